This design comes from an exercise in tuning for small area on the open sky130 flow, not from production work. RTL that was checked went through simulation tests only; none was proved equivalent to the original. Runs are listed by start time; runs that overlapped did not see each other's results, and the first one shown may already differ from the original design. Some runs may be left out. An edit can pass the tests and still lose a function that they never use. No functional check of the RTL was part of runs 5 to 7. No driver is modelled on the clock port, so clock power and skew are understated where the tree is cut down; a real chip needs a root buffer or a tree. No activity file was given, so power comes from the tool's default toggle rates.

### flow/run.sh
#!/bin/bash
# synth_recipe.tcl (not shown) runs the flow's synth.tcl, then flattens the netlist and writes it again
# the make line also repeats each setting of config.mk as NAME=value (left out here)
make -C /OpenROAD-flow-scripts/flow DESIGN_CONFIG=/design/flow/config.mk WORK_HOME=/design/flow/orfs CLKGATE_MAP_FILE= SYNTH_SCRIPT=/design/flow/synth_recipe.tcl finish
### flow/config.mk
export PLATFORM = sky130hd
export DESIGN_NAME = home_automation
export DESIGN_NICKNAME = home_automation
export VERILOG_FILES = /design/flow/design.v
export SDC_FILE = /design/flow/constraint.sdc
export NUM_CORES = 4
export LEC_CHECK = 0
export CAP_MARGIN = 20
export CORE_MARGIN = 2
export CORE_UTILIZATION = 40
export PLACE_DENSITY = 0.6
export SLEW_MARGIN = 20
### flow/constraint.sdc
create_clock -name core_clock -period 10.0 [get_ports {clk}]
set_input_delay 2.0000 -clock core_clock [delete_from_list [all_inputs] [get_ports {clk}]]
set_output_delay 2.0000 -clock core_clock [all_outputs]
set_load 0.01 [all_outputs]
### flow/design.v
`timescale 1ns / 1ps
module uart_controller_rx #(parameter CLOCK_RATE=100_000_000, BAUDE_RATE=9600)(clk, reset, rx, data_ready, data_out);
    input clk, reset, rx;
    output reg data_ready;
    output [7:0] data_out;
    localparam COUNTER_LIMIT = (CLOCK_RATE / BAUDE_RATE);
    localparam COUNTER_WIDTH = $clog2(COUNTER_LIMIT)+1;
    localparam COUNTER_TICK_VALUE = (COUNTER_LIMIT/2)-1;
    localparam STARTBIT=0, DATAPART=1, STOPBIT=2;
    reg counter_enable;
    reg [COUNTER_WIDTH-1:0] counter;
    reg [2:0] status, status_next;
    reg [3:0] dataCounter, dataCounter_next;
    reg [7:0] data, data_next;
    wire tick;
    assign data_out = data;
    assign tick = (counter == COUNTER_TICK_VALUE);
    always @(posedge clk, posedge reset) begin
        if (reset) begin
            counter <= 0;
        end else if ((counter > COUNTER_LIMIT) | ~counter_enable) begin
            counter <= 0;
        end else if (counter_enable) begin
            counter <= (counter + 1);
        end
    end
    always @(posedge clk, posedge reset) begin
        if (reset) begin
            status <= 0;
            dataCounter <= 0;
        end else begin
            status <= status_next;
            dataCounter <= dataCounter_next;
        end
    end
    always @(posedge clk) begin
        data <= data_next;
    end
    always @* begin
        counter_enable = 0;
        status_next = status;
        dataCounter_next = dataCounter;
        data_next = data;
        data_ready = 1'b0;
        case (status)
            STARTBIT: begin
                if (~rx) begin
                    dataCounter_next = 0;
                    counter_enable = 1;
                    status_next = DATAPART;
                end
            end
            DATAPART: begin
                counter_enable = 1;
                if (tick) begin
                    data_next = {rx, data[7:1]};
                    dataCounter_next = dataCounter + 1;
                    if (dataCounter == 8) begin
                        status_next = STOPBIT;
                    end
                end
            end
            STOPBIT: begin
                counter_enable = 1;
                if (tick) begin
                    data_ready = 1'b1;
                    status_next = STARTBIT;
                end
            end
        endcase
    end
endmodule
`timescale 1ns / 1ps
module uart_controller_tx #(parameter CLOCK_RATE=100_000_000, BAUDE_RATE=9600)(clk, reset, tx, data_valid, data_in, done);
    input clk, reset, data_valid;
    input [7:0] data_in;
    output reg tx, done;
    localparam COUNTER_LIMIT = (CLOCK_RATE / BAUDE_RATE);
    localparam COUNTER_WIDTH = $clog2(COUNTER_LIMIT)+1;
    localparam COUNTER_TICK_VALUE = COUNTER_LIMIT-1;
    localparam IDLE=0, STARTBIT=1, DATAPART=2, STOPBIT=3;
    reg counter_enable;
    reg [COUNTER_WIDTH-1:0] counter;
    reg [2:0] status, status_next;
    reg [3:0] dataCounter, dataCounter_next;
    reg [7:0] data, data_next;
    wire tick;
    assign tick = (counter == COUNTER_TICK_VALUE);
    always @(posedge clk, posedge reset) begin
        if (reset) begin
            counter <= 0;
        end else if ((counter == COUNTER_LIMIT) | ~counter_enable) begin
            counter <= 0;
        end else if (counter_enable) begin
            counter <= (counter + 1);
        end
    end
    always @(posedge clk, posedge reset) begin
        if (reset) begin
            status <= 0;
            dataCounter <= 0;
        end else begin
            status <= status_next;
            dataCounter <= dataCounter_next;
        end
    end
    always @(posedge clk) begin
        data <= data_next;
    end
    always @* begin
        counter_enable = 0;
        status_next = status;
        dataCounter_next = dataCounter;
        data_next = data;
        tx = 1'b1;
        done = 1'b0;
        case (status)
            IDLE: begin
                if (data_valid) begin
                    dataCounter_next = 0;
                    counter_enable = 1;
                    data_next = data_in;
                    status_next = STARTBIT;
                end
            end
            STARTBIT: begin
                counter_enable = 1;
                tx = 1'b0;
                if (tick) begin
                    status_next = DATAPART;
                end
            end
            DATAPART: begin
                counter_enable = 1;
                tx = data[0];
                if (tick) begin
                    data_next = {1'b0, data[7:1]};
                    dataCounter_next = dataCounter + 1;
                    if (dataCounter == 7) begin
                        status_next = STOPBIT;
                    end
                end
            end
            STOPBIT: begin
                counter_enable = 1;
                tx = 1'b1;
                if (tick) begin
                    done = 1'b1;
                    status_next = IDLE;
                end
            end
        endcase
    end
endmodule
`timescale 1ns / 1ps
module panel_controller (clk, reset, uart_rx_done, uart_rx_data,
    emergency_control_valid, ECO_mod_valid_r, ac_working_mode_r, person_count_r, security_control_valid_r
);
    input clk, reset, uart_rx_done;
    input [7:0] uart_rx_data;
    output reg emergency_control_valid;
    output reg ECO_mod_valid_r;
    output reg [1:0] ac_working_mode_r;
    output reg [16-1:0] person_count_r;
    output reg security_control_valid_r;
    always @(posedge clk, posedge reset) begin
        if (reset) begin
            emergency_control_valid <= 1'b0;
            ECO_mod_valid_r <= 1'b0;
            security_control_valid_r <= 1'b0;
            ac_working_mode_r <= 2'b0;
            person_count_r <= 'd0;
        end else if (uart_rx_done) begin
            case (uart_rx_data[7:4])
                4'h1: emergency_control_valid <= uart_rx_data[0];
                4'h0: ECO_mod_valid_r <= uart_rx_data[0];
                4'h7: security_control_valid_r <= uart_rx_data[0];
                4'ha: ac_working_mode_r <= uart_rx_data[3:0];
                4'hc: person_count_r <= (person_count_r + {{(16-4){uart_rx_data[3]}}, uart_rx_data[3:0]});
            endcase
        end
    end
endmodule
module ac_control_unit(btn,status,clk,reset);
    input wire clk;
    input wire reset;
    input wire btn;
    reg btn_prev;
    output reg status;
    always @(posedge clk, posedge reset) begin
        if (reset) begin
            status <= 1'b0;
            btn_prev <= 1'b0;
        end else begin
            if(btn && ~btn_prev)begin
                status <= ~status;
            end
            btn_prev <= btn;
        end
    end
endmodule
`timescale 1ns / 1ps
module ac_economy_mode
  (  
input eco_mode_valid_i,
input [8-1:0] WINDOW_STATUS_i,
input [4-1:0] DOOR_STATUS_i,
output close_ac_o 
  );
  wire close_ac_w = (|WINDOW_STATUS_i) | (|DOOR_STATUS_i);
  assign  close_ac_o = close_ac_w & eco_mode_valid_i;
endmodule
module ac_economy_mode_bhv
#(
  parameter HOME_WINDOW_COUNT = 8,   
  parameter HOME_DOOR_COUNT = 4     
)
(
  input eco_mode_valid_i,
  input [HOME_WINDOW_COUNT-1:0] WINDOW_STATUS_i,
  input [HOME_DOOR_COUNT-1:0] DOOR_STATUS_i,
  output reg close_ac_o
);
  always @(*) begin
    if ((|WINDOW_STATUS_i) || (|DOOR_STATUS_i)) begin
      if (eco_mode_valid_i) 
        close_ac_o = 1'b1;
      else 
        close_ac_o = 1'b0;  
    end else begin
      close_ac_o = 1'b0;
    end
  end
endmodule
`timescale 1ns / 1ps
module ac_temp_controller(
    input[1:0] ac_working_mode_i ,
    input[8-1:0] temparature_i,
    output[0:0] heater_mode_active_o,
    output[0:0] cooler_mode_active_o
    );
    wire need_to_cool_w = (temparature_i > 20);
    assign cooler_mode_active_o = (need_to_cool_w & ac_working_mode_i[0]);
    wire need_to_heat_w = (temparature_i < 7);
    assign heater_mode_active_o =(need_to_heat_w & ac_working_mode_i[1]);
endmodule
module ac_temp_controller_bhv(
    input [1:0] ac_working_mode_i,
    input [8-1:0] temparature_i,
    output reg heater_mode_active_o,
    output reg cooler_mode_active_o
);
    always @(*) begin
        if (temparature_i > 20 && ac_working_mode_i[0]) begin
            cooler_mode_active_o = 1'b1;
        end else begin
            cooler_mode_active_o = 1'b0;
        end
        if (temparature_i < 7 && ac_working_mode_i[1]) begin
            heater_mode_active_o = 1'b1;
        end else begin
            heater_mode_active_o = 1'b0;
        end
    end
endmodule
`timescale 1ns / 1ps
module blinds_controller
    (
        input blinds_controller_valid_i,
        input [11:0] time_i,         
        input [7:0] sunlight_level_i,
        output reg blinds_status_o
    );
    always @(*) begin
        if ((6'd8 < time_i[11:6]) & (time_i[11:6] < 6'd17)) begin
            blinds_status_o = 1'b1;      
        end else if (sunlight_level_i > 8'd128) begin  
            blinds_status_o = 1'b1;      
        end else begin
            blinds_status_o = 1'b0;      
        end
    end
endmodule
module blinds_controller_df
    (
        input blinds_controller_valid_i,
        input [11:0] time_i,         
        input [7:0] sunlight_level_i,
        output blinds_status_o
    );
    wire time_condition = (6'd8 < time_i[11:6]) & (time_i[11:6] < 6'd17);   
    wire sunlight_condition = sunlight_level_i > 8'd128;   
    assign blinds_status_o = blinds_controller_valid_i & (time_condition | sunlight_condition);
endmodule
`timescale 1ns / 1ps
module emergency_control
    (
        input emergency_control_valid_i,
        output warning_o, alert_o,
        input water_meter_status_i,
        input [7:0] home_tap_status_i,
        input gas_meter_i,
        input gas_detector_i,
        input [1:0] stove_status_i,
        input [0:0] ac_system_status_i
    );
    assign warning_o = emergency_control_valid_i & water_meter_status_i & ~(|home_tap_status_i);
    assign alert_o = emergency_control_valid_i & (
            ((gas_meter_i & ~((|stove_status_i) | (|ac_system_status_i))) | gas_detector_i)
        );
endmodule
module emergency_control_bhv
    (
        input emergency_control_valid_i,    
        output reg warning_o,               
        output reg alert_o,                 
        input water_meter_status_i,         
        input [7:0] home_tap_status_i,      
        input gas_meter_i,                  
        input gas_detector_i,               
        input [1:0] stove_status_i,         
        input [0:0] ac_system_status_i      
    );
    always @(*) begin
        if (emergency_control_valid_i && water_meter_status_i && ~(|home_tap_status_i)) begin
            warning_o = 1'b1;
        end else begin
            warning_o = 1'b0;
        end
        if (emergency_control_valid_i && 
           ((gas_meter_i && ~((|stove_status_i) || (|ac_system_status_i))) || gas_detector_i)) begin
            alert_o = 1'b1;
        end else begin
            alert_o = 1'b0;
        end
    end
endmodule
`timescale 1ns / 1ps
module fsm_lights(a,b,clk,rst,led_status
);
    input wire a;   
    input wire b;      
    input wire clk;    
    input wire rst;    
    output reg [2:0] led_status;
    localparam
        OFF = 3'b000,
        RED_LIGHT = 3'b001,
        GREEN_LIGHT = 3'b010,
        BLUE_LIGHT = 3'b011,
        WHITE_LIGHT = 3'b100;
    reg [7:0] current_state, next_state;
    always @(*) begin
        case (current_state)
            OFF: begin
                if (a && ~b) next_state = RED_LIGHT;
                else if (~a && b) next_state = GREEN_LIGHT;
                else next_state = OFF;
            end
            RED_LIGHT: begin
                if (a && ~b) next_state = GREEN_LIGHT;              
                else next_state = RED_LIGHT;
            end
            GREEN_LIGHT: begin
                if (a && ~b) next_state = BLUE_LIGHT;
                else if (~a && b) next_state = WHITE_LIGHT;
                else next_state = GREEN_LIGHT;
            end
            BLUE_LIGHT: begin
                if (a && ~b) next_state = WHITE_LIGHT;
                else next_state = BLUE_LIGHT;
            end
            WHITE_LIGHT: begin
                if (a && ~b) next_state = OFF;
                else next_state = WHITE_LIGHT;
            end
            default: next_state = OFF;
        endcase
    end
    always @(posedge clk or posedge rst) begin
        if (rst)
            current_state <= OFF;
        else
            current_state <= next_state;
    end
    always @(*) begin
        led_status = current_state;
    end
endmodule
module secuirty_hazard_controller #(parameter CLOCK_RATE = 100_000_000, parameter COUNTER_LIMIT_IN_SEC = 1) (
        input clk,
        input reset,
        input threat,
        output reg [1:0] security_level
    );
    localparam COUNTER_LIMIT = CLOCK_RATE * COUNTER_LIMIT_IN_SEC;
    localparam COUNTER_WIDTH = $clog2(COUNTER_LIMIT)+1;
    wire tick;
    reg counter_enable;
    reg [COUNTER_WIDTH-1:0] tick_counter;
    reg [3:0] status, status_next;
    reg [7:0] hazard_counter, hazard_counter_next;
    reg [1:0] security_level_next;
    always @(posedge clk, posedge reset) begin
        if (reset) begin
            tick_counter <= 0;
        end else begin
            if (counter_enable | (tick_counter != 0))
                tick_counter <= tick_counter + 1;
            if (tick_counter >= COUNTER_LIMIT)
                tick_counter <= 0;
        end
    end
    assign tick = (tick_counter >= COUNTER_LIMIT);
    always @(posedge clk, posedge reset) begin
        if (reset) begin
            status <= 0;
            hazard_counter <= 0;
            security_level <= 0;
        end else begin
            status <= status_next;
            hazard_counter <= hazard_counter_next;
            security_level <= security_level_next;
        end
    end
    always @(*) begin
        status_next = status;
        counter_enable = 1'b0;
        hazard_counter_next = hazard_counter;
        security_level_next = security_level;
        case (status)
            0: begin
                if (threat) begin
                    status_next = 1;
                    counter_enable = 1;
                end
            end
            1: begin
                if (threat)
                    hazard_counter_next = hazard_counter + 1;
                if (tick) begin
                    status_next = 0;
                    if (hazard_counter < 3)
                        security_level_next = 0;
                    else if (hazard_counter < 7)
                        security_level_next = 1;
                    else if (hazard_counter < 11)
                        security_level_next = 2;
                    else
                        security_level_next = 3;
                end
            end
        endcase
    end
endmodule
`timescale 1ns / 1ps
module security_controller
    (
        input security_control_valid_i,                          
        input [16-1:0] person_count_i,   
        output lock_doors_o, lock_windows_o                      
    );
    wire security_mode_on = security_control_valid_i & (person_count_i == 0);  
    assign lock_doors_o = security_mode_on;
    assign lock_windows_o = security_mode_on;
endmodule
module security_controller_bhv
    (
        input security_control_valid_i,                          
        input [16-1:0] person_count_i,   
        output reg lock_doors_o,                                 
        output reg lock_windows_o                                
    );
    always @(*) begin
        if (security_control_valid_i && (person_count_i == 0)) begin
            lock_doors_o = 1'b1;      
            lock_windows_o = 1'b1;   
        end else begin
            lock_doors_o = 1'b0;      
            lock_windows_o = 1'b0;   
        end
    end
endmodule
`timescale 1ns / 1ps
module home_automation
    (
        input clk, reset,
        input rx,
        output tx,
        output warning_o, alert_o,
        input AC_push_button,
        input threat,
        input[8-1:0] temparature_i,
        input [8-1:0] WINDOW_STATUS_i,
        input [4-1:0] DOOR_STATUS_i,
        input [11:0] time_i,         
        input [7:0] sunlight_level_i,
        output blinds_status_o,
        input wire a,
        input wire b,    
        output wire [2:0] led_status,
        input water_meter_status_i,
        input [7:0] home_tap_status_i,
        input gas_meter_i,
        input gas_detector_i,
        input [1:0] stove_status_i,
        output AC_heat_o, AC_cool_o,
        output lock_doors_o, lock_windows_o
    );
    wire uart_rx_done;
    wire [7:0] uart_rx_data;
    wire done;
    wire uart_send;
    wire [7:0] security_level_uart_data;
    uart_controller_rx
    #(.CLOCK_RATE(1_000_000), .BAUDE_RATE(9600))
    UART_RX
    (clk, reset, rx, uart_rx_done, uart_rx_data);
    uart_controller_tx
    #(.CLOCK_RATE(1_000_000), .BAUDE_RATE(9600))
    UART_TX
    (clk, reset, tx, uart_send, security_level_uart_data, done);
    wire ECO_mod_valid_r;
    wire emergency_control_valid;
    wire [1:0] ac_working_mode_r;
    wire [16-1:0] person_count_r;
    wire security_control_valid_r;
    panel_controller CONTROL_PANEL (clk, reset, uart_rx_done, uart_rx_data,
        emergency_control_valid, ECO_mod_valid_r, ac_working_mode_r, person_count_r, security_control_valid_r
    );
    wire AC_ECO_STATUS;
    wire TEMPCONTROLLER_ac_heat_w;
    wire TEMPCONTROLLER_ac_cool_w;
    wire NOWASTE_ac_energy_w;
    assign AC_heat_o = ~NOWASTE_ac_energy_w & TEMPCONTROLLER_ac_heat_w;
    assign AC_cool_o = ~NOWASTE_ac_energy_w & TEMPCONTROLLER_ac_cool_w;
    ac_control_unit AC_UNIT_CONTROLlER (AC_push_button,AC_ECO_STATUS,clk,reset);
    blinds_controller BLINDS_CONTROLLER
    (
        .blinds_controller_valid_i(AC_ECO_STATUS),
        .time_i(time_i),
        .sunlight_level_i(sunlight_level_i),
        .blinds_status_o(blinds_status_o)
    );
    fsm_lights LIGHTS (a,b,clk,reset,led_status);
    secuirty_hazard_controller
    #(.CLOCK_RATE(10_000), .COUNTER_LIMIT_IN_SEC(1))
    SECURTY_CONTROL
    (
        clk,
        reset,
        threat,
        security_level_uart_data
    );
    assign uart_send = (|security_level_uart_data);
    emergency_control EMERGENCY
    (
        emergency_control_valid,
        warning_o, alert_o,
        water_meter_status_i,
        home_tap_status_i,
        gas_meter_i,
        gas_detector_i,
        stove_status_i,
        (ac_working_mode_r & AC_ECO_STATUS)
    );
    ac_temp_controller AC_TEMP_CONTROLLER
    (
        .ac_working_mode_i(ac_working_mode_r & {2{AC_ECO_STATUS}}),
        .temparature_i(temparature_i),
        .heater_mode_active_o(TEMPCONTROLLER_ac_heat_w),
        .cooler_mode_active_o(TEMPCONTROLLER_ac_cool_w)
    );
    ac_economy_mode AC_ECO_CONTROLLER
    (  
        .eco_mode_valid_i(ECO_mod_valid_r),
        .WINDOW_STATUS_i(WINDOW_STATUS_i),
        .DOOR_STATUS_i(DOOR_STATUS_i),
        .close_ac_o(NOWASTE_ac_energy_w)
    );
    security_controller SECURTY_CONTOLLER
    (
        .security_control_valid_i(security_control_valid_r),
        .person_count_i(person_count_r),
        .lock_doors_o(lock_doors_o),
        .lock_windows_o(lock_windows_o)
    );
endmodule
==> results of run 1 <==
[per-layer routing]
metal  wire [µm]  vias up  part of all wire, %  GRT usage [%]
li1            -     2102                    -              -
met1        5210     2017                   47           22.4
met2        5250       71                   48           27.0
met3         440        8                  4.0           3.81
met4         123        0                  1.1           5.95
met5           0        -                    0              0
[stage by stage]
| step | power, W | cells | setup slack, ps | cell area (µm²) |
|---|---|---|---|---|
| 2_1_floorplan | 0.000654 | 549 | 5070 | 5240 |
| 3_3_place_gp | 0.000732 | 771 | 4130 | 6050 |
| 3_5_place_dp | 0.000744 | 771 | 4160 | 6050 |
| 4_1_cts | 0.00106 | 787 | 4140 | 6310 |
| 5_1_grt | 0.00112 | 787 | 4060 | 6310 |
| 6_report | 0.00104 | 787 | 4150 | 6310 |
[where the power goes]
part | switching (W) | internal [W]
combinational | 0.000128 | 0.000126
sequential | 0.0000572 | 0.000426
clock | 0.000138 | 0.000168
total | 0.000323 | 0.000721
[sequential cells by signal, indices dropped and copies added, names as in the netlist, 4 cells and up]
signal,cells
CONTROL_PANEL.person_count_r,16
SECURTY_CONTROL.hazard_counter,8
SECURTY_CONTROL.tick_counter,15
UART_RX.counter,8
UART_RX.data,8
UART_RX.dataCounter,4
UART_TX.counter,8
UART_TX.dataCounter,4
[cell type report]
cell class                      instances  area (µm²)  share of cell area [%]
Timing Repair Buffer                   67         667                    10.6
Clock inverter                          5        30.0                   0.476
Inverter                               24        91.3                    1.45
Multi-Input combinational cell        418        2780                    44.0
Tap cell                              172         215                    3.41
Clock buffer                           11         233                    3.69
Sequential cell                        90        2300                    36.5
[worst min-delay path by stage]
| stage | slack (ps) | start | end | depth (start not counted) |
|---|---|---|---|---|
| after floorplan | 430 | UART_RX.data[2]$_DFFE_PP_ | UART_RX.data[1]$_DFFE_PP_ | 0 |
| after global placement | 460 | UART_RX.data[2]$_DFFE_PP_ | UART_RX.data[1]$_DFFE_PP_ | 0 |
| after detailed placement | 450 | UART_RX.data[2]$_DFFE_PP_ | UART_RX.data[1]$_DFFE_PP_ | 0 |
| after CTS | 470 | UART_RX.data[2]$_DFFE_PP_ | UART_RX.data[1]$_DFFE_PP_ | 0 |
| after global routing | 500 | UART_RX.data[2]$_DFFE_PP_ | UART_RX.data[1]$_DFFE_PP_ | 0 |
| final | 470 | UART_RX.data[2]$_DFFE_PP_ | UART_RX.data[1]$_DFFE_PP_ | 0 |
[layout by cell type, fill, tap and decap left out, types with 6 or more instances in the layout]
cell type	count
nand3_1	26
clkbuf_16	9
nand2b_1	9
inv_1	23
nor2_1	54
o21ai_0	29
mux2_2	9
a21oi_1	25
a31oi_1	7
and3_1	9
nand2_1	47
a211oi_1	7
dfrtp_1	80
a21o_1	6
nor4_1	14
nand4_1	7
xnor2_1	16
nor2b_1	6
edfxtp_1	10
nor3_1	7
clkdlybuf4s50_1	64
ha_1	33
xor2_1	22
[cell families (layout without fill, tap and decap cells)]
| logic type | Yosys count | in the layout | synth area share [%] |
|---|---|---|---|
| muxes | 12 | 12 | 2.51 |
| adders and majority gates | 34 | 34 | 8.27 |
| and+or+nand+nor | 217 | 217 | 21.4 |
| xor gates and xnor gates | 38 | 38 | 6.36 |
| DFF | 90 | 90 | 44.0 |
| other | 1 | 2 | 0.0717 |
| AOI/OAI and AO/OA | 115 | 115 | 14.3 |
| buffers and inverters | 41 | 107 | 3.04 |
[worst register-to-register path: cells and delay by family, from the launching register on]
kind | cells | cell delay [ps]
adders and majority gates | 1 | 440
DFF | 1 | 840
AOI/OAI and AO/OA | 2 | 790
and+or+nand+nor | 3 | 830
==> impl_results.md, run 1 <==
- Final ANT Viol Nets: 0
- Row count: between 40 and 50
- DR WL/cell: ~14 µm
- Library cells used by synthesis: between 60 and 70
- Setup crit end: warning_o
- CP max FO: 1
- Post-synth top cells: 80 x dfrtp_1, 54 x nor2_1, 47 x nand2_1
- Relative slew slack: between 30 and 40%
- CP required: 8000 ps
- Yosys warns: 9
- Startpoint Class: input port
- GRT Overall Usage: roughly 17%
- CTS Buf Count: 9
- R2R depth: 6
- DRT iter0 DRCs: 230
- Pwr/cell area: roughly 170 nW/µm²
- Vias per std cell: ~5.3
- Layout cell share with drive strength beyond 1: roughly 5.5%
- Clk_skew: between 5 and 6 ps
- CTS root buf: clkbuf_16
- Clk slew on worst S/H paths: 60 ps
- R2R setup slack: between 7000 and 8000 ps
- First-pass GRT wire length: slightly below 20 mm
- Gpl congestion: 0.836
- Port Buf Inserts: 64
- Sequential share of the synthesized area: a little over two fifths
- Minimum clock period: approximately 5800 ps
- Post-synth EDFFs: 10
- Leak: between 2 and 3 nW
- RSZ-0062 raised after global routing: false
- Initial core utilization: roughly two fifths
- Largest net degree at the start of global routing: 81
- CP Depth: 4
- CTS tree: yes
- Sink Count: 90
- # diodes: 0
- Max Cap Viol: 0
- CP Cell Sequence: clkdlybuf4s50_1 > or4_1 > nor4_1 > clkdlybuf4s50_1
- Most common cell on crit path: clkdlybuf4s50_1
- Fmax: roughly 170 MHz
- Fin crit share: approximately three fifths
- Number of global-route vias before repair: between 4000 and 5000
- Post-cts sizing count: 0
- Post-Route WL: 11.0 mm
- Final hold viol count: 0
- Die H: approximately 120 µm
- FILL cells: ~1200
- CORE AREA: around 13000 µm²
- Most common cell in the netlist: dfrtp_1
- Hold Slack: around 470 ps
- Async SR Flop Fraction: around nine tenths
- Yosys top cell area share: around two fifths
- Skew-Pair Late Insertion Delay: 340 ps
- WP data arrival: between 3000 and 4000 ps
- Buf+Inv Stages, Crit Path: 2
- Post-detail-place hpwl: approximately 7.8 mm
- Slew @ Worst Pin: a little under 900 ps
- Nets: ~700
- Postcts setup bufs: 0
- Die Span X: 118 µm
- Worst path slowest cell: clkdlybuf4s50_1
- Full die area: around 14000 µm²
- HP Class: register to register
- Post-route DRC: 0
- IO Count: 71
- Vias: 4198
- Mapped Cells: between 500 and 600
- Synth area leader: dfrtp_1
- Synth Area per Inst: 9.55 µm²
- Synth area leaders: dfrtp_1 38%, ha_1 7.9%, edfxtp_1 5.7%
- Final setup TNS: 0 ps
- Post-Syn Area: 5230 µm²
- Primary FF master, synth: dfrtp_1
- Initial antenna violation count: 0
- Gate family responsible for the most delay along the worst path: buffers and inverters
- Reg2reg start: UART_RX.data[3]$_DFFE_PP_
- CP peak stage delay: 610 ps
- FF-to-FF End: CONTROL_PANEL.person_count_r[13]$_DFFE_PP0P_
- Number of synthesized register bits: 90
- Grt total ovfl: 0
- Setup violations, final: 0
- CP endpoint kind: output pin
- CP Class: input port to output pin
- CP Launch Point: home_tap_status_i[3]
- Max-slew violation count: 0
- # H-tree levels: 3
- DRT Pass-1 Iters: 4
- Area Overhead vs Synth: 20.7%
- CTS Buffer Depth: 2
- CTS Hold Bufs: 0
- Worst vdd ir: 0.000104 V
- End-of-flow core utilization: between 40% and 50%
- Status: complete, no violations
==> run 2: changes to the inputs <==
==> flow/design.v (replaced) <==
module uart_controller_rx (clk, reset, rx, data_ready, data_out);
    input clk, reset, rx;
    output data_ready;
    output [7:0] data_out;
    reg  [6:0] rc;
    reg        busy;
    reg  [8:0] rs;
    wire rtick = (rc == 7'd51);
    wire rwrap = rc[6] & rc[5] & rc[3] & rc[0];            
    wire rzero = ~|rs;
    wire rstop = rs[0];
    assign data_ready = busy & rstop & rtick;
    assign data_out   = rs[8:1];
    wire [7:0] rcy;
    wire [6:0] rinc;
    assign rcy[0] = 1'b1;
    genvar i;
    generate for (i = 0; i < 7; i = i + 1) begin : g_rinc
        assign rinc[i]  = rc[i] ^ rcy[i];
        assign rcy[i+1] = rc[i] & rcy[i];
    end endgenerate
    always @(posedge clk, posedge reset) begin
        if (reset) begin
            rc   <= 7'd0;
            busy <= 1'b0;
        end else begin
            rc <= (rwrap | ~(busy | ~rx)) ? 7'd0 : rinc;
            if (~busy)
                busy <= ~rx;
            else if (data_ready)
                busy <= 1'b0;
        end
    end
    always @(posedge clk) begin
        if (~busy)
            rs <= 9'd0;
        else if (rtick & ~rstop)
            rs <= {rx | rzero, rs[8:1]};
    end
endmodule
module uart_controller_tx (clk, reset, tx, level);
    input clk, reset;
    input [1:0] level;
    output tx;
    reg  [6:0] tc;
    reg  [3:0] ts;
    reg  [1:0] td;
    wire tsend = |level;
    wire ttick = tc[6] & tc[5] & tc[2] & tc[1] & tc[0];     
    wire twrap = tc[6] & tc[5] & tc[3];                     
    wire tidle = (ts == 4'd0);
    wire [7:0] tcy;
    wire [6:0] tinc;
    wire [4:0] scy;
    wire [3:0] sinc;
    assign tcy[0] = 1'b1;
    assign scy[0] = 1'b1;
    genvar i;
    generate for (i = 0; i < 7; i = i + 1) begin : g_tinc
        assign tinc[i]  = tc[i] ^ tcy[i];
        assign tcy[i+1] = tc[i] & tcy[i];
    end
    for (i = 0; i < 4; i = i + 1) begin : g_sinc
        assign sinc[i]  = ts[i] ^ scy[i];
        assign scy[i+1] = ts[i] & scy[i];
    end endgenerate
    always @(posedge clk, posedge reset) begin
        if (reset) begin
            tc <= 7'd0;
            ts <= 4'd0;
        end else begin
            tc <= (twrap | (tidle & ~tsend)) ? 7'd0 : tinc;
            if (tidle) begin
                if (tsend) ts <= 4'd1;
            end else if (ttick)
                ts <= (ts == 4'd10) ? 4'd0 : sinc;
        end
    end
    always @(posedge clk)
        if (tidle & tsend) td <= level;
    assign tx = ~((ts == 4'd1) | (ts == 4'd2 & ~td[0]) | (ts == 4'd3 & ~td[1]) |
                  ((ts >= 4'd4) & (ts <= 4'd9)));
endmodule
module panel_controller (clk, reset, uart_rx_done, uart_rx_data,
    emergency_control_valid, ECO_mod_valid_r, ac_working_mode_r, person_count_r, security_control_valid_r);
    input clk, reset, uart_rx_done;
    input [7:0] uart_rx_data;
    output reg emergency_control_valid;
    output reg ECO_mod_valid_r;
    output reg [1:0] ac_working_mode_r;
    output reg [15:0] person_count_r;
    output reg security_control_valid_r;
    wire [16:0] pcy;
    wire [15:0] psum;
    wire [15:0] padd = {{12{uart_rx_data[3]}}, uart_rx_data[3:0]};
    assign pcy[0] = 1'b0;
    genvar i;
    generate for (i = 0; i < 16; i = i + 1) begin : g_padd
        assign psum[i]  = person_count_r[i] ^ padd[i] ^ pcy[i];
        assign pcy[i+1] = (person_count_r[i] & padd[i]) | (pcy[i] & (person_count_r[i] ^ padd[i]));
    end endgenerate
    always @(posedge clk, posedge reset) begin
        if (reset) begin
            emergency_control_valid  <= 1'b0;
            ECO_mod_valid_r          <= 1'b0;
            security_control_valid_r <= 1'b0;
            ac_working_mode_r        <= 2'b0;
            person_count_r           <= 16'd0;
        end else if (uart_rx_done) begin
            case (uart_rx_data[7:4])
                4'h1: emergency_control_valid  <= uart_rx_data[0];
                4'h0: ECO_mod_valid_r          <= uart_rx_data[0];
                4'h7: security_control_valid_r <= uart_rx_data[0];
                4'ha: ac_working_mode_r        <= uart_rx_data[1:0];
                4'hc: person_count_r <= psum;
                default: ;
            endcase
        end
    end
endmodule
module ac_control_unit(btn, status, clk, reset);
    input wire clk;
    input wire reset;
    input wire btn;
    output reg status;
    reg btn_prev;
    always @(posedge clk, posedge reset) begin
        if (reset) begin
            status   <= 1'b0;
            btn_prev <= 1'b0;
        end else begin
            status   <= status ^ (btn & ~btn_prev);
            btn_prev <= btn;
        end
    end
endmodule
module ac_economy_mode (input eco_mode_valid_i, input [8-1:0] WINDOW_STATUS_i,
    input [4-1:0] DOOR_STATUS_i, output close_ac_o);
    assign close_ac_o = eco_mode_valid_i & ((|WINDOW_STATUS_i) | (|DOOR_STATUS_i));
endmodule
module ac_temp_controller (input [1:0] ac_working_mode_i, input [8-1:0] temparature_i,
    output heater_mode_active_o, output cooler_mode_active_o);
    assign cooler_mode_active_o = (temparature_i > 20) & ac_working_mode_i[0];
    assign heater_mode_active_o = (temparature_i < 7) & ac_working_mode_i[1];
endmodule
module blinds_controller (input [11:0] time_i, input [7:0] sunlight_level_i, output blinds_status_o);
    assign blinds_status_o = ((6'd8 < time_i[11:6]) & (time_i[11:6] < 6'd17)) | (sunlight_level_i > 8'd128);
endmodule
module emergency_control (emergency_control_valid_i, warning_o, alert_o,
    water_meter_status_i, home_tap_status_i, gas_meter_i, gas_detector_i, stove_status_i, ac_system_status_i);
    input emergency_control_valid_i;
    output warning_o, alert_o;
    input water_meter_status_i;
    input [7:0] home_tap_status_i;
    input gas_meter_i, gas_detector_i;
    input [1:0] stove_status_i;
    input ac_system_status_i;
    assign warning_o = emergency_control_valid_i & water_meter_status_i & ~(|home_tap_status_i);
    assign alert_o   = emergency_control_valid_i &
        ((gas_meter_i & ~((|stove_status_i) | ac_system_status_i)) | gas_detector_i);
endmodule
module fsm_lights(a, b, clk, rst, led_status);
    input wire a;
    input wire b;
    input wire clk;
    input wire rst;
    output reg [2:0] led_status;
    wire pa = a & ~b;
    wire pb = ~a & b;
    always @(posedge clk, posedge rst) begin
        if (rst)
            led_status <= 3'd0;
        else begin
            case (led_status)
                3'd0: led_status <= pa ? 3'd1 : (pb ? 3'd2 : 3'd0);
                3'd1: led_status <= pa ? 3'd2 : 3'd1;
                3'd2: led_status <= pa ? 3'd3 : (pb ? 3'd4 : 3'd2);
                3'd3: led_status <= pa ? 3'd4 : 3'd3;
                default: led_status <= pa ? 3'd0 : 3'd4;
            endcase
        end
    end
endmodule
module secuirty_hazard_controller (clk, reset, threat, security_level);
    input clk, reset, threat;
    output reg [1:0] security_level;
    reg [13:0] hc;
    reg  [7:0] hz;
    wire hact = |hc;
    wire hend = hc[13] & hc[10] & hc[9] & hc[8] & hc[4];    
    wire [14:0] hcy;
    wire [13:0] hinc;
    wire [8:0] zcy;
    wire [7:0] zinc;
    assign hcy[0] = 1'b1;
    assign zcy[0] = 1'b1;
    genvar i;
    generate for (i = 0; i < 14; i = i + 1) begin : g_hinc
        assign hinc[i]  = hc[i] ^ hcy[i];
        assign hcy[i+1] = hc[i] & hcy[i];
    end
    for (i = 0; i < 8; i = i + 1) begin : g_zinc
        assign zinc[i]  = hz[i] ^ zcy[i];
        assign zcy[i+1] = hz[i] & zcy[i];
    end endgenerate
    always @(posedge clk, posedge reset) begin
        if (reset) begin
            hc             <= 14'd0;
            hz             <= 8'd0;
            security_level <= 2'd0;
        end else begin
            if (hend)
                hc <= 14'd0;
            else if (hact | threat)
                hc <= hinc;
            if (hact & threat)
                hz <= zinc;
            if (hend)
                security_level <= (hz < 8'd3) ? 2'd0 : (hz < 8'd7) ? 2'd1 : (hz < 8'd11) ? 2'd2 : 2'd3;
        end
    end
endmodule
module security_controller (input security_control_valid_i, input [15:0] person_count_i,
    output lock_doors_o, output lock_windows_o);
    wire on = security_control_valid_i & (person_count_i == 16'd0);
    assign lock_doors_o   = on;
    assign lock_windows_o = on;
endmodule
module home_automation
    (
        input clk, reset,
        input rx,
        output tx,
        output warning_o, alert_o,
        input AC_push_button,
        input threat,
        input [8-1:0] temparature_i,
        input [8-1:0] WINDOW_STATUS_i,
        input [4-1:0] DOOR_STATUS_i,
        input [11:0] time_i,
        input [7:0] sunlight_level_i,
        output blinds_status_o,
        input wire a,
        input wire b,
        output wire [2:0] led_status,
        input water_meter_status_i,
        input [7:0] home_tap_status_i,
        input gas_meter_i,
        input gas_detector_i,
        input [1:0] stove_status_i,
        output AC_heat_o, AC_cool_o,
        output lock_doors_o, lock_windows_o
    );
    wire uart_rx_done;
    wire [7:0] uart_rx_data;
    wire [1:0] security_level;
    uart_controller_rx UART_RX (clk, reset, rx, uart_rx_done, uart_rx_data);
    uart_controller_tx UART_TX (clk, reset, tx, security_level);
    wire ECO_mod_valid_r;
    wire emergency_control_valid;
    wire [1:0] ac_working_mode_r;
    wire [16-1:0] person_count_r;
    wire security_control_valid_r;
    panel_controller CONTROL_PANEL (clk, reset, uart_rx_done, uart_rx_data,
        emergency_control_valid, ECO_mod_valid_r, ac_working_mode_r, person_count_r, security_control_valid_r);
    wire AC_ECO_STATUS;
    ac_control_unit AC_UNIT_CONTROLlER (AC_push_button, AC_ECO_STATUS, clk, reset);
    fsm_lights LIGHTS (a, b, clk, reset, led_status);
    secuirty_hazard_controller SECURTY_CONTROL (clk, reset, threat, security_level);
    wire TEMPCONTROLLER_ac_heat_w, TEMPCONTROLLER_ac_cool_w, NOWASTE_ac_energy_w;
    wire [1:0] ac_mode_w = ac_working_mode_r & {2{AC_ECO_STATUS}};
    assign AC_heat_o = ~NOWASTE_ac_energy_w & TEMPCONTROLLER_ac_heat_w;
    assign AC_cool_o = ~NOWASTE_ac_energy_w & TEMPCONTROLLER_ac_cool_w;
    blinds_controller BLINDS_CONTROLLER (.time_i(time_i), .sunlight_level_i(sunlight_level_i),
        .blinds_status_o(blinds_status_o));
    emergency_control EMERGENCY (emergency_control_valid, warning_o, alert_o,
        water_meter_status_i, home_tap_status_i,
        gas_meter_i, gas_detector_i, stove_status_i, ac_mode_w[0]);
    ac_temp_controller AC_TEMP_CONTROLLER (.ac_working_mode_i(ac_mode_w), .temparature_i(temparature_i),
        .heater_mode_active_o(TEMPCONTROLLER_ac_heat_w), .cooler_mode_active_o(TEMPCONTROLLER_ac_cool_w));
    ac_economy_mode AC_ECO_CONTROLLER (.eco_mode_valid_i(ECO_mod_valid_r), .WINDOW_STATUS_i(WINDOW_STATUS_i),
        .DOOR_STATUS_i(DOOR_STATUS_i), .close_ac_o(NOWASTE_ac_energy_w));
    security_controller SECURTY_CONTOLLER (.security_control_valid_i(security_control_valid_r),
        .person_count_i(person_count_r), .lock_doors_o(lock_doors_o), .lock_windows_o(lock_windows_o));
endmodule
==> run 2 against run 1 <==
  * Sequential power decreased by 16%
  * Flip-flop and latch count decreased by 10
  * Cell count is 28% lower
  * Cell area fell by 16%
  * Hold slack improved by 7.6 ps
==> impl_results.md, run 2 <==
- Status: complete, no violations (unchanged)
- Hold path start: CONTROL_PANEL.person_count_r[15]$_DFFE_PP0P_ (was UART_RX.data[2]$_DFFE_PP_)
- Grt total ovfl: 0 (unchanged)
- Relative slew slack: 36.8% (was 40.0%)
- Library cells used by synthesis: 62 (was 61)
- Die Span X: 108 µm (was 118 µm)
- Final setup TNS: 0 ps (unchanged)
- Top Registers: CONTROL_PANEL.person_count_r: 16 flops, SECURTY_CONTROL.hc: 14 flops, UART_RX.rs: 9 flops (was CONTROL_PANEL.person_count_r: 16 flops, SECURTY_CONTROL.tick_counter: 15 flops)
- Pwr/cell area: 148 nW/µm² (was 165 nW/µm²)
- CTS Buf Count: 9 (unchanged)
- Most common cell in the netlist: dfrtp_1 (unchanged)
- CP required: 10280 ps (was 8000 ps)
- Post-synth top cells: 69 x dfrtp_1, 31 x ha_1, 24 x mux2_2 (was 80 x dfrtp_1, 54 x nor2_1, 47 x nand2_1)
- Vias: 3058 (was 4198)
- FF-to-FF End: CONTROL_PANEL.person_count_r[15]$_DFFE_PP0P_ (was CONTROL_PANEL.person_count_r[13]$_DFFE_PP0P_)
- Post-DP Area: 5090 µm² (was 6050 µm²)
- R2R depth: 18 (was 6)
- Leak: 2.36 nW (was 2.66 nW)
- Die H: 108 µm (was 118 µm)
- Gpl congestion: 0.777 (was 0.836)
- Largest net degree at the start of global routing: 70 (was 81)
- Port Buf Inserts: 64 (unchanged)
- CTS Hold Bufs: 0 (unchanged)
- Sink Count: 80 (was 90)
- Post-synth EDFFs: 2 (was 10)
- Layout cell share with drive strength beyond 1: 12.3% (was 5.53%)
- Full die area: 11600 µm² (was 14000 µm²)
- Hold EP: CONTROL_PANEL.person_count_r[15]$_DFFE_PP0P_ (was UART_RX.data[1]$_DFFE_PP_)
- CORE AREA: 10400 µm² (was 12700 µm²)
- Final ANT Viol Nets: 0 (unchanged)
- Design area: 5280 µm² (was 6310 µm²)
- Register bank with the most flops: CONTROL_PANEL.person_count_r (unchanged)
- RSZ-0062 raised after global routing: false (unchanged)
- Synth area leaders: dfrtp_1 40%, ha_1 9.0%, fa_1 6.5% (was dfrtp_1 38%, ha_1 7.9%, edfxtp_1 5.7%)
- Yosys top cell area share: 40.0% (was 38.3%)
- CTS tree: yes (unchanged)
- Synth area leader: dfrtp_1 (unchanged)
- Fmax: 149 MHz (was 171 MHz)
- Clk slew on worst S/H paths: 80 ps (was 60 ps)
- Post-Syn Area: 4320 µm² (was 5230 µm²)
- CTS Buffer Depth: 2 (unchanged)
- # diodes: 0 (unchanged)
- Clk_skew: 11.7 ps (was 5.69 ps)
- CP max FO: 8 (was 1)
- Skew-Pair Late Insertion Delay: 350 ps (was 340 ps)
- Post-route DRC: 0 (unchanged)
- Slew @ Worst Pin: 945 ps (was 893 ps)
- R2R setup slack: 3300 ps (was 7040 ps)
- Sequential share of the synthesized area: 45.6% (was 44.0%)
- Worst vdd ir: 0.000105 V (was 0.000104 V)
- Max Cap Viol: 0 (unchanged)
- FILL cells: 946 (was 1193)
- Minimum clock period: 6700 ps (was 5850 ps)
- # H-tree levels: 3 (unchanged)
- Commonest non-fill, non-tap cells in the layout: 69 x dfrtp_1, 64 x clkdlybuf4s50_1, 31 x ha_1, 24 x mux2_2 (was 80 x dfrtp_1, 64 x clkdlybuf4s50_1, 54 x nor2_1, 47 x nand2_1, 33 x ha_1)
- Post-Route WL: 8.09 mm (was 11.0 mm)
- Number of global-route vias before repair: 3152 (was 4150)
- CTS root buf: clkbuf_8 (was clkbuf_16)
- Row count: 37 (was 41)
- First-pass GRT wire length: 14.6 mm (was 19.8 mm)
- Primary FF master, synth: dfrtp_1 (unchanged)
- Yosys warns: 6 (was 9)
- DRT Pass-1 Iters: 4 (unchanged)
- Initial core utilization: 41.4% (was 41.3%)
- Fin crit share: 67.0% (was 58.5%)
- Startpoint Class: register (was input port)
- Hold path cells: 1 (was 0)
- Synth Area per Inst: 12.0 µm² (was 9.55 µm²)
- Post-cts sizing count: 0 (unchanged)
- Setup violations, final: 0 (unchanged)
- Initial antenna violation count: 0 (unchanged)
- GRT Overall Usage: 15.6% (was 16.8%)
- DR WL/cell: 14.3 µm (was 14.0 µm)
- Nets: 532 (was 704)
- HP Class: register to register (unchanged)
- Final hold viol count: 0 (unchanged)
- CP endpoint kind: register (was output pin)
- Reg2reg start: UART_RX.rs[1]$_SDFFE_PN0P_ (was UART_RX.data[3]$_DFFE_PP_)
- Commonest non-fill, non-tap cell in the layout: dfrtp_1 (unchanged)
- Async SR Flop Fraction: 86.3% (was 88.9%)
- CP Class: register to register (was input port to output pin)
- Post-detail-place hpwl: 5.83 mm (was 7.79 mm)
- Vias per std cell: 5.38 (was 5.33)
- IO Count: 71 (unchanged)
- WP data arrival: 6980 ps (was 3850 ps)
- Area Overhead vs Synth: 22.2% (was 20.7%)
- Mapped Cells: 361 (was 548)
- Postcts setup bufs: 0 (unchanged)
- Number of flip-flops in the largest register: 16 (unchanged)
- DRT iter0 DRCs: 158 (was 230)
- Max-slew violation count: 0 (unchanged)
- Number of synthesized register bits: 80 (was 90)
==> run 2: cell count changes in the layout (fill, tap and decap cells not counted), sizes merged, moves of 9 or more <==
cell and change:
nand3 -18, nand2 -42, nor3b +9, nor2 -42, xor2 -19, fa +13
and2 +11, dfrtp -11, inv -16, o21ai -22, dfxtp +9, mux2 +16
a21oi -14, xnor2 -11
==> run 2: through the flow <==
| step | power (W) | hold slack [ps] | setup slack [ps] | instances | util, % |
|---|---|---|---|---|---|
| 5_1_grt | 0.000836 | 497 | 2940 | 568 | 50.6 |
| 6_report | 0.000780 | 476 | 3300 | 568 | 50.6 |
| 3_5_place_dp | 0.000570 | 461 | 3260 | 552 | 48.9 |
| 4_1_cts | 0.000790 | 480 | 3260 | 568 | 50.6 |
| 2_1_floorplan | 0.000506 | 433 | 3550 | 361 | - |
| 3_3_place_gp | 0.000566 | 464 | 3320 | 552 | 48.9 |
==> run 2: worst max path at each step <==
stage                     slack [ps]                        from                                            to  cells past startpoint
after floorplan                 3550  UART_RX.rs[1]$_SDFFE_PN0P_  CONTROL_PANEL.person_count_r[15]$_DFFE_PP0P_                     18
after global placement          3320  UART_RX.rs[1]$_SDFFE_PN0P_  CONTROL_PANEL.person_count_r[15]$_DFFE_PP0P_                     18
after detailed placement        3260  UART_RX.rs[1]$_SDFFE_PN0P_  CONTROL_PANEL.person_count_r[15]$_DFFE_PP0P_                     18
after CTS                       3260  UART_RX.rs[1]$_SDFFE_PN0P_  CONTROL_PANEL.person_count_r[15]$_DFFE_PP0P_                     18
after global routing            2940  UART_RX.rs[1]$_SDFFE_PN0P_  CONTROL_PANEL.person_count_r[15]$_DFFE_PP0P_                     18
final                           3300  UART_RX.rs[1]$_SDFFE_PN0P_  CONTROL_PANEL.person_count_r[15]$_DFFE_PP0P_                     18
==> run 2: cells by family (layout without fill, tap and decap cells) <==
kind of cell / Yosys count / after routing / share of synthesized area, %
AO/OA/AOI/OAI: 52 / 52 / 8.73
XOR/XNOR: 8 / 8 / 1.62
adder cells (fa/ha/maj): 45 / 45 / 15.5
buffers and inverters: 21 / 92 / 2.03
flip-flops: 80 / 80 / 45.6
multiplexers: 29 / 29 / 7.45
AND/OR/NAND/NOR: 126 / 126 / 19.1
==> run 2: where the power goes <==
| group | leakage [nW] | internal, W | switching [W] |
|---|---|---|---|
| Clock | 0.0845 | 0.0000972 | 0.000120 |
| Combinational | 1.28 | 0.0000860 | 0.0000705 |
| Sequential | 0.996 | 0.000364 | 0.0000427 |
==> run 2: layout make-up <==
cell class                 instances  area (µm²)  area share [%]
inverter                          10        37.5           0.712
multi-input combinational        260        2260            42.9
tap                              136         170            3.23
timing repair buffer              66         656            12.4
sequential                        80        1970            37.3
clock inverter                     6        45.0           0.854
clock buffer                      10         138            2.61
==> run 2: metal layers <==
layer  vias to the layer above  GRT usage, %  wire length [µm]
met1                      1521          19.8              3770
li1                       1493             -                 -
met4                         0          5.77               155
met2                        30          26.0              4000
met3                        14          3.57               171
met5                         -             0                 0
==> run 2: critical path: stages (launching register included) <==
cell,delay (ps)
dfxtp_1,400
ha_1,250
fa_1,380
fa_1,390
fa_1,390
fa_1,390
fa_1,380
fa_1,380
fa_1,380
fa_1,380
fa_1,400
fa_1,400
fa_1,400
fa_1,390
fa_1,400
fa_1,400
xnor2_1,130
nor4_1,240
xor2_1,170
==> run 3: changes to the inputs <==
--- a/flow/design.v
+++ b/flow/design.v
@@ -5,26 +5,19 @@
     reg  [6:0] rc;
     reg        busy;
     reg  [8:0] rs;
-    wire rtick = (rc == 7'd51);
-    wire rwrap = rc[6] & rc[5] & rc[3] & rc[0];            
+    wire rtick = (rc == 7'b1000100);                       
+    wire rfb   = rc[6] ^ rc[5] ^ rc[1] ^ rc[0] ^ ~|rc[5:0];
+    wire ren   = busy | ~rx;
     wire rzero = ~|rs;
     wire rstop = rs[0];
     assign data_ready = busy & rstop & rtick;
     assign data_out   = rs[8:1];
-    wire [7:0] rcy;
-    wire [6:0] rinc;
-    assign rcy[0] = 1'b1;
-    genvar i;
-    generate for (i = 0; i < 7; i = i + 1) begin : g_rinc
-        assign rinc[i]  = rc[i] ^ rcy[i];
-        assign rcy[i+1] = rc[i] & rcy[i];
-    end endgenerate
     always @(posedge clk, posedge reset) begin
         if (reset) begin
             rc   <= 7'd0;
             busy <= 1'b0;
         end else begin
-            rc <= (rwrap | ~(busy | ~rx)) ? 7'd0 : rinc;
+            rc <= ren ? {rc[5:0], rfb} : 7'd0;
             if (~busy)
                 busy <= ~rx;
             else if (data_ready)
@@ -46,30 +39,24 @@
     reg  [3:0] ts;
     reg  [1:0] td;
     wire tsend = |level;
-    wire ttick = tc[6] & tc[5] & tc[2] & tc[1] & tc[0];     
-    wire twrap = tc[6] & tc[5] & tc[3];                     
     wire tidle = (ts == 4'd0);
-    wire [7:0] tcy;
-    wire [6:0] tinc;
+    wire ten   = ~tidle | tsend;
+    wire ttick = (tc == 7'b1100000);                       
+    wire tfb   = tc[6] ^ tc[5] ^ tc[1] ^ tc[0];
     wire [4:0] scy;
     wire [3:0] sinc;
-    assign tcy[0] = 1'b1;
     assign scy[0] = 1'b1;
     genvar i;
-    generate for (i = 0; i < 7; i = i + 1) begin : g_tinc
-        assign tinc[i]  = tc[i] ^ tcy[i];
-        assign tcy[i+1] = tc[i] & tcy[i];
-    end
-    for (i = 0; i < 4; i = i + 1) begin : g_sinc
+    generate for (i = 0; i < 4; i = i + 1) begin : g_sinc
         assign sinc[i]  = ts[i] ^ scy[i];
         assign scy[i+1] = ts[i] & scy[i];
     end endgenerate
     always @(posedge clk, posedge reset) begin
         if (reset) begin
-            tc <= 7'd0;
+            tc <= 7'b0000001;
             ts <= 4'd0;
         end else begin
-            tc <= (twrap | (tidle & ~tsend)) ? 7'd0 : tinc;
+            tc <= ten ? {tc[5:0], tfb} : 7'b0000001;
             if (tidle) begin
                 if (tsend) ts <= 4'd1;
             end else if (ttick)
@@ -92,7 +79,9 @@
     output reg security_control_valid_r;
     wire [16:0] pcy;
     wire [15:0] psum;
-    wire [15:0] padd = {{12{uart_rx_data[3]}}, uart_rx_data[3:0]};
+    wire       padd_en = uart_rx_done & (uart_rx_data[7:4] == 4'hc);
+    wire [3:0] pn      = uart_rx_data[3:0] & {4{padd_en}};
+    wire [15:0] padd   = {{12{pn[3]}}, pn};
     assign pcy[0] = 1'b0;
     genvar i;
     generate for (i = 0; i < 16; i = i + 1) begin : g_padd
@@ -100,19 +89,23 @@
         assign pcy[i+1] = (person_count_r[i] & padd[i]) | (pcy[i] & (person_count_r[i] ^ padd[i]));
     end endgenerate
     always @(posedge clk, posedge reset) begin
+        if (reset)
+            person_count_r <= 16'd0;
+        else
+            person_count_r <= psum;
+    end
+    always @(posedge clk, posedge reset) begin
         if (reset) begin
             emergency_control_valid  <= 1'b0;
             ECO_mod_valid_r          <= 1'b0;
             security_control_valid_r <= 1'b0;
             ac_working_mode_r        <= 2'b0;
-            person_count_r           <= 16'd0;
         end else if (uart_rx_done) begin
             case (uart_rx_data[7:4])
                 4'h1: emergency_control_valid  <= uart_rx_data[0];
                 4'h0: ECO_mod_valid_r          <= uart_rx_data[0];
                 4'h7: security_control_valid_r <= uart_rx_data[0];
                 4'ha: ac_working_mode_r        <= uart_rx_data[1:0];
-                4'hc: person_count_r <= psum;
                 default: ;
             endcase
         end
@@ -186,20 +179,16 @@
     output reg [1:0] security_level;
     reg [13:0] hc;
     reg  [7:0] hz;
-    wire hact = |hc;
-    wire hend = hc[13] & hc[10] & hc[9] & hc[8] & hc[4];    
-    wire [14:0] hcy;
-    wire [13:0] hinc;
+    wire hlow  = |hc[12:0];
+    wire hact  = hc[13] | hlow;                  
+    wire hend  = hc[13] & ~hlow;                 
+    wire hfb   = (hc[13] ^ hc[8] ^ hc[2] ^ hc[1]) & ~hend;
+    wire hst   = threat & ~hact;                 
     wire [8:0] zcy;
     wire [7:0] zinc;
-    assign hcy[0] = 1'b1;
-    assign zcy[0] = 1'b1;
+    assign zcy[0] = hact & threat;
     genvar i;
-    generate for (i = 0; i < 14; i = i + 1) begin : g_hinc
-        assign hinc[i]  = hc[i] ^ hcy[i];
-        assign hcy[i+1] = hc[i] & hcy[i];
-    end
-    for (i = 0; i < 8; i = i + 1) begin : g_zinc
+    generate for (i = 0; i < 8; i = i + 1) begin : g_zinc
         assign zinc[i]  = hz[i] ^ zcy[i];
         assign zcy[i+1] = hz[i] & zcy[i];
     end endgenerate
@@ -209,12 +198,8 @@
             hz             <= 8'd0;
             security_level <= 2'd0;
         end else begin
-            if (hend)
-                hc <= 14'd0;
-            else if (hact | threat)
-                hc <= hinc;
-            if (hact & threat)
-                hz <= zinc;
+            hc <= {hc[12:2], hc[1] | hst, hc[0], hfb};
+            hz <= zinc;
             if (hend)
                 security_level <= (hz < 8'd3) ? 2'd0 : (hz < 8'd7) ? 2'd1 : (hz < 8'd11) ? 2'd2 : 2'd3;
         end
==> flow/flow/run.sh (new file) <==
#!/bin/bash
# The standard layout (standard.sh) with three changes:
#  - after synthesis (POST_SYNTH hook) every combinational cell is given its
#    smallest drive strength; the standard repair steps resize where needed;
#  - input/output port buffers are sky130_fd_sc_hd__buf_1;
#  - the clock tree uses small clock buffers and no dummy loads.
# All ORFS logs stay under orfs/logs; make's own output goes to standard_flow.log.
set -euo pipefail
HERE=$(pwd)
CTS="-sink_clustering_enable -repair_clock_nets -buf_list {sky130_fd_sc_hd__clkbuf_4 sky130_fd_sc_hd__clkbuf_8} -root_buf sky130_fd_sc_hd__clkbuf_8 -dont_use_dummy_load"
bash standard.sh \
  "POST_SYNTH_TCL=$HERE/flow/downsize.tcl" \
  "BUFFER_PORTS_ARGS=-buffer_cell sky130_fd_sc_hd__buf_1" \
  "CTS_ARGS=$CTS" \
  finish > standard_flow.log 2>&1
==> flow/flow/downsize.tcl (new file) <==
# POST_SYNTH hook: give every combinational cell the smallest-area drive
# strength of its own type (same function and pins).  Registers keep the
# cell type synthesis gave them.  Later repair_design / repair_timing steps
# of the standard flow upsize or buffer again wherever slew, capacitance or
# timing need it.
set db [ord::get_db]
set block [ord::get_db_block]
set dont_use {}
if { [info exists ::env(DONT_USE_CELLS)] } { set dont_use $::env(DONT_USE_CELLS) }
array set best {}
foreach lib [$db getLibs] {
  foreach m [$lib getMasters] {
    set n [$m getName]
    if { [lsearch -exact $dont_use $n] >= 0 } { continue }
    if { ![regexp {^(sky130_fd_sc_hd__[a-z0-9]+)_([0-9]+)$} $n -> base drv] } { continue }
    set a [expr { [$m getWidth] * [$m getHeight] }]
    if { ![info exists best($base)] || $a < [lindex $best($base) 1] } {
      set best($base) [list $n $a]
    }
  }
}
set swapped 0
foreach inst [$block getInsts] {
  set m [$inst getMaster]
  set n [$m getName]
  if { ![regexp {^(sky130_fd_sc_hd__[a-z0-9]+)_([0-9]+)$} $n -> base drv] } { continue }
  if { [regexp {__(df|dl|sdf|edf|sedf|conb|clk)} $n] } { continue }
  if { ![info exists best($base)] } { continue }
  set target [lindex $best($base) 0]
  if { $target ne $n && [lindex $best($base) 1] < [expr { [$m getWidth] * [$m getHeight] }] } {
    replace_cell [$inst getName] $target
    incr swapped
  }
}
puts "downsize: swapped $swapped instances to their smallest drive strength"
==> flow/standard.sh (new file) <==
#!/bin/bash
# synth_recipe.tcl (not shown) runs the flow's synth.tcl, then flattens the netlist and writes it again
# the make line also repeats each setting of config.mk as NAME=value (left out here)
make -C /OpenROAD-flow-scripts/flow DESIGN_CONFIG=/design/flow/config.mk WORK_HOME=/design/flow/orfs CLKGATE_MAP_FILE= SYNTH_SCRIPT=/design/flow/synth_recipe.tcl "${@:-finish}"
removed: flow/run.sh
==> run 3 against run 2 <==
  * Still clean
  * Synthesized area shrank 18%
  * Routed wire length shrank 31%
  * Register-to-register slack lost 210 ps
  * Utilization shrank 3.9 points
  * Via count shrank 24%
==> impl_results.md, run 3 <==
- Synth area leaders: dfrtp_1 48%, fa_1 7.9%, dfxtp_1 5.1% (was dfrtp_1 40%, ha_1 9.0%, fa_1 6.5%)
- CP endpoint kind: register (unchanged)
- Final ANT Viol Nets: 0 (unchanged)
- Setup violations, final: 0 (unchanged)
- Commonest non-fill, non-tap cell in the layout: dfrtp_1 (unchanged)
- Top layer in use: met4 (unchanged)
- Post-Syn Area: 3530 µm² (was 4320 µm²)
- DRT Pass-1 Iters: 4 (unchanged)
- Initial core utilization: 40.9% (was 41.4%)
- Layout cell share with drive strength beyond 1: 5.87% (was 12.3%)
- Clk_skew: 21.1 ps (was 11.7 ps)
- Most common cell on crit path: fa_1 (unchanged)
- Number of synthesized register bits: 80 (unchanged)
- Grt total ovfl: 0 (unchanged)
- Max Cap Viol: 0 (unchanged)
- Vias per std cell: 5.01 (was 5.38)
- Top Registers: CONTROL_PANEL.person_count_r: 16 flops, SECURTY_CONTROL.hc: 14 flops, UART_RX.rs: 9 flops (unchanged)
- Detail Route met3 WL: 209 µm (was 171 µm)
- Hold path cells: 0 (was 1)
- End-of-flow core utilization: 46.8% (was 50.6%)
- Power Total: 0.000783 W (was 0.000780 W)
- Non-Filler Instances: 466 (was 568)
- # H-tree levels: 3 (unchanged)
- Yosys Chip Area: around 3600 µm²
- Gpl congestion: 0.738 (was 0.777)
- CTS Buffer Depth: 2 (unchanged)
- Nets: 443 (was 532)
- R2R depth: 22 (was 18)
- Post-synth top cells: 68 x dfrtp_1, 20 x nor2_1, 16 x and2_1 (was 69 x dfrtp_1, 31 x ha_1, 24 x mux2_2)
- Library cells used by synthesis: 47 (was 62)
- Primary FF master, synth: dfrtp_1 (unchanged)
- WL met2: 2.79 mm (was 4.00 mm)
- Metal-1 WL: 2.57 mm (was 3.77 mm)
- # diodes: 0 (unchanged)
- Worst path slowest cell: fa_1 (was dfxtp_1)
- CTS root buf: clkbuf_8 (unchanged)
- CP required: 10170 ps (was 10280 ps)
- CTS tree: yes (unchanged)
- Largest net degree at the start of global routing: 70 (unchanged)
- IO Count: 71 (unchanged)
- Fmax: 145 MHz (was 149 MHz)
- CP Cell Sequence: or4_1 > nor4_1 > and2_1 > ha_1 > inv_1 > fa_1 > inv_1 > fa_1 > fa_1 > fa_1 > fa_1 > fa_1 > fa_1 > fa_1 > fa_1 > fa_1 > fa_1 > fa_1 > fa_1 > fa_1 > xnor2_1 > xnor2_1 (was ha_1 > fa_1 > fa_1 > fa_1 > fa_1 > fa_1 > fa_1 > fa_1 > fa_1 > fa_1 > fa_1 > fa_1 > fa_1 > fa_1 > fa_1 > xnor2_1 > nor4_1 > xor2_1)
- Max-slew violation count: 0 (unchanged)
- Vias: 2333 (was 3058)
- WP data arrival: 7090 ps (was 6980 ps)
- Full die area: 9600 µm² (was 11600 µm²)
- CTS Hold Bufs: 0 (unchanged)
- Relative slew slack: 43.9% (was 36.8%)
- R2R setup slack: 3090 ps (was 3300 ps)
- Worst vdd ir: 0.0000831 V (was 0.000105 V)
- DRT iter0 DRCs: 74 (was 158)
- Slew @ Worst Pin: 841 ps (was 945 ps)
- Die H: 98.0 µm (was 108 µm)
- Initial antenna violation count: 0 (unchanged)
- CP Class: register to register (unchanged)
- Reg2reg start: UART_RX.rc[1]$_DFF_PP0_ (was UART_RX.rs[1]$_SDFFE_PN0P_)
- Post-detail-place hpwl: 4.05 mm (was 5.83 mm)
- Hold path start: SECURTY_CONTROL.hc[3]$_DFF_PP0_ (was CONTROL_PANEL.person_count_r[15]$_DFFE_PP0P_)
- Fin crit share: 69.1% (was 67.0%)
- Synth Area per Inst: 12.3 µm² (was 12.0 µm²)
- Commonest non-fill, non-tap cells in the layout: 68 x dfrtp_1, 64 x buf_1, 20 x nor2_1, 16 x and2_1 (was 69 x dfrtp_1, 64 x clkdlybuf4s50_1, 31 x ha_1, 24 x mux2_2)
- Clk slew on worst S/H paths: 90 ps (was 80 ps)
- FF-to-FF End: CONTROL_PANEL.person_count_r[15]$_DFF_PP0_ (was CONTROL_PANEL.person_count_r[15]$_DFFE_PP0P_)
- First-pass GRT wire length: 10.6 mm (was 14.6 mm)
- Yosys warns: 6 (unchanged)
- Status: complete, no violations (unchanged)
- CTS Buf Count: 9 (unchanged)
- Hold EP: SECURTY_CONTROL.hc[4]$_DFF_PP0_ (was CONTROL_PANEL.person_count_r[15]$_DFFE_PP0P_)
- Synth area leader: dfrtp_1 (unchanged)
- CP max FO: 5 (was 8)
- Mapped Cells: 288 (was 361)
- DR WL/cell: 12.1 µm (was 14.3 µm)
- FILL cells: 818 (was 946)
- Minimum clock period: 6910 ps (was 6700 ps)
- Most common cell in the netlist: dfrtp_1 (unchanged)
- CP peak stage delay: 410 ps (was 400 ps)
- Area Overhead vs Synth: 14.4% (was 22.2%)
- Placed Instances: 457 (was 552)
- Postcts setup bufs: 0 (unchanged)
- Yosys top cell area share: 47.8% (was 40.0%)
- Post-cts sizing count: 0 (unchanged)
- Port Buf Inserts: 64 (unchanged)
- Post-route DRC: 0 (unchanged)
- Final hold viol count: 0 (unchanged)
- Sequential share of the synthesized area: 55.3% (was 45.6%)
- Register bank with the most flops: CONTROL_PANEL.person_count_r (unchanged)
- RSZ-0062 raised after global routing: false (unchanged)
- CORE AREA: 8640 µm² (was 10400 µm²)
- Hold Slack: 365 ps (was 476 ps)
- Final setup TNS: 0 ps (unchanged)
- HP Class: register to register (unchanged)
- Skew-Pair Late Insertion Delay: 350 ps (about the same)
- Pwr/cell area: 194 nW/µm² (was 148 nW/µm²)
- Row count: 34 (was 37)
- Number of global-route vias before repair: 2414 (was 3152)
- Die Span X: 98.0 µm (was 108 µm)
- Async SR Flop Fraction: 86.3% (unchanged)
- Sink Count: 80 (unchanged)
- Leak: 1.76 nW (was 2.36 nW)
- GRT Overall Usage: 13.6% (was 15.6%)
- Post-Route WL: 5.63 mm (was 8.09 mm)
- Number of flip-flops in the largest register: 16 (unchanged)
- Startpoint Class: register (unchanged)
- Post-synth EDFFs: 2 (unchanged)
-- run 3: cell types whose count changed after synthesis, sizes merged, moves of 5 or more --
| cell | before | now |
|---|---|---|
| xnor2 | 5 | 10 |
| o31ai | 8 | 0 |
| nor3b | 14 | 2 |
| nor2 | 12 | 20 |
| mux2 | 25 | 6 |
| ha | 31 | 9 |
| clkbuf | 7 | 2 |
| nand4 | 13 | 6 |
-- run 3: per-stage QoR --
stage	area [µm²]	setup WS, ps
3_3_place_gp	3910	3190
5_1_grt	4040	2680
3_5_place_dp	3910	3110
6_report	4040	3090
4_1_cts	4030	3080
2_1_floorplan	3530	3400
-- run 3: power breakdown --
part,switching (W),internal [W],total (W)
clock,0.0000961,0.0000804,0.000176
sequential,0.0000637,0.000397,0.000460
combinational,0.0000684,0.0000776,0.000146
-- run 3: area by class of cell --
| class | instances | area [µm²] | share of cell area [%] |
|---|---|---|---|
| tap | 108 | 135 | 3.35 |
| timing repair buffer | 65 | 248 | 6.14 |
| inverter | 8 | 30.0 | 0.744 |
| multi-input combinational | 196 | 1530 | 38.0 |
| sequential | 80 | 1970 | 48.7 |
| clock buffer | 9 | 124 | 3.07 |
-- run 3: worst max path at each step --
| stage | start | to | slack, ps | cells past startpoint |
|---|---|---|---|---|
| 6_report | UART_RX.rc[1]$_DFF_PP0_ | CONTROL_PANEL.person_count_r[15]$_DFF_PP0_ | 3090 | 22 |
| 5_1_grt | UART_RX.rc[1]$_DFF_PP0_ | CONTROL_PANEL.person_count_r[15]$_DFF_PP0_ | 2680 | 22 |
| 4_1_cts | UART_RX.busy$_DFF_PP0_ | CONTROL_PANEL.person_count_r[15]$_DFF_PP0_ | 3080 | 22 |
| 3_5_place_dp | UART_RX.busy$_DFF_PP0_ | CONTROL_PANEL.person_count_r[15]$_DFF_PP0_ | 3110 | 22 |
| 3_3_place_gp | UART_RX.busy$_DFF_PP0_ | CONTROL_PANEL.person_count_r[15]$_DFF_PP0_ | 3190 | 22 |
| 2_1_floorplan | UART_RX.rc[1]$_DFF_PP0_ | CONTROL_PANEL.person_count_r[15]$_DFF_PP0_ | 3400 | 23 |
-- run 3: cells by family after synthesis --
kind of cell | synth area share [%]
simple gates | 18.8
xor+xnor | 4.18
fa+ha+maj | 11.0
compound gates | 5.27
flops | 55.3
buf+inv | 1.58
mux | 3.86
-- run 3: per-layer routing --
metal | GRT usage [%] | vias to the layer above
li1 | - | 1152
met1 | 17.5 | 1138
met2 | 21.9 | 37
met3 | 4.44 | 6
met4 | 4.17 | 0
met5 | 0 | -
-- run 3: worst max-delay path: cells and delay by family, from the launching register on --
family | cells | cell delay (ps)
fa+ha+maj | 15 | 5420
xor+xnor | 2 | 280
flops | 1 | 380
buf+inv | 2 | 110
simple gates | 3 | 550
==> run 4: changes to the inputs <==
==> flow/flow/run.sh (replaced) <==
#!/bin/bash
# The standard layout (standard.sh) with these changes:
#  - synthesis is the standard synthesis script with only the ABC mapping
#    script replaced by an area-oriented one (flow/area.abc); registers are
#    mapped before ABC runs, so they are the standard synthesis's registers;
#  - after synthesis (POST_SYNTH hook) every combinational cell is given its
#    smallest drive strength; the standard repair steps resize where needed;
#  - input/output port buffers are sky130_fd_sc_hd__buf_1;
#  - the clock tree uses small clock buffers and no dummy loads.
# All ORFS logs stay under orfs/logs; make's own output goes to standard_flow.log.
set -euo pipefail
HERE=$(pwd)
# synthesis script: synth_recipe.tcl, sourcing a copy of ORFS synth.tcl whose
# abc call uses flow/area.abc as its script
sed 's#log_cmd abc {\*}$abc_args#set si [expr {[lsearch $abc_args -script] + 1}]\nset abc_args [lreplace $abc_args $si $si '"$HERE"'/flow/area.abc]\nlog_cmd abc {*}$abc_args#' \
  "$FLOW_HOME/scripts/synth.tcl" > "$HERE/synth_area.tcl"
grep -q 'flow/area.abc' "$HERE/synth_area.tcl"
sed 's#source $::env(SCRIPTS_DIR)/synth.tcl#source '"$HERE"'/synth_area.tcl#' synth_recipe.tcl > "$HERE/synth_recipe_area.tcl"
grep -q 'synth_area.tcl' "$HERE/synth_recipe_area.tcl"
CTS="-sink_clustering_enable -repair_clock_nets -buf_list {sky130_fd_sc_hd__clkbuf_4 sky130_fd_sc_hd__clkbuf_8} -root_buf sky130_fd_sc_hd__clkbuf_8 -dont_use_dummy_load"
bash standard.sh \
  "SYNTH_SCRIPT=$HERE/synth_recipe_area.tcl" \
  "ABC_AREA=1" \
  "POST_SYNTH_TCL=$HERE/flow/downsize.tcl" \
  "BUFFER_PORTS_ARGS=-buffer_cell sky130_fd_sc_hd__buf_1" \
  "CTS_ARGS=$CTS" \
  finish > standard_flow.log 2>&1
==> flow/flow/area.abc (new file) <==
strash
ifraig
scorr
dc2
strash
balance
rewrite
refactor
balance
rewrite
rewrite -z
balance
refactor -z
rewrite -z
balance
dch -f
map -a
topo
dnsize
==> run 4 against run 3 <==
  * Largest cell class unchanged
  * Non-clock buffer count is 1 higher
  * Clock skew is 1.1 ps higher
  * Clock power hardly changed
  * Global-route usage is 0.16 points higher
==> impl_results.md, run 4 <==
- Port Buf Inserts: 64 (unchanged)
- Layout cell share with drive strength beyond 1: 3.78% (was 5.87%)
- End-of-flow core utilization: 47.7% (was 46.8%)
- Initial antenna violation count: 0 (unchanged)
- CTS root buf: clkbuf_8 (unchanged)
- Fmax: 140 MHz (was 145 MHz)
- Final ANT Viol Nets: 0 (unchanged)
- CTS Buffer Depth: 2 (unchanged)
- CP required: 10190 ps (was 10170 ps)
- Yosys warns: 6 (unchanged)
- Post-detail-place hpwl: 4.27 mm (was 4.05 mm)
- IO Count: 71 (unchanged)
- Vias per std cell: 4.89 (was 5.01)
- DRT iter0 DRCs: 33 (was 74)
- Minimum clock period: 7170 ps (was 6910 ps)
- CP max FO: 4 (was 5)
- Worst vdd ir: 0.0000936 V (was 0.0000831 V)
- Post-Route WL: 5.77 mm (was 5.63 mm)
- Postcts setup bufs: 0 (unchanged)
- Fin crit share: 71.7% (was 69.1%)
- Initial core utilization: 41.6% (was 40.9%)
- Nets: 482 (was 443)
- Top layer in use: met4 (unchanged)
- GRT Overall Usage: 13.7% (was 13.6%)
- Number of synthesized register bits: 80 (unchanged)
- Commonest non-fill, non-tap cells in the layout: 68 x dfrtp_1, 64 x buf_1, 52 x nor2_1, 42 x clkinv_1, 22 x nand2_1 (was 68 x dfrtp_1, 64 x buf_1, 20 x nor2_1, 16 x and2_1)
- Hold path start: SECURTY_CONTROL.hc[11]$_DFF_PP0_ (was SECURTY_CONTROL.hc[3]$_DFF_PP0_)
- Final setup TNS: 0 ps (unchanged)
- Gate family responsible for the most delay along the worst path: adder cells (unchanged)
- Startpoint Class: register (unchanged)
- WP data arrival: 7360 ps (was 7090 ps)
- Number of flip-flops in the largest register: 16 (unchanged)
- CTS Hold Bufs: 0 (unchanged)
- Post-route DRC: 0 (unchanged)
- Area Overhead vs Synth: 14.8% (was 14.4%)
- # H-tree levels: 3 (unchanged)
- Leak: 1.73 nW (was 1.76 nW)
- Async SR Flop Fraction: 86.3% (unchanged)
- Register bank with the most flops: CONTROL_PANEL.person_count_r (unchanged)
- Relative slew slack: 43.0% (was 43.9%)
- Full die area: 9340 µm² (was 9600 µm²)
- Status: complete, no violations (unchanged)
- Post-cts sizing count: 0 (unchanged)
- R2R depth: 28 (was 22)
- CP Class: register to register (unchanged)
- Slew @ Worst Pin: 851 ps (was 841 ps)
- Most common cell on crit path: fa_1 (unchanged)
- Largest net degree at the start of global routing: 70 (unchanged)
- Synth area leaders: dfrtp_1 50%, fa_1 8.2%, nor2_1 5.7% (was dfrtp_1 48%, fa_1 7.9%, dfxtp_1 5.1%)
- Gpl congestion: 0.784 (was 0.738)
- Placed Instances: 493 (was 457)
- Grt total ovfl: 0 (unchanged)
- FF-to-FF End: CONTROL_PANEL.person_count_r[15]$_DFF_PP0_ (unchanged)
- Final hold viol count: 0 (unchanged)
- Skew-Pair Late Insertion Delay: 340 ps (was 350 ps)
- R2R setup slack: 2830 ps (was 3090 ps)
- Top Registers: CONTROL_PANEL.person_count_r: 16 flops, SECURTY_CONTROL.hc: 14 flops, UART_RX.rs: 9 flops (unchanged)
- CP peak stage delay: 420 ps (was 410 ps)
- Clk_skew: 22.2 ps (was 21.1 ps)
- Synth Area per Inst: 10.6 µm² (was 12.3 µm²)
- RSZ-0062 raised after global routing: false (unchanged)
- CTS tree: yes (unchanged)
- Yosys Chip Area: 3440 µm² (was 3560 µm²)
- Hold path cells: 0 (unchanged)
- Die Span X: 96.6 µm (was 98.0 µm)
- Commonest non-fill, non-tap cell in the layout: dfrtp_1 (unchanged)
- Sequential share of the synthesized area: 57.3% (was 55.3%)
- Number of global-route vias before repair: 2447 (was 2414)
- Hold EP: SECURTY_CONTROL.hc[12]$_DFF_PP0_ (was SECURTY_CONTROL.hc[4]$_DFF_PP0_)
- WL met2: 2.61 mm (was 2.79 mm)
- Synth area leader: dfrtp_1 (unchanged)
- Worst path slowest cell: fa_1 (unchanged)
- CORE AREA: 8260 µm² (was 8640 µm²)
- Primary FF master, synth: dfrtp_1 (unchanged)
- Max Cap Viol: 0 (unchanged)
- Clk slew on worst S/H paths: 70 ps (was 90 ps)
- HP Class: register to register (unchanged)
- # diodes: 0 (unchanged)
- Row count: 33 (was 34)
- Detail Route met3 WL: 348 µm (was 209 µm)
- Yosys top cell area share: 49.5% (was 47.8%)
- Reg2reg start: UART_RX.rc[5]$_DFF_PP0_ (was UART_RX.rc[1]$_DFF_PP0_)
- Non-Filler Instances: 502 (was 466)
- Metal-1 WL: 2.72 mm (was 2.57 mm)
- DRT Pass-1 Iters: 4 (unchanged)
- Buf+Inv Stages, Crit Path: 5 (was 2)
- Die H: 96.6 µm (was 98.0 µm)
- Sink Count: 80 (unchanged)
- Max-slew violation count: 0 (unchanged)
- Mapped Cells: 323 (was 288)
- Post-Syn Area: 3430 µm² (was 3530 µm²)
- CP endpoint kind: register (unchanged)
- CTS Buf Count: 9 (unchanged)
- DR WL/cell: 11.5 µm (was 12.1 µm)
- Vias: 2454 (was 2333)
- Most common cell in the netlist: dfrtp_1 (unchanged)
- First-pass GRT wire length: 10.6 mm (about the same)
- Setup violations, final: 0 (unchanged)
- Library cells used by synthesis: 34 (was 47)
- Pwr/cell area: 221 nW/µm² (was 194 nW/µm²)
- Post-synth EDFFs: 2 (unchanged)
- Post-synth top cells: 68 x dfrtp_1, 52 x nor2_1, 43 x clkinv_1 (was 68 x dfrtp_1, 20 x nor2_1, 16 x and2_1)
## run 4: routing by layer
layer  vias to the layer above  track usage, %
li1                       1242               -
met1                      1140            18.0
met2                        65            21.5
met3                         7            4.19
met4                         0            5.20
met5                         -               0
## run 4: how the worst max path moves through the flow
| stage | start | end | slack, ps | cells past startpoint |
|---|---|---|---|---|
| 2_1_floorplan | UART_RX.rc[5]$_DFF_PP0_ | CONTROL_PANEL.person_count_r[15]$_DFF_PP0_ | 3220 | 28 |
| 3_3_place_gp | UART_RX.rc[5]$_DFF_PP0_ | CONTROL_PANEL.person_count_r[15]$_DFF_PP0_ | 3020 | 28 |
| 3_5_place_dp | UART_RX.rc[5]$_DFF_PP0_ | CONTROL_PANEL.person_count_r[15]$_DFF_PP0_ | 2850 | 28 |
| 4_1_cts | UART_RX.rc[5]$_DFF_PP0_ | CONTROL_PANEL.person_count_r[15]$_DFF_PP0_ | 2820 | 28 |
| 5_1_grt | UART_RX.rc[5]$_DFF_PP0_ | CONTROL_PANEL.person_count_r[15]$_DFF_PP0_ | 2490 | 28 |
| 6_report | UART_RX.rc[5]$_DFF_PP0_ | CONTROL_PANEL.person_count_r[15]$_DFF_PP0_ | 2830 | 28 |
## run 4: report_power, final
part | internal, W | switching, W | total, W
sequential | 0.000416 | 0.0000679 | 0.000484
clock | 0.0000804 | 0.0000960 | 0.000176
combinational | 0.0000897 | 0.000121 | 0.000211
## run 4: cells by family after synthesis
group | count (synthesis) | synth area share, %
and+or+nand+nor | 116 | 15.1
buffers and inverters | 44 | 4.91
DFF | 80 | 57.3
adders and majority gates | 23 | 11.4
AOI/OAI and AO/OA | 49 | 8.34
xor gates and xnor gates | 9 | 2.29
muxes | 2 | 0.619
## run 4: area by class of cell
cell class	instances	area (µm²)
Timing Repair Buffer	66	255
Clock buffer	9	124
Fill cell	774	4320
Sequential cell	80	1970
Inverter	43	161
Tap cell	105	131
Multi-Input combinational cell	199	1300
## run 4: worst register-to-register path: cells and delay by family (launching register included)
family,cells,cell delay [ps]
AND/OR/NAND/NOR,6,480
flip-flops,1,370
XOR/XNOR,2,340
adder cells (fa/ha/maj),15,5510
buffers and inverters,5,340
## run 4: metrics by stage
step	worst slack [ps]	power (W)	hold slack [ps]	instance area, µm²
2_1_floorplan	3220	0.000640	354	3430
3_3_place_gp	3020	0.000694	359	3810
3_5_place_dp	2850	0.000705	364	3810
4_1_cts	2820	0.000885	361	3940
5_1_grt	2490	0.000945	385	3940
6_report	2830	0.000871	364	3940
==> run 5: changes to the inputs <==
--- a/flow/design.v
+++ b/flow/design.v
@@ -36,37 +36,29 @@
     input [1:0] level;
     output tx;
     reg  [6:0] tc;
-    reg  [3:0] ts;
-    reg  [1:0] td;
+    reg  [3:0] q;
     wire tsend = |level;
-    wire tidle = (ts == 4'd0);
+    wire tidle = ~|q;
     wire ten   = ~tidle | tsend;
     wire ttick = (tc == 7'b1100000);                       
     wire tfb   = tc[6] ^ tc[5] ^ tc[1] ^ tc[0];
-    wire [4:0] scy;
-    wire [3:0] sinc;
-    assign scy[0] = 1'b1;
-    genvar i;
-    generate for (i = 0; i < 4; i = i + 1) begin : g_sinc
-        assign sinc[i]  = ts[i] ^ scy[i];
-        assign scy[i+1] = ts[i] & scy[i];
-    end endgenerate
     always @(posedge clk, posedge reset) begin
         if (reset) begin
             tc <= 7'b0000001;
-            ts <= 4'd0;
+            q  <= 4'b0000;
         end else begin
             tc <= ten ? {tc[5:0], tfb} : 7'b0000001;
             if (tidle) begin
-                if (tsend) ts <= 4'd1;
-            end else if (ttick)
-                ts <= (ts == 4'd10) ? 4'd0 : sinc;
-        end
-    end
-    always @(posedge clk)
-        if (tidle & tsend) td <= level;
-    assign tx = ~((ts == 4'd1) | (ts == 4'd2 & ~td[0]) | (ts == 4'd3 & ~td[1]) |
-                  ((ts >= 4'd4) & (ts <= 4'd9)));
+                if (tsend) q <= {2'b10, level};
+            end else if (ttick) begin
+                if (~q[3])                 q <= {1'b0, q[2:0] + 3'd1};
+                else if (q[1:0] == 2'b00)  q <= 4'b0001;
+                else if (~q[2])            q <= {2'b11, q[1:0]};
+                else                       q <= {1'b1, q[1], 2'b00};
+            end
+        end
+    end
+    assign tx = q[3] ? (q[2] & (q[0] | ~q[1])) : ((q[2:0] == 3'd0) | (q[2:0] == 3'd7));
 endmodule
 module panel_controller (clk, reset, uart_rx_done, uart_rx_data,
     emergency_control_valid, ECO_mod_valid_r, ac_working_mode_r, person_count_r, security_control_valid_r);
==> flow/flow/area.abc (replaced) <==
strash
&get -n
&st
&dch -f
&nf -R 1000
&put
topo
dnsize
==> run 5 against run 4 <==
  * Hold slack worse by 7.0 ps
  * Cell count fell by 5.6%
  * Sequential power is essentially flat
  * Flip-flop and latch count down 2
  * Via count is 3.0% lower
  * Routed wire length is 0.16% higher
  * First-iteration DRC count rose by 130%
  * Count of clock-buffer cells in the layout unchanged
  * Critical path depth down 4
  * Still clean on timing, DRC and antenna
  * Combinational power down 4%
  * Non-clock buffer count did not move
  * Register-to-register slack improved by 20 ps
==> impl_results.md, run 5 <==
- WP data arrival: 7400 ps (was 7360 ps)
- End-of-flow core utilization: 47.6% (was 47.7%)
- Port Buf Inserts: 64 (unchanged)
- Library cells used by synthesis: 36 (was 34)
- Max-slew violation count: 0 (unchanged)
- Register bank with the most flops: CONTROL_PANEL.person_count_r (unchanged)
- CTS Hold Bufs: 0 (unchanged)
- Post-cts sizing count: 0 (unchanged)
- Full die area: 9270 µm² (was 9340 µm²)
- Final hold viol count: 0 (unchanged)
- Most common cell in the netlist: dfrtp_1 (unchanged)
- Minimum clock period: 7140 ps (was 7170 ps)
- CTS tree: yes (unchanged)
- Post-route DRC: 0 (unchanged)
- CP endpoint kind: register (unchanged)
- Pre-CTS WS: 2860 ps (was 2850 ps)
- Relative slew slack: 44.3% (was 43.0%)
- Row count: 33 (unchanged)
- Clk slew on worst S/H paths: 70 ps (about the same)
- Synth area leaders: dfrtp_1 50%, fa_1 8.2%, dfxtp_1 5.3% (was dfrtp_1 50%, fa_1 8.2%, nor2_1 5.7%)
- Leak: 1.74 nW (was 1.73 nW)
- Initial core utilization: 41.4% (was 41.6%)
- Postcts setup bufs: 0 (unchanged)
- Vias per std cell: 5.02 (was 4.89)
- Commonest non-fill, non-tap cells in the layout: 68 x dfrtp_1, 64 x buf_1, 36 x nor2_1, 19 x o21ai_0, 18 x nand2_1 (was 68 x dfrtp_1, 64 x buf_1, 52 x nor2_1, 42 x clkinv_1, 22 x nand2_1)
- CTS Buf Count: 9 (unchanged)
- Primary FF master, synth: dfrtp_1 (unchanged)
- CTS root buf: clkbuf_8 (unchanged)
- DRT iter0 DRCs: 76 (was 33)
- Register area: 1910 µm² (was 1970 µm²)
- Gpl congestion: 0.768 (was 0.784)
- Hold Slack: 357 ps (was 364 ps)
- # diodes: 0 (unchanged)
- CP required: 10260 ps (was 10190 ps)
- GRT Overall Usage: 14.0% (was 13.7%)
- Worst path slowest cell: fa_1 (unchanged)
- Number of global-route vias before repair: 2296 (was 2447)
- Mapped Cells: 295 (was 323)
- Vias: 2380 (was 2454)
- CORE AREA: 8220 µm² (was 8260 µm²)
- DR WL/cell: 12.2 µm (was 11.5 µm)
- Reg2reg start: UART_RX.rc[1]$_DFF_PP0_ (was UART_RX.rc[5]$_DFF_PP0_)
- Most common cell on crit path: fa_1 (unchanged)
- Synth area leader: dfrtp_1 (unchanged)
- Yosys top cell area share: 49.9% (was 49.5%)
- CP Launch Point: UART_RX.rc[1]$_DFF_PP0_ (was UART_RX.rc[5]$_DFF_PP0_)
- FILL cells: 754 (was 774)
- Top Registers: CONTROL_PANEL.person_count_r: 16 flops, SECURTY_CONTROL.hc: 14 flops, UART_RX.rs: 9 flops (unchanged)
- Clk_skew: 16.4 ps (was 22.2 ps)
- Post-Route WL: 5.78 mm (was 5.77 mm)
- Layout cell share with drive strength beyond 1: 3.52% (was 3.78%)
- Worst vdd ir: 0.000120 V (was 0.0000936 V)
- Post-synth EDFFs: 0 (was 2)
- Fin crit share: 71.4% (was 71.7%)
- Fmax: 140 MHz (about the same)
- Setup violations, final: 0 (unchanged)
- Number of flip-flops in the largest register: 16 (unchanged)
- RSZ-0062 raised after global routing: false (unchanged)
- Die Span X: 96.3 µm (was 96.6 µm)
- Final setup TNS: 0 ps (unchanged)
- CP Class: register to register (unchanged)
- # H-tree levels: 3 (unchanged)
- CTS Buffer Depth: 2 (unchanged)
- CP max FO: 6 (was 4)
- HP Class: register to register (unchanged)
- Sequential share of the synthesized area: 56.0% (was 57.3%)
- Largest net degree at the start of global routing: 70 (unchanged)
- Synth Area per Inst: 11.5 µm² (was 10.6 µm²)
- Async SR Flop Fraction: 88.5% (was 86.3%)
- Post-detail-place hpwl: 4.21 mm (was 4.27 mm)
- Non-Filler Instances: 474 (was 502)
- Startpoint Class: register (unchanged)
- Placed Instances: 465 (was 493)
- Post-synth top cells: 68 x dfrtp_1, 36 x nor2_1, 19 x o21ai_0 (was 68 x dfrtp_1, 52 x nor2_1, 43 x clkinv_1)
- Nets: 457 (was 482)
- Pwr/cell area: 221 nW/µm² (about the same)
- CP Cell Sequence: nor3_1 > nand4_1 > nor2_1 > and4_1 > and2_0 > ha_1 > clkinv_1 > fa_1 > clkinv_1 > fa_1 > fa_1 > fa_1 > fa_1 > fa_1 > fa_1 > fa_1 > fa_1 > fa_1 > fa_1 > fa_1 > fa_1 > fa_1 > xnor2_1 > xnor2_1
- Sink Count: 78 (was 80)
- Status: complete, no violations (unchanged)
- Slew @ Worst Pin: 835 ps (was 851 ps)
- PnR worst setup slack: 2860 ps (was 2830 ps)
- Hold path start: SECURTY_CONTROL.hc[9]$_DFF_PP0_ (was SECURTY_CONTROL.hc[11]$_DFF_PP0_)
- Area Overhead vs Synth: 14.9% (was 14.8%)
- Multi-input gate area: 1460 µm² (was 1300 µm²)
- First-pass GRT wire length: 9.94 mm (was 10.6 mm)
- Initial antenna violation count: 0 (unchanged)
- Skew-Pair Late Insertion Delay: 340 ps (about the same)
- Grt total ovfl: 0 (unchanged)
- Max Cap Viol: 0 (unchanged)
- CP peak stage delay: 400 ps (was 420 ps)
- DRT Pass-1 Iters: 4 (unchanged)
- Yosys Chip Area: 3410 µm² (was 3440 µm²)
- IO Count: 71 (unchanged)
- Yosys warns: 6 (unchanged)
- Final ANT Viol Nets: 0 (unchanged)
- Die H: 96.3 µm (was 96.6 µm)
- Commonest non-fill, non-tap cell in the layout: dfrtp_1 (unchanged)
- Number of synthesized register bits: 78 (was 80)
- Post-Syn Area: 3400 µm² (was 3430 µm²)
## run 5: cell type report
type,instances,area share [%]
timing repair buffer,66,6.53
sequential,78,48.8
clock buffer,9,3.17
inverter,10,0.960
tap,105,3.36
multi-input combinational,206,37.2
## run 5: metrics by stage
| step | total power, W | area (µm²) |
|---|---|---|
| floorplan | 0.000628 | 3400 |
| global placement | 0.000685 | 3790 |
| detailed placement | 0.000696 | 3790 |
| CTS | 0.000876 | 3910 |
| global route | 0.000935 | 3910 |
| finish | 0.000863 | 3910 |
## run 5: power breakdown
part	total (W)	switching [W]	internal, W
sequential	0.000485	0.0000786	0.000406
combinational	0.000203	0.000112	0.0000913
clock	0.000175	0.0000950	0.0000804
total	0.000863	0.000285	0.000578
## run 5: path summary, 6_finish.rpt
kind / end / slack [ps] / depth (start not counted)
hold / removal: SECURTY_CONTROL.hc[10]$_DFF_PP0_ / 360 / 0
min in group asynchronous: UART_TX.q[2]$_DFFE_PP0P_ / 1880 / 3
hold reg to reg: SECURTY_CONTROL.hc[10]$_DFF_PP0_ / 360 / 0
setup / recovery: CONTROL_PANEL.person_count_r[15]$_DFF_PP0_ / 2860 / 24
max in group asynchronous: SECURTY_CONTROL.hc[0]$_DFF_PP0_ / 7560 / 3
setup reg to reg: CONTROL_PANEL.person_count_r[15]$_DFF_PP0_ / 2860 / 24
## run 5: logic make-up (layout without fill, tap and decap cells)
kind of cell / count (synthesis) / count (layout) / share of synthesized area (%)
and+or+nand+nor: 121 / 121 / 18.2
DFF: 78 / 78 / 56.0
AOI/OAI and AO/OA: 43 / 43 / 7.45
adders and majority gates: 26 / 26 / 12.6
xor gates and xnor gates: 12 / 12 / 3.08
buffers and inverters: 11 / 85 / 1.32
muxes: 4 / 4 / 1.32
## run 5: routing by layer
layer  up-vias  global-route usage (%)  part of all wire [%]
met5         -                       0                     0
met4         0                    3.57                  0.99
met3         7                    5.17                   4.1
met2        33                    21.8                    49
met1      1167                    18.5                    46
li1       1173                       -                     -
## run 5: critical path, delay by kind of cell (launching register included)
| kind | cells | cell delay (ps) |
|---|---|---|
| adders and majority gates | 15 | 5410 |
| and+or+nand+nor | 5 | 800 |
| DFF | 1 | 380 |
| xor gates and xnor gates | 2 | 350 |
| buffers and inverters | 2 | 120 |
==> run 6: changes to the inputs <==
--- a/flow/design.v
+++ b/flow/design.v
@@ -10,7 +10,7 @@
     wire ren   = busy | ~rx;
     wire rzero = ~|rs;
     wire rstop = rs[0];
-    assign data_ready = busy & rstop & rtick;
+    assign data_ready = rstop & rtick;
     assign data_out   = rs[8:1];
     always @(posedge clk, posedge reset) begin
         if (reset) begin
@@ -24,12 +24,9 @@
                 busy <= 1'b0;
         end
     end
-    always @(posedge clk) begin
-        if (~busy)
-            rs <= 9'd0;
-        else if (rtick & ~rstop)
-            rs <= {rx | rzero, rs[8:1]};
-    end
+    wire rsh = rtick & ~rstop;
+    always @(posedge clk)
+        rs <= rsh ? {rx | rzero, rs[8:1]} : (rs & {9{busy}});
 endmodule
 module uart_controller_tx (clk, reset, tx, level);
     input clk, reset;
@@ -42,14 +39,14 @@
     wire ten   = ~tidle | tsend;
     wire ttick = (tc == 7'b1100000);                       
     wire tfb   = tc[6] ^ tc[5] ^ tc[1] ^ tc[0];
-    always @(posedge clk, posedge reset) begin
-        if (reset) begin
-            tc <= 7'b0000001;
+    always @(posedge clk)
+        tc <= ten ? {tc[5:0], tfb} : 7'b0000001;
+    always @(posedge clk, posedge reset) begin
+        if (reset) begin
             q  <= 4'b0000;
         end else begin
-            tc <= ten ? {tc[5:0], tfb} : 7'b0000001;
-            if (tidle) begin
-                if (tsend) q <= {2'b10, level};
+            if (tidle & tsend) begin
+                q <= {2'b10, level};
             end else if (ttick) begin
                 if (~q[3])                 q <= {1'b0, q[2:0] + 3'd1};
                 else if (q[1:0] == 2'b00)  q <= 4'b0001;
==> flow/flow/area.abc (replaced) <==
strash
balance
rewrite
refactor
balance
rewrite
rewrite -z
balance
refactor -z
rewrite -z
balance
strash
&get -n
&st
&dch -f
&nf -R 1000
&put
strash
&get -n
&st
&dch -f
&nf -R 1000
&put
strash
&get -n
&st
&dch -f
&nf -R 1000
&put
topo
dnsize
==> run 6 against run 5 <==
  * Critical path depth rose by 1
  * Combinational power fell by 34%
  * Fmax fell by 1.8%
  * Critical path type unchanged
  * Largest cell class unchanged
  * Still clean
  * Synthesized cell count fell by 8.1%
  * Cell count fell by 4.9%
  * Highest routed layer unchanged
  * First-iteration DRC count fell by 17%
==> impl_results.md, run 6 <==
- Int Power: 0.000532 W (was 0.000578 W)
- First-pass GRT wire length: 9.32 mm (was 9.94 mm)
- Post-cts sizing count: 0 (unchanged)
- Post-detail-place hpwl: 4.21 mm (about the same)
- Full die area: 9020 µm² (was 9270 µm²)
- Yosys Chip Area: 3310 µm² (was 3410 µm²)
- Grt total ovfl: 0 (unchanged)
- Design area: 3820 µm² (was 3910 µm²)
- CTS tree: yes (unchanged)
- Primary FF master, synth: dfrtp_1 (unchanged)
- Initial antenna violation count: 0 (unchanged)
- Postcts setup bufs: 0 (unchanged)
- Fin crit share: 72.8% (was 71.4%)
- Sequential share of the synthesized area: 56.5% (was 56.0%)
- Register bank with the most flops: CONTROL_PANEL.person_count_r (unchanged)
- CTS Hold Bufs: 0 (unchanged)
- DR WL/cell: 12.5 µm (was 12.2 µm)
- Max-slew violation count: 0 (unchanged)
- Post-synth top cells: 62 x dfrtp_1, 17 x nor2_1, 16 x dfxtp_1 (was 68 x dfrtp_1, 36 x nor2_1, 19 x o21ai_0)
- Initial core utilization: 40.7% (was 41.4%)
- Final hold viol count: 0 (unchanged)
- GRT Overall Usage: 13.6% (was 14.0%)
- Gpl congestion: 0.694 (was 0.768)
- Largest net degree at the start of global routing: 63 (was 70)
- Switching Share: 29.1% (was 33.1%)
- Die H: 95.0 µm (was 96.3 µm)
- Setup violations, final: 0 (unchanged)
- WL met2: 2.85 mm (was 2.82 mm)
- Vias per std cell: 5.04 (was 5.02)
- Detail Route met3 WL: 243 µm (was 239 µm)
- Vias: 2274 (was 2380)
- Commonest non-fill, non-tap cells in the layout: 64 x buf_1, 62 x dfrtp_1, 17 x nor2_1, 16 x dfxtp_1, 15 x and2_0 (was 68 x dfrtp_1, 64 x buf_1, 36 x nor2_1, 19 x o21ai_0, 18 x nand2_1)
- Number of global-route vias before repair: 2116 (was 2296)
- # diodes: 0 (unchanged)
- Minimum clock period: 7280 ps (was 7140 ps)
- WP data arrival: 7520 ps (was 7400 ps)
- Comb pwr share: 17.7% (was 23.5%)
- CORE AREA: 8130 µm² (was 8220 µm²)
- HP Class: register to register (unchanged)
- Fmax: 137 MHz (was 140 MHz)
- Mapped Cells: 271 (was 295)
- Post-Route WL: 5.64 mm (was 5.78 mm)
- Status: complete, no violations (unchanged)
- Synth area leader: dfrtp_1 (unchanged)
- Max Cap Viol: 0 (unchanged)
- Yosys warns: 6 (unchanged)
- Sink Count: 78 (unchanged)
- Row count: 33 (unchanged)
- # H-tree levels: 3 (unchanged)
- Synth Area per Inst: 12.2 µm² (was 11.5 µm²)
- Yosys top cell area share: 46.8% (was 49.9%)
- Number of synthesized register bits: 78 (unchanged)
- Clk slew on worst S/H paths: 80 ps (was 70 ps)
- Layout cell share with drive strength beyond 1: 3.76% (was 3.52%)
- DRT Pass-1 Iters: 4 (unchanged)
- Commonest non-fill, non-tap cell in the layout: buf_1 (was dfrtp_1)
- Area Overhead vs Synth: 15.5% (was 14.9%)
- Synth area leaders: dfrtp_1 47%, dfxtp_1 9.7%, fa_1 8.5% (was dfrtp_1 50%, fa_1 8.2%, dfxtp_1 5.3%)
- RSZ-0062 raised after global routing: false (unchanged)
- Skew-Pair Late Insertion Delay: 340 ps (about the same)
- CTS Buf Count: 9 (unchanged)
- CP Class: register to register (unchanged)
- Top Registers: CONTROL_PANEL.person_count_r: 16 flops, SECURTY_CONTROL.hc: 14 flops, UART_RX.rs: 9 flops (unchanged)
- Post-synth EDFFs: 0 (unchanged)
- Slew @ Worst Pin: 763 ps (was 835 ps)
- DRT iter0 DRCs: 63 (was 76)
- Post-Syn Area: 3310 µm² (was 3400 µm²)
- Metal-1 WL: 2.49 mm (was 2.67 mm)
- Nets: 433 (was 457)
- CTS Buffer Depth: 2 (unchanged)
- Library cells used by synthesis: 39 (was 36)
- IO Count: 71 (unchanged)
- CP endpoint kind: register (unchanged)
- Port Buf Inserts: 64 (unchanged)
- Sequential Power Share: 59.0% (was 56.2%)
- Relative slew slack: 49.1% (was 44.3%)
- Most common cell in the netlist: dfrtp_1 (unchanged)
- Top layer in use: met4 (unchanged)
- P_sw: 0.000219 W (was 0.000285 W)
- CP max FO: 5 (was 6)
- Leak: 1.69 nW (was 1.74 nW)
- Clk_skew: 15.3 ps (was 16.4 ps)
- Startpoint Class: register (unchanged)
- Post-route DRC: 0 (unchanged)
- CP required: 10250 ps (was 10260 ps)
- Final setup TNS: 0 ps (unchanged)
- Pwr/cell area: 196 nW/µm² (was 221 nW/µm²)
- Post-DP Area: 3700 µm² (was 3790 µm²)
- Worst vdd ir: 0.0000794 V (was 0.000120 V)
- CTS root buf: clkbuf_8 (unchanged)
- Clock share of power: 23.3% (was 20.3%)
- Number of flip-flops in the largest register: 16 (unchanged)
- Die Span X: 95.0 µm (was 96.3 µm)
- Async SR Flop Fraction: 79.5% (was 88.5%)
- Final ANT Viol Nets: 0 (unchanged)
==> run 6: changes by cell type in the layout (fill, tap and decap cells not counted), moves of 2 or more <==
cell	before	now
nor3_1	10	7
a21oi_1	8	11
a311oi_1	2	0
o21ai_0	19	11
a22o_1	0	9
a211oi_1	2	0
dfxtp_1	9	16
nor2_1	36	17
nand2_1	18	12
dfrtp_1	68	62
mux2_1	4	6
and3_1	0	2
==> run 6: metrics by stage <==
stage / util, % / setup WS [ps] / instances / power, W / hold WS, ps
floorplan: - / 3140 / 271 / 0.000535 / 354
global placement: 45.5 / 2870 / 442 / 0.000577 / 360
detailed placement: 45.5 / 2720 / 442 / 0.000585 / 363
CTS: 47.0 / 2660 / 451 / 0.000766 / 381
global route: 47.0 / 2270 / 451 / 0.000807 / 394
finish: 47.0 / 2720 / 451 / 0.000751 / 377
==> run 6: cell families after synthesis <==
logic type      share of synthesized area, %
compound gates                          8.91
simple gates                            15.3
fa+ha+maj                               12.6
xor+xnor                                2.91
mux                                     2.34
flops                                   56.5
buf+inv                                 1.47
==> run 6: critical path: stages, from the launching register on <==
cell      delay (ps)
dfrtp_1          390
nor3_1            80
nand3_1          110
nor4b_1          110
nor3b_1          160
and3_1           230
and2_0           180
ha_1             180
clkinv_1          50
fa_1             160
clkinv_1          80
fa_1             370
fa_1             410
fa_1             400
fa_1             390
fa_1             390
fa_1             410
fa_1             400
fa_1             390
fa_1             390
fa_1             400
fa_1             390
fa_1             390
fa_1             390
xnor2_1          190
xnor2_1          140
==> run 6: path summary, 6_finish.rpt <==
kind	startpoint	endpoint	slack, ps	cells after the start
setup / recovery	UART_RX.rc[1]$_DFF_PP0_	CONTROL_PANEL.person_count_r[15]$_DFF_PP0_	2720	25
hold / removal	SECURTY_CONTROL.hc[11]$_DFF_PP0_	SECURTY_CONTROL.hc[12]$_DFF_PP0_	380	0
setup reg to reg	UART_RX.rc[1]$_DFF_PP0_	CONTROL_PANEL.person_count_r[15]$_DFF_PP0_	2720	25
hold reg to reg	SECURTY_CONTROL.hc[11]$_DFF_PP0_	SECURTY_CONTROL.hc[12]$_DFF_PP0_	380	0
max in group asynchronous	reset	CONTROL_PANEL.person_count_r[13]$_DFF_PP0_	7630	3
min in group asynchronous	reset	UART_TX.q[3]$_DFFE_PP0P_	1830	3
==> run 6: per-layer routing <==
layer / track usage [%] / vias to the layer above
met4: 5.80 / 0
met1: 17.5 / 1126
met3: 4.31 / 4
li1: - / 1111
met2: 21.3 / 33
met5: 0 / -
==> run 6: layout make-up <==
class | instances | area (µm²)
Timing Repair Buffer | 67 | 263
Clock buffer | 9 | 124
Multi-Input combinational cell | 181 | 1390
Inverter | 11 | 41.3
Fill cell | 772 | 4310
Tap cell | 105 | 131
Sequential cell | 78 | 1870
==> run 6: power groups by stage <==
stage | Combinational, W | Clock (W) | Sequential, W
finish | 0.000133 | 0.000175 | 0.000443
global route | 0.000155 | 0.000196 | 0.000456
CTS | 0.000137 | 0.000184 | 0.000445
detailed placement | 0.000135 | 0 | 0.000450
global placement | 0.000129 | 0 | 0.000447
floorplan | 0.0000979 | 0 | 0.000437
==> run 7: changes to the inputs <==
--- a/flow/flow/run.sh
+++ b/flow/flow/run.sh
@@ -6,7 +6,9 @@
 #  - after synthesis (POST_SYNTH hook) every combinational cell is given its
 #    smallest drive strength; the standard repair steps resize where needed;
 #  - input/output port buffers are sky130_fd_sc_hd__buf_1;
-#  - the clock tree uses small clock buffers and no dummy loads.
+#  - the clock tree uses small clock buffers and no dummy loads; after
+#    clock_tree_synthesis (POST_CTS hook, flow/clock_tree.tcl) its eight leaf
+#    buffers are regrouped into four clusters around the registers' centroids.
 # All ORFS logs stay under orfs/logs; make's own output goes to standard_flow.log.
 set -euo pipefail
 HERE=$(pwd)
@@ -24,4 +26,5 @@
   "POST_SYNTH_TCL=$HERE/flow/downsize.tcl" \
   "BUFFER_PORTS_ARGS=-buffer_cell sky130_fd_sc_hd__buf_1" \
   "CTS_ARGS=$CTS" \
+  "POST_CTS_TCL=$HERE/flow/clock_tree.tcl" \
   finish > standard_flow.log 2>&1
==> flow/flow/clock_tree.tcl (new file) <==
# Merge leaf clock buffers: keep `keep` leaves (those driven by the root),
# move the sinks of each other leaf to the nearest kept one, and give kept
# leaves the master `leaf_master`.
proc merge_clock_leaves { keep leaf_master root_master } {
  set block [ord::get_db_block]
  set db [ord::get_db]
  set clk_net [$block findNet clk]
  set roots {}
  foreach it [$clk_net getITerms] { if { [$it isInputSignal] } { lappend roots [$it getInst] } }
  if { [llength $roots] != 1 } { puts "merge: clock port drives [llength $roots] cells, left as is"; return }
  set root [lindex $roots 0]
  set rout [[$root findITerm X] getNet]
  set leaves {}
  foreach it [$rout getITerms] {
    set inst [$it getInst]
    if { $inst == $root } { continue }
    if { [string match *clkbuf* [[$inst getMaster] getName]] } { lappend leaves $inst }
  }
  # choose kept leaves greedily: farthest-point sampling
  set kept [list [lindex $leaves 0]]
  while { [llength $kept] < $keep && [llength $kept] < [llength $leaves] } {
    set bestd -1; set besti {}
    foreach l $leaves {
      if { [lsearch $kept $l] >= 0 } { continue }
      set lx [lindex [$l getLocation] 0]; set ly [lindex [$l getLocation] 1]
      set md 1e18
      foreach k $kept {
        set d [expr { abs($lx - [lindex [$k getLocation] 0]) + abs($ly - [lindex [$k getLocation] 1]) }]
        if { $d < $md } { set md $d }
      }
      if { $md > $bestd } { set bestd $md; set besti $l }
    }
    lappend kept $besti
  }
  set removed 0
  foreach l $leaves {
    if { [lsearch $kept $l] >= 0 } { continue }
    set lnet [[$l findITerm X] getNet]
    set sinks {}
    foreach sit [$lnet getITerms] { if { [$sit getInst] != $l } { lappend sinks $sit } }
    foreach sit $sinks {
      set bb [[$sit getInst] getLocation]
      set md 1e18; set tgt {}
      foreach k $kept {
        set d [expr { abs([lindex $bb 0] - [lindex [$k getLocation] 0]) + abs([lindex $bb 1] - [lindex [$k getLocation] 1]) }]
        if { $d < $md } { set md $d; set tgt $k }
      }
      $sit disconnect
      $sit connect [[$tgt findITerm X] getNet]
    }
    [$l findITerm A] disconnect
    [$l findITerm X] disconnect
    odb::dbInst_destroy $l
    odb::dbNet_destroy $lnet
    incr removed
  }
  foreach k $kept { $k swapMaster [$db findMaster $leaf_master] }
  $root swapMaster [$db findMaster $root_master]
  puts "merge: removed $removed leaves, kept [llength $kept] ($leaf_master), root $root_master"
}

# Re-cluster the clock sinks: keep `keep` leaf buffers, assign every sink to
# its nearest kept leaf and move each leaf to its cluster's centroid (a few
# Lloyd iterations), with leaf master `leaf_master` and root `root_master`.
proc recluster_clock { keep leaf_master root_master iters } {
  merge_clock_leaves $keep $leaf_master $root_master
  set block [ord::get_db_block]
  set clk_net [$block findNet clk]
  foreach it [$clk_net getITerms] { if { [$it isInputSignal] } { set root [$it getInst] } }
  set rout [[$root findITerm X] getNet]
  set leaves {}
  foreach it [$rout getITerms] {
    set inst [$it getInst]
    if { $inst != $root } { lappend leaves $inst }
  }
  set sinks {}
  foreach l $leaves {
    foreach sit [[[$l findITerm X] getNet] getITerms] { if { [$sit getInst] != $l } { lappend sinks $sit } }
  }
  for { set n 0 } { $n < $iters } { incr n } {
    # centroids
    foreach l $leaves { set sx($l) 0.0; set sy($l) 0.0; set cnt($l) 0 }
    foreach sit $sinks {
      set l [[[$sit getNet] getFirstOutput] getInst]
      set loc [[$sit getInst] getLocation]
      set sx($l) [expr { $sx($l) + [lindex $loc 0] }]
      set sy($l) [expr { $sy($l) + [lindex $loc 1] }]
      incr cnt($l)
    }
    foreach l $leaves {
      if { $cnt($l) > 0 } {
        $l setLocation [expr { int($sx($l) / $cnt($l)) }] [expr { int($sy($l) / $cnt($l)) }]
      }
    }
    # reassign
    foreach sit $sinks {
      set loc [[$sit getInst] getLocation]
      set md 1e18; set tgt {}
      foreach l $leaves {
        set d [expr { abs([lindex $loc 0] - [lindex [$l getLocation] 0]) + abs([lindex $loc 1] - [lindex [$l getLocation] 1]) }]
        if { $d < $md } { set md $d; set tgt $l }
      }
      set tnet [[$tgt findITerm X] getNet]
      if { [$sit getNet] != $tnet } { $sit disconnect; $sit connect $tnet }
    }
  }
  # root at the centroid of the leaves
  set x 0.0; set y 0.0
  foreach l $leaves { set x [expr { $x + [lindex [$l getLocation] 0] }]; set y [expr { $y + [lindex [$l getLocation] 1] }] }
  $root setLocation [expr { int($x / [llength $leaves]) }] [expr { int($y / [llength $leaves]) }]
  foreach l $leaves { puts "recluster: leaf [$l getName] drives [expr {[llength [[[$l findITerm X] getNet] getITerms]] - 1}] sinks" }
}

# POST_CTS hook: the H-tree from clock_tree_synthesis has one root and eight
# leaf buffers; regroup the registers into CLK_LEAVES clusters around their
# centroids, each driven by one leaf buffer, then legalize the placement.
set nleaves 4
if { [info exists ::env(CLK_LEAVES)] } { set nleaves $::env(CLK_LEAVES) }
set leafm sky130_fd_sc_hd__clkbuf_8
if { [info exists ::env(CLK_LEAF_CELL)] } { set leafm $::env(CLK_LEAF_CELL) }
set rootm sky130_fd_sc_hd__clkbuf_4
if { [info exists ::env(CLK_ROOT_CELL)] } { set rootm $::env(CLK_ROOT_CELL) }
recluster_clock $nleaves $leafm $rootm 6
detailed_placement
estimate_parasitics -placement
report_clock_skew
==> run 7 against run 6 <==
  * Global-route usage shrank 0.56 points
  * Critical path type unchanged
  * Clock power fell by 29%
  * Routed wire length fell by 2.0%
  * Combinational power about the same
  * Critical endpoint unchanged
  * Setup slack better by 3.3 ps
  * Synthesized cell count is the same
  * Die area stayed put
  * Largest cell class unchanged
  * First-iteration DRC count fell by 19%
  * Via count decreased by 1.5%
  * Fmax is essentially flat
  * Count of clock-buffer cells in the layout decreased by 4
==> impl_results.md, run 7 <==
- Number of synthesized register bits: 78 (unchanged)
- DR WL/cell: 12.4 µm (was 12.5 µm)
- Largest net degree at the start of global routing: 63 (unchanged)
- DRT Pass-1 Iters: 4 (unchanged)
- Status: complete, no violations (unchanged)
- Top Registers: CONTROL_PANEL.person_count_r: 16 flops, SECURTY_CONTROL.hc: 14 flops, UART_RX.rs: 9 flops (unchanged)
- Final hold viol count: 0 (unchanged)
- CP Class: register to register (unchanged)
- Register area: 1870 µm² (unchanged)
- CP required: 10290 ps (was 10250 ps)
- Library cells used by synthesis: 39 (unchanged)
- Compound-Gate Fraction of Synth Area: 8.91% (unchanged)
- Die Span X: 95.0 µm (unchanged)
- Final ANT Viol Nets: 0 (unchanged)
- Skew-Pair Late Insertion Delay: 380 ps (was 340 ps)
- Register bank with the most flops: CONTROL_PANEL.person_count_r (unchanged)
- Most common cell on crit path: fa_1 (unchanged)
- Clk_skew: 17.5 ps (was 15.3 ps)
- Vias per std cell: 5.01 (was 5.04)
- Hold path start: SECURTY_CONTROL.hc[12]$_DFF_PP0_ (was SECURTY_CONTROL.hc[11]$_DFF_PP0_)
- Yosys top cell area share: 46.8% (unchanged)
- Post-DP Area: 3700 µm² (unchanged)
- GRT Overall Usage: 13.1% (was 13.6%)
- Clk slew on worst S/H paths: 120 ps (was 80 ps)
- Buf+Inv Stages, Crit Path: 2 (unchanged)
- Mapped Cells: 271 (unchanged)
- RSZ-0062 raised after global routing: false (unchanged)
- Commonest non-fill, non-tap cells in the layout: 64 x buf_1, 62 x dfrtp_1, 17 x nor2_1, 16 x dfxtp_1, 15 x and2_0 (unchanged)
- WP data arrival: 7560 ps (was 7520 ps)
- Initial core utilization: 40.7% (unchanged)
- Fin crit share: 72.7% (was 72.8%)
- Area Overhead vs Synth: 13.7% (was 15.5%)
- Multi-input gate area: 1390 µm² (unchanged)
- Largest family of logic cells by synthesized area: simple AND/OR/NAND/NOR gates (unchanged)
- Non-Filler Instances: 447 (was 451)
- Row count: 33 (unchanged)
- Final setup TNS: 0 ps (unchanged)
- Post-synthesis mux area share: 2.34% (unchanged)
- Nets: 429 (was 433)
- Placed Instances: 442 (unchanged)
- Port Buf Inserts: 64 (unchanged)
- IO Count: 71 (unchanged)
- Async SR Flop Fraction: 79.5% (unchanged)
- Layout cell share with drive strength beyond 1: 2.63% (was 3.76%)
- Gate family responsible for the most delay along the worst path: adder cells (unchanged)
- Synth area leader: dfrtp_1 (unchanged)
- Setup violations, final: 0 (unchanged)
- FILL cells: 777 (was 772)
- Synth Area per Inst: 12.2 µm² (unchanged)
- Reg2reg start: UART_RX.rc[1]$_DFF_PP0_ (unchanged)
- Worst vdd ir: 0.000117 V (was 0.0000794 V)
- Yosys Chip Area: 3310 µm² (unchanged)
- First-pass GRT wire length: 9.14 mm (was 9.32 mm)
- Slew @ Worst Pin: 764 ps (was 763 ps)
- Startpoint Class: register (unchanged)
- Design area: 3760 µm² (was 3820 µm²)
- Sequential share of the synthesized area: 56.5% (unchanged)
- Primary FF master, synth: dfrtp_1 (unchanged)
- Yosys warns: 6 (unchanged)
- Die H: 95.0 µm (unchanged)
- CP max FO: 5 (unchanged)
- Gpl congestion: 0.694 (unchanged)
- Sink Count: 78 (unchanged)
- HP Class: register to register (unchanged)
- Vias: 2241 (was 2274)
- Max-slew violation count: 0 (unchanged)
- Hold Slack: 389 ps (was 377 ps)
- Post-detail-place hpwl: 4.21 mm (unchanged)
- Post-Route WL: 5.53 mm (was 5.64 mm)
- Number of flip-flops in the largest register: 16 (unchanged)
- DRT iter0 DRCs: 51 (was 63)
- Grt total ovfl: 0 (unchanged)
- Full die area: 9020 µm² (unchanged)
- CP peak stage delay: 410 ps (about the same)
- Max Cap Viol: 0 (unchanged)
- Synth area leaders: dfrtp_1 47%, dfxtp_1 9.7%, fa_1 8.5% (unchanged)
- Post-synth top cells: 62 x dfrtp_1, 17 x nor2_1, 16 x dfxtp_1 (unchanged)
- Post-synth EDFFs: 0 (unchanged)
- Post-route DRC: 0 (unchanged)
- CP Launch Point: UART_RX.rc[1]$_DFF_PP0_ (unchanged)
- Fmax: 138 MHz (was 137 MHz)
- Minimum clock period: 7270 ps (was 7280 ps)
- Initial antenna violation count: 0 (unchanged)
- Number of global-route vias before repair: 2077 (was 2116)
- Xor/xnor share of the synthesized area: 2.91% (unchanged)
- Pwr/cell area: 186 nW/µm² (was 196 nW/µm²)
- Post-Synth Adder-Cell Area: 12.6% (unchanged)
- Most common cell in the netlist: dfrtp_1 (unchanged)
- CP endpoint kind: register (unchanged)
- Post-synthesis simple-gate area fraction: 15.3% (unchanged)
- Leak: 1.66 nW (was 1.69 nW)
- Post-Syn Area: 3310 µm² (unchanged)
- Relative slew slack: 49.1% (about the same)
- Commonest non-fill, non-tap cell in the layout: buf_1 (unchanged)
- # diodes: 0 (unchanged)
- CORE AREA: 8130 µm² (unchanged)
- Worst path slowest cell: fa_1 (unchanged)
==> run 7: cell counts after synthesis <==
Identical to the previous run, type by type.
==> run 7: area by class of cell <==
type | count | share of cell area, %
Multi-Input combinational cell | 181 | 37.0
Inverter | 11 | 1.10
Sequential cell | 78 | 49.8
Tap cell | 105 | 3.49
Timing Repair Buffer | 67 | 6.98
Clock buffer | 5 | 1.66
==> run 7: power by group <==
group	switching (W)	internal, W	total [W]
clock network	0.0000830	0.0000412	0.000124
logic	0.0000685	0.0000647	0.000133
registers	0.0000560	0.000386	0.000442
==> run 7: final timing paths <==
| kind | endpoint | slack [ps] | depth (start not counted) |
|---|---|---|---|
| max | CONTROL_PANEL.person_count_r[15]$_DFF_PP0_ | 2730 | 25 |
| min | SECURTY_CONTROL.hc[13]$_DFF_PP0_ | 390 | 0 |
| max reg2reg | CONTROL_PANEL.person_count_r[15]$_DFF_PP0_ | 2730 | 25 |
| min reg2reg | SECURTY_CONTROL.hc[13]$_DFF_PP0_ | 390 | 0 |
| max in group asynchronous | CONTROL_PANEL.person_count_r[2]$_DFF_PP0_ | 7680 | 3 |
| min in group asynchronous | UART_TX.q[3]$_DFFE_PP0P_ | 1790 | 3 |
==> run 7: worst reg2reg max path: cells and delay by family (launching register included) <==
family,cells,cell delay (ps)
buf+inv,2,130
flops,1,400
simple gates,6,870
fa+ha+maj,15,5460
xor+xnor,2,330
==> run 7: per-stage QoR <==
stage	worst slack (ps)	utilization (%)	power, W
3_5_place_dp	2720	45.5	0.000585
3_3_place_gp	2870	45.5	0.000577
6_report	2730	46.3	0.000700
5_1_grt	2270	46.3	0.000755
2_1_floorplan	3140	-	0.000535
==> run 7: cell families (layout without fill, tap and decap cells) <==
group / Yosys count / after routing
and+or+nand+nor: 93 / 93
DFF: 78 / 78
AOI/OAI and AO/OA: 45 / 45
adders and majority gates: 25 / 25
buffers and inverters: 12 / 83
xor gates and xnor gates: 11 / 11
muxes: 7 / 7
==> run 7: layer usage <==
| metal | vias to the layer above | global-route usage [%] | part of all wire [%] |
|---|---|---|---|
| met1 | 1106 | 17.4 | 45 |
| met3 | 8 | 3.11 | 3.5 |
| met4 | 0 | 4.71 | 1.3 |
| met5 | - | 0 | 0 |
| li1 | 1100 | - | - |
| met2 | 27 | 20.9 | 50 |
==> run 8: changes to the inputs <==
--- a/flow/design.v
+++ b/flow/design.v
@@ -48,14 +48,14 @@
             if (tidle & tsend) begin
                 q <= {2'b10, level};
             end else if (ttick) begin
-                if (~q[3])                 q <= {1'b0, q[2:0] + 3'd1};
+                if (~q[3])                 q <= {1'b0, q[1:0], q[2] ^ (q[0] | ~q[1])};
                 else if (q[1:0] == 2'b00)  q <= 4'b0001;
                 else if (~q[2])            q <= {2'b11, q[1:0]};
                 else                       q <= {1'b1, q[1], 2'b00};
             end
         end
     end
-    assign tx = q[3] ? (q[2] & (q[0] | ~q[1])) : ((q[2:0] == 3'd0) | (q[2:0] == 3'd7));
+    assign tx = q[3] ? (q[2] & (q[0] | ~q[1])) : (~q[1] & ~q[0]);
 endmodule
 module panel_controller (clk, reset, uart_rx_done, uart_rx_data,
     emergency_control_valid, ECO_mod_valid_r, ac_working_mode_r, person_count_r, security_control_valid_r);
==> run 8 against run 7 <==
  * Largest power group unchanged
  * Critical path depth decreased by 1
  * Still clean
  * Flip-flop and latch count unchanged
  * Sequential power decreased by 2%
==> impl_results.md, run 8 <==
- Setup crit end: CONTROL_PANEL.person_count_r[15]$_DFF_PP0_ (unchanged)
- Worst path slowest cell: dfrtp_1 (was fa_1)
- Post-route DRC: 0 (unchanged)
- Yosys top cell area share: 47.5% (was 46.8%)
- GRT Overall Usage: 12.5% (was 13.1%)
- CP Depth: 24 (was 25)
- Relative slew slack: 49.8% (was 49.1%)
- Initial antenna violation count: 0 (unchanged)
- Gpl congestion: 0.706 (was 0.694)
- Commonest non-fill, non-tap cells in the layout: 64 x buf_1, 62 x dfrtp_1, 18 x nor2_1, 17 x nand2_1, 16 x dfxtp_1 (was 64 x buf_1, 62 x dfrtp_1, 17 x nor2_1, 16 x dfxtp_1, 15 x and2_0)
- Gate family responsible for the most delay along the worst path: adder cells (unchanged)
- Async SR Flop Fraction: 79.5% (unchanged)
- CP endpoint kind: register (unchanged)
- Slew @ Worst Pin: 754 ps (was 764 ps)
- Number of synthesized register bits: 78 (unchanged)
- Post-detail-place hpwl: 3.99 mm (was 4.21 mm)
- DR WL/cell: 12.4 µm (about the same)
- Synth area leader: dfrtp_1 (unchanged)
- Clk_skew: 22.7 ps (was 17.5 ps)
- Die H: 94.4 µm (was 95.0 µm)
- Largest net degree at the start of global routing: 63 (unchanged)
- Top Registers: CONTROL_PANEL.person_count_r: 16 flops, SECURTY_CONTROL.hc: 14 flops, UART_RX.rs: 9 flops (unchanged)
- Sequential share of the synthesized area: 57.3% (was 56.5%)
- Startpoint Class: register (unchanged)
- Register bank with the most flops: CONTROL_PANEL.person_count_r (unchanged)
- Power Total: 0.000667 W (was 0.000700 W)
- Number of global-route vias before repair: 1964 (was 2077)
- Post-synth top cells: 62 x dfrtp_1, 18 x nor2_1, 17 x nand2_1 (was 62 x dfrtp_1, 17 x nor2_1, 16 x dfxtp_1)
- Synth Area per Inst: 12.3 µm² (was 12.2 µm²)
- Full die area: 8900 µm² (was 9020 µm²)
- Non-Filler Instances: 437 (was 447)
- IO Count: 71 (unchanged)
- Sink Count: 78 (unchanged)
- Worst vdd ir: 0.0000988 V (was 0.000117 V)
- Post-Syn Area: 3270 µm² (was 3310 µm²)
- CP Class: register to register (unchanged)
- Mapped Cells: 265 (was 271)
- Layout cell share with drive strength beyond 1: 2.39% (was 2.63%)
- Vias: 2140 (was 2241)
- Port Buf Inserts: 64 (unchanged)
- Post-Route WL: 5.41 mm (was 5.53 mm)
- Setup violations, final: 0 (unchanged)
- CORE AREA: 7810 µm² (was 8130 µm²)
- Primary FF master, synth: dfrtp_1 (unchanged)
- First-pass GRT wire length: 8.70 mm (was 9.14 mm)
- # diodes: 0 (unchanged)
- FILL cells: 741 (was 777)
- HP Class: register to register (unchanged)
- CP max FO: 4 (was 5)
- Reg2reg start: UART_RX.rc[5]$_DFF_PP0_ (was UART_RX.rc[1]$_DFF_PP0_)
- Placed Instances: 432 (was 442)
- Most common cell in the netlist: dfrtp_1 (unchanged)
- Library cells used by synthesis: 37 (was 39)
- R2R depth: 24 (was 25)
- Initial core utilization: 41.8% (was 40.7%)
- Commonest non-fill, non-tap cell in the layout: buf_1 (unchanged)
- R2R setup slack: 2930 ps (was 2730 ps)
- Row count: 32 (was 33)
- Nets: 420 (was 429)
- Vias per std cell: 4.90 (was 5.01)
- Max-slew violation count: 0 (unchanged)
- Synth area leaders: dfrtp_1 47%, dfxtp_1 9.8%, fa_1 8.6% (was dfrtp_1 47%, dfxtp_1 9.7%, fa_1 8.5%)
- Final ANT Viol Nets: 0 (unchanged)
- Leak: 1.64 nW (was 1.66 nW)
- Status: complete, no violations (unchanged)
- Fmax: 141 MHz (was 138 MHz)
- FF-to-FF End: CONTROL_PANEL.person_count_r[15]$_DFF_PP0_ (unchanged)
- RSZ-0062 raised after global routing: false (unchanged)
- Area Overhead vs Synth: 13.5% (was 13.7%)
- WP data arrival: 7380 ps (was 7560 ps)
- Final setup TNS: 0 ps (unchanged)
- Max Cap Viol: 0 (unchanged)
- CP Launch Point: UART_RX.rc[5]$_DFF_PP0_ (was UART_RX.rc[1]$_DFF_PP0_)
- CP Cell Sequence: nor4_1 > and4b_1 > nand2_1 > nor4_1 > and2_0 > ha_1 > clkinv_1 > fa_1 > clkinv_1 > fa_1 > fa_1 > fa_1 > fa_1 > fa_1 > fa_1 > fa_1 > fa_1 > fa_1 > fa_1 > fa_1 > fa_1 > fa_1 > xnor2_1 > xnor2_1
- Fin crit share: 70.7% (was 72.7%)
- Pwr/cell area: 180 nW/µm² (was 186 nW/µm²)
- DRT iter0 DRCs: 50 (was 51)
- Number of flip-flops in the largest register: 16 (unchanged)
- Yosys warns: 6 (unchanged)
- Skew-Pair Late Insertion Delay: 380 ps (about the same)
- Buf+Inv Stages, Crit Path: 2 (unchanged)
- Post-synth EDFFs: 0 (unchanged)
- CP required: 10310 ps (was 10290 ps)
- Minimum clock period: 7070 ps (was 7270 ps)
- CP peak stage delay: 410 ps (about the same)
- Yosys Chip Area: 3270 µm² (was 3310 µm²)
- Die Span X: 94.4 µm (was 95.0 µm)
- DRT Pass-1 Iters: 4 (unchanged)
- Clk slew on worst S/H paths: 120 ps (about the same)
- Final hold viol count: 0 (unchanged)
- Most common cell on crit path: fa_1 (unchanged)
- Grt total ovfl: 0 (unchanged)
-- run 8: cell count changes in the layout (fill, tap and decap cells not counted), moves of 2 or more --
cell      previous run  this run
ha_1                11         9
a21boi_0             2         0
a21oi_1             11         8
o21ai_0             11         9
xor2_1               5         7
clkinv_1            10         8
o21a_1               2         4
nand2_1             12        17
-- run 8: per-layer routing --
metal	track usage, %	vias up	wire length, µm
li1	-	1070	-
met2	19.4	31	2470
met4	4.35	0	73
met1	17.2	1033	2680
met3	3.11	6	189
met5	0	-	0
-- run 8: kinds of logic (layout without fill, tap and decap cells) --
family / Yosys count / after routing / share of synthesized area, %
compound gates: 41 / 41 / 8.46
xor+xnor: 13 / 13 / 3.48
fa+ha+maj: 23 / 23 / 12.0
buf+inv: 10 / 80 / 1.26
flops: 78 / 78 / 57.3
mux: 8 / 8 / 2.72
simple gates: 92 / 92 / 14.8
-- run 8: how the worst min path moves through the flow --
stage                                     start                                to  slack [ps]  cells past startpoint
2_1_floorplan   SECURTY_CONTROL.hc[0]$_DFF_PP0_   SECURTY_CONTROL.hc[1]$_DFF_PP0_         350                      0
3_3_place_gp    SECURTY_CONTROL.hc[7]$_DFF_PP0_   SECURTY_CONTROL.hc[8]$_DFF_PP0_         360                      0
3_5_place_dp    SECURTY_CONTROL.hc[5]$_DFF_PP0_   SECURTY_CONTROL.hc[6]$_DFF_PP0_         360                      0
5_1_grt        SECURTY_CONTROL.hc[10]$_DFF_PP0_  SECURTY_CONTROL.hc[11]$_DFF_PP0_         410                      0
6_report        SECURTY_CONTROL.hc[5]$_DFF_PP0_   SECURTY_CONTROL.hc[6]$_DFF_PP0_         380                      0
-- run 8: worst register-to-register path, cell delays in order, from the launching register on --
cell and delay (ps):
dfrtp_1 410, nor4_1 90, and4b_1 230, nand2_1 130, nor4_1 100, and2_0 180
ha_1 180, clkinv_1 50, fa_1 150, clkinv_1 70, fa_1 390, fa_1 410
fa_1 400, fa_1 390, fa_1 390, fa_1 390, fa_1 390, fa_1 390
fa_1 380, fa_1 390, fa_1 390, fa_1 400, fa_1 390, xnor2_1 200
xnor2_1 130
-- run 8: where the power goes --
part / internal, W / switching [W]
Clock: 0.0000413 / 0.0000835
Combinational: 0.0000572 / 0.0000523
Sequential: 0.000383 / 0.0000503
Total: 0.000481 / 0.000186
-- run 8: final cells by class --
type / count / area, µm² / share of cell area [%]
sequential: 78 / 1870 / 50.5
multi-input combinational: 177 / 1360 / 36.6
timing repair buffer: 66 / 255 / 6.88
tap: 102 / 128 / 3.44
clock buffer: 5 / 62.6 / 1.69
inverter: 9 / 33.8 / 0.911
-- run 8: through the flow --
step	instance area [µm²]	worst slack [ps]	hold slack [ps]	utilization [%]
global placement	3640	3030	358	46.7
global route	3710	2600	408	47.5
floorplan	3270	3280	354	-
detailed placement	3640	2950	361	46.7
finish	3710	2930	384	47.5
==> run 9: changes to the inputs <==
--- a/flow/flow/run.sh
+++ b/flow/flow/run.sh
@@ -20,7 +20,7 @@
 sed 's#source $::env(SCRIPTS_DIR)/synth.tcl#source '"$HERE"'/synth_area.tcl#' synth_recipe.tcl > "$HERE/synth_recipe_area.tcl"
 grep -q 'synth_area.tcl' "$HERE/synth_recipe_area.tcl"
 CTS="-sink_clustering_enable -repair_clock_nets -buf_list {sky130_fd_sc_hd__clkbuf_4 sky130_fd_sc_hd__clkbuf_8} -root_buf sky130_fd_sc_hd__clkbuf_8 -dont_use_dummy_load"
-bash standard.sh \
+bash standard.sh "CLK_ROOT_CELL=sky130_fd_sc_hd__clkbuf_8" \
   "SYNTH_SCRIPT=$HERE/synth_recipe_area.tcl" \
   "ABC_AREA=1" \
   "POST_SYNTH_TCL=$HERE/flow/downsize.tcl" \
==> run 9 against run 8 <==
  * Still clean
  * Routed wire length about the same
  * Non-clock buffer count stayed put
  * Clock power rose by 4%
  * Sequential power about the same
  * Via count about the same
  * Die area is the same
  * Clock skew hardly changed
  * Largest power group unchanged
  * Highest routed layer unchanged
==> impl_results.md, run 9 <==
- WP data arrival: 7340 ps (was 7380 ps)
- CP max FO: 4 (unchanged)
- DR WL/cell: 12.4 µm (about the same)
- Library cells used by synthesis: 37 (unchanged)
- Die H: 94.4 µm (unchanged)
- Final ANT Viol Nets: 0 (unchanged)
- Register bank with the most flops: CONTROL_PANEL.person_count_r (unchanged)
- First-pass GRT wire length: 8.70 mm (unchanged)
- Sequential share of the synthesized area: 57.3% (unchanged)
- CP required: 10270 ps (was 10310 ps)
- Relative slew slack: 49.8% (about the same)
- Commonest non-fill, non-tap cell in the layout: buf_1 (unchanged)
- Max-slew violation count: 0 (unchanged)
- CP Class: register to register (unchanged)
- Setup violations, final: 0 (unchanged)
- Yosys top cell area share: 47.5% (unchanged)
- Post-synth top cells: 62 x dfrtp_1, 18 x nor2_1, 17 x nand2_1 (unchanged)
- Commonest non-fill, non-tap cells in the layout: 64 x buf_1, 62 x dfrtp_1, 18 x nor2_1, 17 x nand2_1, 16 x dfxtp_1 (unchanged)
- CORE AREA: 7810 µm² (unchanged)
- Gpl congestion: 0.706 (unchanged)
- Max Cap Viol: 0 (unchanged)
- DRT Pass-1 Iters: 4 (unchanged)
- Area Overhead vs Synth: 13.7% (was 13.5%)
- Async SR Flop Fraction: 79.5% (unchanged)
- Synth area leader: dfrtp_1 (unchanged)
- Post-Route WL: 5.41 mm (about the same)
- Worst vdd ir: 0.000102 V (was 0.0000988 V)
- CP endpoint kind: register (unchanged)
- Full die area: 8900 µm² (unchanged)
- Port Buf Inserts: 64 (unchanged)
- Synth area leaders: dfrtp_1 47%, dfxtp_1 9.8%, fa_1 8.6% (unchanged)
- Multi-input gate area: 1360 µm² (unchanged)
- Slew @ Worst Pin: 753 ps (was 754 ps)
- Row count: 32 (unchanged)
- Largest net degree at the start of global routing: 63 (unchanged)
- Skew-Pair Late Insertion Delay: 330 ps (was 380 ps)
- Fmax: 141 MHz (about the same)
- Number of synthesized register bits: 78 (unchanged)
- Post-synth EDFFs: 0 (unchanged)
- HP Class: register to register (unchanged)
- GRT Overall Usage: 12.5% (unchanged)
- Initial core utilization: 41.8% (unchanged)
- Initial antenna violation count: 0 (unchanged)
- Synth Area per Inst: 12.3 µm² (unchanged)
- Post-route DRC: 0 (unchanged)
- Yosys Chip Area: 3270 µm² (unchanged)
- Final setup TNS: 0 ps (unchanged)
- Nets: 420 (unchanged)
- Non-Filler Instances: 437 (unchanged)
- Most common cell in the netlist: dfrtp_1 (unchanged)
- Grt total ovfl: 0 (unchanged)
- RSZ-0062 raised after global routing: false (unchanged)
- Leak: 1.64 nW (about the same)
- Sink Count: 78 (unchanged)
- Pwr/cell area: 181 nW/µm² (was 180 nW/µm²)
- Final hold viol count: 0 (unchanged)
- Post-Syn Area: 3270 µm² (unchanged)
- Die Span X: 94.4 µm (unchanged)
- Number of global-route vias before repair: 1964 (unchanged)
- Post-detail-place hpwl: 3.99 mm (unchanged)
- Number of flip-flops in the largest register: 16 (unchanged)
- Layout cell share with drive strength beyond 1: 2.39% (unchanged)
- Power Total: 0.000672 W (was 0.000667 W)
- Mapped Cells: 265 (unchanged)
- Fin crit share: 70.7% (about the same)
- Minimum clock period: 7070 ps (about the same)
- Vias: 2138 (was 2140)
- Yosys warns: 6 (unchanged)
- Clk slew on worst S/H paths: 120 ps (about the same)
- DRT iter0 DRCs: 56 (was 50)
- Status: complete, no violations (unchanged)
- FILL cells: 740 (was 741)
- Placed Instances: 432 (unchanged)
- PnR worst setup slack: 2930 ps (about the same)
- Top Registers: CONTROL_PANEL.person_count_r: 16 flops, SECURTY_CONTROL.hc: 14 flops, UART_RX.rs: 9 flops (unchanged)
- Startpoint Class: register (unchanged)
- IO Count: 71 (unchanged)
- End-of-flow core utilization: 47.6% (was 47.5%)
- Vias per std cell: 4.89 (was 4.90)
- Clk_skew: 22.6 ps (was 22.7 ps)
- Pre-CTS WS: 2950 ps (unchanged)
- # diodes: 0 (unchanged)
- Register area: 1870 µm² (unchanged)
- Primary FF master, synth: dfrtp_1 (unchanged)
run 9: cell counts after synthesis:
No cell type changed its count.
run 9: layout make-up:
| class | instances | area share (%) |
|---|---|---|
| sequential | 78 | 50.4 |
| multi-input combinational | 177 | 36.5 |
| timing repair buffer | 66 | 6.87 |
| tap | 102 | 3.44 |
| clock buffer | 5 | 1.85 |
| inverter | 9 | 0.910 |
run 9: power breakdown:
group	switching [W]	internal, W
registers	0.0000503	0.000383
logic	0.0000523	0.0000572
clock network	0.0000838	0.0000459
total	0.000186	0.000486
run 9: final timing paths:
path	slack, ps	start	end	cells after the start
max in group asynchronous	7640	reset	CONTROL_PANEL.security_control_valid_r$_DFFE_PP0P_	3
worst max register to register	2930	UART_RX.rc[5]$_DFF_PP0_	CONTROL_PANEL.person_count_r[15]$_DFF_PP0_	24
worst min register to register	380	SECURTY_CONTROL.hc[5]$_DFF_PP0_	SECURTY_CONTROL.hc[6]$_DFF_PP0_	0
worst max-delay path	2930	UART_RX.rc[5]$_DFF_PP0_	CONTROL_PANEL.person_count_r[15]$_DFF_PP0_	24
min in group asynchronous	1840	reset	UART_TX.q[0]$_DFFE_PP0P_	3
worst min-delay path	380	SECURTY_CONTROL.hc[5]$_DFF_PP0_	SECURTY_CONTROL.hc[6]$_DFF_PP0_	0
run 9: layer usage:
| layer | share of wire, % | global-route usage (%) | vias up |
|---|---|---|---|
| met5 | 0 | 0 | - |
| met4 | 1.4 | 4.35 | 0 |
| met3 | 3.7 | 3.11 | 6 |
| met2 | 46 | 19.4 | 32 |
| met1 | 49 | 17.2 | 1030 |
| li1 | - | - | 1070 |
run 9: worst max-delay path, cell delays in order (launching register included):
cell      delay, ps
dfrtp_1         410
nor4_1           90
and4b_1         230
nand2_1         120
nor4_1          100
and2_0          180
ha_1            180
clkinv_1         50
fa_1            150
clkinv_1         70
fa_1            390
fa_1            410
fa_1            400
fa_1            390
fa_1            390
fa_1            390
fa_1            390
fa_1            390
fa_1            380
fa_1            390
fa_1            390
fa_1            400
fa_1            390
xnor2_1         200
xnor2_1         130
run 9: cells by family after synthesis:
group / Yosys count / share of synthesized area [%]
compound gates: 41 / 8.46
fa+ha+maj: 23 / 12.0
xor+xnor: 13 / 3.48
mux: 8 / 2.72
simple gates: 92 / 14.8
flops: 78 / 57.3
buf+inv: 10 / 1.26
run 9: metrics by stage:
step	hold WS [ps]	area [µm²]
floorplan	354	3270
global placement	358	3640
detailed placement	361	3640
global route	407	3710
finish	384	3710
==> run 10: changes to the inputs <==
--- a/flow/flow/run.sh
+++ b/flow/flow/run.sh
@@ -20,7 +20,7 @@
 sed 's#source $::env(SCRIPTS_DIR)/synth.tcl#source '"$HERE"'/synth_area.tcl#' synth_recipe.tcl > "$HERE/synth_recipe_area.tcl"
 grep -q 'synth_area.tcl' "$HERE/synth_recipe_area.tcl"
 CTS="-sink_clustering_enable -repair_clock_nets -buf_list {sky130_fd_sc_hd__clkbuf_4 sky130_fd_sc_hd__clkbuf_8} -root_buf sky130_fd_sc_hd__clkbuf_8 -dont_use_dummy_load"
-bash standard.sh "CLK_ROOT_CELL=sky130_fd_sc_hd__clkbuf_8" \
+bash standard.sh "CLK_LEAVES=6" \
   "SYNTH_SCRIPT=$HERE/synth_recipe_area.tcl" \
   "ABC_AREA=1" \
   "POST_SYNTH_TCL=$HERE/flow/downsize.tcl" \
==> run 10 against run 9 <==
  * Still clean
  * Clock skew increased by 16 ps
  * Flip-flop and latch count unchanged
  * Fmax decreased by 0.50%
  * Critical endpoint unchanged
==> impl_results.md, run 10 <==
- Startpoint Class: register (unchanged)
- Max Cap Viol: 0 (unchanged)
- Final setup TNS: 0 ps (unchanged)
- Initial core utilization: 41.8% (unchanged)
- Synth Area per Inst: 12.3 µm² (unchanged)
- Gpl congestion: 0.706 (unchanged)
- Mapped Cells: 265 (unchanged)
- Commonest non-fill, non-tap cell in the layout: buf_1 (unchanged)
- Initial antenna violation count: 0 (unchanged)
- HP Class: register to register (unchanged)
- Post-synth EDFFs: 0 (unchanged)
- Clk slew on worst S/H paths: 110 ps (was 120 ps)
- Max-slew violation count: 0 (unchanged)
- GRT Overall Usage: 12.9% (was 12.5%)
- Post-Route WL: 5.50 mm (was 5.41 mm)
- Yosys Chip Area: 3270 µm² (unchanged)
- R2R setup slack: 2900 ps (was 2930 ps)
- Sink Count: 78 (unchanged)
- Die H: 94.4 µm (unchanged)
- Vias: 2129 (was 2138)
- Fmax: 141 MHz (about the same)
- Final hold viol count: 0 (unchanged)
- Synth area leader: dfrtp_1 (unchanged)
- CP endpoint kind: register (unchanged)
- Commonest non-fill, non-tap cells in the layout: 64 x buf_1, 62 x dfrtp_1, 18 x nor2_1, 17 x nand2_1, 16 x dfxtp_1 (unchanged)
- Port Buf Inserts: 64 (unchanged)
- Library cells used by synthesis: 37 (unchanged)
- Yosys warns: 6 (unchanged)
- Fin crit share: 71.0% (was 70.7%)
- Sequential share of the synthesized area: 57.3% (unchanged)
- Top Registers: CONTROL_PANEL.person_count_r: 16 flops, SECURTY_CONTROL.hc: 14 flops, UART_RX.rs: 9 flops (unchanged)
- WP data arrival: 7420 ps (was 7340 ps)
- Yosys top cell area share: 47.5% (unchanged)
- Setup violations, final: 0 (unchanged)
- Largest net degree at the start of global routing: 63 (unchanged)
- Worst vdd ir: 0.0000975 V (was 0.000102 V)
- Die Span X: 94.4 µm (unchanged)
- # diodes: 0 (unchanged)
- CP Class: register to register (unchanged)
- Post-detail-place hpwl: 3.99 mm (unchanged)
- Post-route DRC: 0 (unchanged)
- Post-synth top cells: 62 x dfrtp_1, 18 x nor2_1, 17 x nand2_1 (unchanged)
- Layout cell share with drive strength beyond 1: 2.97% (was 2.39%)
- CP required: 10320 ps (was 10270 ps)
- RSZ-0062 raised after global routing: false (unchanged)
- Hold EP: SECURTY_CONTROL.hc[11]$_DFF_PP0_ (was SECURTY_CONTROL.hc[6]$_DFF_PP0_)
- Area Overhead vs Synth: 14.4% (was 13.7%)
- Synth area leaders: dfrtp_1 47%, dfxtp_1 9.8%, fa_1 8.6% (unchanged)
- CP max FO: 4 (unchanged)
- Primary FF master, synth: dfrtp_1 (unchanged)
- Vias per std cell: 4.85 (was 4.89)
- IO Count: 71 (unchanged)
- Status: complete, no violations (unchanged)
- Post-Syn Area: 3270 µm² (unchanged)
- Number of synthesized register bits: 78 (unchanged)
- Nets: 422 (was 420)
- Hold path start: SECURTY_CONTROL.hc[10]$_DFF_PP0_ (was SECURTY_CONTROL.hc[5]$_DFF_PP0_)
- Async SR Flop Fraction: 79.5% (unchanged)
- Full die area: 8900 µm² (unchanged)
- Number of global-route vias before repair: 1965 (was 1964)
- First-pass GRT wire length: 8.76 mm (was 8.70 mm)
- Pwr/cell area: 185 nW/µm² (was 181 nW/µm²)
- Clk_skew: 38.5 ps (was 22.6 ps)
- Final ANT Viol Nets: 0 (unchanged)
- Skew-Pair Late Insertion Delay: 420 ps (was 330 ps)
- FF-to-FF End: CONTROL_PANEL.person_count_r[15]$_DFF_PP0_ (unchanged)
- R2R depth: 24 (unchanged)
- DRT iter0 DRCs: 64 (was 56)
- DRT Pass-1 Iters: 4 (unchanged)
- CORE AREA: 7810 µm² (unchanged)
- Number of flip-flops in the largest register: 16 (unchanged)
- Relative slew slack: 49.9% (was 49.8%)
- Minimum clock period: 7100 ps (was 7070 ps)
- DR WL/cell: 12.5 µm (was 12.4 µm)
- Row count: 32 (unchanged)
- Hold path cells: 0 (unchanged)
- Most common cell in the netlist: dfrtp_1 (unchanged)
- Reg2reg start: UART_RX.rc[5]$_DFF_PP0_ (unchanged)
- Post-DP Area: 3640 µm² (unchanged)
- Design area: 3730 µm² (was 3710 µm²)
- Grt total ovfl: 0 (unchanged)
- Register bank with the most flops: CONTROL_PANEL.person_count_r (unchanged)
- Leak: 1.65 nW (was 1.64 nW)
- Slew @ Worst Pin: 751 ps (was 753 ps)
==> run 10: cell counts after synthesis <==
No cell type changed its count.
==> run 10: layout make-up <==
| type | count | area (µm²) |
|---|---|---|
| Timing Repair Buffer | 66 | 255 |
| Tap cell | 102 | 128 |
| Sequential cell | 78 | 1870 |
| Inverter | 9 | 33.8 |
| Fill cell | 741 | 4070 |
| Clock buffer | 7 | 90.1 |
| Multi-Input combinational cell | 177 | 1360 |
==> run 10: power breakdown <==
part           internal (W)  switching [W]  total [W]
sequential         0.000383      0.0000504   0.000434
clock             0.0000581      0.0000885   0.000147
combinational     0.0000572      0.0000526   0.000110
==> run 10: cells by family after synthesis <==
logic type               after synthesis  share of synthesized area [%]
AO/OA/AOI/OAI                         41                           8.46
adder cells (fa/ha/maj)               23                           12.0
buffers and inverters                 10                           1.26
flip-flops                            78                           57.3
multiplexers                           8                           2.72
XOR/XNOR                              13                           3.48
AND/OR/NAND/NOR                       92                           14.8
==> run 10: critical path, stage by stage (launching register included) <==
cell	delay, ps
dfrtp_1	400
nor4_1	90
and4b_1	230
nand2_1	120
nor4_1	100
and2_0	180
ha_1	180
clkinv_1	50
fa_1	150
clkinv_1	70
fa_1	390
fa_1	410
fa_1	400
fa_1	390
fa_1	390
fa_1	390
fa_1	390
fa_1	390
fa_1	390
fa_1	390
fa_1	390
fa_1	400
fa_1	390
xnor2_1	200
xnor2_1	130
==> run 10: worst max path at each step <==
stage	startpoint	end	slack, ps	depth (start not counted)
after floorplan	UART_RX.rc[5]$_DFF_PP0_	CONTROL_PANEL.person_count_r[15]$_DFF_PP0_	3280	24
final	UART_RX.rc[5]$_DFF_PP0_	CONTROL_PANEL.person_count_r[15]$_DFF_PP0_	2900	24
after global routing	UART_RX.rc[1]$_DFF_PP0_	CONTROL_PANEL.person_count_r[15]$_DFF_PP0_	2560	24
after detailed placement	UART_RX.rc[5]$_DFF_PP0_	CONTROL_PANEL.person_count_r[15]$_DFF_PP0_	2950	24
after global placement	UART_RX.rc[0]$_DFF_PP0_	CONTROL_PANEL.person_count_r[15]$_DFF_PP0_	3030	24
==> run 10: metrics by stage <==
stage	std cells	util, %	power [W]	hold WS [ps]	worst slack (ps)
detailed placement	432	46.7	0.000551	361	2950
finish	439	47.8	0.000690	378	2900
global placement	432	46.7	0.000548	358	3030
floorplan	265	-	0.000513	354	3280
global route	439	47.8	0.000742	406	2560
==> run 10: per-layer routing <==
metal / GRT usage [%] / wire, µm
met1: 17.2 / 2630
met3: 4.07 / 251
met5: 0 / 0
met2: 19.4 / 2510
met4: 5.80 / 110
==> run 11: changes to the inputs <==
--- a/flow/flow/run.sh
+++ b/flow/flow/run.sh
@@ -20,7 +20,7 @@
 sed 's#source $::env(SCRIPTS_DIR)/synth.tcl#source '"$HERE"'/synth_area.tcl#' synth_recipe.tcl > "$HERE/synth_recipe_area.tcl"
 grep -q 'synth_area.tcl' "$HERE/synth_recipe_area.tcl"
 CTS="-sink_clustering_enable -repair_clock_nets -buf_list {sky130_fd_sc_hd__clkbuf_4 sky130_fd_sc_hd__clkbuf_8} -root_buf sky130_fd_sc_hd__clkbuf_8 -dont_use_dummy_load"
-bash standard.sh "CLK_LEAVES=6" \
+bash standard.sh "CLK_LEAVES=5" \
   "SYNTH_SCRIPT=$HERE/synth_recipe_area.tcl" \
   "ABC_AREA=1" \
   "POST_SYNTH_TCL=$HERE/flow/downsize.tcl" \
==> run 11 against run 10 <==
  * Clock skew is 9.8 ps lower
  * Routed wire length is 1.3% lower
  * Power fell by 1.5%
  * Still clean on timing, DRC and antenna
  * Sequential share of layout area up 0.19 points
  * Via count grew 1.1%
  * Non-clock buffer count unchanged
  * Sequential power barely moved
  * Synthesized area stayed put
  * Setup slack better by 13 ps
==> impl_results.md, run 11 <==
- Status: complete, no violations (unchanged)
- Number of synthesized register bits: 78 (unchanged)
- Number of global-route vias before repair: 1966 (was 1965)
- HP Class: register to register (unchanged)
- Setup violations, final: 0 (unchanged)
- Slew @ Worst Pin: 755 ps (was 751 ps)
- Final hold viol count: 0 (unchanged)
- RSZ-0062 raised after global routing: false (unchanged)
- Initial core utilization: 41.8% (unchanged)
- Leak: 1.64 nW (was 1.65 nW)
- Commonest non-fill, non-tap cell in the layout: buf_1 (unchanged)
- Final setup TNS: 0 ps (unchanged)
- Minimum clock period: 7090 ps (was 7100 ps)
- GRT Overall Usage: 12.7% (was 12.9%)
- Post-synthesis mux area share: 2.72% (unchanged)
- Grt total ovfl: 0 (unchanged)
- First-pass GRT wire length: 8.72 mm (was 8.76 mm)
- CP Depth: 24 (unchanged)
- Top Registers: CONTROL_PANEL.person_count_r: 16 flops, SECURTY_CONTROL.hc: 14 flops, UART_RX.rs: 9 flops (unchanged)
- Post-synth top cells: 62 x dfrtp_1, 18 x nor2_1, 17 x nand2_1 (unchanged)
- Die H: 94.4 µm (unchanged)
- Gpl congestion: 0.706 (unchanged)
- Register bank with the most flops: CONTROL_PANEL.person_count_r (unchanged)
- Vias: 2153 (was 2129)
- Skew-Pair Late Insertion Delay: 380 ps (was 420 ps)
- Pwr/cell area: 183 nW/µm² (was 185 nW/µm²)
- Synth area leader: dfrtp_1 (unchanged)
- Initial antenna violation count: 0 (unchanged)
- CP endpoint kind: register (unchanged)
- Port Buf Inserts: 64 (unchanged)
- Post-Syn Area: 3270 µm² (unchanged)
- Compound-Gate Fraction of Synth Area: 8.46% (unchanged)
- Yosys Chip Area: 3270 µm² (unchanged)
- Number of flip-flops in the largest register: 16 (unchanged)
- Clk slew on worst S/H paths: 110 ps (about the same)
- IO Count: 71 (unchanged)
- Vias per std cell: 4.92 (was 4.85)
- Fmax: 141 MHz (about the same)
- WP data arrival: 7410 ps (was 7420 ps)
- Gate family responsible for the most delay along the worst path: adder cells (unchanged)
- CORE AREA: 7810 µm² (unchanged)
- Clk_skew: 28.7 ps (was 38.5 ps)
- R2R depth: 24 (unchanged)
- DRT iter0 DRCs: 53 (was 64)
- Worst path slowest cell: dfrtp_1 (was fa_1)
- Largest family of logic cells by synthesized area: simple AND/OR/NAND/NOR gates (unchanged)
- Hold Slack: 359 ps (was 378 ps)
- Post-route DRC: 0 (unchanged)
- Hold path start: SECURTY_CONTROL.hc[10]$_DFF_PP0_ (unchanged)
- FF-to-FF End: CONTROL_PANEL.person_count_r[15]$_DFF_PP0_ (unchanged)
- Relative slew slack: 49.7% (was 49.9%)
- CP Class: register to register (unchanged)
- Xor/xnor share of the synthesized area: 3.48% (unchanged)
- Post-Synth Adder-Cell Area: 12.0% (unchanged)
- Most common cell in the netlist: dfrtp_1 (unchanged)
- Primary FF master, synth: dfrtp_1 (unchanged)
- Worst vdd ir: 0.000108 V (was 0.0000975 V)
- Synth area leaders: dfrtp_1 47%, dfxtp_1 9.8%, fa_1 8.6% (unchanged)
- Layout cell share with drive strength beyond 1: 2.68% (was 2.97%)
- Sequential share of the synthesized area: 57.3% (unchanged)
- Yosys warns: 6 (unchanged)
- # diodes: 0 (unchanged)
- Post-Route WL: 5.44 mm (was 5.50 mm)
- Synth Area per Inst: 12.3 µm² (unchanged)
- Final ANT Viol Nets: 0 (unchanged)
- Row count: 32 (unchanged)
- Mapped Cells: 265 (unchanged)
- CP peak stage delay: 410 ps (about the same)
- CP Cell Sequence: nor4_1 > and4b_1 > nand2_1 > nor4_1 > and2_0 > ha_1 > clkinv_1 > fa_1 > clkinv_1 > fa_1 > fa_1 > fa_1 > fa_1 > fa_1 > fa_1 > fa_1 > fa_1 > fa_1 > fa_1 > fa_1 > fa_1 > fa_1 > xnor2_1 > xnor2_1 (unchanged)
- DR WL/cell: 12.4 µm (was 12.5 µm)
- Die Span X: 94.4 µm (unchanged)
- Sink Count: 78 (unchanged)
- CP max FO: 4 (unchanged)
- Buf+Inv Stages, Crit Path: 2 (unchanged)
- R2R setup slack: 2910 ps (was 2900 ps)
- DRT Pass-1 Iters: 4 (unchanged)
- Post-detail-place hpwl: 3.99 mm (unchanged)
- Post-synthesis simple-gate area fraction: 14.8% (unchanged)
- Most common cell on crit path: fa_1 (unchanged)
- Largest net degree at the start of global routing: 63 (unchanged)
- Commonest non-fill, non-tap cells in the layout: 64 x buf_1, 62 x dfrtp_1, 18 x nor2_1, 17 x nand2_1, 16 x dfxtp_1 (unchanged)
- Full die area: 8900 µm² (unchanged)
- Setup crit end: CONTROL_PANEL.person_count_r[15]$_DFF_PP0_ (unchanged)
- CP Launch Point: UART_RX.rc[5]$_DFF_PP0_ (unchanged)
- Area Overhead vs Synth: 13.9% (was 14.4%)
- Max Cap Viol: 0 (unchanged)
- Post-synth EDFFs: 0 (unchanged)
- Max-slew violation count: 0 (unchanged)
- Reg2reg start: UART_RX.rc[5]$_DFF_PP0_ (unchanged)
- CP required: 10320 ps (about the same)
- Yosys top cell area share: 47.5% (unchanged)
- Fin crit share: 70.9% (was 71.0%)
- Async SR Flop Fraction: 79.5% (unchanged)
- Nets: 421 (was 422)
- Startpoint Class: register (unchanged)
- Library cells used by synthesis: 37 (unchanged)
[run 11: cell counts after synthesis]
Identical to the previous run, type by type.
[run 11: worst min-delay path by stage]
stage / slack [ps] / to / cells past startpoint
final: 360 / SECURTY_CONTROL.hc[11]$_DFF_PP0_ / 0
after global routing: 360 / SECURTY_CONTROL.hc[11]$_DFF_PP0_ / 0
after detailed placement: 360 / SECURTY_CONTROL.hc[6]$_DFF_PP0_ / 0
after global placement: 360 / SECURTY_CONTROL.hc[8]$_DFF_PP0_ / 0
after floorplan: 350 / SECURTY_CONTROL.hc[1]$_DFF_PP0_ / 0
[run 11: per-stage QoR]
| stage | total power, W | instances | setup slack [ps] | utilization (%) | instance area, µm² |
|---|---|---|---|---|---|
| 2_1_floorplan | 0.000513 | 265 | 3280 | - | 3270 |
| 3_3_place_gp | 0.000548 | 432 | 3030 | 46.7 | 3640 |
| 3_5_place_dp | 0.000551 | 432 | 2950 | 46.7 | 3640 |
| 5_1_grt | 0.000732 | 438 | 2610 | 47.7 | 3720 |
| 6_report | 0.000680 | 438 | 2910 | 47.7 | 3720 |
[run 11: report_power, final]
| group | internal [W] | total [W] | switching (W) |
|---|---|---|---|
| logic | 0.0000572 | 0.000109 | 0.0000523 |
| clock network | 0.0000498 | 0.000137 | 0.0000871 |
| registers | 0.000383 | 0.000433 | 0.0000504 |
| total | 0.000490 | 0.000680 | 0.000190 |
[run 11: layout make-up]
cell class | instances | area, µm²
clock buffers | 6 | 76.3
fillers | 738 | 4090
inverters | 9 | 33.8
multi-input cells | 177 | 1360
flip-flops and latches | 78 | 1870
well taps | 102 | 128
repair buffers | 66 | 255
[run 11: metal layers]
| layer | share of wire, % | global-route usage, % |
|---|---|---|
| met5 | 0 | 0 |
| met4 | 1.7 | 5.43 |
| met3 | 3.4 | 3.35 |
| met2 | 46 | 19.5 |
| met1 | 49 | 17.1 |
[run 11: worst register-to-register path, stage by stage, from the launching register on]
cell and delay (ps):
dfrtp_1 410, nor4_1 100, and4b_1 230, nand2_1 130
nor4_1 100, and2_0 180, ha_1 180, clkinv_1 50
fa_1 150, clkinv_1 70, fa_1 390, fa_1 410
fa_1 400, fa_1 390, fa_1 390, fa_1 390
fa_1 390, fa_1 390, fa_1 380, fa_1 390
fa_1 390, fa_1 400, fa_1 390, xnor2_1 200
xnor2_1 130
[run 11: cells by family (layout without fill, tap and decap cells)]
kind of cell,count (synthesis),in the layout
flip-flops,78,78
adder cells (fa/ha/maj),23,23
AO/OA/AOI/OAI,41,41
XOR/XNOR,13,13
buffers and inverters,10,81
AND/OR/NAND/NOR,92,92
multiplexers,8,8
==> run 12: changes to the inputs <==
--- a/flow/flow/run.sh
+++ b/flow/flow/run.sh
@@ -20,7 +20,7 @@
 sed 's#source $::env(SCRIPTS_DIR)/synth.tcl#source '"$HERE"'/synth_area.tcl#' synth_recipe.tcl > "$HERE/synth_recipe_area.tcl"
 grep -q 'synth_area.tcl' "$HERE/synth_recipe_area.tcl"
 CTS="-sink_clustering_enable -repair_clock_nets -buf_list {sky130_fd_sc_hd__clkbuf_4 sky130_fd_sc_hd__clkbuf_8} -root_buf sky130_fd_sc_hd__clkbuf_8 -dont_use_dummy_load"
-bash standard.sh "CLK_LEAVES=5" \
+bash standard.sh "CLK_NO_ROOT=1" \
   "SYNTH_SCRIPT=$HERE/synth_recipe_area.tcl" \
   "ABC_AREA=1" \
   "POST_SYNTH_TCL=$HERE/flow/downsize.tcl" \
--- a/flow/flow/clock_tree.tcl
+++ b/flow/flow/clock_tree.tcl
@@ -121,6 +121,20 @@
 set rootm sky130_fd_sc_hd__clkbuf_4
 if { [info exists ::env(CLK_ROOT_CELL)] } { set rootm $::env(CLK_ROOT_CELL) }
 recluster_clock $nleaves $leafm $rootm 6
+if { [info exists ::env(CLK_NO_ROOT)] && $nleaves <= 4 } {
+  set block [ord::get_db_block]
+  set clk_net [$block findNet clk]
+  foreach it [$clk_net getITerms] { if { [$it isInputSignal] } { set root [$it getInst] } }
+  set rnet [[$root findITerm X] getNet]
+  set lits {}
+  foreach it [$rnet getITerms] { if { [$it getInst] != $root } { lappend lits $it } }
+  foreach it $lits { $it disconnect; $it connect $clk_net }
+  [$root findITerm A] disconnect
+  [$root findITerm X] disconnect
+  odb::dbInst_destroy $root
+  odb::dbNet_destroy $rnet
+  puts "clock_tree: root buffer removed; clock port drives [llength $lits] leaf buffers"
+}
 detailed_placement
 estimate_parasitics -placement
 report_clock_skew
==> run 12 against run 11 <==
  * Fmax about the same
  * Die area unchanged
  * Count of clock-buffer cells in the layout down 2
  * First-iteration DRC count up 19%
  * Global-route usage down 0.48 points
  * Largest power group unchanged
==> impl_results.md, run 12 <==
- Multi-input gate area: 1360 µm² (unchanged)
- Yosys warns: 6 (unchanged)
- Post-Route WL: 5.36 mm (was 5.44 mm)
- Final ANT Viol Nets: 0 (unchanged)
- Number of flip-flops in the largest register: 16 (unchanged)
- Switching Share: 27.0% (was 27.9%)
- Post-detail-place hpwl: 3.99 mm (unchanged)
- Max-slew violation count: 0 (unchanged)
- Clk slew on worst S/H paths: 120 ps (was 110 ps)
- Largest family of logic cells by synthesized area: simple AND/OR/NAND/NOR gates (unchanged)
- Comb pwr share: 16.7% (was 16.1%)
- Largest net degree at the start of global routing: 63 (unchanged)
- CP max FO: 4 (unchanged)
- Area Overhead vs Synth: 13.3% (was 13.9%)
- Clock share of power: 17.0% (was 20.1%)
- R2R depth: 24 (unchanged)
- Gpl congestion: 0.706 (unchanged)
- Slew @ Worst Pin: 748 ps (was 755 ps)
- WP data arrival: 7200 ps (was 7410 ps)
- Final hold viol count: 0 (unchanged)
- Post-Synth Adder-Cell Area: 12.0% (unchanged)
- Initial antenna violation count: 0 (unchanged)
- Number of synthesized register bits: 78 (unchanged)
- Async SR Flop Fraction: 79.5% (unchanged)
- Fmax: 141 MHz (about the same)
- P_sw: 0.000176 W (was 0.000190 W)
- Relative slew slack: 50.1% (was 49.7%)
- Pwr/cell area: 177 nW/µm² (was 183 nW/µm²)
- Pre-CTS WS: 2950 ps (unchanged)
- Reg2reg start: UART_RX.rc[5]$_DFF_PP0_ (unchanged)
- Vias per std cell: 4.88 (was 4.92)
- Number of global-route vias before repair: 1943 (was 1966)
- Max Cap Viol: 0 (unchanged)
- Yosys top cell area share: 47.5% (unchanged)
- Compound-Gate Fraction of Synth Area: 8.46% (unchanged)
- Hold path start: SECURTY_CONTROL.hc[10]$_DFF_PP0_ (unchanged)
- Register area: 1870 µm² (unchanged)
- Commonest non-fill, non-tap cell in the layout: buf_1 (unchanged)
- Hold path cells: 0 (unchanged)
- Setup violations, final: 0 (unchanged)
- IO Count: 71 (unchanged)
- Die H: 94.4 µm (unchanged)
- DRT Pass-1 Iters: 4 (unchanged)
- Post-synth EDFFs: 0 (unchanged)
- Post-route DRC: 0 (unchanged)
- HP Class: register to register (unchanged)
- CP endpoint kind: register (unchanged)
- Worst vdd ir: 0.0000941 V (was 0.000108 V)
- CP required: 10110 ps (was 10320 ps)
- # diodes: 0 (unchanged)
- Grt total ovfl: 0 (unchanged)
- PnR worst setup slack: 2910 ps (about the same)
- Clk_skew: 25.4 ps (was 28.7 ps)
- RSZ-0062 raised after global routing: false (unchanged)
- Most common cell in the netlist: dfrtp_1 (unchanged)
- FILL cells: 741 (was 738)
- First-pass GRT wire length: 8.67 mm (was 8.72 mm)
- Post-synthesis simple-gate area fraction: 14.8% (unchanged)
- Synth area leaders: dfrtp_1 47%, dfxtp_1 9.8%, fa_1 8.6% (unchanged)
- DR WL/cell: 12.3 µm (was 12.4 µm)
- Yosys Chip Area: 3270 µm² (unchanged)
- Leak: 1.63 nW (was 1.64 nW)
- Initial core utilization: 41.8% (unchanged)
- Sink Count: 78 (unchanged)
- Synth area leader: dfrtp_1 (unchanged)
- Fin crit share: 70.9% (about the same)
- CP Class: register to register (unchanged)
- Post-synthesis mux area share: 2.72% (unchanged)
- Hold EP: SECURTY_CONTROL.hc[11]$_DFF_PP0_ (unchanged)
- Top Registers: CONTROL_PANEL.person_count_r: 16 flops, SECURTY_CONTROL.hc: 14 flops, UART_RX.rs: 9 flops (unchanged)
- DRT iter0 DRCs: 63 (was 53)
- CORE AREA: 7810 µm² (unchanged)
- Primary FF master, synth: dfrtp_1 (unchanged)
- Sequential Power Share: 66.3% (was 63.8%)
- Post-Syn Area: 3270 µm² (unchanged)
- Minimum clock period: 7090 ps (about the same)
- Layout cell share with drive strength beyond 1: 2.10% (was 2.68%)
- Int Power: 0.000477 W (was 0.000490 W)
- R2R setup slack: 2910 ps (about the same)
- Startpoint Class: register (unchanged)
- Nets: 419 (was 421)
- Port Buf Inserts: 64 (unchanged)
- Status: complete, no violations (unchanged)
- Die Span X: 94.4 µm (unchanged)
- Sequential share of the synthesized area: 57.3% (unchanged)
- Full die area: 8900 µm² (unchanged)
- GRT Overall Usage: 12.2% (was 12.7%)
- Final setup TNS: 0 ps (unchanged)
- Commonest non-fill, non-tap cells in the layout: 64 x buf_1, 62 x dfrtp_1, 18 x nor2_1, 17 x nand2_1, 16 x dfxtp_1 (unchanged)
- Xor/xnor share of the synthesized area: 3.48% (unchanged)
- Mapped Cells: 265 (unchanged)
- Post-synth top cells: 62 x dfrtp_1, 18 x nor2_1, 17 x nand2_1 (unchanged)
- Vias: 2126 (was 2153)
- Synth Area per Inst: 12.3 µm² (unchanged)
- Register bank with the most flops: CONTROL_PANEL.person_count_r (unchanged)
- Row count: 32 (unchanged)
- FF-to-FF End: CONTROL_PANEL.person_count_r[15]$_DFF_PP0_ (unchanged)
- Skew-Pair Late Insertion Delay: 180 ps (was 380 ps)
- Library cells used by synthesis: 37 (unchanged)
run 12: cell counts after synthesis:
Identical to the previous run, type by type.
run 12: worst max-delay path by stage:
| stage | from | to | slack [ps] | cells past startpoint |
|---|---|---|---|---|
| after floorplan | UART_RX.rc[5]$_DFF_PP0_ | CONTROL_PANEL.person_count_r[15]$_DFF_PP0_ | 3280 | 24 |
| after global placement | UART_RX.rc[0]$_DFF_PP0_ | CONTROL_PANEL.person_count_r[15]$_DFF_PP0_ | 3030 | 24 |
| after detailed placement | UART_RX.rc[5]$_DFF_PP0_ | CONTROL_PANEL.person_count_r[15]$_DFF_PP0_ | 2950 | 24 |
| after global routing | UART_RX.rc[1]$_DFF_PP0_ | CONTROL_PANEL.person_count_r[15]$_DFF_PP0_ | 2600 | 24 |
| final | UART_RX.rc[5]$_DFF_PP0_ | CONTROL_PANEL.person_count_r[15]$_DFF_PP0_ | 2910 | 24 |
run 12: cell type report:
| type | count | area share (%) |
|---|---|---|
| clock buffer | 4 | 1.49 |
| inverter | 9 | 0.913 |
| multi-input combinational | 177 | 36.7 |
| sequential | 78 | 50.6 |
| tap | 102 | 3.45 |
| timing repair buffer | 66 | 6.90 |
run 12: worst max-delay path, cell delays in order, from the launching register on:
cell and delay [ps]:
dfrtp_1 410, nor4_1 90, and4b_1 230, nand2_1 130, nor4_1 100, and2_0 180
ha_1 180, clkinv_1 50, fa_1 150, clkinv_1 70, fa_1 390, fa_1 410
fa_1 400, fa_1 390, fa_1 390, fa_1 390, fa_1 390, fa_1 390
fa_1 380, fa_1 390, fa_1 390, fa_1 400, fa_1 390, xnor2_1 200
xnor2_1 130
run 12: kinds of logic (layout without fill, tap and decap cells):
kind of cell / count (synthesis) / count (layout)
XOR/XNOR: 13 / 13
AND/OR/NAND/NOR: 92 / 92
buffers and inverters: 10 / 79
adder cells (fa/ha/maj): 23 / 23
flip-flops: 78 / 78
multiplexers: 8 / 8
AO/OA/AOI/OAI: 41 / 41
run 12: power by group through the flow:
stage               registers (W)  clock network, W  logic (W)
finish                   0.000433          0.000111   0.000109
global placement         0.000439                 0   0.000109
detailed placement       0.000440                 0   0.000111
floorplan                0.000431                 0  0.0000823
global route             0.000444          0.000131   0.000130
run 12: stage by stage:
stage	hold WS [ps]	total power, W	cell area, µm²	instances	utilization, %
after floorplan	354	0.000513	3270	265	-
after global placement	358	0.000548	3640	432	46.7
after detailed placement	361	0.000551	3640	432	46.7
after global routing	407	0.000705	3700	436	47.4
final	389	0.000653	3700	436	47.4
run 12: routing by layer:
layer | vias to the layer above | GRT usage, % | share of wire [%]
li1 | 1067 | - | -
met1 | 1028 | 17.3 | 49
met2 | 26 | 19.3 | 46
met3 | 5 | 2.63 | 3.3
met4 | 0 | 2.90 | 0.97
met5 | - | 0 | 0
==> run 13: changes to the inputs <==
--- a/flow/flow/clock_tree.tcl
+++ b/flow/flow/clock_tree.tcl
@@ -92,17 +92,45 @@
         $l setLocation [expr { int($sx($l) / $cnt($l)) }] [expr { int($sy($l) / $cnt($l)) }]
       }
     }
-    # reassign
+    # reassign, nearest leaf first but at most `cap` sinks per leaf, so that
+    # the leaves carry equal loads
+    set cap [expr { int(ceil(double([llength $sinks]) / [llength $leaves])) }]
+    set pairs {}
+    set si 0
     foreach sit $sinks {
       set loc [[$sit getInst] getLocation]
-      set md 1e18; set tgt {}
+      set li 0
       foreach l $leaves {
         set d [expr { abs([lindex $loc 0] - [lindex [$l getLocation] 0]) + abs([lindex $loc 1] - [lindex [$l getLocation] 1]) }]
-        if { $d < $md } { set md $d; set tgt $l }
+        lappend pairs [list $d $si $li]
+        incr li
       }
-      set tnet [[$tgt findITerm X] getNet]
+      incr si
+    }
+    set pairs [lsort -real -index 0 $pairs]
+    array unset done; array unset load
+    for { set li 0 } { $li < [llength $leaves] } { incr li } { set load($li) 0 }
+    foreach p $pairs {
+      lassign $p d si li
+      if { [info exists done($si)] || $load($li) >= $cap } { continue }
+      set done($si) 1
+      incr load($li)
+      set sit [lindex $sinks $si]
+      set tnet [[[lindex $leaves $li] findITerm X] getNet]
       if { [$sit getNet] != $tnet } { $sit disconnect; $sit connect $tnet }
     }
+  }
+  # final leaf positions: centroids of their clusters
+  foreach l $leaves { set sx($l) 0.0; set sy($l) 0.0; set cnt($l) 0 }
+  foreach sit $sinks {
+    set l [[[$sit getNet] getFirstOutput] getInst]
+    set loc [[$sit getInst] getLocation]
+    set sx($l) [expr { $sx($l) + [lindex $loc 0] }]
+    set sy($l) [expr { $sy($l) + [lindex $loc 1] }]
+    incr cnt($l)
+  }
+  foreach l $leaves {
+    if { $cnt($l) > 0 } { $l setLocation [expr { int($sx($l) / $cnt($l)) }] [expr { int($sy($l) / $cnt($l)) }] }
   }
   # root at the centroid of the leaves
   set x 0.0; set y 0.0
@@ -120,7 +148,7 @@
 if { [info exists ::env(CLK_LEAF_CELL)] } { set leafm $::env(CLK_LEAF_CELL) }
 set rootm sky130_fd_sc_hd__clkbuf_4
 if { [info exists ::env(CLK_ROOT_CELL)] } { set rootm $::env(CLK_ROOT_CELL) }
-recluster_clock $nleaves $leafm $rootm 6
+recluster_clock $nleaves $leafm $rootm 10
 if { [info exists ::env(CLK_NO_ROOT)] && $nleaves <= 4 } {
   set block [ord::get_db_block]
   set clk_net [$block findNet clk]
==> run 13 against run 12 <==
  * Still clean
  * First-iteration DRC count decreased by 14%
  * Setup slack got worse by 11 ps
  * Combinational power about the same
  * Sequential power about the same
  * Utilization unchanged
  * Power about the same
  * Fmax decreased by 0.16%
  * Cell area unchanged
  * Via count increased by 0.71%
  * Critical endpoint unchanged
  * Highest routed layer unchanged
==> impl_results.md, run 13 <==
- Synth area leader: dfrtp_1 (unchanged)
- Slew @ Worst Pin: 755 ps (was 748 ps)
- HP Class: register to register (unchanged)
- Port Buf Inserts: 64 (unchanged)
- CP max FO: 4 (unchanged)
- Max Cap Viol: 0 (unchanged)
- Reg2reg start: UART_RX.rc[5]$_DFF_PP0_ (unchanged)
- Post-detail-place hpwl: 3.99 mm (unchanged)
- First-pass GRT wire length: 8.61 mm (was 8.67 mm)
- Post-synth top cells: 62 x dfrtp_1, 18 x nor2_1, 17 x nand2_1 (unchanged)
- Async SR Flop Fraction: 79.5% (unchanged)
- Register bank with the most flops: CONTROL_PANEL.person_count_r (unchanged)
- Final ANT Viol Nets: 0 (unchanged)
- Die H: 94.4 µm (unchanged)
- Grt total ovfl: 0 (unchanged)
- Synth Area per Inst: 12.3 µm² (unchanged)
- Final setup TNS: 0 ps (unchanged)
- WP data arrival: 7200 ps (about the same)
- CP required: 10100 ps (was 10110 ps)
- Commonest non-fill, non-tap cell in the layout: buf_1 (unchanged)
- CP endpoint kind: register (unchanged)
- Fin crit share: 71.0% (was 70.9%)
- Number of synthesized register bits: 78 (unchanged)
- Startpoint Class: register (unchanged)
- Switching Share: 26.9% (was 27.0%)
- IO Count: 71 (unchanged)
- Gpl congestion: 0.706 (unchanged)
- Mapped Cells: 265 (unchanged)
- CORE AREA: 7810 µm² (unchanged)
- Initial antenna violation count: 0 (unchanged)
- Fmax: 141 MHz (about the same)
- Number of flip-flops in the largest register: 16 (unchanged)
- Vias: 2141 (was 2126)
- Skew-Pair Late Insertion Delay: 170 ps (was 180 ps)
- Die Span X: 94.4 µm (unchanged)
- Yosys Chip Area: 3270 µm² (unchanged)
- Yosys warns: 6 (unchanged)
- Hold path start: SECURTY_CONTROL.hc[10]$_DFF_PP0_ (unchanged)
- End-of-flow core utilization: 47.4% (unchanged)
- Vias per std cell: 4.91 (was 4.88)
- Synth area leaders: dfrtp_1 47%, dfxtp_1 9.8%, fa_1 8.6% (unchanged)
- CP Launch Point: UART_RX.rc[5]$_DFF_PP0_ (unchanged)
- DR WL/cell: 12.3 µm (about the same)
- Comb pwr share: 16.7% (about the same)
- CP Class: register to register (unchanged)
- Setup violations, final: 0 (unchanged)
- Final hold viol count: 0 (unchanged)
- # diodes: 0 (unchanged)
- Status: complete, no violations (unchanged)
- Initial core utilization: 41.8% (unchanged)
- Post-Syn Area: 3270 µm² (unchanged)
- Primary FF master, synth: dfrtp_1 (unchanged)
- Sequential share of the synthesized area: 57.3% (unchanged)
- DRT Pass-1 Iters: 5 (was 4)
- Commonest non-fill, non-tap cells in the layout: 64 x buf_1, 62 x dfrtp_1, 18 x nor2_1, 17 x nand2_1, 16 x dfxtp_1 (unchanged)
- DRT iter0 DRCs: 54 (was 63)
- Leak: 1.63 nW (unchanged)
- GRT Overall Usage: 12.2% (about the same)
- Nets: 419 (unchanged)
- Pwr/cell area: 177 nW/µm² (about the same)
- Top Registers: CONTROL_PANEL.person_count_r: 16 flops, SECURTY_CONTROL.hc: 14 flops, UART_RX.rs: 9 flops (unchanged)
- Post-route DRC: 0 (unchanged)
- Minimum clock period: 7100 ps (was 7090 ps)
- Worst vdd ir: 0.0000660 V (was 0.0000941 V)
- Largest net degree at the start of global routing: 63 (unchanged)
- Post-synth EDFFs: 0 (unchanged)
- Most common cell in the netlist: dfrtp_1 (unchanged)
- Clk_skew: 6.88 ps (was 25.4 ps)
- Max-slew violation count: 0 (unchanged)
- Yosys top cell area share: 47.5% (unchanged)
- Post-Route WL: 5.38 mm (was 5.36 mm)
- Layout cell share with drive strength beyond 1: 2.10% (unchanged)
- Library cells used by synthesis: 37 (unchanged)
- Relative slew slack: 49.7% (was 50.1%)
- Clock share of power: 16.9% (was 17.0%)
- Int Power: 0.000477 W (about the same)
- Clk slew on worst S/H paths: 110 ps (was 120 ps)
- Number of global-route vias before repair: 1945 (was 1943)
- RSZ-0062 raised after global routing: false (unchanged)
- Full die area: 8900 µm² (unchanged)
- Row count: 32 (unchanged)
- Sequential Power Share: 66.3% (about the same)
- Sink Count: 78 (unchanged)
- P_sw: 0.000176 W (about the same)
- Area Overhead vs Synth: 13.3% (unchanged)
-- run 13: cell counts after synthesis --
Identical to the previous run, type by type.
-- run 13: path summary, 6_finish.rpt --
| path | end | slack, ps | cells past startpoint |
|---|---|---|---|
| max | CONTROL_PANEL.person_count_r[15]$_DFF_PP0_ | 2900 | 24 |
| min | SECURTY_CONTROL.hc[11]$_DFF_PP0_ | 380 | 0 |
| max reg2reg | CONTROL_PANEL.person_count_r[15]$_DFF_PP0_ | 2900 | 24 |
| min reg2reg | SECURTY_CONTROL.hc[11]$_DFF_PP0_ | 380 | 0 |
| max in group asynchronous | CONTROL_PANEL.person_count_r[10]$_DFF_PP0_ | 7490 | 3 |
| min in group asynchronous | CONTROL_PANEL.emergency_control_valid$_DFFE_PP0P_ | 2010 | 3 |
-- run 13: cell families after synthesis --
family,count (synthesis),synth area share [%]
fa+ha+maj,23,12.0
buf+inv,10,1.26
compound gates,41,8.46
simple gates,92,14.8
xor+xnor,13,3.48
flops,78,57.3
mux,8,2.72
-- run 13: area by class of cell --
type                            count  area (µm²)
Tap cell                          102         128
Inverter                            9        33.8
Clock buffer                        4        55.1
Multi-Input combinational cell    177        1360
Fill cell                         741        4110
Timing Repair Buffer               66         255
Sequential cell                    78        1870
-- run 13: power groups by stage --
stage          Combinational (W)  Clock [W]  Sequential [W]
6_report                0.000109   0.000111        0.000433
5_1_grt                 0.000130   0.000129        0.000444
3_5_place_dp            0.000111          0        0.000440
3_3_place_gp            0.000109          0        0.000439
2_1_floorplan          0.0000823          0        0.000431
-- run 13: routing by layer --
layer / share of wire, % / up-vias / routed length [µm] / global-route usage [%]
met2: 46 / 32 / 2480 / 19.4
met5: 0 / - / 0 / 0
met1: 49 / 1036 / 2650 / 17.1
met4: 0.78 / 0 / 42 / 2.54
met3: 3.8 / 4 / 205 / 3.35
li1: - / 1069 / - / -
-- run 13: worst max-delay path, cell delays in order, from the launching register on --
cell and delay [ps]:
dfrtp_1 410, nor4_1 90, and4b_1 230, nand2_1 130, nor4_1 100, and2_0 180
ha_1 180, clkinv_1 50, fa_1 150, clkinv_1 70, fa_1 390, fa_1 410
fa_1 400, fa_1 390, fa_1 390, fa_1 390, fa_1 390, fa_1 390
fa_1 380, fa_1 390, fa_1 390, fa_1 400, fa_1 390, xnor2_1 200
xnor2_1 130
-- run 13: per-stage QoR --
step                total power (W)  setup slack, ps  hold WS [ps]  area [µm²]  cells
global route               0.000703             2570           403        3700    436
detailed placement         0.000551             2950           361        3640    432
floorplan                  0.000513             3280           354        3270    265
finish                     0.000653             2900           377        3700    436
global placement           0.000548             3030           358        3640    432
==> run 14: changes to the inputs <==
--- a/flow/design.v
+++ b/flow/design.v
@@ -7,26 +7,29 @@
     reg  [8:0] rs;
     wire rtick = (rc == 7'b1000100);                       
     wire rfb   = rc[6] ^ rc[5] ^ rc[1] ^ rc[0] ^ ~|rc[5:0];
-    wire ren   = busy | ~rx;
     wire rzero = ~|rs;
     wire rstop = rs[0];
     assign data_ready = rstop & rtick;
     assign data_out   = rs[8:1];
-    always @(posedge clk, posedge reset) begin
-        if (reset) begin
-            rc   <= 7'd0;
+    always @(posedge clk)
+        rc <= busy ? {rc[5:0], rfb} : (rstop ? 7'b0010011 : 7'b0000001);    
+    always @(posedge clk, posedge reset) begin
+        if (reset)
             busy <= 1'b0;
-        end else begin
-            rc <= ren ? {rc[5:0], rfb} : 7'd0;
-            if (~busy)
-                busy <= ~rx;
-            else if (data_ready)
-                busy <= 1'b0;
-        end
-    end
-    wire rsh = rtick & ~rstop;
+        else if (~busy)
+            busy <= ~rx;
+        else if (data_ready)
+            busy <= 1'b0;
+    end
+    wire rsh = rtick & ~rstop & busy;
     always @(posedge clk)
-        rs <= rsh ? {rx | rzero, rs[8:1]} : (rs & {9{busy}});
+        rs[8:1] <= rsh ? {rx | rzero, rs[8:2]} : (rs[8:1] & {8{busy}});
+    always @(posedge clk, posedge reset) begin
+        if (reset)
+            rs[0] <= 1'b0;
+        else
+            rs[0] <= rsh ? rs[1] : (rs[0] & busy);
+    end
 endmodule
 module uart_controller_tx (clk, reset, tx, level);
     input clk, reset;
==> run 14 against run 13 <==
  * Still clean on timing, DRC and antenna
  * Count of clock-buffer cells in the layout is the same
  * Setup slack gained 150 ps
  * Clock power is essentially flat
  * First-iteration DRC count shrank 17%
  * Via count shrank 0.98%
  * Non-clock buffer count is the same
  * Register-to-register slack gained 150 ps
  * Utilization shrank 0.16 points
  * Critical path depth is the same
  * Sequential power shrank 7.9%
  * Global-route usage grew 0.26 points
  * Critical endpoint unchanged
  * Largest cell class unchanged
  * Largest power group unchanged
==> impl_results.md, run 14 <==
- P_sw: 0.000148 W (was 0.000176 W)
- Port Buf Inserts: 64 (unchanged)
- Initial core utilization: 41.7% (was 41.8%)
- Design area: 3690 µm² (was 3700 µm²)
- Commonest non-fill, non-tap cells in the layout: 64 x buf_1, 56 x dfrtp_1, 22 x dfxtp_1, 22 x nand2_1, 19 x nor2_1 (was 64 x buf_1, 62 x dfrtp_1, 18 x nor2_1, 17 x nand2_1, 16 x dfxtp_1)
- Nets: 424 (was 419)
- Status: complete, no violations (unchanged)
- Multi-input gate area: 1380 µm² (was 1360 µm²)
- HP Class: register to register (unchanged)
- Register bank with the most flops: CONTROL_PANEL.person_count_r (unchanged)
- Yosys Chip Area: 3260 µm² (was 3270 µm²)
- Comb pwr share: 12.7% (was 16.7%)
- CP Cell Sequence: nor2b_1 > and3_1 > nand3_1 > nor4b_1 > and2_0 > ha_1 > clkinv_1 > fa_1 > clkinv_1 > fa_1 > fa_1 > fa_1 > fa_1 > fa_1 > fa_1 > fa_1 > fa_1 > fa_1 > fa_1 > fa_1 > fa_1 > fa_1 > xnor2_1 > xnor2_1 (was nor4_1 > and4b_1 > nand2_1 > nor4_1 > and2_0 > ha_1 > clkinv_1 > fa_1 > clkinv_1 > fa_1 > fa_1 > fa_1 > fa_1 > fa_1 > fa_1 > fa_1 > fa_1 > fa_1 > fa_1 > fa_1 > fa_1 > fa_1 > xnor2_1 > xnor2_1)
- Vias: 2120 (was 2141)
- Post-DP Area: 3630 µm² (was 3640 µm²)
- Yosys warns: 6 (unchanged)
- Post-synth top cells: 56 x dfrtp_1, 22 x dfxtp_1, 22 x nand2_1 (was 62 x dfrtp_1, 18 x nor2_1, 17 x nand2_1)
- Post-synth EDFFs: 0 (unchanged)
- Number of synthesized register bits: 78 (unchanged)
- Sequential share of the synthesized area: 56.6% (was 57.3%)
- Layout cell share with drive strength beyond 1: 2.06% (was 2.10%)
- Pre-CTS WS: 3070 ps (was 2950 ps)
- R2R setup slack: 3050 ps (was 2900 ps)
- Primary FF master, synth: dfrtp_1 (unchanged)
- Final setup TNS: 0 ps (unchanged)
- Sequential Power Share: 68.0% (was 66.3%)
- Commonest non-fill, non-tap cell in the layout: buf_1 (unchanged)
- Startpoint Class: register (unchanged)
- Register area: 1840 µm² (was 1870 µm²)
- Initial antenna violation count: 0 (unchanged)
- Worst path slowest cell: fa_1 (was dfrtp_1)
- Post-Syn Area: 3250 µm² (was 3270 µm²)
- Final ANT Viol Nets: 0 (unchanged)
- Sink Count: 78 (unchanged)
- Clk slew on worst S/H paths: 120 ps (was 110 ps)
- Int Power: 0.000439 W (was 0.000477 W)
- Area Overhead vs Synth: 13.3% (about the same)
- Die Span X: 94.2 µm (was 94.4 µm)
- GRT Overall Usage: 12.5% (was 12.2%)
- Pwr/cell area: 159 nW/µm² (was 177 nW/µm²)
- Yosys top cell area share: 43.0% (was 47.5%)
- Switching Share: 25.2% (was 26.9%)
- Synth area leaders: dfrtp_1 43%, dfxtp_1 14%, fa_1 8.6% (was dfrtp_1 47%, dfxtp_1 9.8%, fa_1 8.6%)
- Async SR Flop Fraction: 71.8% (was 79.5%)
- Full die area: 8870 µm² (was 8900 µm²)
- Minimum clock period: 6950 ps (was 7100 ps)
- Gate family responsible for the most delay along the worst path: adder cells (unchanged)
- Worst vdd ir: 0.0000948 V (was 0.0000660 V)
- Gpl congestion: 0.700 (was 0.706)
- First-pass GRT wire length: 8.81 mm (was 8.61 mm)
- Most common cell on crit path: fa_1 (unchanged)
- CP required: 10110 ps (was 10100 ps)
- Number of global-route vias before repair: 1975 (was 1945)
- Most common cell in the netlist: dfrtp_1 (unchanged)
- Setup violations, final: 0 (unchanged)
- CP endpoint kind: register (unchanged)
- Max-slew violation count: 0 (unchanged)
- CP Class: register to register (unchanged)
- FILL cells: 749 (was 741)
- Grt total ovfl: 0 (unchanged)
- Synth Area per Inst: 12.0 µm² (was 12.3 µm²)
- # diodes: 0 (unchanged)
- CP max FO: 4 (unchanged)
- Number of flip-flops in the largest register: 16 (unchanged)
- Buf+Inv Stages, Crit Path: 2 (unchanged)
- Fin crit share: 69.5% (was 71.0%)
- Skew-Pair Late Insertion Delay: 170 ps (about the same)
- CORE AREA: 7810 µm² (unchanged)
- Top Registers: CONTROL_PANEL.person_count_r: 16 flops, SECURTY_CONTROL.hc: 14 flops, UART_RX.rs: 9 flops (unchanged)
- Library cells used by synthesis: 38 (was 37)
- Leak: 1.65 nW (was 1.63 nW)
- PnR worst setup slack: 3050 ps (was 2900 ps)
- Power Total: 0.000587 W (was 0.000653 W)
- Post-Route WL: 5.24 mm (was 5.38 mm)
- WP data arrival: 7060 ps (was 7200 ps)
- CP peak stage delay: 400 ps (was 410 ps)
- Synth area leader: dfrtp_1 (unchanged)
- Clock share of power: 19.3% (was 16.9%)
- Post-detail-place hpwl: 3.92 mm (was 3.99 mm)
- DRT Pass-1 Iters: 6 (was 5)
- Row count: 32 (unchanged)
- DRT iter0 DRCs: 45 (was 54)
- Mapped Cells: 270 (was 265)
- Relative slew slack: 53.6% (was 49.7%)
- Slew @ Worst Pin: 695 ps (was 755 ps)
- Die H: 94.2 µm (was 94.4 µm)
- Fmax: 144 MHz (was 141 MHz)
- RSZ-0062 raised after global routing: false (unchanged)
- IO Count: 71 (unchanged)
- Vias per std cell: 4.81 (was 4.91)
- DR WL/cell: 11.9 µm (was 12.3 µm)
- Largest net degree at the start of global routing: 57 (was 63)
- Max Cap Viol: 0 (unchanged)
- Final hold viol count: 0 (unchanged)
- Clk_skew: 14.3 ps (was 6.88 ps)
- Post-route DRC: 0 (unchanged)
[run 14: layer usage]
metal	vias up	global-route usage (%)	part of all wire (%)
met2	17	19.4	47
met5	-	0	0
met1	1010	17.5	49
met4	0	2.90	0.97
met3	6	3.45	2.9
li1	1087	-	-
[run 14: stage by stage]
step / utilization (%) / hold slack, ps / std cells
floorplan: - / 354 / 270
global placement: 46.5 / 360 / 437
detailed placement: 46.5 / 360 / 437
global route: 47.2 / 395 / 441
finish: 47.2 / 385 / 441
[run 14: cells by family after synthesis]
logic type	Yosys count	synth area share (%)
AO/OA/AOI/OAI	40	8.18
XOR/XNOR	13	3.50
adder cells (fa/ha/maj)	23	12.1
buffers and inverters	9	1.15
flip-flops	78	56.5
multiplexers	9	3.07
AND/OR/NAND/NOR	98	15.5
[run 14: final cells by class]
cell class	count	area share, %
Sequential cell	78	49.9
Multi-Input combinational cell	183	37.4
Timing Repair Buffer	66	6.92
Tap cell	102	3.46
Clock buffer	4	1.49
Inverter	8	0.814
[run 14: power by group through the flow]
stage / clock, W / sequential, W / combinational [W]
2_1_floorplan: 0 / 0.000401 / 0.0000504
3_3_place_gp: 0 / 0.000405 / 0.0000743
5_1_grt: 0.000133 / 0.000407 / 0.0000868
3_5_place_dp: 0 / 0.000407 / 0.0000777
6_report: 0.000113 / 0.000399 / 0.0000747
[run 14: worst reg2reg max path, stage by stage (launching register included)]
cell and delay, ps:
dfxtp_1 330, nor2b_1 130, and3_1 200, nand3_1 110
nor4b_1 90, and2_0 170, ha_1 180, clkinv_1 50
fa_1 160, clkinv_1 70, fa_1 380, fa_1 380
fa_1 400, fa_1 390, fa_1 390, fa_1 390
fa_1 390, fa_1 380, fa_1 390, fa_1 390
fa_1 390, fa_1 400, fa_1 390, xnor2_1 200
xnor2_1 130
[run 14: final timing paths]
kind / startpoint / end / depth (start not counted)
max: UART_RX.rc[2]$_SDFF_PN0_ / CONTROL_PANEL.person_count_r[15]$_DFF_PP0_ / 24
min: SECURTY_CONTROL.hc[0]$_DFF_PP0_ / SECURTY_CONTROL.hc[1]$_DFF_PP0_ / 0
max reg2reg: UART_RX.rc[2]$_SDFF_PN0_ / CONTROL_PANEL.person_count_r[15]$_DFF_PP0_ / 24
min reg2reg: SECURTY_CONTROL.hc[0]$_DFF_PP0_ / SECURTY_CONTROL.hc[1]$_DFF_PP0_ / 0
max in group asynchronous: reset / SECURTY_CONTROL.hc[8]$_DFF_PP0_ / 3
min in group asynchronous: reset / SECURTY_CONTROL.hc[2]$_DFF_PP0_ / 3
==> run 15: changes to the inputs <==
--- a/flow/design.v
+++ b/flow/design.v
@@ -5,14 +5,14 @@
     reg  [6:0] rc;
     reg        busy;
     reg  [8:0] rs;
-    wire rtick = (rc == 7'b1000100);                       
-    wire rfb   = rc[6] ^ rc[5] ^ rc[1] ^ rc[0] ^ ~|rc[5:0];
+    wire rtick = (rc == 7'b1001000);                       
+    wire rfb   = rc[0] ^ rc[6] ^ (rc[1] & ~rc[4]);
     wire rzero = ~|rs;
     wire rstop = rs[0];
     assign data_ready = rstop & rtick;
     assign data_out   = rs[8:1];
     always @(posedge clk)
-        rc <= busy ? {rc[5:0], rfb} : (rstop ? 7'b0010011 : 7'b0000001);    
+        rc <= busy ? {rc[5:0], rfb} : (rstop ? 7'b0100011 : 7'b0100001);    
     always @(posedge clk, posedge reset) begin
         if (reset)
             busy <= 1'b0;
--- a/flow/flow/clock_tree.tcl
+++ b/flow/flow/clock_tree.tcl
@@ -165,4 +165,51 @@
 }
 detailed_placement
 estimate_parasitics -placement
+
+set slew_target 0.100
+if { [info exists ::env(CLK_SLEW_TARGET)] } { set slew_target $::env(CLK_SLEW_TARGET) }
+proc clock_leaves {} {
+  set block [ord::get_db_block]
+  set leaves {}
+  foreach inst [$block getInsts] {
+    set m [[$inst getMaster] getName]
+    if { ![string match *clkbuf* $m] } { continue }
+    set onet [[$inst findITerm X] getNet]
+    set drives_regs 0
+    foreach it [$onet getITerms] {
+      if { [string match *df* [[[$it getInst] getMaster] getName]] } { set drives_regs 1; break }
+    }
+    if { $drives_regs } { lappend leaves $inst }
+  }
+  return $leaves
+}
+foreach pass {1 2 3 4} {
+  set changed 0
+  foreach l [clock_leaves] {
+    set mx 0
+    foreach it [[[$l findITerm X] getNet] getITerms] {
+      set i [$it getInst]
+      if { $i == $l } { continue }
+      set p [get_pins "[$i getName]/[[$it getMTerm] getName]"]
+      set s [get_property $p slew_max]
+      if { $s > $mx } { set mx $s }
+    }
+    set m [[$l getMaster] getName]
+    puts [format "clock_tree: leaf %s (%s) worst clock-pin slew %.1f ps" [$l getName] $m [expr {$mx * 1000}]]
+    if { $mx > $slew_target } {
+      set up ""
+      if { $m eq "sky130_fd_sc_hd__clkbuf_4" } { set up sky130_fd_sc_hd__clkbuf_8 }
+      if { $m eq "sky130_fd_sc_hd__clkbuf_8" } { set up sky130_fd_sc_hd__clkbuf_16 }
+      if { $up ne "" } {
+        replace_cell [$l getName] $up
+        puts "clock_tree: leaf [$l getName] upsized to $up"
+        set changed 1
+      }
+    }
+  }
+  if { !$changed } { break }
+  estimate_parasitics -placement
+}
+detailed_placement
+estimate_parasitics -placement
 report_clock_skew
==> run 15 against run 14 <==
  * Still clean
  * Synthesized cell count decreased by 2.2%
  * Clock power increased by 32%
  * Via count increased by 0.66%
  * Flip-flop and latch count unchanged
  * Cell area increased by 0.54%
  * Largest cell class unchanged
  * Largest power group unchanged
  * Highest routed layer unchanged
==> impl_results.md, run 15 <==
- Status: complete, no violations (unchanged)
- Max Cap Viol: 0 (unchanged)
- Relative slew slack: 54.2% (was 53.6%)
- Slew @ Worst Pin: 686 ps (was 695 ps)
- Commonest non-fill, non-tap cell in the layout: buf_1 (unchanged)
- Initial antenna violation count: 0 (unchanged)
- Yosys top cell area share: 43.4% (was 43.0%)
- Post-Syn Area: 3230 µm² (was 3250 µm²)
- HP Class: register to register (unchanged)
- Top Registers: CONTROL_PANEL.person_count_r: 16 flops, SECURTY_CONTROL.hc: 14 flops, UART_RX.rs: 9 flops (unchanged)
- Sequential share of the synthesized area: 57.0% (was 56.6%)
- Post-synth top cells: 56 x dfrtp_1, 22 x dfxtp_1, 19 x nor2_1 (was 56 x dfrtp_1, 22 x dfxtp_1, 22 x nand2_1)
- Placed Instances: 431 (was 437)
- Layout cell share with drive strength beyond 1: 2.10% (was 2.06%)
- Fmax: 146 MHz (was 144 MHz)
- Port Buf Inserts: 64 (unchanged)
- Vias: 2134 (was 2120)
- Async SR Flop Fraction: 71.8% (unchanged)
- Post-Route WL: 5.23 mm (was 5.24 mm)
- Final hold viol count: 0 (unchanged)
- Clk slew on worst S/H paths: 90 ps (was 120 ps)
- Pwr/cell area: 168 nW/µm² (was 159 nW/µm²)
- Leak: 1.65 nW (about the same)
- Sink Count: 78 (unchanged)
- First-pass GRT wire length: 8.85 mm (was 8.81 mm)
- Row count: 32 (unchanged)
- # diodes: 0 (unchanged)
- Most common cell in the netlist: dfrtp_1 (unchanged)
- GRT Overall Usage: 12.5% (about the same)
- Grt total ovfl: 0 (unchanged)
- Register bank with the most flops: CONTROL_PANEL.person_count_r (unchanged)
- CP required: 10070 ps (was 10110 ps)
- Gpl congestion: 0.740 (was 0.700)
- Non-Filler Instances: 435 (was 441)
- Fin crit share: 68.6% (was 69.5%)
- CORE AREA: 7770 µm² (was 7810 µm²)
- Area Overhead vs Synth: 14.8% (was 13.3%)
- Vias per std cell: 4.91 (was 4.81)
- Synth area leaders: dfrtp_1 43%, dfxtp_1 14%, fa_1 8.7% (was dfrtp_1 43%, dfxtp_1 14%, fa_1 8.6%)
- Synth area leader: dfrtp_1 (unchanged)
- Largest net degree at the start of global routing: 57 (unchanged)
- Primary FF master, synth: dfrtp_1 (unchanged)
- Synth Area per Inst: 12.2 µm² (was 12.0 µm²)
- Mapped Cells: 264 (was 270)
- Number of global-route vias before repair: 1983 (was 1975)
- Setup violations, final: 0 (unchanged)
- Post-synth EDFFs: 0 (unchanged)
- DRT iter0 DRCs: 56 (was 45)
- DRT Pass-1 Iters: 4 (was 6)
- Yosys warns: 6 (unchanged)
- WP data arrival: 6930 ps (was 7060 ps)
- Die H: 93.8 µm (was 94.2 µm)
- Worst vdd ir: 0.0000753 V (was 0.0000948 V)
- RSZ-0062 raised after global routing: false (unchanged)
- Number of flip-flops in the largest register: 16 (unchanged)
- DR WL/cell: 12.0 µm (was 11.9 µm)
- CP endpoint kind: register (unchanged)
- Skew-Pair Late Insertion Delay: 150 ps (was 170 ps)
- IO Count: 71 (unchanged)
- Initial core utilization: 41.6% (was 41.7%)
- Minimum clock period: 6860 ps (was 6950 ps)
- Final ANT Viol Nets: 0 (unchanged)
- Post-route DRC: 0 (unchanged)
- Final setup TNS: 0 ps (unchanged)
- Max-slew violation count: 0 (unchanged)
- Number of synthesized register bits: 78 (unchanged)
- Full die area: 8810 µm² (was 8870 µm²)
- Startpoint Class: register (unchanged)
- Post-detail-place hpwl: 3.84 mm (was 3.92 mm)
- Commonest non-fill, non-tap cells in the layout: 64 x buf_1, 56 x dfrtp_1, 22 x dfxtp_1, 19 x nor2_1, 18 x nand2_1 (was 64 x buf_1, 56 x dfrtp_1, 22 x dfxtp_1, 22 x nand2_1, 19 x nor2_1)
- Library cells used by synthesis: 35 (was 38)
- Die Span X: 93.8 µm (was 94.2 µm)
- Yosys Chip Area: 3230 µm² (was 3260 µm²)
- CP Class: register to register (unchanged)
- CP max FO: 4 (unchanged)
- FILL cells: 719 (was 749)
- Nets: 418 (was 424)
- Clk_skew: 12.6 ps (was 14.3 ps)
[run 15: path summary, 6_finish.rpt]
check                                                                          end  depth (start not counted)                            start  slack, ps
worst max-delay path                    CONTROL_PANEL.person_count_r[15]$_DFF_PP0_                         25            UART_RX.rc[1]$_DFF_P_       3140
worst min-delay path                               SECURTY_CONTROL.hc[1]$_DFF_PP0_                          0  SECURTY_CONTROL.hc[0]$_DFF_PP0_        370
worst max register to register          CONTROL_PANEL.person_count_r[15]$_DFF_PP0_                         25            UART_RX.rc[1]$_DFF_P_       3140
worst min register to register                     SECURTY_CONTROL.hc[1]$_DFF_PP0_                          0  SECURTY_CONTROL.hc[0]$_DFF_PP0_        370
max in group asynchronous       CONTROL_PANEL.security_control_valid_r$_DFFE_PP0P_                          3                            reset       7520
min in group asynchronous                                 UART_TX.q[3]$_DFFE_PP0P_                          3                            reset       2010
[run 15: final cells by class]
class	count	area (µm²)	share of cell area, %
Sequential cell	78	1840	49.7
Multi-Input combinational cell	178	1360	36.6
Timing Repair Buffer	66	255	6.88
Tap cell	102	128	3.44
Clock buffer	4	100	2.70
Inverter	7	26.3	0.709
[run 15: power breakdown]
group          internal [W]  switching, W  total [W]
Combinational     0.0000375     0.0000363  0.0000738
Sequential         0.000365     0.0000347   0.000399
Clock             0.0000725     0.0000764   0.000149
[run 15: cells by family (layout without fill, tap and decap cells)]
| group | after synthesis | after routing | synth area share, % |
|---|---|---|---|
| adders and majority gates | 23 | 23 | 12.2 |
| xor gates and xnor gates | 11 | 11 | 2.98 |
| and+or+nand+nor | 95 | 95 | 15.3 |
| DFF | 78 | 78 | 57.0 |
| buffers and inverters | 8 | 77 | 1.05 |
| AOI/OAI and AO/OA | 39 | 39 | 8.13 |
| muxes | 10 | 10 | 3.45 |
[run 15: through the flow]
stage	hold slack, ps	area, µm²	setup WS, ps	util [%]	power, W
final	373	3710	3140	47.7	0.000622
after global routing	389	3710	2750	47.7	0.000658
after detailed placement	363	3610	3170	46.4	0.000483
after global placement	359	3610	3170	46.4	0.000479
after floorplan	354	3230	3400	-	0.000452
[run 15: worst max-delay path, cell delays in order (launching register included)]
cell and delay (ps):
dfxtp_1 340, nor2_1 50, nand3_1 70, nor4_1 70
nand2_1 150, nor2_1 90, and2_0 160, ha_1 170
clkinv_1 50, fa_1 150, clkinv_1 70, fa_1 380
fa_1 400, fa_1 390, fa_1 390, fa_1 390
fa_1 390, fa_1 390, fa_1 390, fa_1 390
fa_1 390, fa_1 390, fa_1 390, fa_1 390
xnor2_1 200, xnor2_1 140
[run 15: metal layers]
layer	wire, µm	global-route usage (%)	vias up	part of all wire, %
li1	-	-	1073	-
met1	2540	17.3	1032	49
met2	2490	19.9	25	48
met3	157	3.13	4	3.0
met4	37	2.90	0	0.71
met5	0	0	-	0
==> run 16: changes to the inputs <==
--- a/flow/flow/run.sh
+++ b/flow/flow/run.sh
@@ -20,7 +20,7 @@
 sed 's#source $::env(SCRIPTS_DIR)/synth.tcl#source '"$HERE"'/synth_area.tcl#' synth_recipe.tcl > "$HERE/synth_recipe_area.tcl"
 grep -q 'synth_area.tcl' "$HERE/synth_recipe_area.tcl"
 CTS="-sink_clustering_enable -repair_clock_nets -buf_list {sky130_fd_sc_hd__clkbuf_4 sky130_fd_sc_hd__clkbuf_8} -root_buf sky130_fd_sc_hd__clkbuf_8 -dont_use_dummy_load"
-bash standard.sh "CLK_NO_ROOT=1" \
+bash standard.sh "CLK_LEAVES=5" "CLK_SLEW_TARGET=0.105" \
   "SYNTH_SCRIPT=$HERE/synth_recipe_area.tcl" \
   "ABC_AREA=1" \
   "POST_SYNTH_TCL=$HERE/flow/downsize.tcl" \
==> run 16 against run 15 <==
  * Clock skew up 6.0 ps
  * Still clean on timing, DRC and antenna
  * Synthesized area did not move
  * Critical endpoint unchanged
  * Hold slack got worse by 11 ps
==> impl_results.md, run 16 <==
- Library cells used by synthesis: 35 (unchanged)
- Post-Route WL: 5.29 mm (was 5.23 mm)
- Vias per std cell: 4.89 (was 4.91)
- Sequential share of the synthesized area: 57.0% (unchanged)
- Most common cell on crit path: fa_1 (unchanged)
- Mapped Cells: 264 (unchanged)
- Power Total: 0.000635 W (was 0.000622 W)
- CP max FO: 4 (unchanged)
- Worst vdd ir: 0.0000913 V (was 0.0000753 V)
- Startpoint Class: register (unchanged)
- IO Count: 71 (unchanged)
- CP peak stage delay: 400 ps (about the same)
- Largest net degree at the start of global routing: 57 (unchanged)
- Layout cell share with drive strength beyond 1: 2.69% (was 2.10%)
- Yosys top cell area share: 43.4% (unchanged)
- Top Registers: CONTROL_PANEL.person_count_r: 16 flops, SECURTY_CONTROL.hc: 14 flops, UART_RX.rs: 9 flops (unchanged)
- Clock share of power: 25.5% (was 23.9%)
- CORE AREA: 7770 µm² (unchanged)
- Post-synth EDFFs: 0 (unchanged)
- GRT Overall Usage: 12.9% (was 12.5%)
- Post-route DRC: 0 (unchanged)
- WP data arrival: 7190 ps (was 6930 ps)
- Relative slew slack: 54.6% (was 54.2%)
- Yosys Chip Area: 3230 µm² (unchanged)
- DRT Pass-1 Iters: 4 (unchanged)
- DRT iter0 DRCs: 49 (was 56)
- Setup violations, final: 0 (unchanged)
- Final setup TNS: 0 ps (unchanged)
- Die H: 93.8 µm (unchanged)
- Vias: 2136 (was 2134)
- DR WL/cell: 12.1 µm (was 12.0 µm)
- Row count: 32 (unchanged)
- Die Span X: 93.8 µm (unchanged)
- Most common cell in the netlist: dfrtp_1 (unchanged)
- CP required: 10320 ps (was 10070 ps)
- Max-slew violation count: 0 (unchanged)
- Pwr/cell area: 171 nW/µm² (was 168 nW/µm²)
- Final hold viol count: 0 (unchanged)
- Clk slew on worst S/H paths: 90 ps (about the same)
- P_sw: 0.000166 W (was 0.000147 W)
- Async SR Flop Fraction: 71.8% (unchanged)
- HP Class: register to register (unchanged)
- Minimum clock period: 6870 ps (was 6860 ps)
- Nets: 420 (was 418)
- Full die area: 8810 µm² (unchanged)
- Slew @ Worst Pin: 681 ps (was 686 ps)
- Leak: 1.65 nW (about the same)
- CP endpoint kind: register (unchanged)
- Clk_skew: 18.5 ps (was 12.6 ps)
- Grt total ovfl: 0 (unchanged)
- Port Buf Inserts: 64 (unchanged)
- Register bank with the most flops: CONTROL_PANEL.person_count_r (unchanged)
- Synth area leaders: dfrtp_1 43%, dfxtp_1 14%, fa_1 8.7% (unchanged)
- Commonest non-fill, non-tap cell in the layout: buf_1 (unchanged)
- Number of flip-flops in the largest register: 16 (unchanged)
- Initial antenna violation count: 0 (unchanged)
- Comb pwr share: 11.6% (was 11.9%)
- Area Overhead vs Synth: 14.8% (about the same)
- Post-synth top cells: 56 x dfrtp_1, 22 x dfxtp_1, 19 x nor2_1 (unchanged)
- CP Class: register to register (unchanged)
- Fin crit share: 68.7% (was 68.6%)
- Sequential Power Share: 62.9% (was 64.2%)
- Final ANT Viol Nets: 0 (unchanged)
- Worst path slowest cell: fa_1 (unchanged)
- # diodes: 0 (unchanged)
- Commonest non-fill, non-tap cells in the layout: 64 x buf_1, 56 x dfrtp_1, 22 x dfxtp_1, 19 x nor2_1, 18 x nand2_1 (unchanged)
- Post-Syn Area: 3230 µm² (unchanged)
- Synth area leader: dfrtp_1 (unchanged)
- Number of global-route vias before repair: 1993 (was 1983)
- RSZ-0062 raised after global routing: false (unchanged)
- Int Power: 0.000469 W (was 0.000475 W)
- Switching Share: 26.2% (was 23.7%)
- First-pass GRT wire length: 8.93 mm (was 8.85 mm)
- Synth Area per Inst: 12.2 µm² (unchanged)
- Status: complete, no violations (unchanged)
- Max Cap Viol: 0 (unchanged)
- Post-detail-place hpwl: 3.84 mm (unchanged)
- Number of synthesized register bits: 78 (unchanged)
- Yosys warns: 6 (unchanged)
- Skew-Pair Late Insertion Delay: 410 ps (was 150 ps)
- Primary FF master, synth: dfrtp_1 (unchanged)
- Gpl congestion: 0.740 (unchanged)
- Fmax: 146 MHz (about the same)
- Sink Count: 78 (unchanged)
- Initial core utilization: 41.6% (unchanged)
## run 16: cell families (layout without fill, tap and decap cells)
logic type                 Yosys count  count (layout)  share of synthesized area [%]
and+or+nand+nor                     95              95                           15.3
DFF                                 78              78                           57.0
AOI/OAI and AO/OA                   39              39                           8.13
adders and majority gates           23              23                           12.2
xor gates and xnor gates            11              11                           2.98
muxes                               10              10                           3.45
buffers and inverters                8              79                           1.05
## run 16: worst paths after layout
check	cells after the start	slack, ps	startpoint	endpoint
min in group asynchronous	3	1740	reset	LIGHTS.led_status[1]$_DFF_PP0_
worst max-delay path	25	3130	UART_RX.rc[1]$_DFF_P_	CONTROL_PANEL.person_count_r[15]$_DFF_PP0_
worst min register to register	0	360	SECURTY_CONTROL.hc[5]$_DFF_PP0_	SECURTY_CONTROL.hc[6]$_DFF_PP0_
worst max register to register	25	3130	UART_RX.rc[1]$_DFF_P_	CONTROL_PANEL.person_count_r[15]$_DFF_PP0_
worst min-delay path	0	360	SECURTY_CONTROL.hc[5]$_DFF_PP0_	SECURTY_CONTROL.hc[6]$_DFF_PP0_
max in group asynchronous	3	7780	reset	CONTROL_PANEL.security_control_valid_r$_DFFE_PP0P_
## run 16: layer usage
metal,routed length (µm),track usage (%)
met1,2510,17.2
met2,2530,20.4
met3,197,4.09
met4,54,3.62
met5,0,0
## run 16: worst max-delay path: cells and delay by family, from the launching register on
family,cells,cell delay [ps]
XOR/XNOR,2,330
adder cells (fa/ha/maj),15,5400
buffers and inverters,2,120
flip-flops,1,350
AND/OR/NAND/NOR,6,580
## run 16: stage by stage
stage	instances	hold slack, ps	setup slack (ps)	util, %	area (µm²)
5_1_grt	437	374	2720	47.7	3710
3_5_place_dp	431	363	3170	46.4	3610
2_1_floorplan	264	354	3400	-	3230
3_3_place_gp	431	359	3170	46.4	3610
6_report	437	362	3130	47.7	3710
## run 16: cell type report
| type | instances | area [µm²] |
|---|---|---|
| clock buffer | 6 | 98.8 |
| fill | 724 | 4060 |
| inverter | 7 | 26.3 |
| multi-input combinational | 178 | 1360 |
| sequential | 78 | 1840 |
| tap | 102 | 128 |
| timing repair buffer | 66 | 255 |
## run 16: power groups by stage
stage,clock (W),sequential [W],combinational (W)
finish,0.000162,0.000399,0.0000738
global route,0.000180,0.000407,0.0000864
detailed placement,0,0.000407,0.0000764
global placement,0,0.000405,0.0000744
floorplan,0,0.000401,0.0000505
==> run 17: changes to the inputs <==
--- a/flow/flow/run.sh
+++ b/flow/flow/run.sh
@@ -20,7 +20,7 @@
 sed 's#source $::env(SCRIPTS_DIR)/synth.tcl#source '"$HERE"'/synth_area.tcl#' synth_recipe.tcl > "$HERE/synth_recipe_area.tcl"
 grep -q 'synth_area.tcl' "$HERE/synth_recipe_area.tcl"
 CTS="-sink_clustering_enable -repair_clock_nets -buf_list {sky130_fd_sc_hd__clkbuf_4 sky130_fd_sc_hd__clkbuf_8} -root_buf sky130_fd_sc_hd__clkbuf_8 -dont_use_dummy_load"
-bash standard.sh "CLK_LEAVES=5" "CLK_SLEW_TARGET=0.105" \
+bash standard.sh "CLK_NO_ROOT=1" "CLK_SLEW_TARGET=0.112" \
   "SYNTH_SCRIPT=$HERE/synth_recipe_area.tcl" \
   "ABC_AREA=1" \
   "POST_SYNTH_TCL=$HERE/flow/downsize.tcl" \
--- a/flow/flow/clock_tree.tcl
+++ b/flow/flow/clock_tree.tcl
@@ -95,6 +95,7 @@
     # reassign, nearest leaf first but at most `cap` sinks per leaf, so that
     # the leaves carry equal loads
     set cap [expr { int(ceil(double([llength $sinks]) / [llength $leaves])) }]
+    if { [info exists ::env(CLK_CAP_SLACK)] } { incr cap $::env(CLK_CAP_SLACK) }
     set pairs {}
     set si 0
     foreach sit $sinks {
==> run 17 against run 16 <==
  * Cell count shrank 0.46%
  * Still clean on timing, DRC and antenna
  * Setup slack gained 47 ps
  * Largest cell class unchanged
  * Routed wire length shrank 1.3%
  * Cell area shrank 0.27%
  * Combinational power is essentially flat
==> impl_results.md, run 17 <==
- Area Overhead vs Synth: 14.5% (was 14.8%)
- Sequential share of the synthesized area: 57.0% (unchanged)
- DRT Pass-1 Iters: 4 (unchanged)
- First-pass GRT wire length: 8.82 mm (was 8.93 mm)
- Final setup TNS: 0 ps (unchanged)
- DR WL/cell: 12.0 µm (was 12.1 µm)
- Yosys Chip Area: 3230 µm² (unchanged)
- Die Span X: 93.8 µm (unchanged)
- Register bank with the most flops: CONTROL_PANEL.person_count_r (unchanged)
- Number of global-route vias before repair: 1980 (was 1993)
- Most common cell in the netlist: dfrtp_1 (unchanged)
- Status: complete, no violations (unchanged)
- Die H: 93.8 µm (unchanged)
- Number of synthesized register bits: 78 (unchanged)
- Post-route DRC: 0 (unchanged)
- Initial antenna violation count: 0 (unchanged)
- Async SR Flop Fraction: 71.8% (unchanged)
- Port Buf Inserts: 64 (unchanged)
- CORE AREA: 7770 µm² (unchanged)
- Largest net degree at the start of global routing: 57 (unchanged)
- Row count: 32 (unchanged)
- Clk_skew: 24.0 ps (was 18.5 ps)
- Synth area leader: dfrtp_1 (unchanged)
- Primary FF master, synth: dfrtp_1 (unchanged)
- Post-detail-place hpwl: 3.84 mm (unchanged)
- Worst vdd ir: 0.0000752 V (was 0.0000913 V)
- DRT iter0 DRCs: 51 (was 49)
- Max Cap Viol: 0 (unchanged)
- Nets: 418 (was 420)
- Leak: 1.64 nW (was 1.65 nW)
- Startpoint Class: register (unchanged)
- Max-slew violation count: 0 (unchanged)
- Post-synth EDFFs: 0 (unchanged)
- CP required: 10100 ps (was 10320 ps)
- Final hold viol count: 0 (unchanged)
- Relative slew slack: 54.2% (was 54.6%)
- Gpl congestion: 0.740 (unchanged)
- Skew-Pair Late Insertion Delay: 160 ps (was 410 ps)
- Fin crit share: 68.2% (was 68.7%)
- Vias per std cell: 4.89 (about the same)
- Clk slew on worst S/H paths: 110 ps (was 90 ps)
- Layout cell share with drive strength beyond 1: 2.10% (was 2.69%)
- Pre-CTS WS: 3170 ps (unchanged)
- Yosys top cell area share: 43.4% (unchanged)
- Slew @ Worst Pin: 687 ps (was 681 ps)
- Vias: 2125 (was 2136)
- Full die area: 8810 µm² (unchanged)
- Yosys warns: 6 (unchanged)
- IO Count: 71 (unchanged)
- RSZ-0062 raised after global routing: false (unchanged)
- CP Class: register to register (unchanged)
- Final ANT Viol Nets: 0 (unchanged)
- # diodes: 0 (unchanged)
- Post-synth top cells: 56 x dfrtp_1, 22 x dfxtp_1, 19 x nor2_1 (unchanged)
- CP max FO: 4 (unchanged)
- Minimum clock period: 6820 ps (was 6870 ps)
- CP endpoint kind: register (unchanged)
- HP Class: register to register (unchanged)
- Grt total ovfl: 0 (unchanged)
- Commonest non-fill, non-tap cells in the layout: 64 x buf_1, 56 x dfrtp_1, 22 x dfxtp_1, 19 x nor2_1, 18 x nand2_1 (unchanged)
- Mapped Cells: 264 (unchanged)
- Setup violations, final: 0 (unchanged)
- Post-Route WL: 5.22 mm (was 5.29 mm)
- Pwr/cell area: 166 nW/µm² (was 171 nW/µm²)
- GRT Overall Usage: 12.4% (was 12.9%)
- Top Registers: CONTROL_PANEL.person_count_r: 16 flops, SECURTY_CONTROL.hc: 14 flops, UART_RX.rs: 9 flops (unchanged)
- Library cells used by synthesis: 35 (unchanged)
- Post-Syn Area: 3230 µm² (unchanged)
- Fmax: 147 MHz (was 146 MHz)
- Initial core utilization: 41.6% (unchanged)
- PnR worst setup slack: 3180 ps (was 3130 ps)
- Synth area leaders: dfrtp_1 43%, dfxtp_1 14%, fa_1 8.7% (unchanged)
- Number of flip-flops in the largest register: 16 (unchanged)
- Sink Count: 78 (unchanged)
- WP data arrival: 6920 ps (was 7190 ps)
- Synth Area per Inst: 12.2 µm² (unchanged)
- Commonest non-fill, non-tap cell in the layout: buf_1 (unchanged)
run 17: area by class of cell:
| class | instances | area [µm²] |
|---|---|---|
| fill | 721 | 4070 |
| sequential | 78 | 1840 |
| multi-input combinational | 178 | 1360 |
| timing repair buffer | 66 | 255 |
| tap | 102 | 128 |
| clock buffer | 4 | 88.8 |
| inverter | 7 | 26.3 |
run 17: path summary, 6_finish.rpt:
check                           slack [ps]                                                end  cells past startpoint                       startpoint
worst max-delay path                  3180         CONTROL_PANEL.person_count_r[15]$_DFF_PP0_                     25            UART_RX.rc[1]$_DFF_P_
worst min-delay path                   370                    SECURTY_CONTROL.hc[1]$_DFF_PP0_                      0  SECURTY_CONTROL.hc[0]$_DFF_PP0_
worst max register to register        3180         CONTROL_PANEL.person_count_r[15]$_DFF_PP0_                     25            UART_RX.rc[1]$_DFF_P_
worst min register to register         370                    SECURTY_CONTROL.hc[1]$_DFF_PP0_                      0  SECURTY_CONTROL.hc[0]$_DFF_PP0_
max in group asynchronous             7520         CONTROL_PANEL.person_count_r[13]$_DFF_PP0_                      3                            reset
min in group asynchronous             1990  CONTROL_PANEL.emergency_control_valid$_DFFE_PP0P_                      3                            reset
run 17: kinds of logic (layout without fill, tap and decap cells):
kind of cell / count (synthesis) / count (layout) / share of synthesized area, %
DFF: 78 / 78 / 57.0
xor gates and xnor gates: 11 / 11 / 2.98
muxes: 10 / 10 / 3.45
AOI/OAI and AO/OA: 39 / 39 / 8.13
adders and majority gates: 23 / 23 / 12.2
buffers and inverters: 8 / 77 / 1.05
and+or+nand+nor: 95 / 95 / 15.3
run 17: worst max-delay path: stages (launching register included):
cell	delay, ps
dfxtp_1	340
nor2_1	50
nand3_1	70
nor4_1	70
nand2_1	140
nor2_1	90
and2_0	160
ha_1	170
clkinv_1	50
fa_1	150
clkinv_1	70
fa_1	380
fa_1	400
fa_1	390
fa_1	390
fa_1	390
fa_1	390
fa_1	390
fa_1	390
fa_1	390
fa_1	390
fa_1	390
fa_1	390
fa_1	390
xnor2_1	200
xnor2_1	140
run 17: power breakdown:
part	switching (W)	internal [W]	leakage, nW
registers	0.0000347	0.000365	0.903
clock network	0.0000767	0.0000638	0.0442
logic	0.0000363	0.0000375	0.693
run 17: through the flow:
| stage | hold WS, ps | util [%] | area [µm²] | power [W] | std cells |
|---|---|---|---|---|---|
| floorplan | 354 | - | 3230 | 0.000452 | 264 |
| detailed placement | 363 | 46.4 | 3610 | 0.000483 | 431 |
| global placement | 359 | 46.4 | 3610 | 0.000479 | 431 |
| global route | 389 | 47.6 | 3700 | 0.000650 | 435 |
| finish | 373 | 47.6 | 3700 | 0.000614 | 435 |
run 17: per-layer routing:
metal  vias to the layer above  track usage (%)  part of all wire (%)
li1                       1074                -                     -
met1                      1019             17.5                    49
met2                        25             19.6                    47
met3                         7             1.93                   2.6
met4                         0             3.99                   1.4
met5                         -                0                     0
==> run 18: changes to the inputs <==
--- a/flow/flow/run.sh
+++ b/flow/flow/run.sh
@@ -20,7 +20,7 @@
 sed 's#source $::env(SCRIPTS_DIR)/synth.tcl#source '"$HERE"'/synth_area.tcl#' synth_recipe.tcl > "$HERE/synth_recipe_area.tcl"
 grep -q 'synth_area.tcl' "$HERE/synth_recipe_area.tcl"
 CTS="-sink_clustering_enable -repair_clock_nets -buf_list {sky130_fd_sc_hd__clkbuf_4 sky130_fd_sc_hd__clkbuf_8} -root_buf sky130_fd_sc_hd__clkbuf_8 -dont_use_dummy_load"
-bash standard.sh "CLK_NO_ROOT=1" "CLK_SLEW_TARGET=0.112" \
+bash standard.sh "CLK_NO_ROOT=1" "CLK_SLEW_TARGET=0.112" "CLK_CAP_SLACK=100" \
   "SYNTH_SCRIPT=$HERE/synth_recipe_area.tcl" \
   "ABC_AREA=1" \
   "POST_SYNTH_TCL=$HERE/flow/downsize.tcl" \
==> run 18 against run 17 <==
  * Critical path depth did not move
  * Critical endpoint unchanged
  * Synthesized cell count did not move
  * Still clean
  * Global-route usage decreased by 0.28 points
  * Setup slack lost 27 ps
  * Register-to-register slack worse by 30 ps
  * Via count rose by 0.28%
  * Critical path type unchanged
  * Clock power fell by 9%
  * Largest cell class unchanged
==> impl_results.md, run 18 <==
- Status: complete, no violations (unchanged)
- Post-Syn Area: 3230 µm² (unchanged)
- CORE AREA: 7770 µm² (unchanged)
- Grt total ovfl: 0 (unchanged)
- Library cells used by synthesis: 35 (unchanged)
- DRT Pass-1 Iters: 4 (unchanged)
- Post-detail-place hpwl: 3.84 mm (unchanged)
- CP max FO: 4 (unchanged)
- Setup violations, final: 0 (unchanged)
- Relative slew slack: 54.3% (was 54.2%)
- Register bank with the most flops: CONTROL_PANEL.person_count_r (unchanged)
- Power Total: 0.000602 W (was 0.000614 W)
- Top Registers: CONTROL_PANEL.person_count_r: 16 flops, SECURTY_CONTROL.hc: 14 flops, UART_RX.rs: 9 flops (unchanged)
- Clk_skew: 19.0 ps (was 24.0 ps)
- CP required: 10090 ps (was 10100 ps)
- Non-Filler Instances: 435 (unchanged)
- Number of global-route vias before repair: 1960 (was 1980)
- IO Count: 71 (unchanged)
- Synth area leaders: dfrtp_1 43%, dfxtp_1 14%, fa_1 8.7% (unchanged)
- Yosys warns: 6 (unchanged)
- Most common cell in the netlist: dfrtp_1 (unchanged)
- CP endpoint kind: register (unchanged)
- R2R setup slack: 3150 ps (was 3180 ps)
- Number of synthesized register bits: 78 (unchanged)
- First-pass GRT wire length: 8.67 mm (was 8.82 mm)
- Vias: 2131 (was 2125)
- Fin crit share: 68.5% (was 68.2%)
- Max-slew violation count: 0 (unchanged)
- Hold EP: SECURTY_CONTROL.hc[12]$_DFF_PP0_ (was SECURTY_CONTROL.hc[1]$_DFF_PP0_)
- Nets: 418 (unchanged)
- FILL cells: 727 (was 721)
- Synth Area per Inst: 12.2 µm² (unchanged)
- Post-synth top cells: 56 x dfrtp_1, 22 x dfxtp_1, 19 x nor2_1 (unchanged)
- CP Class: register to register (unchanged)
- Yosys top cell area share: 43.4% (unchanged)
- Minimum clock period: 6850 ps (was 6820 ps)
- Port Buf Inserts: 64 (unchanged)
- Worst vdd ir: 0.0000957 V (was 0.0000752 V)
- Post-DP Area: 3610 µm² (unchanged)
- # diodes: 0 (unchanged)
- Row count: 32 (unchanged)
- Die H: 93.8 µm (unchanged)
- Sequential share of the synthesized area: 57.0% (unchanged)
- Full die area: 8810 µm² (unchanged)
- Final ANT Viol Nets: 0 (unchanged)
- Clk slew on worst S/H paths: 100 ps (was 110 ps)
- Skew-Pair Late Insertion Delay: 160 ps (about the same)
- Commonest non-fill, non-tap cells in the layout: 64 x buf_1, 56 x dfrtp_1, 22 x dfxtp_1, 19 x nor2_1, 18 x nand2_1 (unchanged)
- Async SR Flop Fraction: 71.8% (unchanged)
- Max Cap Viol: 0 (unchanged)
- RSZ-0062 raised after global routing: false (unchanged)
- Sink Count: 78 (unchanged)
- Hold path cells: 0 (unchanged)
- Primary FF master, synth: dfrtp_1 (unchanged)
- Design area: 3680 µm² (was 3700 µm²)
- Slew @ Worst Pin: 686 ps (was 687 ps)
- HP Class: register to register (unchanged)
- Initial core utilization: 41.6% (unchanged)
- Area Overhead vs Synth: 14.1% (was 14.5%)
- CP Launch Point: UART_RX.rc[4]$_SDFF_PN0_ (was UART_RX.rc[1]$_DFF_P_)
- Initial antenna violation count: 0 (unchanged)
- Final hold viol count: 0 (unchanged)
- FF-to-FF End: CONTROL_PANEL.person_count_r[15]$_DFF_PP0_ (unchanged)
- Placed Instances: 431 (unchanged)
- Die Span X: 93.8 µm (unchanged)
- Vias per std cell: 4.90 (was 4.89)
- Post-Route WL: 5.17 mm (was 5.22 mm)
- Post-route DRC: 0 (unchanged)
- Mapped Cells: 264 (unchanged)
- WP data arrival: 6940 ps (was 6920 ps)
- Number of flip-flops in the largest register: 16 (unchanged)
- Layout cell share with drive strength beyond 1: 2.10% (unchanged)
- Synth area leader: dfrtp_1 (unchanged)
- Commonest non-fill, non-tap cell in the layout: buf_1 (unchanged)
- Leak: 1.64 nW (about the same)
- R2R depth: 25 (unchanged)
- Final setup TNS: 0 ps (unchanged)
- Post-synth EDFFs: 0 (unchanged)
- DRT iter0 DRCs: 64 (was 51)
- Yosys Chip Area: 3230 µm² (unchanged)
- Largest net degree at the start of global routing: 57 (unchanged)
- Pwr/cell area: 163 nW/µm² (was 166 nW/µm²)
- Fmax: 146 MHz (was 147 MHz)
- Reg2reg start: UART_RX.rc[4]$_SDFF_PN0_ (was UART_RX.rc[1]$_DFF_P_)
- GRT Overall Usage: 12.1% (was 12.4%)
- Gpl congestion: 0.740 (unchanged)
- Hold path start: SECURTY_CONTROL.hc[11]$_DFF_PP0_ (was SECURTY_CONTROL.hc[0]$_DFF_PP0_)
- Startpoint Class: register (unchanged)
- DR WL/cell: 11.9 µm (was 12.0 µm)
[run 18: cell families after synthesis]
kind of cell	after synthesis	synth area share (%)
adders and majority gates	23	12.2
muxes	10	3.45
and+or+nand+nor	95	15.3
xor gates and xnor gates	11	2.98
AOI/OAI and AO/OA	39	8.13
buffers and inverters	8	1.05
DFF	78	57.0
[run 18: where the power goes]
group          internal [W]   total, W  switching (W)
registers          0.000365   0.000399      0.0000347
clock network     0.0000550   0.000129      0.0000741
logic             0.0000374  0.0000738      0.0000363
[run 18: worst max-delay path by stage]
stage / endpoint / slack (ps)
floorplan: CONTROL_PANEL.person_count_r[15]$_DFF_PP0_ / 3400
global placement: CONTROL_PANEL.person_count_r[15]$_DFF_PP0_ / 3170
detailed placement: CONTROL_PANEL.person_count_r[15]$_DFF_PP0_ / 3170
global route: CONTROL_PANEL.person_count_r[15]$_DFF_PP0_ / 2760
finish: CONTROL_PANEL.person_count_r[15]$_DFF_PP0_ / 3150
[run 18: worst max-delay path, stage by stage, from the launching register on]
cell	delay, ps
dfxtp_1	350
nor2_1	40
nand3_1	70
nor4_1	70
nand2_1	140
nor2_1	90
and2_0	160
ha_1	180
clkinv_1	50
fa_1	150
clkinv_1	70
fa_1	380
fa_1	400
fa_1	390
fa_1	390
fa_1	390
fa_1	390
fa_1	390
fa_1	390
fa_1	390
fa_1	390
fa_1	390
fa_1	390
fa_1	390
xnor2_1	200
xnor2_1	130
[run 18: area by class of cell]
type / instances / area (µm²) / share of cell area (%)
repair buffers: 66 / 255 / 6.93
well taps: 102 / 128 / 3.46
clock buffers: 4 / 77.6 / 2.11
flip-flops and latches: 78 / 1840 / 50.0
inverters: 7 / 26.3 / 0.713
multi-input cells: 178 / 1360 / 36.8
[run 18: metrics by stage]
stage	utilization, %	hold WS [ps]	setup slack (ps)
3_3_place_gp	46.4	359	3170
2_1_floorplan	-	354	3400
6_report	47.4	379	3150
5_1_grt	47.4	390	2760
3_5_place_dp	46.4	363	3170
[run 18: metal layers]
layer  wire, µm  global-route usage, %  part of all wire, %  up-vias
met2       2490                   19.2                   48       21
met3        141                   2.17                  2.7        3
met5          0                      0                    0        -
met4         34                   3.26                 0.66        0
li1           -                      -                    -     1075
met1       2500                   17.2                   48     1032
==> run 19: changes to the inputs <==
--- a/flow/flow/run.sh
+++ b/flow/flow/run.sh
@@ -20,7 +20,7 @@
 sed 's#source $::env(SCRIPTS_DIR)/synth.tcl#source '"$HERE"'/synth_area.tcl#' synth_recipe.tcl > "$HERE/synth_recipe_area.tcl"
 grep -q 'synth_area.tcl' "$HERE/synth_recipe_area.tcl"
 CTS="-sink_clustering_enable -repair_clock_nets -buf_list {sky130_fd_sc_hd__clkbuf_4 sky130_fd_sc_hd__clkbuf_8} -root_buf sky130_fd_sc_hd__clkbuf_8 -dont_use_dummy_load"
-bash standard.sh "CLK_NO_ROOT=1" "CLK_SLEW_TARGET=0.112" "CLK_CAP_SLACK=100" \
+bash standard.sh "CLK_NO_ROOT=1" "CLK_SLEW_TARGET=0.112" "CLK_CAP_SLACK=2" \
   "SYNTH_SCRIPT=$HERE/synth_recipe_area.tcl" \
   "ABC_AREA=1" \
   "POST_SYNTH_TCL=$HERE/flow/downsize.tcl" \
==> run 19 against run 18 <==
  * Sequential power hardly changed
  * Critical path type unchanged
  * Critical path depth stayed put
  * Routed wire length is 0.93% higher
  * Power is 1.8% higher
  * Register-to-register slack worse by 20 ps
  * Setup slack worse by 20 ps
  * Highest routed layer unchanged
  * Still clean on timing, DRC and antenna
==> impl_results.md, run 19 <==
- Status: complete, no violations (unchanged)
- Number of synthesized register bits: 78 (unchanged)
- Final ANT Viol Nets: 0 (unchanged)
- Post-route DRC: 0 (unchanged)
- Yosys warns: 6 (unchanged)
- CP Depth: 25 (unchanged)
- End-of-flow core utilization: 47.6% (was 47.4%)
- Max Cap Viol: 0 (unchanged)
- Largest net degree at the start of global routing: 57 (unchanged)
- Worst path slowest cell: fa_1 (unchanged)
- Top Registers: CONTROL_PANEL.person_count_r: 16 flops, SECURTY_CONTROL.hc: 14 flops, UART_RX.rs: 9 flops (unchanged)
- Compound-Gate Fraction of Synth Area: 8.13% (unchanged)
- CORE AREA: 7770 µm² (unchanged)
- Setup violations, final: 0 (unchanged)
- CP max FO: 4 (unchanged)
- Final setup TNS: 0 ps (unchanged)
- Commonest non-fill, non-tap cell in the layout: buf_1 (unchanged)
- Slew @ Worst Pin: 688 ps (was 686 ps)
- Number of flip-flops in the largest register: 16 (unchanged)
- Skew-Pair Late Insertion Delay: 150 ps (was 160 ps)
- DRT iter0 DRCs: 53 (was 64)
- Clk_skew: 10.9 ps (was 19.0 ps)
- Library cells used by synthesis: 35 (unchanged)
- Leak: 1.64 nW (about the same)
- Final hold viol count: 0 (unchanged)
- Post-detail-place hpwl: 3.84 mm (unchanged)
- Initial core utilization: 41.6% (unchanged)
- Max-slew violation count: 0 (unchanged)
- Largest family of logic cells by synthesized area: simple AND/OR/NAND/NOR gates (unchanged)
- Nets: 418 (unchanged)
- Primary FF master, synth: dfrtp_1 (unchanged)
- Startpoint Class: register (unchanged)
- Sink Count: 78 (unchanged)
- Number of global-route vias before repair: 1982 (was 1960)
- HP Class: register to register (unchanged)
- # diodes: 0 (unchanged)
- Layout cell share with drive strength beyond 1: 2.10% (unchanged)
- Synth Area per Inst: 12.2 µm² (unchanged)
- Design area: 3700 µm² (was 3680 µm²)
- DR WL/cell: 12.0 µm (was 11.9 µm)
- Fmax: 146 MHz (about the same)
- Hold path cells: 0 (unchanged)
- Grt total ovfl: 0 (unchanged)
- Gate family responsible for the most delay along the worst path: adder cells (unchanged)
- Post-Route WL: 5.22 mm (was 5.17 mm)
- Minimum clock period: 6870 ps (was 6850 ps)
- Worst vdd ir: 0.000108 V (was 0.0000957 V)
- FF-to-FF End: CONTROL_PANEL.person_count_r[15]$_DFF_PP0_ (unchanged)
- Vias: 2141 (was 2131)
- Post-synth EDFFs: 0 (unchanged)
- Buf+Inv Stages, Crit Path: 2 (unchanged)
- Yosys top cell area share: 43.4% (unchanged)
- DRT Pass-1 Iters: 4 (unchanged)
- Initial antenna violation count: 0 (unchanged)
- Vias per std cell: 4.92 (was 4.90)
- Yosys Chip Area: 3230 µm² (unchanged)
- Post-synthesis mux area share: 3.45% (unchanged)
- Synth area leaders: dfrtp_1 43%, dfxtp_1 14%, fa_1 8.7% (unchanged)
- CP Launch Point: UART_RX.rc[1]$_DFF_P_ (was UART_RX.rc[4]$_SDFF_PN0_)
- Row count: 32 (unchanged)
- Die H: 93.8 µm (unchanged)
- Most common cell on crit path: fa_1 (unchanged)
- GRT Overall Usage: 12.3% (was 12.1%)
- Pwr/cell area: 166 nW/µm² (was 163 nW/µm²)
- Register bank with the most flops: CONTROL_PANEL.person_count_r (unchanged)
- Clk slew on worst S/H paths: 90 ps (was 100 ps)
- Setup crit end: CONTROL_PANEL.person_count_r[15]$_DFF_PP0_ (unchanged)
- Reg2reg start: UART_RX.rc[1]$_DFF_P_ (was UART_RX.rc[4]$_SDFF_PN0_)
- R2R depth: 25 (unchanged)
- Placed Instances: 431 (unchanged)
- CP endpoint kind: register (unchanged)
- Commonest non-fill, non-tap cells in the layout: 64 x buf_1, 56 x dfrtp_1, 22 x dfxtp_1, 19 x nor2_1, 18 x nand2_1 (unchanged)
- Post-Syn Area: 3230 µm² (unchanged)
- Post-DP Area: 3610 µm² (unchanged)
- Full die area: 8810 µm² (unchanged)
- Synth area leader: dfrtp_1 (unchanged)
- First-pass GRT wire length: 8.78 mm (was 8.67 mm)
- Area Overhead vs Synth: 14.5% (was 14.1%)
- CP Class: register to register (unchanged)
- RSZ-0062 raised after global routing: false (unchanged)
- CP peak stage delay: 400 ps (about the same)
- Die Span X: 93.8 µm (unchanged)
- Async SR Flop Fraction: 71.8% (unchanged)
- Sequential share of the synthesized area: 57.0% (unchanged)
- IO Count: 71 (unchanged)
- Most common cell in the netlist: dfrtp_1 (unchanged)
- Gpl congestion: 0.740 (unchanged)
- Post-synthesis simple-gate area fraction: 15.3% (unchanged)
- Post-Synth Adder-Cell Area: 12.2% (unchanged)
- Non-Filler Instances: 435 (unchanged)
- Relative slew slack: 54.1% (was 54.3%)
- Fin crit share: 68.7% (was 68.5%)
- Port Buf Inserts: 64 (unchanged)
- WP data arrival: 6940 ps (about the same)
- CP required: 10070 ps (was 10090 ps)
- Post-synth top cells: 56 x dfrtp_1, 22 x dfxtp_1, 19 x nor2_1 (unchanged)
- Xor/xnor share of the synthesized area: 2.98% (unchanged)
- R2R setup slack: 3130 ps (was 3150 ps)
- Mapped Cells: 264 (unchanged)
## run 19: worst min-delay path by stage
stage                                            to  slack [ps]                            start
floorplan           SECURTY_CONTROL.hc[1]$_DFF_PP0_         350  SECURTY_CONTROL.hc[0]$_DFF_PP0_
global placement    SECURTY_CONTROL.hc[8]$_DFF_PP0_         360  SECURTY_CONTROL.hc[7]$_DFF_PP0_
detailed placement  SECURTY_CONTROL.hc[8]$_DFF_PP0_         360  SECURTY_CONTROL.hc[7]$_DFF_PP0_
global route        SECURTY_CONTROL.hc[6]$_DFF_PP0_         380  SECURTY_CONTROL.hc[5]$_DFF_PP0_
finish              SECURTY_CONTROL.hc[8]$_DFF_PP0_         370  SECURTY_CONTROL.hc[7]$_DFF_PP0_
## run 19: cell type report
type / instances / area [µm²]
clock buffer: 4 / 88.8
fill: 727 / 4070
inverter: 7 / 26.3
multi-input combinational: 178 / 1360
sequential: 78 / 1840
tap: 102 / 128
timing repair buffer: 66 / 255
## run 19: worst reg2reg max path: cells and delay by family (launching register included)
| family | cells | cell delay [ps] |
|---|---|---|
| fa+ha+maj | 15 | 5410 |
| xor+xnor | 2 | 330 |
| simple gates | 6 | 580 |
| buf+inv | 2 | 120 |
| flops | 1 | 350 |
## run 19: logic make-up (layout without fill, tap and decap cells)
family,count (synthesis),count (layout)
fa+ha+maj,23,23
buf+inv,8,77
flops,78,78
xor+xnor,11,11
mux,10,10
simple gates,95,95
compound gates,39,39
## run 19: per-layer routing
layer	vias to the layer above	wire length (µm)	global-route usage, %
met5	-	0	0
met4	0	68	3.62
met3	5	140	2.17
met2	23	2510	19.8
met1	1035	2500	17.1
li1	1078	-	-
## run 19: power by group
group / leakage [nW] / total [W] / internal, W / switching (W)
combinational: 0.693 / 0.0000738 / 0.0000375 / 0.0000364
clock: 0.0442 / 0.000140 / 0.0000638 / 0.0000762
sequential: 0.903 / 0.000399 / 0.000365 / 0.0000346
total: 1.64 / 0.000613 / 0.000466 / 0.000147
## run 19: through the flow
stage	power (W)	setup WS, ps	hold WS, ps
finish	0.000613	3130	369
global route	0.000650	2720	383
detailed placement	0.000483	3170	363
global placement	0.000479	3170	359
floorplan	0.000452	3400	354
==> run 20: changes to the inputs <==
--- a/flow/flow/run.sh
+++ b/flow/flow/run.sh
@@ -20,7 +20,7 @@
 sed 's#source $::env(SCRIPTS_DIR)/synth.tcl#source '"$HERE"'/synth_area.tcl#' synth_recipe.tcl > "$HERE/synth_recipe_area.tcl"
 grep -q 'synth_area.tcl' "$HERE/synth_recipe_area.tcl"
 CTS="-sink_clustering_enable -repair_clock_nets -buf_list {sky130_fd_sc_hd__clkbuf_4 sky130_fd_sc_hd__clkbuf_8} -root_buf sky130_fd_sc_hd__clkbuf_8 -dont_use_dummy_load"
-bash standard.sh "CLK_NO_ROOT=1" "CLK_SLEW_TARGET=0.112" "CLK_CAP_SLACK=2" \
+bash standard.sh "CLK_NO_ROOT=1" "CLK_SLEW_TARGET=0.112" "CLK_CAP_SLACK=4" \
   "SYNTH_SCRIPT=$HERE/synth_recipe_area.tcl" \
   "ABC_AREA=1" \
   "POST_SYNTH_TCL=$HERE/flow/downsize.tcl" \
==> run 20 against run 19 <==
  * Count of clock-buffer cells in the layout unchanged
  * Setup slack gained 21 ps
  * Still clean
  * Clock skew shrank 5.4 ps
  * Sequential share of layout area grew 0.15 points
  * Utilization fell by 0.15 points
==> impl_results.md, run 20 <==
- Status: complete, no violations (unchanged)
- CORE AREA: 7770 µm² (unchanged)
- Die H: 93.8 µm (unchanged)
- Register bank with the most flops: CONTROL_PANEL.person_count_r (unchanged)
- Grt total ovfl: 0 (unchanged)
- Library cells used by synthesis: 35 (unchanged)
- Post-synth top cells: 56 x dfrtp_1, 22 x dfxtp_1, 19 x nor2_1 (unchanged)
- CP max FO: 4 (unchanged)
- Largest net degree at the start of global routing: 57 (unchanged)
- # diodes: 0 (unchanged)
- Full die area: 8810 µm² (unchanged)
- Fin crit share: 68.5% (was 68.7%)
- DR WL/cell: 11.9 µm (was 12.0 µm)
- CP required: 10090 ps (was 10070 ps)
- Pwr/cell area: 164 nW/µm² (was 166 nW/µm²)
- Final hold viol count: 0 (unchanged)
- Multi-input gate area: 1360 µm² (unchanged)
- Fmax: 146 MHz (about the same)
- Slew @ Worst Pin: 690 ps (was 688 ps)
- Sequential share of the synthesized area: 57.0% (unchanged)
- Post-Route WL: 5.19 mm (was 5.22 mm)
- IO Count: 71 (unchanged)
- Row count: 32 (unchanged)
- Post-Syn Area: 3230 µm² (unchanged)
- Startpoint Class: register (unchanged)
- Initial antenna violation count: 0 (unchanged)
- CP Class: register to register (unchanged)
- Non-Filler Instances: 435 (unchanged)
- Commonest non-fill, non-tap cells in the layout: 64 x buf_1, 56 x dfrtp_1, 22 x dfxtp_1, 19 x nor2_1, 18 x nand2_1 (unchanged)
- Final ANT Viol Nets: 0 (unchanged)
- Hold path start: SECURTY_CONTROL.hc[7]$_DFF_PP0_ (unchanged)
- Minimum clock period: 6850 ps (was 6870 ps)
- Max Cap Viol: 0 (unchanged)
- R2R setup slack: 3150 ps (was 3130 ps)
- Commonest non-fill, non-tap cell in the layout: buf_1 (unchanged)
- Post-route DRC: 0 (unchanged)
- Layout cell share with drive strength beyond 1: 2.10% (unchanged)
- Worst path slowest cell: fa_1 (unchanged)
- Hold path cells: 0 (unchanged)
- Synth area leader: dfrtp_1 (unchanged)
- CP peak stage delay: 400 ps (about the same)
- Max-slew violation count: 0 (unchanged)
- Register area: 1840 µm² (unchanged)
- Number of global-route vias before repair: 1957 (was 1982)
- Vias: 2130 (was 2141)
- First-pass GRT wire length: 8.80 mm (was 8.78 mm)
- Gpl congestion: 0.740 (unchanged)
- GRT Overall Usage: 12.4% (was 12.3%)
- Relative slew slack: 54.0% (was 54.1%)
- WP data arrival: 6940 ps (about the same)
- Initial core utilization: 41.6% (unchanged)
- Die Span X: 93.8 µm (unchanged)
- Sink Count: 78 (unchanged)
- FILL cells: 730 (was 727)
- Leak: 1.64 nW (about the same)
- Skew-Pair Late Insertion Delay: 150 ps (about the same)
- Port Buf Inserts: 64 (unchanged)
- Clk slew on worst S/H paths: 100 ps (was 90 ps)
- Yosys warns: 6 (unchanged)
- Hold EP: SECURTY_CONTROL.hc[8]$_DFF_PP0_ (unchanged)
- Most common cell in the netlist: dfrtp_1 (unchanged)
- HP Class: register to register (unchanged)
- Placed Instances: 431 (unchanged)
- FF-to-FF End: CONTROL_PANEL.person_count_r[15]$_DFF_PP0_ (unchanged)
- Post-detail-place hpwl: 3.84 mm (unchanged)
- RSZ-0062 raised after global routing: false (unchanged)
- Number of flip-flops in the largest register: 16 (unchanged)
- Yosys top cell area share: 43.4% (unchanged)
- Async SR Flop Fraction: 71.8% (unchanged)
- Setup violations, final: 0 (unchanged)
- Reg2reg start: UART_RX.rc[1]$_DFF_P_ (unchanged)
- Primary FF master, synth: dfrtp_1 (unchanged)
- Yosys Chip Area: 3230 µm² (unchanged)
- Top Registers: CONTROL_PANEL.person_count_r: 16 flops, SECURTY_CONTROL.hc: 14 flops, UART_RX.rs: 9 flops (unchanged)
- Mapped Cells: 264 (unchanged)
- CP endpoint kind: register (unchanged)
- DRT Pass-1 Iters: 4 (unchanged)
- Synth Area per Inst: 12.2 µm² (unchanged)
- Final setup TNS: 0 ps (unchanged)
- Number of synthesized register bits: 78 (unchanged)
- DRT iter0 DRCs: 54 (was 53)
- Synth area leaders: dfrtp_1 43%, dfxtp_1 14%, fa_1 8.7% (unchanged)
- Nets: 418 (unchanged)
- Vias per std cell: 4.90 (was 4.92)
- R2R depth: 25 (unchanged)
- Most common cell on crit path: fa_1 (unchanged)
- Post-synth EDFFs: 0 (unchanged)
- Worst vdd ir: 0.0000902 V (was 0.000108 V)
- Area Overhead vs Synth: 14.1% (was 14.5%)
- Clk_skew: 5.54 ps (was 10.9 ps)
## run 20: cell counts after synthesis
No cell type changed its count.
## run 20: cell type report
class                      instances  share of cell area [%]
clock buffer                       4                    2.11
multi-input combinational        178                    36.8
inverter                           7                   0.713
timing repair buffer              66                    6.93
tap                              102                    3.46
sequential                        78                    50.0
## run 20: cell families after synthesis
| family | after synthesis | synth area share [%] |
|---|---|---|
| AOI/OAI and AO/OA | 39 | 8.13 |
| xor gates and xnor gates | 11 | 2.98 |
| adders and majority gates | 23 | 12.2 |
| buffers and inverters | 8 | 1.05 |
| DFF | 78 | 57.0 |
| muxes | 10 | 3.45 |
| and+or+nand+nor | 95 | 15.3 |
## run 20: worst max-delay path, delay by kind of cell, from the launching register on
family	cells	cell delay [ps]
fa+ha+maj	15	5390
buf+inv	2	120
xor+xnor	2	330
flops	1	350
simple gates	6	590
## run 20: how the worst max path moves through the flow
stage	from	to	slack (ps)	cells after the start
after global placement	UART_RX.rc[1]$_DFF_P_	CONTROL_PANEL.person_count_r[15]$_DFF_PP0_	3170	25
after floorplan	UART_RX.rc[1]$_DFF_P_	CONTROL_PANEL.person_count_r[15]$_DFF_PP0_	3400	25
after global routing	UART_RX.rc[1]$_DFF_P_	CONTROL_PANEL.person_count_r[15]$_DFF_PP0_	2750	25
after detailed placement	UART_RX.rc[1]$_DFF_P_	CONTROL_PANEL.person_count_r[15]$_DFF_PP0_	3170	25
final	UART_RX.rc[1]$_DFF_P_	CONTROL_PANEL.person_count_r[15]$_DFF_PP0_	3150	25
## run 20: metrics by stage
stage | setup slack [ps] | area [µm²] | hold slack, ps | power, W | util (%)
2_1_floorplan | 3400 | 3230 | 354 | 0.000452 | -
3_3_place_gp | 3170 | 3610 | 359 | 0.000479 | 46.4
3_5_place_dp | 3170 | 3610 | 363 | 0.000483 | 46.4
5_1_grt | 2750 | 3680 | 398 | 0.000640 | 47.4
6_report | 3150 | 3680 | 383 | 0.000604 | 47.4
## run 20: metal layers
metal  track usage [%]  vias to the layer above  routed length [µm]
li1                  -                     1070                   -
met1              17.3                     1025                2540
met2              19.6                       29                2450
met3              2.17                        6                 149
met4              3.99                        0                  63
met5                 0                        -                   0
## run 20: power breakdown
part / internal, W / total (W) / switching, W
Sequential: 0.000365 / 0.000399 / 0.0000347
Combinational: 0.0000375 / 0.0000738 / 0.0000363
Clock: 0.0000551 / 0.000131 / 0.0000755
Total: 0.000457 / 0.000604 / 0.000146

-- separate check: timing with driven ports --
Ports are ideal in the flow. The routed layouts listed here were re-timed in OpenROAD. Step 1: set_driving_cell puts a clkbuf_16 on clk and a buf_2 on each other input, an assumption about the parent block. Step 2 moves the port delays by t, midway between the first and last clock arrival at a register: inputs arrive t later, outputs are due t later. That takes back most of the time a late clock gives input paths. Slacks: ideal ports / drivers / drivers and shift; pairs: ideal ports / drivers.
run | t (ns) | slack for setup (ns) | hold WS [ns] | worst data-port slew with drivers (ns)
run 1 | 0.377 | 4.152 / 4.131 / 4.131 | 0.468 / 0.468 / 0.468 | 0.04
run 2 | 0.380 | 3.299 / 3.299 / 3.299 | 0.476 / 0.476 / 0.476 | 0.04
run 3 | 0.363 | 3.088 / 3.088 / 3.088 | 0.365 / 0.365 / 0.365 | 0.03
run 4 | 0.360 | 2.833 / 2.833 / 2.833 | 0.364 / 0.364 / 0.364 | 0.03
run 5 | 0.357 | 2.855 / 2.855 / 2.855 | 0.357 / 0.357 / 0.357 | 0.04
run 6 | 0.361 | 2.725 / 2.725 / 2.725 | 0.377 / 0.377 / 0.377 | 0.03
run 7 | 0.396 | 2.728 / 2.728 / 2.728 | 0.389 / 0.389 / 0.389 | 0.03
run 8 | 0.395 | 2.929 / 2.929 / 2.929 | 0.384 / 0.384 / 0.384 | 0.04
run 9 | 0.353 | 2.931 / 2.931 / 2.931 | 0.384 / 0.384 / 0.384 | 0.04
run 10 | 0.429 | 2.896 / 2.896 / 2.896 | 0.378 / 0.378 / 0.378 | 0.04
run 11 | 0.399 | 2.909 / 2.909 / 2.909 | 0.359 / 0.359 / 0.359 | 0.04
run 12 | 0.217 | 2.913 / 2.913 / 2.913 | 0.389 / 0.389 / 0.389 | 0.04
run 13 | 0.220 | 2.902 / 2.902 / 2.902 | 0.377 / 0.377 / 0.377 | 0.04
run 14 | 0.224 | 3.049 / 3.049 / 3.049 | 0.385 / 0.385 / 0.385 | 0.04
run 15 | 0.216 | 3.139 / 3.139 / 3.139 | 0.373 / 0.373 / 0.373 | 0.04
run 16 | 0.424 | 3.128 / 3.128 / 3.128 | 0.362 / 0.362 / 0.362 | 0.04
run 17 | 0.217 | 3.175 / 3.175 / 3.175 | 0.373 / 0.373 / 0.373 | 0.04
run 18 | 0.213 | 3.148 / 3.148 / 3.148 | 0.379 / 0.379 / 0.379 | 0.04
run 19 | 0.213 | 3.128 / 3.128 / 3.128 | 0.369 / 0.369 / 0.369 | 0.04
run 20 | 0.215 | 3.149 / 3.149 / 3.149 | 0.383 / 0.383 / 0.383 | 0.04
After both steps setup and hold are still met in every run listed. For run 1, which loses most, drivers alone change the setup slack by -0.021 ns; drivers and shift together by -0.021 ns.
